From an optimization exercise on the open Yosys and OpenROAD flow, aimed at small area, a short achievable clock period and few clock cycles per item; shortcuts taken in it are not production practice.
Only simulation tests tie the RTL to the original design; equivalence was not proved.
Order is by start time. A run may have started before the one above it ended, and the first run may already hold edits.
Some runs may be left out. An edit can pass the tests and still lose a function that they never use.

[flow/config.mk]
export PLATFORM = sky130hd
export DESIGN_NAME = decipher
export DESIGN_NICKNAME = decipher
export VERILOG_FILES = /design/flow/design.v
export SDC_FILE = /design/flow/constraint.sdc
export NUM_CORES = 4
export LEC_CHECK = 0
export CAP_MARGIN = 20
export CORE_MARGIN = 2
export CORE_UTILIZATION = 40
export SLEW_MARGIN = 20
[flow/constraint.sdc]
create_clock -name core_clock -period 8.0 [get_ports {clk_in}]
set_input_delay 1.6000 -clock core_clock [delete_from_list [all_inputs] [get_ports {clk_in}]]
set_output_delay 1.6000 -clock core_clock [all_outputs]
set_load 0.01 [all_outputs]
[flow/design.v]
`timescale 1ns / 1ps
`default_nettype none
function automatic [3:0] g4mul(input [3:0] a, input [3:0] b);
    logic [6:0] p;
    begin
        p = ({7{b[0]}} & {3'b0, a}) ^ ({7{b[1]}} & {2'b0, a, 1'b0})
          ^ ({7{b[2]}} & {1'b0, a, 2'b0}) ^ ({7{b[3]}} & {a, 3'b0});
        g4mul = p[3:0] ^ {p[6:4], 1'b0} ^ {1'b0, p[6:4]};
    end
endfunction
function automatic [3:0] g4sq(input [3:0] x);
    g4sq = {x[3], x[1] ^ x[3], x[2], x[0] ^ x[2]};
endfunction
function automatic [3:0] g4sql(input [3:0] x);
    g4sql = {x[0] ^ x[1] ^ x[2], x[1] ^ x[2], x[0] ^ x[1], x[2] ^ x[3]};
endfunction
function automatic [3:0] g4inv(input [3:0] x);
    case (x)
        4'd0: g4inv = 4'd0;
        4'd1: g4inv = 4'd1;
        4'd2: g4inv = 4'd9;
        4'd3: g4inv = 4'd14;
        4'd4: g4inv = 4'd13;
        4'd5: g4inv = 4'd11;
        4'd6: g4inv = 4'd7;
        4'd7: g4inv = 4'd6;
        4'd8: g4inv = 4'd15;
        4'd9: g4inv = 4'd2;
        4'd10: g4inv = 4'd12;
        4'd11: g4inv = 4'd5;
        4'd12: g4inv = 4'd10;
        4'd13: g4inv = 4'd4;
        4'd14: g4inv = 4'd3;
        4'd15: g4inv = 4'd8;
        default: g4inv = 4'd0;
    endcase
endfunction
function automatic [7:0] cinv(input [7:0] a);
    logic [3:0] d, di;
    begin
        d = g4sql(a[7:4]) ^ g4mul(a[7:4], a[3:0]) ^ g4sq(a[3:0]);
        di = g4inv(d);
        cinv = {g4mul(a[7:4], di), g4mul(a[7:4] ^ a[3:0], di)};
    end
endfunction
function automatic [7:0] fwd_in(input [7:0] x);
    fwd_in = {
        x[5] ^ x[7],
        x[1] ^ x[4] ^ x[5] ^ x[6],
        x[2] ^ x[3] ^ x[5] ^ x[7],
        x[2] ^ x[3] ^ x[4] ^ x[6] ^ x[7],
        x[1] ^ x[3] ^ x[6] ^ x[7],
        x[1] ^ x[6] ^ x[7],
        x[2] ^ x[3] ^ x[5],
        x[0] ^ x[5]};
endfunction
function automatic [7:0] fwd_out(input [7:0] a);
    fwd_out = {
        a[1] ^ a[2] ^ a[3] ^ a[4],
        ~(a[4] ^ a[7]),
        ~(a[1] ^ a[2] ^ a[4] ^ a[5] ^ a[7]),
        a[0] ^ a[1] ^ a[2] ^ a[4] ^ a[5] ^ a[7],
        a[0] ^ a[4] ^ a[6],
        a[0] ^ a[1] ^ a[3],
        ~(a[0] ^ a[2]),
        ~(a[0] ^ a[4] ^ a[5] ^ a[7])};
endfunction
function automatic [7:0] inv_in(input [7:0] x);
    inv_in = {
        x[1] ^ x[2] ^ x[6] ^ x[7],
        x[1] ^ x[2] ^ x[3] ^ x[4] ^ x[5] ^ x[7],
        ~(x[0] ^ x[4] ^ x[5] ^ x[6]),
        ~(x[1] ^ x[2] ^ x[7]),
        x[0] ^ x[1] ^ x[2] ^ x[4],
        x[1] ^ x[4] ^ x[5],
        ~(x[0] ^ x[1] ^ x[5]),
        ~(x[4] ^ x[5])};
endfunction
function automatic [7:0] inv_out(input [7:0] a);
    inv_out = {
        a[1] ^ a[5],
        a[1] ^ a[2] ^ a[4] ^ a[6],
        a[1] ^ a[5] ^ a[7],
        a[2] ^ a[6] ^ a[7],
        a[2] ^ a[3],
        a[2] ^ a[3] ^ a[5] ^ a[7],
        a[4] ^ a[5] ^ a[6],
        a[0] ^ a[1] ^ a[5] ^ a[7]};
endfunction
function automatic [7:0] sbox(input [7:0] x);
    sbox = fwd_out(cinv(fwd_in(x)));
endfunction
function automatic [7:0] inv_sbox(input [7:0] x);
    inv_sbox = inv_out(cinv(inv_in(x)));
endfunction
function automatic [7:0] xtime(input [7:0] a);
    xtime = {a[6:0], 1'b0} ^ (8'h1b & {8{a[7]}});
endfunction
function automatic [31:0] inv_mix_col(input [7:0] a0, input [7:0] a1, input [7:0] a2, input [7:0] a3);
    logic [7:0] u, v, b0, b1, b2, b3, t;
    begin
        u = xtime(xtime(a0 ^ a2));
        v = xtime(xtime(a1 ^ a3));
        b0 = a0 ^ u;
        b1 = a1 ^ v;
        b2 = a2 ^ u;
        b3 = a3 ^ v;
        t = b0 ^ b1 ^ b2 ^ b3;
        inv_mix_col = {b0 ^ t ^ xtime(b0 ^ b1),
                       b1 ^ t ^ xtime(b1 ^ b2),
                       b2 ^ t ^ xtime(b2 ^ b3),
                       b3 ^ t ^ xtime(b3 ^ b0)};
    end
endfunction
function automatic [7:0] rcon(input [3:0] i);
    case (i)
        4'd1: rcon = 8'h01;
        4'd2: rcon = 8'h02;
        4'd3: rcon = 8'h04;
        4'd4: rcon = 8'h08;
        4'd5: rcon = 8'h10;
        4'd6: rcon = 8'h20;
        4'd7: rcon = 8'h40;
        4'd8: rcon = 8'h80;
        4'd9: rcon = 8'h1b;
        4'd10: rcon = 8'h36;
        default: rcon = 8'h00;
    endcase
endfunction
module decipher(
    input wire clk_in,
    input wire rst_in,
    input wire start,
    input wire [127:0] block_in,
    input wire [127:0] key_in,
    output logic [127:0] deciphered_block,
    output logic decipher_complete
);
    logic [127:0] state;     
    logic [127:0] key;       
    logic [3:0] idx;         
    logic busy;              
    logic back;              
    wire load = start & ~busy;
    logic [127:0] kb;        
    logic [7:0] rc;
    logic [127:0] knext;     
    always_comb begin
        logic [7:0] x, t;
        kb = load ? key_in : key;
        rc = load ? 8'h01 : rcon(back ? idx : idx + 4'd1);
        for (int r = 0; r < 4; r++) begin
            x = kb[127 - 8 * (4 * ((r + 1) % 4) + 3) -: 8];
            if (back & ~load)
                x = x ^ kb[127 - 8 * (4 * ((r + 1) % 4) + 2) -: 8];
            t = sbox(x) ^ (r == 0 ? rc : 8'h00);
            if (back & ~load) begin
                knext[127 - 8 * (4 * r + 3) -: 8] = kb[127 - 8 * (4 * r + 3) -: 8] ^ kb[127 - 8 * (4 * r + 2) -: 8];
                knext[127 - 8 * (4 * r + 2) -: 8] = kb[127 - 8 * (4 * r + 2) -: 8] ^ kb[127 - 8 * (4 * r + 1) -: 8];
                knext[127 - 8 * (4 * r + 1) -: 8] = kb[127 - 8 * (4 * r + 1) -: 8] ^ kb[127 - 8 * (4 * r + 0) -: 8];
                knext[127 - 8 * (4 * r + 0) -: 8] = kb[127 - 8 * (4 * r + 0) -: 8] ^ t;
            end else begin
                knext[127 - 8 * (4 * r + 0) -: 8] = kb[127 - 8 * (4 * r + 0) -: 8] ^ t;
                knext[127 - 8 * (4 * r + 1) -: 8] = kb[127 - 8 * (4 * r + 1) -: 8] ^ kb[127 - 8 * (4 * r + 0) -: 8] ^ t;
                knext[127 - 8 * (4 * r + 2) -: 8] = kb[127 - 8 * (4 * r + 2) -: 8] ^ kb[127 - 8 * (4 * r + 1) -: 8]
                                                  ^ kb[127 - 8 * (4 * r + 0) -: 8] ^ t;
                knext[127 - 8 * (4 * r + 3) -: 8] = kb[127 - 8 * (4 * r + 3) -: 8] ^ kb[127 - 8 * (4 * r + 2) -: 8]
                                                  ^ kb[127 - 8 * (4 * r + 1) -: 8] ^ kb[127 - 8 * (4 * r + 0) -: 8] ^ t;
            end
        end
    end
    logic [127:0] sub;       
    logic [127:0] mixed;
    always_comb begin
        for (int r = 0; r < 4; r++)
            for (int c = 0; c < 4; c++)
                sub[127 - 8 * (4 * r + c) -: 8] = inv_sbox(state[127 - 8 * (4 * r + (c + 4 - r) % 4) -: 8])
                                                 ^ knext[127 - 8 * (4 * r + c) -: 8];
        for (int c = 0; c < 4; c++)
            {mixed[127 - 8 * (4 * 0 + c) -: 8], mixed[127 - 8 * (4 * 1 + c) -: 8],
             mixed[127 - 8 * (4 * 2 + c) -: 8], mixed[127 - 8 * (4 * 3 + c) -: 8]} =
                inv_mix_col(sub[127 - 8 * (4 * 0 + c) -: 8], sub[127 - 8 * (4 * 1 + c) -: 8],
                            sub[127 - 8 * (4 * 2 + c) -: 8], sub[127 - 8 * (4 * 3 + c) -: 8]);
    end
    assign deciphered_block = sub;
    always_ff @(posedge clk_in) begin
        key <= knext;
        if (load)
            state <= block_in;
        else if (back)
            state <= mixed;
        else if (idx == 4'd9)
            state <= state ^ knext;
        if (rst_in) begin
            busy <= 1'b0;
            decipher_complete <= 1'b0;
        end else begin
            decipher_complete <= 1'b0;
            if (load) begin
                busy <= 1'b1;
                back <= 1'b0;
                idx <= 4'd1;
            end else if (busy) begin
                if (back) begin
                    idx <= idx - 4'd1;
                    if (idx == 4'd2) begin
                        busy <= 1'b0;
                        decipher_complete <= 1'b1;
                    end
                end else begin
                    idx <= idx + 4'd1;
                    if (idx == 4'd9)
                        back <= 1'b1;
                end
            end
        end
    end
endmodule
`default_nettype wire
[flow/run.sh]
#!/bin/bash
# synth_recipe.tcl (not shown) runs the flow's synth.tcl, then flattens the netlist and writes it again
# the make line also repeats each setting of config.mk as NAME=value (left out here)
make -C /OpenROAD-flow-scripts/flow DESIGN_CONFIG=/design/flow/config.mk WORK_HOME=/design/flow/orfs CLKGATE_MAP_FILE= SYNTH_SCRIPT=/design/flow/synth_recipe.tcl finish
==> key figures, run 1 <==
Route
  – DRT antenna net count: 0
  – Drt pass-1 iters: 6
  – Number of vias per cell: 5.40
  – Drt total wl: 269,000 um
  – DRC Markers: 0
  – Via count: 59,100
  – Drt wl/cell: 24.6 um
  – Iteration-0 DRC Markers: 5,784

Yosys
  – Mux contribution to synthesized area: 0.0592
  – FF+latch count, synth: 263
  – Top FF cell, synth: edfxtp_1
  – Synth top area cells: xnor2_1 (25%), xor2_1 (10%), xnor3_1 (7.8%)
  – Count of yosys warnings during synthesis: 1
  – Sequential fraction of the synthesis area: 0.112
  – Mapped cell area: 0.0587 mm2
  – Cells after synthesis: 6,984
  – Post-synth top area cell: xnor2_1
  – Largest family of logic cells by synthesized area: XOR/XNOR gates
  – Post-synth ARST share: 0
  – Synth Area in Compound Gates: 0.122
  – Post-Synth XOR/XNOR Area: 0.481
  – Distinct cell type count after synthesis: 129
  – Area share of the largest cell type after synthesis: 0.246
  – Syn nets: 7,435
  – Synth Area in Adders: 0.0426
  – Simple-Gate Fraction of Synth Area: 0.139
  – Syn_area_per_cell: 8.40 um2
  – Post-synth EDFFs: 133

Place
  – HPWL Detailed: 221,000 um
  – GPL Wtd Cong: 1.02
  – Placed Area: 0.0789 mm2
  – Pre-CTS WS: -2.44 ns
  – IO Port Bufs: 387

STA
  – Final worst-path cycle share: 1.20
  – Setup Viol. Count Final: 256
  – Period minus WS final: 9.63 ns
  – Final hold vios: 0
  – Peak Freq: 104 MHz
  – Worst Tran Pin Value: 1.47 ns
  – RSZ-0062 raised after global routing: true
  – Slew Viols, Final: 0
  – Final setup margin: -1.63 ns
  – Skew final: 0.0380 ns
  – Slew HR: 0.00811
  – Setup TNS: -300.35 ns
  – Worst hold slack: 0.687 ns

Critical path
  – Worst path slowest cell: xor3_2
  – CP Max Fanout: 5
  – Startpoint Class: input pin
  – Kind of critical path: in2out
  – WP data required: 6.40 ns
  – R2r startpoint: busy$_SDFF_PP0_
  – Reg-to-Reg End: state[38]$_DFFE_PP_
  – Setup slack, reg-to-reg: -0.92 ns
  – Critical Path Sink Type: output port
  – Worst EP arrival: 8.03 ns
  – Slowest stage delay, CP: 0.53 ns
  – FF-to-FF path depth: 42

Clock tree
  – Clock transition at path regs: 0.06 ns
  – CTS tree: yes
  – Clk latency of the worst-skew pair: 0.64 ns
  – Cts bufs inserted: 40
  – Max clock buf depth: 3
  – H-Tree Depth: 2
  – Hold_buf cts: 0
  – TritonCTS Sinks: 263
  – CTS root buf: clkbuf_16

Floorplanning
  – Core Rows: 140
  – Core ar.: 0.146 mm2
  – Die W: 387 um
  – Die area: 0.150 mm2
  – Ports: 388
  – Die Y: 387 um
  – Initial core utilization: 0.403

Status
  – Violated checks: max-capacitance violations, negative setup slack
  – Status: finished with violations

Global routing
  – Antenna violations before repair: 11
  – Vias in the first global route: 56,700
  – Overall Global Routing Usage: 0.344
  – Largest net degree at the start of global routing: 65
  – Total gr overflow: 0
  – First-pass GRT wire length: 383,000 um

Layout
  – Register area: 0.00660 mm2
  – Leading cell type in the layout, fill and taps excluded: buf_4
  – Nets: 9,433
  – Commonest non-fill, non-tap cells in the layout: buf_4 (1,682), xnor2_1 (1,420), xor2_1 (606)
  – Synth-to-layout area growth: 47.8%
  – Share of layout cells above drive strength 1: 0.343
  – Multi-input gate area: 0.0553 mm2
  – Fill count: 12,600
  – Fin area: 0.0868 mm2

Min path
  – Worst Min Path Start: key[24]$_DFF_P_
  – Worst hold endpoint: key[16]$_DFF_P_
  – Worst hold path depth: 3
  – Worst Hold Class: reg2reg

Run
  – Max cap viols: 1
worst max-delay path by stage:
stage                     from                     to  slack [ns]  depth (start not counted)
floorplan                start   deciphered_block[68]       -1.03                         30
detailed placement       start   deciphered_block[68]       -2.44                         31
global route             start   deciphered_block[75]       -1.85                         35
global placement         start  deciphered_block[117]       -2.26                         30
finish                   start   deciphered_block[75]       -1.63                         34
CTS                 key_in[35]   deciphered_block[71]       -1.72                         28
cell usage after synthesis (41+ instances only):
| library cell | count |
|---|---|
| a211oi_1 | 44 |
| a21oi_1 | 283 |
| a22oi_1 | 61 |
| and2_1 | 41 |
| and3_1 | 46 |
| clkbuf_1 | 256 |
| dfxtp_1 | 130 |
| edfxtp_1 | 133 |
| ha_1 | 192 |
| inv_1 | 251 |
| mux2_2 | 55 |
| mux2i_1 | 261 |
| nand2_1 | 631 |
| nand2b_1 | 49 |
| nand3_1 | 85 |
| nor2_1 | 534 |
| nor3_1 | 128 |
| o211ai_1 | 49 |
| o21ai_0 | 256 |
| o22ai_1 | 51 |
| xnor2_1 | 1649 |
| xnor2_2 | 73 |
| xnor3_1 | 202 |
| xor2_1 | 684 |
| xor3_1 | 42 |
metrics by stage:
| step | util | std cells |
|---|---|---|
| 3_3_place_gp | 0.541 | 10500 |
| 3_5_place_dp | 0.541 | 10500 |
| 2_1_floorplan | - | 6984 |
| 5_1_grt | 0.595 | 10900 |
| 6_report | 0.595 | 10900 |
| 4_1_cts | 0.576 | 10800 |
worst max-delay path: cells and delay by family:
family / cells / cell delay (ns)
XOR/XNOR: 7 / 2.04
adder cells (fa/ha/maj): 2 / 0.29
AND/OR/NAND/NOR: 6 / 1.44
buffers and inverters: 11 / 1.26
AO/OA/AOI/OAI: 7 / 1.15
multiplexers: 1 / 0.22
logic make-up after synthesis:
kind of cell / after synthesis
adders and majority gates: 202
muxes: 329
DFF: 263
xor gates and xnor gates: 2700
AOI/OAI and AO/OA: 1095
buffers and inverters: 630
and+or+nand+nor: 1765
layer usage:
| layer | wire (um) | share of wire | track usage |
|---|---|---|---|
| met1 | 113000 | 0.42 | 0.465 |
| met2 | 118000 | 0.44 | 0.534 |
| met3 | 22200 | 0.083 | 0.0507 |
| met4 | 16200 | 0.060 | 0.174 |
| met5 | 24 | 0.000089 | 0 |
state kept, by name, indices dropped and copies added, names as in the netlist:
signal,count
idx,4
decipher_complete,1
state,128
back,1
busy,1
key,128
layout make-up:
type                            count  share of cell area
Clock inverter                     26             0.00394
Clock buffer                       48              0.0129
Inverter                          279              0.0129
Antenna cell                        4            0.000115
Sequential cell                   263              0.0760
Timing Repair Buffer             2307               0.229
Multi-Input combinational cell   6091               0.638
Tap cell                         1917              0.0276
timing repair:
| action | 4_1_cts | 5_1_grt |
|---|---|---|
| gates cloned | 4 | 0 |
| pin swaps | 221 | 207 |
| endpoints found under the setup margin | 256 | 256 |
| gates resized for setup | 702 | 475 |
| setup buffers | 208 | 131 |
Testbench counts, summed over its fixed seeds: cycles 5,120, blocks 256.
Power of run 1 is left out: the tool's default activity adds up to more than one toggle a clock period on the data nets, which glitch-free logic cannot reach.
==> run 2, diff against run 1 <==
--- a/flow/design.v
+++ b/flow/design.v
@@ -141,20 +141,20 @@
     logic [3:0] idx;         
     logic busy;              
     logic back;              
-    wire load = start & ~busy;
+    logic last;              
     logic [127:0] kb;        
     logic [7:0] rc;
     logic [127:0] knext;     
     always_comb begin
         logic [7:0] x, t;
-        kb = load ? key_in : key;
-        rc = load ? 8'h01 : rcon(back ? idx : idx + 4'd1);
+        kb = busy ? key : key_in;
+        rc = busy ? rcon(back ? idx : idx + 4'd1) : 8'h01;
         for (int r = 0; r < 4; r++) begin
             x = kb[127 - 8 * (4 * ((r + 1) % 4) + 3) -: 8];
-            if (back & ~load)
+            if (busy & back)
                 x = x ^ kb[127 - 8 * (4 * ((r + 1) % 4) + 2) -: 8];
             t = sbox(x) ^ (r == 0 ? rc : 8'h00);
-            if (back & ~load) begin
+            if (busy & back) begin
                 knext[127 - 8 * (4 * r + 3) -: 8] = kb[127 - 8 * (4 * r + 3) -: 8] ^ kb[127 - 8 * (4 * r + 2) -: 8];
                 knext[127 - 8 * (4 * r + 2) -: 8] = kb[127 - 8 * (4 * r + 2) -: 8] ^ kb[127 - 8 * (4 * r + 1) -: 8];
                 knext[127 - 8 * (4 * r + 1) -: 8] = kb[127 - 8 * (4 * r + 1) -: 8] ^ kb[127 - 8 * (4 * r + 0) -: 8];
@@ -182,13 +182,13 @@
                 inv_mix_col(sub[127 - 8 * (4 * 0 + c) -: 8], sub[127 - 8 * (4 * 1 + c) -: 8],
                             sub[127 - 8 * (4 * 2 + c) -: 8], sub[127 - 8 * (4 * 3 + c) -: 8]);
     end
-    assign deciphered_block = sub;
+    assign deciphered_block = state;
     always_ff @(posedge clk_in) begin
         key <= knext;
-        if (load)
+        if (!busy)
             state <= block_in;
         else if (back)
-            state <= mixed;
+            state <= last ? sub : mixed;
         else if (idx == 4'd9)
             state <= state ^ knext;
         if (rst_in) begin
@@ -196,22 +196,24 @@
             decipher_complete <= 1'b0;
         end else begin
             decipher_complete <= 1'b0;
-            if (load) begin
-                busy <= 1'b1;
-                back <= 1'b0;
-                idx <= 4'd1;
-            end else if (busy) begin
-                if (back) begin
-                    idx <= idx - 4'd1;
-                    if (idx == 4'd2) begin
-                        busy <= 1'b0;
-                        decipher_complete <= 1'b1;
-                    end
-                end else begin
-                    idx <= idx + 4'd1;
-                    if (idx == 4'd9)
-                        back <= 1'b1;
+            if (!busy) begin
+                if (start) begin
+                    busy <= 1'b1;
+                    back <= 1'b0;
+                    last <= 1'b0;
+                    idx <= 4'd1;
                 end
+            end else if (back) begin
+                idx <= idx - 4'd1;
+                last <= idx == 4'd2;
+                if (last) begin
+                    busy <= 1'b0;
+                    decipher_complete <= 1'b1;
+                end
+            end else begin
+                idx <= idx + 4'd1;
+                if (idx == 4'd9)
+                    back <= 1'b1;
             end
         end
     end
==> run 2 against run 1 <==
Effect of this change:
- the layout fails its checks (negative setup slack)
- wire length is 2.0% higher
- fmax is 9.3% higher
- register-to-register slack better by 0.25 ns
- non-clock buffer count fell by 107
- sequential cell count up 1
- core utilization is 0.24 points higher
- synthesized area is 0.49% higher
- critical path depth up 7
- clock skew shrank 0.021 ns
- die area is 0.49% higher
- critical endpoint is now state[4]$_DFFE_PP_
- largest cell class unchanged
==> key figures, run 2 <==
Status
  – Status: finished with violations
  – Violated checks: negative setup slack

Critical path
  – WP data required: 8.43 ns
  – WP buf/inv: 13
  – Startpoint Class: input pin
  – Slowest stage delay, CP: 0.50 ns
  – Cell family with most CP delay: XOR/XNOR gates
  – CP Max Fanout: 4
  – Setup slack, reg-to-reg: -0.67 ns
  – Worst EP arrival: 9.25 ns
  – Critical Path Sink Type: flip-flop
  – Kind of critical path: in2reg
  – Worst path slowest cell: xnor3_2

STA
  – Peak Freq: 113 MHz
  – Final hold vios: 0
  – Period minus WS final: 8.81 ns
  – RSZ-0062 raised after global routing: true
  – Slew HR: 0.197
  – Final worst-path cycle share: 1.10
  – Worst hold slack: 0.667 ns
  – Skew final: 0.0166 ns
  – Setup Viol. Count Final: 128
  – Final setup margin: -0.814 ns
  – Worst Tran Pin Value: 1.20 ns
  – Slew Viols, Final: 0

Yosys
  – Syn nets: 7,343
  – Distinct cell type count after synthesis: 118
  – Mapped cell area: 0.0590 mm2
  – Top FF cell, synth: edfxtp_1
  – Sequential fraction of the synthesis area: 0.112
  – Post-synth top area cell: xnor2_1
  – FF+latch count, synth: 264
  – Area share of the largest cell type after synthesis: 0.239
  – Syn_area_per_cell: 8.58 um2
  – Count of yosys warnings during synthesis: 1
  – Post-synth EDFFs: 134
  – Most common cell in the netlist: xnor2_1
  – Cells after synthesis: 6,876
  – Post-synth ARST share: 0
  – Synth top area cells: xnor2_1 (24%), xor2_1 (10%), xnor3_1 (7.9%)
  – Commonest cells post-synth: xnor2_1 (1,611), xor2_1 (701), nand2_1 (639)

Floorplanning
  – Initial core utilization: 0.404
  – Core Rows: 140
  – Die Y: 388 um
  – Die area: 0.151 mm2
  – Die W: 388 um
  – Ports: 388
  – Core ar.: 0.146 mm2

Route
  – Iteration-0 DRC Markers: 5,483
  – Via count: 58,300
  – DRC Markers: 0
  – Drt total wl: 275,000 um
  – Number of vias per cell: 5.44
  – Drt wl/cell: 25.6 um
  – DRT antenna net count: 0
  – Drt pass-1 iters: 7

Run
  – Max cap viols: 0

Clock tree
  – H-Tree Depth: 2
  – TritonCTS Sinks: 264
  – Cts bufs inserted: 38
  – Max clock buf depth: 3
  – CTS tree: yes
  – Clk latency of the worst-skew pair: 0.60 ns
  – CTS root buf: clkbuf_16
  – Hold_buf cts: 0
  – Clock transition at path regs: 0.06 ns

Layout
  – Synth-to-layout area growth: 48.0%
  – Leading cell type in the layout, fill and taps excluded: buf_4
  – Share of layout cells above drive strength 1: 0.344
  – Commonest non-fill, non-tap cells in the layout: buf_4 (1,597), xnor2_1 (1,288), nand2_1 (623)
  – Largest regs: key: 128 flops, state: 128 flops, idx: 4 flops
  – Nets: 9,240

Place
  – GPL Wtd Cong: 1.07
  – HPWL Detailed: 226,000 um
  – IO Port Bufs: 387

Global routing
  – Total gr overflow: 0
  – Overall Global Routing Usage: 0.352
  – Largest net degree at the start of global routing: 61
  – First-pass GRT wire length: 390,000 um
  – Antenna violations before repair: 13
  – Vias in the first global route: 56,200

Min path
  – Worst Hold Class: reg2reg
run 2: cell count changes in the layout (fill, tap and decap cells not counted), sizes merged, moves of 19 or more:
cell,change
nor3,-37
mux2,+22
xnor2,-32
nor2,-23
o21ai,-50
xor2,+20
clkdlybuf4s50,+100
inv,-38
a22oi,-31
a221oi,+26
buf,-171
a21bo,+19
o221ai,+26
run 2: logic make-up after synthesis:
kind of cell	share of synthesized area
xor+xnor	0.484
fa+ha+maj	0.0462
compound gates	0.126
buf+inv	0.0394
flops	0.112
mux	0.0607
simple gates	0.131
run 2: layer usage:
metal  global-route usage  up-vias  part of all wire
met5                    0        -           0.00017
met4                0.152        8             0.052
met3               0.0738      481             0.092
met2                0.546     2451              0.44
met1                0.470    28400              0.42
li1                     -    27000                 -
run 2: final cells by class:
type | count | area [um2]
clock inverters | 19 | 175
well taps | 1917 | 2400
inverters | 230 | 875
fillers | 12600 | 58800
flip-flops and latches | 264 | 6630
multi-input cells | 6039 | 57300
diodes | 3 | 7.51
clock buffers | 51 | 1080
repair buffers | 2200 | 18900
run 2: worst paths after layout:
check                     start                  to  cells past startpoint
max                  key_in[33]  state[4]$_DFFE_PP_                     41
min              key[7]$_DFF_P_      key[7]$_DFF_P_                      3
max reg2reg  back$_SDFFCE_PN0P_  state[4]$_DFFE_PP_                     41
min reg2reg      key[7]$_DFF_P_      key[7]$_DFF_P_                      3
run 2: worst min-delay path, stage by stage (launching register included):
cell	delay, ns
dfxtp_1	0.35
xor2_1	0.07
nor2_1	0.11
a21oi_2	0.07
run 2: through the flow:
step                       util  area (um2)  setup slack (ns)  TNS, ns  std cells
after floorplan               -       61200            -0.602   -28.87       6876
after global placement    0.533       77900             -1.95  -200.32      10400
after detailed placement  0.534       77900             -2.01  -206.51      10400
after CTS                 0.581       84900            -0.542   -43.40      10600
after global routing      0.598       87300            -0.959   -96.77      10700
final                     0.598       87300            -0.814   -71.37      10700
run 2: repair_timing:
action                     CTS  global route
buffers inserted           229            97
gates resized for setup    719           262
hold endpoints to repair     0             0
setup endpoints to repair  128           128
pin swaps                  463           235
Testbench counts for the RTL of run 2, summed over its fixed seeds: cycles 5,376, blocks 256.
Power of run 2 is left out for the same reason.
==> run 3, diff against run 2 <==
--- a/flow/design.v
+++ b/flow/design.v
@@ -175,7 +175,7 @@
         for (int r = 0; r < 4; r++)
             for (int c = 0; c < 4; c++)
                 sub[127 - 8 * (4 * r + c) -: 8] = inv_sbox(state[127 - 8 * (4 * r + (c + 4 - r) % 4) -: 8])
-                                                 ^ knext[127 - 8 * (4 * r + c) -: 8];
+                                                 ^ key[127 - 8 * (4 * r + c) -: 8];
         for (int c = 0; c < 4; c++)
             {mixed[127 - 8 * (4 * 0 + c) -: 8], mixed[127 - 8 * (4 * 1 + c) -: 8],
              mixed[127 - 8 * (4 * 2 + c) -: 8], mixed[127 - 8 * (4 * 3 + c) -: 8]} =
@@ -184,7 +184,8 @@
     end
     assign deciphered_block = state;
     always_ff @(posedge clk_in) begin
-        key <= knext;
+        if (!(busy & ~back & idx == 4'd9))
+            key <= knext;
         if (!busy)
             state <= block_in;
         else if (back)
@@ -205,15 +206,16 @@
                 end
             end else if (back) begin
                 idx <= idx - 4'd1;
-                last <= idx == 4'd2;
+                last <= idx == 4'd1;
                 if (last) begin
                     busy <= 1'b0;
                     decipher_complete <= 1'b1;
                 end
             end else begin
-                idx <= idx + 4'd1;
                 if (idx == 4'd9)
                     back <= 1'b1;
+                else
+                    idx <= idx + 4'd1;
             end
         end
     end
==> run 3 against run 2 <==
Effect of this change:
- sequential share of layout area up 2.4 points
- core utilization down 10 points
- cell count down 2.5%
- hold slack better by 0.054 ns
- clock skew up 0.013 ns
- cell area down 9.1%
- the run now finishes clean
- sequential cell count unchanged
- non-clock buffer count down 814
- synthesized cell count up 4.8%
- wire length up 2.5%
- synthesized area up 9.4%
- die area up 9.3%
==> key figures, run 3 <==
Route
  – DRT antenna net count: 0
  – DRC Markers: 0
  – Iteration-0 DRC Markers: 7,152
  – Via count: 60,100
  – Drt total wl: 281,000 um
  – Number of vias per cell: 5.75
  – Drt wl/cell: 26.9 um
  – Drt pass-1 iters: 8

Yosys
  – Syn nets: 7,685
  – Sequential fraction of the synthesis area: 0.123
  – Post-synth EDFFs: 262
  – Count of yosys warnings during synthesis: 1
  – Post-synth ARST share: 0
  – Distinct cell type count after synthesis: 125
  – Cells after synthesis: 7,203
  – Mapped cell area: 0.0645 mm2
  – FF+latch count, synth: 264
  – Area share of the largest cell type after synthesis: 0.202
  – Most common cell in the netlist: xnor2_1
  – Synth top area cells: xnor2_1 (20%), edfxtp_1 (12%), xnor3_1 (10%)
  – Commonest cells post-synth: xnor2_1 (1,485), xor2_1 (654), nand2_1 (557)
  – Post-synth top area cell: xnor2_1
  – Syn_area_per_cell: 8.96 um2
  – Top FF cell, synth: edfxtp_1

Floorplanning
  – Initial core utilization: 0.402
  – Die W: 406 um
  – Core Rows: 147
  – Die Y: 406 um
  – Core ar.: 0.160 mm2
  – Die area: 0.165 mm2
  – Ports: 388

STA
  – Slew HR: 0.259
  – Setup TNS: 0 ns
  – Period minus WS final: 7.77 ns
  – Slew Viols, Final: 0
  – Setup Viol. Count Final: 0
  – Worst hold slack: 0.722 ns
  – Final hold vios: 0
  – Worst Tran Pin Value: 1.10 ns
  – Peak Freq: 129 MHz
  – Skew final: 0.0300 ns
  – Final worst-path cycle share: 0.972
  – Final setup margin: 0.226 ns

Place
  – Pre-CTS WS: -0.576 ns
  – GPL Wtd Cong: 1.04
  – HPWL Detailed: 231,000 um
  – IO Port Bufs: 387

Clock tree
  – Hold_buf cts: 0
  – Max clock buf depth: 3
  – TritonCTS Sinks: 264
  – CTS tree: yes
  – Clk latency of the worst-skew pair: 0.64 ns
  – H-Tree Depth: 2
  – Cts bufs inserted: 40
  – Clock transition at path regs: 0.06 ns
  – CTS root buf: clkbuf_16

Layout
  – Synth-to-layout area growth: 23.0%
  – Largest regs: key: 128 flops, state: 128 flops, idx: 4 flops
  – Share of layout cells above drive strength 1: 0.191
  – Leading cell type in the layout, fill and taps excluded: xnor2_1
  – Nets: 8,743
  – Commonest non-fill, non-tap cells in the layout: xnor2_1 (1,431), buf_4 (985), xor2_1 (637)

Critical path
  – Slowest stage delay, CP: 0.51 ns
  – Worst EP arrival: 8.11 ns
  – Critical Path Sink Type: flip-flop
  – Kind of critical path: in2reg
  – Worst path slowest cell: clkdlybuf4s50_1
  – WP data required: 8.34 ns
  – CP Max Fanout: 5
  – Startpoint Class: input pin

Global routing
  – Antenna violations before repair: 11
  – First-pass GRT wire length: 398,000 um
  – Overall Global Routing Usage: 0.331
  – Vias in the first global route: 56,300
  – Largest net degree at the start of global routing: 97
  – Total gr overflow: 0

Run
  – Max cap viols: 0

Min path
  – Worst Hold Class: reg2reg

Status
  – Status: no timing/DRC/antenna violations
==> run 3: cell types whose count changed in the layout (fill, tap and decap cells not counted), moves of 77 or more <==
cell,delta
xnor3_1,+139
xnor2_4,-128
buf_4,-612
xnor2_2,-141
nand3_1,+77
dfxtp_1,-128
buf_6,-156
edfxtp_1,+128
xnor2_1,+143
==> run 3: final timing paths <==
| check | slack (ns) | start | to | cells after the start |
|---|---|---|---|---|
| hold reg to reg | 0.72 | idx[3]$_SDFFCE_PN0P_ | last$_SDFFCE_PN0P_ | 1 |
| hold / removal | 0.72 | idx[3]$_SDFFCE_PN0P_ | last$_SDFFCE_PN0P_ | 1 |
| setup reg to reg | 0.24 | state[18]$_DFFE_PP_ | state[28]$_DFFE_PP_ | 27 |
| setup / recovery | 0.23 | key_in[66] | key[109]$_DFFE_PN_ | 30 |
==> run 3: layout make-up <==
class	instances	area, um2
Clock inverter	24	363
Timing Repair Buffer	1386	11500
Multi-Input combinational cell	6333	55000
Inverter	236	892
Fill cell	15200	81000
Antenna cell	3	7.51
Clock buffer	46	1020
Sequential cell	264	7910
Tap cell	2160	2700
==> run 3: routing by layer <==
metal	vias to the layer above	global-route usage	share of wire
met1	29300	0.453	0.41
met5	-	0	0.00021
met2	3081	0.495	0.42
met4	8	0.152	0.057
li1	27300	-	-
met3	503	0.0703	0.11
==> run 3: what timing repair did <==
item	CTS	global route
setup endpoints to repair	12	119
buffers inserted	0	36
cloned	0	0
gates resized for setup	4	151
pin swaps	0	24
==> run 3: worst max-delay path, delay by kind of cell <==
| kind | cells | cell delay [ns] |
|---|---|---|
| buf+inv | 8 | 1.69 |
| simple gates | 2 | 0.12 |
| xor+xnor | 12 | 2.93 |
| compound gates | 4 | 0.92 |
| fa+ha+maj | 2 | 0.54 |
| mux | 2 | 0.30 |
==> run 3: cells by family after synthesis <==
family	count (synthesis)	synth area share
XOR/XNOR	2663	0.468
AO/OA/AOI/OAI	1306	0.143
adder cells (fa/ha/maj)	237	0.0454
multiplexers	280	0.0466
flip-flops	264	0.123
AND/OR/NAND/NOR	1847	0.136
buffers and inverters	606	0.0399
==> run 3: through the flow <==
step                cells  instance area [um2]  utilization
floorplan            7203                64500            -
global placement    10300                76800        0.479
detailed placement  10300                76800        0.479
CTS                 10400                78200        0.488
global route        10500                79400        0.495
finish              10500                79400        0.495
Testbench counts for the RTL of run 3, summed over its fixed seeds: cycles 5,376, blocks 256.
Power of run 3 is left out for the same reason.
==> run 4, diff against run 3 <==
==> flow/design.v (replaced) <==
`timescale 1ns / 1ps
`default_nettype none
function automatic [3:0] g4inv(input [3:0] x);
    case (x)
        4'd0: g4inv = 4'd0;
        4'd1: g4inv = 4'd1;
        4'd2: g4inv = 4'd9;
        4'd3: g4inv = 4'd14;
        4'd4: g4inv = 4'd13;
        4'd5: g4inv = 4'd11;
        4'd6: g4inv = 4'd7;
        4'd7: g4inv = 4'd6;
        4'd8: g4inv = 4'd15;
        4'd9: g4inv = 4'd2;
        4'd10: g4inv = 4'd12;
        4'd11: g4inv = 4'd5;
        4'd12: g4inv = 4'd10;
        4'd13: g4inv = 4'd4;
        4'd14: g4inv = 4'd3;
        4'd15: g4inv = 4'd8;
        default: g4inv = 4'd0;
    endcase
endfunction
function automatic [7:0] sbox(input [7:0] x);
    logic [125:0] t;
    begin
        t[0] = x[1] ^ x[7];
        t[1] = x[2] ^ x[3];
        t[2] = x[4] ^ x[5];
        t[3] = x[6] ^ t[0];
        t[4] = x[0] ^ t[1];
        t[5] = x[6] ^ t[2];
        t[6] = x[0] ^ x[5];
        t[7] = x[5] ^ t[1];
        t[8] = x[3] ^ t[3];
        t[9] = x[3] ^ x[6];
        t[10] = t[4] ^ t[5];
        t[11] = x[0] ^ x[2];
        t[12] = x[1] ^ x[5];
        t[13] = x[2] ^ x[5];
        t[14] = x[4] ^ x[6];
        t[15] = x[5] ^ x[7];
        t[16] = x[0] ^ t[2];
        t[17] = x[2] ^ t[0];
        t[18] = x[3] ^ t[2];
        t[19] = x[5] ^ t[0];
        t[20] = x[7] ^ t[1];
        t[21] = x[7] ^ t[2];
        t[22] = x[7] ^ t[9];
        t[23] = t[0] ^ t[2];
        t[24] = t[9] ^ t[12];
        t[25] = x[1] ^ t[5];
        t[26] = x[4] ^ t[3];
        t[27] = x[6] ^ t[4];
        t[28] = x[7] ^ t[7];
        t[29] = t[0] ^ t[7];
        t[30] = t[3] ^ t[6];
        t[31] = t[3] ^ t[13];
        t[32] = t[6] ^ t[17];
        t[33] = t[14] ^ t[20];
        t[34] = x[4] ^ t[8];
        t[35] = x[5] ^ t[8];
        t[36] = x[7] ^ t[10];
        t[37] = t[33] & t[6];
        t[38] = t[28] & t[7];
        t[39] = t[5] & t[4];
        t[40] = t[25] & t[3];
        t[41] = t[15] & t[8];
        t[42] = t[26] & x[3];
        t[43] = t[29] & t[30];
        t[44] = t[1] & t[31];
        t[45] = t[19] & t[11];
        t[46] = t[37] ^ t[38];
        t[47] = t[39] ^ t[42];
        t[48] = t[40] ^ t[44];
        t[49] = t[43] ^ t[46];
        t[50] = t[37] ^ t[44];
        t[51] = t[41] ^ t[16];
        t[52] = t[42] ^ t[18];
        t[53] = t[45] ^ t[22];
        t[54] = t[23] ^ t[47];
        t[55] = t[46] ^ t[48];
        t[56] = t[47] ^ t[48];
        t[57] = t[49] ^ t[52];
        t[58] = t[49] ^ t[53];
        t[59] = t[50] ^ t[54];
        t[60] = t[51] ^ t[55];
        t[61] = t[56] ^ t[58];
        {t[65], t[64], t[63], t[62]} = g4inv({t[61], t[57], t[59], t[60]});
        t[66] = t[62] ^ t[63];
        t[67] = t[64] ^ t[65];
        t[68] = t[62] ^ t[64];
        t[69] = t[63] ^ t[65];
        t[70] = t[66] ^ t[67];
        t[71] = t[33] & t[62];
        t[72] = t[28] & t[63];
        t[73] = t[5] & t[66];
        t[74] = t[25] & t[64];
        t[75] = t[15] & t[65];
        t[76] = t[26] & t[67];
        t[77] = t[29] & t[68];
        t[78] = t[1] & t[69];
        t[79] = t[19] & t[70];
        t[80] = t[36] & t[62];
        t[81] = x[7] & t[63];
        t[82] = t[10] & t[66];
        t[83] = t[21] & t[64];
        t[84] = t[24] & t[65];
        t[85] = t[34] & t[67];
        t[86] = t[27] & t[68];
        t[87] = t[35] & t[69];
        t[88] = t[32] & t[70];
        t[89] = t[75] ^ t[77];
        t[90] = t[71] ^ t[78];
        t[91] = t[80] ^ t[83];
        t[92] = t[84] ^ t[87];
        t[93] = t[79] ^ t[89];
        t[94] = t[90] ^ t[91];
        t[95] = t[82] ^ t[86];
        t[96] = t[81] ^ t[92];
        t[97] = t[86] ^ t[92];
        t[98] = t[93] ^ t[94];
        t[99] = t[72] ^ t[74];
        t[100] = t[73] ^ t[76];
        t[101] = t[74] ^ t[76];
        t[102] = t[75] ^ t[85];
        t[103] = t[80] ^ t[88];
        t[104] = t[81] ^ t[87];
        t[105] = t[83] ^ t[85];
        t[106] = t[78] ^ t[89];
        t[107] = t[84] ^ t[95];
        t[108] = t[88] ^ t[99];
        t[109] = t[90] ^ t[95];
        t[110] = t[91] ^ t[101];
        t[111] = t[93] ^ t[100];
        t[112] = t[93] ^ t[104];
        t[113] = t[94] ^ t[102];
        t[114] = t[96] ^ t[106];
        t[115] = t[97] ^ t[103];
        t[116] = t[97] ^ t[105];
        t[117] = t[96] ^ t[98];
        t[118] = t[98] ^ t[107];
        t[119] = t[108] ^ t[113];
        t[120] = t[109] ^ t[112];
        t[121] = t[110] ^ t[114];
        t[122] = ~t[117];
        t[123] = ~t[116];
        t[124] = ~t[120];
        t[125] = ~t[111];
        sbox = {t[119], t[125], t[124], t[118], t[121], t[115], t[123], t[122]};
    end
endfunction
function automatic [7:0] inv_sbox(input [7:0] x);
    logic [134:0] t;
    begin
        t[0] = x[4] ^ x[5];
        t[1] = x[1] ^ x[2];
        t[2] = x[0] ^ x[7];
        t[3] = x[3] ^ t[0];
        t[4] = x[4] ^ x[6];
        t[5] = x[7] ^ t[1];
        t[6] = x[6] ^ t[2];
        t[7] = t[0] ^ t[1];
        t[8] = x[1] ^ t[3];
        t[9] = x[0] ^ x[1];
        t[10] = x[0] ^ x[2];
        t[11] = x[2] ^ x[7];
        t[12] = x[3] ^ t[1];
        t[13] = x[0] ^ x[4];
        t[14] = x[0] ^ x[6];
        t[15] = x[5] ^ x[6];
        t[16] = x[1] ^ t[0];
        t[17] = x[1] ^ t[2];
        t[18] = x[1] ^ t[4];
        t[19] = x[2] ^ t[0];
        t[20] = x[3] ^ t[4];
        t[21] = x[3] ^ t[11];
        t[22] = x[4] ^ t[9];
        t[23] = x[5] ^ t[9];
        t[24] = x[5] ^ t[10];
        t[25] = t[0] ^ t[14];
        t[26] = t[1] ^ t[13];
        t[27] = t[2] ^ t[4];
        t[28] = t[11] ^ t[15];
        t[29] = x[2] ^ t[6];
        t[30] = x[6] ^ t[3];
        t[31] = x[6] ^ t[5];
        t[32] = t[0] ^ t[5];
        t[33] = t[2] ^ t[3];
        t[34] = t[2] ^ t[7];
        t[35] = t[2] ^ t[12];
        t[36] = t[3] ^ t[5];
        t[37] = t[4] ^ t[12];
        t[38] = t[6] ^ t[7];
        t[39] = t[10] ^ t[20];
        t[40] = x[6] ^ t[8];
        t[41] = t[6] ^ t[8];
        t[42] = ~t[5];
        t[43] = ~t[25];
        t[44] = ~t[3];
        t[45] = ~t[34];
        t[46] = ~t[0];
        t[47] = ~t[23];
        t[48] = ~x[1];
        t[49] = ~t[19];
        t[50] = ~t[40];
        t[51] = t[42] & t[46];
        t[52] = t[43] & t[47];
        t[53] = t[38] & t[22];
        t[54] = t[36] & t[16];
        t[55] = t[31] & t[26];
        t[56] = t[30] & t[24];
        t[57] = t[44] & t[48];
        t[58] = t[45] & t[49];
        t[59] = t[35] & t[7];
        t[60] = t[51] ^ t[52];
        t[61] = t[53] ^ t[56];
        t[62] = t[54] ^ t[58];
        t[63] = t[57] ^ t[60];
        t[64] = t[51] ^ t[58];
        t[65] = t[55] ^ t[50];
        t[66] = t[56] ^ t[41];
        t[67] = t[59] ^ t[37];
        t[68] = t[29] ^ t[61];
        t[69] = t[60] ^ t[62];
        t[70] = t[61] ^ t[62];
        t[71] = t[63] ^ t[66];
        t[72] = t[63] ^ t[67];
        t[73] = t[64] ^ t[68];
        t[74] = t[65] ^ t[69];
        t[75] = t[70] ^ t[72];
        {t[79], t[78], t[77], t[76]} = g4inv({t[75], t[71], t[73], t[74]});
        t[80] = t[76] ^ t[77];
        t[81] = t[78] ^ t[79];
        t[82] = t[76] ^ t[78];
        t[83] = t[77] ^ t[79];
        t[84] = t[80] ^ t[81];
        t[85] = t[42] & t[76];
        t[86] = t[43] & t[77];
        t[87] = t[38] & t[80];
        t[88] = t[36] & t[78];
        t[89] = t[31] & t[79];
        t[90] = t[30] & t[81];
        t[91] = t[44] & t[82];
        t[92] = t[45] & t[83];
        t[93] = t[35] & t[84];
        t[94] = t[32] & t[76];
        t[95] = t[18] & t[77];
        t[96] = t[28] & t[80];
        t[97] = t[21] & t[78];
        t[98] = t[27] & t[79];
        t[99] = t[39] & t[81];
        t[100] = t[8] & t[82];
        t[101] = t[17] & t[83];
        t[102] = t[33] & t[84];
        t[103] = t[88] ^ t[91];
        t[104] = t[96] ^ t[101];
        t[105] = t[86] ^ t[93];
        t[106] = t[94] ^ t[99];
        t[107] = t[103] ^ t[104];
        t[108] = t[85] ^ t[87];
        t[109] = t[90] ^ t[92];
        t[110] = t[95] ^ t[100];
        t[111] = t[97] ^ t[102];
        t[112] = t[105] ^ t[107];
        t[113] = t[87] ^ t[88];
        t[114] = t[92] ^ t[93];
        t[115] = t[95] ^ t[96];
        t[116] = t[97] ^ t[98];
        t[117] = t[89] ^ t[103];
        t[118] = t[89] ^ t[109];
        t[119] = t[99] ^ t[103];
        t[120] = t[104] ^ t[106];
        t[121] = t[104] ^ t[111];
        t[122] = t[105] ^ t[115];
        t[123] = t[106] ^ t[110];
        t[124] = t[108] ^ t[109];
        t[125] = t[113] ^ t[114];
        t[126] = t[107] ^ t[110];
        t[127] = t[108] ^ t[117];
        t[128] = t[116] ^ t[119];
        t[129] = t[120] ^ t[124];
        t[130] = t[123] ^ t[125];
        t[131] = t[106] ^ t[112];
        t[132] = t[111] ^ t[112];
        t[133] = t[118] ^ t[126];
        t[134] = t[122] ^ t[128];
        inv_sbox = {t[129], t[133], t[131], t[130], t[121], t[132], t[127], t[134]};
    end
endfunction
function automatic [7:0] xtime(input [7:0] a);
    xtime = {a[6:0], 1'b0} ^ (8'h1b & {8{a[7]}});
endfunction
function automatic [31:0] inv_mix_col(input [7:0] a0, input [7:0] a1, input [7:0] a2, input [7:0] a3);
    logic [7:0] u, v, b0, b1, b2, b3, t;
    begin
        u = xtime(xtime(a0 ^ a2));
        v = xtime(xtime(a1 ^ a3));
        b0 = a0 ^ u;
        b1 = a1 ^ v;
        b2 = a2 ^ u;
        b3 = a3 ^ v;
        t = b0 ^ b1 ^ b2 ^ b3;
        inv_mix_col = {b0 ^ t ^ xtime(b0 ^ b1),
                       b1 ^ t ^ xtime(b1 ^ b2),
                       b2 ^ t ^ xtime(b2 ^ b3),
                       b3 ^ t ^ xtime(b3 ^ b0)};
    end
endfunction
function automatic [7:0] rcon(input [3:0] i);
    case (i)
        4'd1: rcon = 8'h01;
        4'd2: rcon = 8'h02;
        4'd3: rcon = 8'h04;
        4'd4: rcon = 8'h08;
        4'd5: rcon = 8'h10;
        4'd6: rcon = 8'h20;
        4'd7: rcon = 8'h40;
        4'd8: rcon = 8'h80;
        4'd9: rcon = 8'h1b;
        4'd10: rcon = 8'h36;
        default: rcon = 8'h00;
    endcase
endfunction
function automatic [127:0] key_step(input [127:0] k, input [31:0] sw, input [7:0] rc);
    logic [7:0] w;
    begin
        for (int r = 0; r < 4; r++) begin
            w = k[127 - 8 * (4 * r) -: 8] ^ sw[31 - 8 * r -: 8] ^ (r == 0 ? rc : 8'h00);
            key_step[127 - 8 * (4 * r + 0) -: 8] = w;
            for (int c = 1; c < 4; c++) begin
                w = w ^ k[127 - 8 * (4 * r + c) -: 8];
                key_step[127 - 8 * (4 * r + c) -: 8] = w;
            end
        end
    end
endfunction
module decipher(
    input wire clk_in,
    input wire rst_in,
    input wire start,
    input wire [127:0] block_in,
    input wire [127:0] key_in,
    output logic [127:0] deciphered_block,
    output logic decipher_complete
);
    logic [127:0] state;     
    logic [127:0] key;       
    logic [31:0] sw;         
    logic [3:0] idx;         
    logic busy;              
    logic back;              
    logic last;              
    logic [127:0] kfwd;      
    logic [31:0] sx;         
    logic [31:0] so;         
    logic [127:0] krev;      
    always_comb begin
        kfwd = key_step(key, sw, rcon(idx + 4'd1));
        for (int r = 0; r < 4; r++) begin
            if (!busy)
                sx[31 - 8 * r -: 8] = key_in[127 - 8 * (4 * ((r + 1) % 4) + 3) -: 8];
            else if (!back)
                sx[31 - 8 * r -: 8] = kfwd[127 - 8 * (4 * ((r + 1) % 4) + 3) -: 8];
            else
                sx[31 - 8 * r -: 8] = key[127 - 8 * (4 * ((r + 1) % 4) + 3) -: 8]
                                    ^ key[127 - 8 * (4 * ((r + 1) % 4) + 2) -: 8];
            so[31 - 8 * r -: 8] = sbox(sx[31 - 8 * r -: 8]);
        end
        for (int r = 0; r < 4; r++) begin
            for (int c = 1; c < 4; c++)
                krev[127 - 8 * (4 * r + c) -: 8] = key[127 - 8 * (4 * r + c) -: 8] ^ key[127 - 8 * (4 * r + c - 1) -: 8];
            krev[127 - 8 * (4 * r) -: 8] = key[127 - 8 * (4 * r) -: 8] ^ so[31 - 8 * r -: 8]
                                          ^ (r == 0 ? rcon(idx) : 8'h00);
        end
    end
    logic [127:0] sub;       
    logic [127:0] mixed;
    always_comb begin
        for (int r = 0; r < 4; r++)
            for (int c = 0; c < 4; c++)
                sub[127 - 8 * (4 * r + c) -: 8] = inv_sbox(state[127 - 8 * (4 * r + (c + 4 - r) % 4) -: 8])
                                                 ^ key[127 - 8 * (4 * r + c) -: 8];
        for (int c = 0; c < 4; c++)
            {mixed[127 - 8 * (4 * 0 + c) -: 8], mixed[127 - 8 * (4 * 1 + c) -: 8],
             mixed[127 - 8 * (4 * 2 + c) -: 8], mixed[127 - 8 * (4 * 3 + c) -: 8]} =
                inv_mix_col(sub[127 - 8 * (4 * 0 + c) -: 8], sub[127 - 8 * (4 * 1 + c) -: 8],
                            sub[127 - 8 * (4 * 2 + c) -: 8], sub[127 - 8 * (4 * 3 + c) -: 8]);
    end
    assign deciphered_block = state;
    always_ff @(posedge clk_in) begin
        sw <= so;
        if (!busy)
            key <= key_in;
        else if (!back)
            key <= kfwd;
        else
            key <= krev;
        if (!busy)
            state <= block_in;
        else if (back)
            state <= last ? sub : mixed;
        else if (idx == 4'd8)
            state <= state ^ key_step(kfwd, so, rcon(4'd10));
        if (rst_in) begin
            busy <= 1'b0;
            decipher_complete <= 1'b0;
        end else begin
            decipher_complete <= 1'b0;
            if (!busy) begin
                if (start) begin
                    busy <= 1'b1;
                    back <= 1'b0;
                    last <= 1'b0;
                    idx <= 4'd0;
                end
            end else if (back) begin
                idx <= idx - 4'd1;
                last <= idx == 4'd1;
                if (last) begin
                    busy <= 1'b0;
                    decipher_complete <= 1'b1;
                end
            end else begin
                idx <= idx + 4'd1;
                if (idx == 4'd8)
                    back <= 1'b1;
            end
        end
    end
endmodule
`default_nettype wire
==> run 4 against run 3 <==
Effect of this change:
- cell count rose by 1.2%
- critical endpoint is now state[68]$_DFFE_PP_
- via count rose by 0.66%
- cell area fell by 1.3%
- synthesized area rose by 1.9%
- wire length rose by 0.41%
- setup slack got worse by 0.052 ns
- largest cell class unchanged
- core utilization fell by 1.4 points
- hold slack got worse by 0.077 ns
==> key figures, run 4 <==
Layout
  – Leading cell type in the layout, fill and taps excluded: xnor2_1
  – Finished Core Util: 0.481
  – Fin area: 0.0784 mm2
  – Share of layout cells above drive strength 1: 0.168
  – Commonest non-fill, non-tap cells in the layout: xnor2_1 (1,785), buf_4 (751), xor2_1 (679)
  – Largest regs: key: 128 flops, state: 128 flops, sw: 32 flops
  – Nets: 8,788
  – Fill count: 15,800
  – Synth-to-layout area growth: 19.2%

Critical path
  – Startpoint Class: flip-flop
  – WP data required: 8.36 ns
  – Kind of critical path: reg2reg
  – Critical Path Sink Type: flip-flop
  – CP Max Fanout: 10
  – Worst EP arrival: 8.19 ns

Place
  – HPWL Detailed: 233,000 um
  – Pre-CTS WS: -0.567 ns
  – GPL Wtd Cong: 1.04
  – Placed Area: 0.0761 mm2
  – IO Port Bufs: 387

Min path
  – Worst Hold Class: reg2reg

STA
  – Period minus WS final: 7.83 ns
  – Slew HR: 0.179
  – Worst hold slack: 0.645 ns
  – Final worst-path cycle share: 0.978
  – Worst Tran Pin Value: 1.23 ns
  – Setup Viol. Count Final: 0
  – Skew final: 0.0244 ns
  – Peak Freq: 128 MHz
  – Final hold vios: 0
  – Slew Viols, Final: 0
  – Final setup margin: 0.174 ns

Global routing
  – Total gr overflow: 0
  – Antenna violations before repair: 13
  – Vias in the first global route: 57,000
  – First-pass GRT wire length: 401,000 um
  – Overall Global Routing Usage: 0.323
  – Largest net degree at the start of global routing: 73

Floorplanning
  – Core Rows: 148
  – Die area: 0.168 mm2
  – Ports: 388
  – Die W: 409 um
  – Core ar.: 0.163 mm2
  – Initial core utilization: 0.404
  – Die Y: 409 um

Yosys
  – Top FF cell, synth: dfxtp_1
  – Commonest cells post-synth: xnor2_1 (1,826), xor2_1 (693), nor2_1 (479)
  – Post-synth EDFFs: 134
  – Syn_area_per_cell: 8.66 um2
  – Mux contribution to synthesized area: 0.0770
  – Largest family of logic cells by synthesized area: XOR/XNOR gates
  – Distinct cell type count after synthesis: 134
  – Synth Area in Compound Gates: 0.149
  – Area share of the largest cell type after synthesis: 0.243
  – Post-Synth XOR/XNOR Area: 0.461
  – Synth top area cells: xnor2_1 (24%), xor2_1 (9.2%), xnor3_1 (6.4%)
  – Most common cell in the netlist: xnor2_1
  – Mapped cell area: 0.0658 mm2
  – Simple-Gate Fraction of Synth Area: 0.124
  – Sequential fraction of the synthesis area: 0.113
  – Synth Area in Adders: 0.0333
  – Count of yosys warnings during synthesis: 1
  – Cells after synthesis: 7,596
  – Post-synth top area cell: xnor2_1
  – Post-synth ARST share: 0
  – FF+latch count, synth: 304
  – Syn nets: 8,021

Route
  – Via count: 60,500
  – DRT antenna net count: 0
  – DRC Markers: 0
  – Number of vias per cell: 5.72
  – Drt wl/cell: 26.7 um
  – Drt total wl: 283,000 um
  – Drt pass-1 iters: 9
  – Iteration-0 DRC Markers: 7,330

Clock tree
  – Clk latency of the worst-skew pair: 0.64 ns
  – CTS tree: yes
  – H-Tree Depth: 2
  – TritonCTS Sinks: 304
  – Max clock buf depth: 3
  – CTS root buf: clkbuf_16
  – Clock transition at path regs: 0.06 ns
  – Cts bufs inserted: 44

Status
  – Status: no timing/DRC/antenna violations

Run
  – Max cap viols: 0
## run 4: cell count changes after synthesis, moves of 33 or more
cell	previous run	this run
xnor2_1	1485	1826
dfxtp_1	2	170
edfxtp_1	262	134
nand2_1	557	441
xnor3_1	296	187
mux2_2	58	158
mux2i_1	206	281
ha_1	223	166
buf_2	111	161
xor2_1	654	693
nor2_1	514	479
o211ai_1	77	110
## run 4: what timing repair did
action                                  4_1_cts  5_1_grt
resized for setup                             7       97
pin swaps                                     0        9
hold buffers                                  0        0
setup buffers                                 0       15
endpoints found under the setup margin       10      102
## run 4: final timing paths
path | from | endpoint | slack, ns | cells after the start
setup / recovery | state[31]$_DFFE_PP_ | state[68]$_DFFE_PP_ | 0.17 | 26
hold / removal | idx[0]$_DFFE_PP_ | idx[0]$_DFFE_PP_ | 0.64 | 1
setup reg to reg | state[31]$_DFFE_PP_ | state[68]$_DFFE_PP_ | 0.17 | 26
hold reg to reg | idx[0]$_DFFE_PP_ | idx[0]$_DFFE_PP_ | 0.64 | 1
## run 4: area by class of cell
cell class                      count  area (um2)  share of cell area
Multi-Input combinational cell   6619       56100               0.716
Timing Repair Buffer             1146        9670               0.123
Sequential cell                   304        7430              0.0948
Tap cell                         2175        2720              0.0347
Clock buffer                       58        1240              0.0158
Inverter                          248         936              0.0119
Clock inverter                     23         218             0.00278
Antenna cell                        3        7.51           0.0000958
## run 4: critical path: stages (launching register included)
cell,delay (ns)
edfxtp_1,0.55
xor2_2,0.32
xnor3_2,0.57
mux2_2,0.35
xnor2_1,0.29
nor2_1,0.11
or2_2,0.35
ha_1,0.34
mux2_2,0.28
mux2_2,0.38
xnor2_2,0.29
xnor2_1,0.14
or4_1,0.51
o211ai_1,0.14
xnor2_1,0.33
xor2_1,0.20
buf_4,0.15
xor2_1,0.30
buf_4,0.21
xnor2_1,0.09
xnor2_1,0.42
buf_4,0.23
xnor2_1,0.13
xnor2_1,0.16
nor2_1,0.18
a211oi_2,0.43
nor2_1,0.08
## run 4: routing by layer
layer  up-vias  track usage  part of all wire
li1      27700            -                 -
met1     29500        0.443              0.42
met2      2807        0.493              0.43
met3       457       0.0533             0.090
met4         6        0.151             0.056
met5         -            0           0.00013
## run 4: through the flow
step	setup TNS (ns)	instances
finish	0	10600
global route	-0.114	10600
CTS	0	10600
detailed placement	-2.42	10500
global placement	-0.764	10500
floorplan	0	7596
## run 4: logic make-up after synthesis
kind of cell | after synthesis
xor+xnor | 2911
compound gates | 1382
fa+ha+maj | 177
flops | 304
mux | 466
buf+inv | 673
simple gates | 1683
Testbench counts for the RTL of run 4, summed over its fixed seeds: cycles 5,376, blocks 256.
Power of run 4 is left out for the same reason.
==> run 5, diff against run 4 <==
--- a/flow/design.v
+++ b/flow/design.v
@@ -288,39 +288,199 @@
         inv_sbox = {t[129], t[133], t[131], t[130], t[121], t[132], t[127], t[134]};
     end
 endfunction
-function automatic [7:0] xtime(input [7:0] a);
-    xtime = {a[6:0], 1'b0} ^ (8'h1b & {8{a[7]}});
-endfunction
 function automatic [31:0] inv_mix_col(input [7:0] a0, input [7:0] a1, input [7:0] a2, input [7:0] a3);
-    logic [7:0] u, v, b0, b1, b2, b3, t;
+    logic [181:0] t;
     begin
-        u = xtime(xtime(a0 ^ a2));
-        v = xtime(xtime(a1 ^ a3));
-        b0 = a0 ^ u;
-        b1 = a1 ^ v;
-        b2 = a2 ^ u;
-        b3 = a3 ^ v;
-        t = b0 ^ b1 ^ b2 ^ b3;
-        inv_mix_col = {b0 ^ t ^ xtime(b0 ^ b1),
-                       b1 ^ t ^ xtime(b1 ^ b2),
-                       b2 ^ t ^ xtime(b2 ^ b3),
-                       b3 ^ t ^ xtime(b3 ^ b0)};
+        t[0] = a0[5] ^ a2[5];
+        t[1] = a1[5] ^ a3[5];
+        t[2] = a0[6] ^ a2[6];
+        t[3] = a1[6] ^ a3[6];
+        t[4] = a0[3] ^ a1[7];
+        t[5] = a0[7] ^ a2[7];
+        t[6] = a2[3] ^ a3[7];
+        t[7] = a0[0] ^ a2[0];
+        t[8] = a0[1] ^ a2[1];
+        t[9] = a0[2] ^ a2[2];
+        t[10] = a0[4] ^ a2[4];
+        t[11] = a1[0] ^ a3[0];
+        t[12] = a1[1] ^ a3[1];
+        t[13] = a1[2] ^ a3[2];
+        t[14] = a1[3] ^ a3[3];
+        t[15] = a1[4] ^ a3[4];
+        t[16] = a1[7] ^ a3[7];
+        t[17] = a0[7] ^ a3[3];
+        t[18] = a1[3] ^ a2[7];
+        t[19] = a0[0] ^ a1[7];
+        t[20] = a0[7] ^ a2[0];
+        t[21] = a1[0] ^ a2[7];
+        t[22] = a0[0] ^ a2[7];
+        t[23] = a0[1] ^ a1[1];
+        t[24] = a0[1] ^ a1[2];
+        t[25] = a0[1] ^ a3[0];
+        t[26] = a0[2] ^ a1[2];
+        t[27] = a0[2] ^ a2[1];
+        t[28] = a0[2] ^ a2[3];
+        t[29] = a0[3] ^ a1[2];
+        t[30] = a0[4] ^ a1[4];
+        t[31] = a0[4] ^ a1[5];
+        t[32] = a0[5] ^ a1[5];
+        t[33] = a0[5] ^ a1[6];
+        t[34] = a0[5] ^ a2[4];
+        t[35] = a0[6] ^ a1[6];
+        t[36] = a0[6] ^ a1[7];
+        t[37] = a0[6] ^ a2[5];
+        t[38] = a0[7] ^ a1[0];
+        t[39] = a0[7] ^ a1[1];
+        t[40] = a0[7] ^ a2[2];
+        t[41] = a0[7] ^ a2[6];
+        t[42] = a1[1] ^ a2[1];
+        t[43] = a1[4] ^ a2[4];
+        t[44] = a1[5] ^ a2[5];
+        t[45] = a1[6] ^ a2[6];
+        t[46] = a1[7] ^ a2[7];
+        t[47] = a2[0] ^ a3[1];
+        t[48] = t[0] ^ t[1];
+        t[49] = t[2] ^ t[3];
+        t[50] = t[2] ^ t[8];
+        t[51] = t[3] ^ t[12];
+        t[52] = t[4] ^ t[6];
+        t[53] = t[5] ^ t[14];
+        t[54] = t[7] ^ t[11];
+        t[55] = t[9] ^ t[13];
+        t[56] = t[10] ^ t[15];
+        t[57] = a3[2] ^ t[4];
+        t[58] = t[0] ^ t[16];
+        t[59] = t[1] ^ t[5];
+        t[60] = t[2] ^ t[11];
+        t[61] = t[2] ^ t[15];
+        t[62] = t[3] ^ t[7];
+        t[63] = t[3] ^ t[10];
+        t[64] = t[5] ^ t[9];
+        t[65] = t[6] ^ t[17];
+        t[66] = t[7] ^ t[13];
+        t[67] = t[8] ^ t[9];
+        t[68] = t[10] ^ t[12];
+        t[69] = a0[4] ^ t[15];
+        t[70] = a1[4] ^ t[4];
+        t[71] = a1[7] ^ t[20];
+        t[72] = a2[1] ^ t[19];
+        t[73] = a2[2] ^ t[16];
+        t[74] = a2[2] ^ t[29];
+        t[75] = a2[4] ^ t[4];
+        t[76] = a2[5] ^ t[1];
+        t[77] = a2[6] ^ t[32];
+        t[78] = a2[7] ^ t[6];
+        t[79] = a2[7] ^ t[35];
+        t[80] = a3[0] ^ t[19];
+        t[81] = a3[0] ^ t[46];
+        t[82] = a3[1] ^ t[11];
+        t[83] = a3[1] ^ t[16];
+        t[84] = a3[2] ^ t[11];
+        t[85] = a3[4] ^ t[0];
+        t[86] = a3[4] ^ t[1];
+        t[87] = a3[4] ^ t[6];
+        t[88] = a3[5] ^ t[0];
+        t[89] = a3[5] ^ t[33];
+        t[90] = a3[5] ^ t[37];
+        t[91] = a3[6] ^ t[36];
+        t[92] = a3[6] ^ t[41];
+        t[93] = a3[6] ^ t[44];
+        t[94] = a3[7] ^ t[20];
+        t[95] = a3[7] ^ t[21];
+        t[96] = a3[7] ^ t[22];
+        t[97] = a3[7] ^ t[38];
+        t[98] = a3[7] ^ t[45];
+        t[99] = t[13] ^ t[17];
+        t[100] = t[13] ^ t[18];
+        t[101] = t[14] ^ t[26];
+        t[102] = t[14] ^ t[40];
+        t[103] = t[15] ^ t[18];
+        t[104] = t[18] ^ t[28];
+        t[105] = t[48] ^ t[50];
+        t[106] = t[48] ^ t[51];
+        t[107] = t[49] ^ t[55];
+        t[108] = t[52] ^ t[53];
+        t[109] = t[48] ^ t[60];
+        t[110] = t[48] ^ t[62];
+        t[111] = t[49] ^ t[64];
+        t[112] = t[49] ^ t[66];
+        t[113] = t[54] ^ t[57];
+        t[114] = t[56] ^ t[58];
+        t[115] = t[56] ^ t[59];
+        t[116] = t[21] ^ t[72];
+        t[117] = t[23] ^ t[73];
+        t[118] = t[24] ^ t[82];
+        t[119] = t[25] ^ t[94];
+        t[120] = t[27] ^ t[83];
+        t[121] = t[30] ^ t[52];
+        t[122] = t[31] ^ t[53];
+        t[123] = t[34] ^ t[52];
+        t[124] = t[39] ^ t[80];
+        t[125] = t[42] ^ t[84];
+        t[126] = t[43] ^ t[53];
+        t[127] = t[47] ^ t[95];
+        t[128] = t[54] ^ t[65];
+        t[129] = t[54] ^ t[78];
+        t[130] = t[61] ^ t[89];
+        t[131] = t[61] ^ t[93];
+        t[132] = t[63] ^ t[77];
+        t[133] = t[63] ^ t[90];
+        t[134] = t[65] ^ t[67];
+        t[135] = t[67] ^ t[75];
+        t[136] = t[68] ^ t[70];
+        t[137] = t[68] ^ t[87];
+        t[138] = t[69] ^ t[106];
+        t[139] = t[71] ^ t[109];
+        t[140] = t[74] ^ t[106];
+        t[141] = t[76] ^ t[107];
+        t[142] = t[79] ^ t[114];
+        t[143] = t[81] ^ t[110];
+        t[144] = t[85] ^ t[107];
+        t[145] = t[86] ^ t[107];
+        t[146] = t[88] ^ t[107];
+        t[147] = t[91] ^ t[115];
+        t[148] = t[92] ^ t[114];
+        t[149] = t[96] ^ t[109];
+        t[150] = t[97] ^ t[110];
+        t[151] = t[98] ^ t[115];
+        t[152] = t[99] ^ t[105];
+        t[153] = t[100] ^ t[105];
+        t[154] = t[101] ^ t[105];
+        t[155] = t[102] ^ t[105];
+        t[156] = t[103] ^ t[106];
+        t[157] = t[104] ^ t[106];
+        t[158] = t[105] ^ t[124];
+        t[159] = t[105] ^ t[127];
+        t[160] = t[106] ^ t[116];
+        t[161] = t[106] ^ t[119];
+        t[162] = t[108] ^ t[130];
+        t[163] = t[108] ^ t[131];
+        t[164] = t[108] ^ t[132];
+        t[165] = t[108] ^ t[133];
+        t[166] = t[111] ^ t[118];
+        t[167] = t[111] ^ t[125];
+        t[168] = t[112] ^ t[117];
+        t[169] = t[112] ^ t[120];
+        t[170] = t[113] ^ t[155];
+        t[171] = t[113] ^ t[157];
+        t[172] = t[121] ^ t[141];
+        t[173] = t[122] ^ t[144];
+        t[174] = t[123] ^ t[145];
+        t[175] = t[126] ^ t[146];
+        t[176] = t[128] ^ t[140];
+        t[177] = t[129] ^ t[154];
+        t[178] = t[134] ^ t[138];
+        t[179] = t[135] ^ t[156];
+        t[180] = t[136] ^ t[152];
+        t[181] = t[137] ^ t[153];
+        inv_mix_col = {{t[142], t[164], t[172], t[179], t[177], t[168], t[160], t[139]}, {t[151], t[163], t[175], t[181], t[176], t[167], t[159], t[143]}, {t[148], t[165], t[174], t[178], t[170], t[169], t[161], t[149]}, {t[147], t[162], t[173], t[180], t[171], t[166], t[158], t[150]}};
     end
 endfunction
-function automatic [7:0] rcon(input [3:0] i);
-    case (i)
-        4'd1: rcon = 8'h01;
-        4'd2: rcon = 8'h02;
-        4'd3: rcon = 8'h04;
-        4'd4: rcon = 8'h08;
-        4'd5: rcon = 8'h10;
-        4'd6: rcon = 8'h20;
-        4'd7: rcon = 8'h40;
-        4'd8: rcon = 8'h80;
-        4'd9: rcon = 8'h1b;
-        4'd10: rcon = 8'h36;
-        default: rcon = 8'h00;
-    endcase
+function automatic [7:0] xtime(input [7:0] a);
+    xtime = {a[6:0], 1'b0} ^ (8'h1b & {8{a[7]}});
+endfunction
+function automatic [7:0] inv_xtime(input [7:0] a);
+    inv_xtime = {1'b0, a[7:1]} ^ (8'h8d & {8{a[0]}});
 endfunction
 function automatic [127:0] key_step(input [127:0] k, input [31:0] sw, input [7:0] rc);
     logic [7:0] w;
@@ -348,6 +508,7 @@
     logic [127:0] key;       
     logic [31:0] sw;         
     logic [3:0] idx;         
+    logic [7:0] rc;          
     logic busy;              
     logic back;              
     logic last;              
@@ -356,7 +517,7 @@
     logic [31:0] so;         
     logic [127:0] krev;      
     always_comb begin
-        kfwd = key_step(key, sw, rcon(idx + 4'd1));
+        kfwd = key_step(key, sw, rc);
         for (int r = 0; r < 4; r++) begin
             if (!busy)
                 sx[31 - 8 * r -: 8] = key_in[127 - 8 * (4 * ((r + 1) % 4) + 3) -: 8];
@@ -371,7 +532,18 @@
             for (int c = 1; c < 4; c++)
                 krev[127 - 8 * (4 * r + c) -: 8] = key[127 - 8 * (4 * r + c) -: 8] ^ key[127 - 8 * (4 * r + c - 1) -: 8];
             krev[127 - 8 * (4 * r) -: 8] = key[127 - 8 * (4 * r) -: 8] ^ so[31 - 8 * r -: 8]
-                                          ^ (r == 0 ? rcon(idx) : 8'h00);
+                                          ^ (r == 0 ? rc : 8'h00);
+        end
+    end
+    logic [127:0] k10_pre;
+    always_comb begin
+        logic [7:0] w;
+        for (int r = 0; r < 4; r++) begin
+            w = (r == 0) ? 8'h36 : 8'h00;
+            for (int c = 0; c < 4; c++) begin
+                w = w ^ kfwd[127 - 8 * (4 * r + c) -: 8];
+                k10_pre[127 - 8 * (4 * r + c) -: 8] = state[127 - 8 * (4 * r + c) -: 8] ^ w;
+            end
         end
     end
     logic [127:0] sub;       
@@ -391,6 +563,12 @@
     always_ff @(posedge clk_in) begin
         sw <= so;
         if (!busy)
+            rc <= 8'h01;
+        else if (back)
+            rc <= inv_xtime(rc);
+        else if (idx != 4'd8)
+            rc <= xtime(rc);
+        if (!busy)
             key <= key_in;
         else if (!back)
             key <= kfwd;
@@ -401,7 +579,7 @@
         else if (back)
             state <= last ? sub : mixed;
         else if (idx == 4'd8)
-            state <= state ^ key_step(kfwd, so, rcon(4'd10));
+            state <= k10_pre ^ {{4{so[31:24]}}, {4{so[23:16]}}, {4{so[15:8]}}, {4{so[7:0]}}};
         if (rst_in) begin
             busy <= 1'b0;
             decipher_complete <= 1'b0;
==> flow/flow/run.sh (new file) <==
#!/bin/bash
# Own flow: the standard layout, except that synthesis maps the logic with an
# area-recovering ABC script (flow/abc_speed.script) in place of ORFS's abc_speed.script.
# Registers are mapped before ABC runs, so they are the standard synthesis's.
set -euo pipefail
here=$(pwd)
rm -rf "$here/scripts_synth"
cp -r "$FLOW_HOME/scripts" "$here/scripts_synth"
cp "$here/flow/abc_speed.script" "$here/scripts_synth/abc_speed.script"
SCRIPTS_DIR="$here/scripts_synth" bash standard.sh synth > "$here/synth.log" 2>&1
bash standard.sh > "$here/layout.log" 2>&1
test -f out/final.def
==> flow/flow/abc_speed.script (new file) <==
strash
&get -n
&fraig -x
&put
scorr
dc2
strash
&get -n
&dch -f
&nf -R 1000
&put
buffer -c
topo
stime -c
dnsize -c
==> flow/standard.sh (new file) <==
#!/bin/bash
# synth_recipe.tcl (not shown) runs the flow's synth.tcl, then flattens the netlist and writes it again
# the make line also repeats each setting of config.mk as NAME=value (left out here)
make -C /OpenROAD-flow-scripts/flow DESIGN_CONFIG=/design/flow/config.mk WORK_HOME=/design/flow/orfs CLKGATE_MAP_FILE= SYNTH_SCRIPT=/design/flow/synth_recipe.tcl "${@:-finish}"
removed: flow/run.sh
==> run 5 against run 4 <==
Effect of this change:
- sequential share of layout area rose by 3.3 points
- still clean on timing, DRC and antenna
- critical path depth is the same
- core utilization grew 0.25 points
- critical path type unchanged
- largest cell class unchanged
- first-iteration DRC count fell by 51%
==> key figures, run 5 <==
Status
  – Status: no timing/DRC/antenna violations

Route
  – Drt pass-1 iters: 6
  – Drt wl/cell: 23.1 um
  – DRT antenna net count: 0
  – Iteration-0 DRC Markers: 3,601
  – Drt total wl: 190,000 um
  – Via count: 43,000
  – Number of vias per cell: 5.22
  – DRC Markers: 0

Yosys
  – Post-Synth XOR/XNOR Area: 0.560
  – Commonest cells post-synth: xnor2_1 (2,219), xor2_1 (861), nand2_1 (439)
  – Synth Area in Adders: 0.0298
  – Sequential fraction of the synthesis area: 0.154
  – Post-synth ARST share: 0
  – Synth Area in Compound Gates: 0.118
  – Syn nets: 6,386
  – Syn_area_per_cell: 8.01 um2
  – Simple-Gate Fraction of Synth Area: 0.0976
  – Synth top area cells: xnor2_1 (40%), xor2_1 (16%), edfxtp_1 (8.3%)
  – Top FF cell, synth: dfxtp_1
  – Mux contribution to synthesized area: 0.00561
  – Post-synth EDFFs: 134
  – Area share of the largest cell type after synthesis: 0.403
  – Mapped cell area: 0.0482 mm2
  – Largest family of logic cells by synthesized area: XOR/XNOR gates
  – Cells after synthesis: 6,017
  – FF+latch count, synth: 304
  – Most common cell in the netlist: xnor2_1
  – Distinct cell type count after synthesis: 53
  – Post-synth top area cell: xnor2_1
  – Count of yosys warnings during synthesis: 1

Critical path
  – Critical Path Sink Type: flip-flop
  – Slowest stage delay, CP: 0.57 ns
  – WP buf/inv: 3
  – Kind of critical path: reg2reg
  – Startpoint Class: flip-flop
  – Cell family with most CP delay: XOR/XNOR gates
  – Worst EP arrival: 8.21 ns
  – WP data required: 8.48 ns
  – CP startpoint: state[84]$_DFFE_PP_
  – R2r startpoint: state[84]$_DFFE_PP_
  – Cell with the most instances on the worst path: xnor2_1
  – Worst path slowest cell: edfxtp_1
  – CP Max Fanout: 6

Floorplanning
  – Initial core utilization: 0.402
  – Core ar.: 0.120 mm2
  – Die W: 351 um
  – Die Y: 351 um
  – Ports: 388
  – Core Rows: 127
  – Die area: 0.123 mm2

Place
  – GPL Wtd Cong: 0.993
  – Placed Area: 0.0563 mm2
  – IO Port Bufs: 387
  – HPWL Detailed: 157,000 um

Clock tree
  – Cts bufs inserted: 41
  – H-Tree Depth: 2
  – Hold_buf cts: 0
  – CTS root buf: clkbuf_16
  – CTS tree: yes
  – Max clock buf depth: 3
  – TritonCTS Sinks: 304
  – Clk latency of the worst-skew pair: 0.62 ns
  – Clock transition at path regs: 0.06 ns
  – Post-CTS setup buffer count: 0

Layout
  – Leading cell type in the layout, fill and taps excluded: xnor2_1
  – Register area: 0.00743 mm2
  – Commonest non-fill, non-tap cells in the layout: xnor2_1 (2,197), xor2_1 (854), nand2_1 (437)
  – Synth-to-layout area growth: 20.1%
  – Multi-input gate area: 0.0393 mm2
  – Fin area: 0.0579 mm2
  – Fill count: 11,900
  – Nets: 6,959
  – Share of layout cells above drive strength 1: 0.0840
  – Largest regs: key: 128 flops, state: 128 flops, sw: 32 flops
  – Finished Core Util: 0.483

STA
  – Setup TNS: 0 ns
  – Peak Freq: 129 MHz
  – Setup Viol. Count Final: 0
  – Skew final: 0.0330 ns
  – Worst hold slack: 0.541 ns
  – Final worst-path cycle share: 0.967
  – Slew Viols, Final: 0
  – Slew HR: 0.266
  – Period minus WS final: 7.74 ns
  – RSZ-0062 raised after global routing: true
  – Final hold vios: 0
  – Worst Tran Pin Value: 1.10 ns

Global routing
  – Largest net degree at the start of global routing: 184
  – GR peak layer: met2
  – Overall Global Routing Usage: 0.298
  – First-pass GRT wire length: 275,000 um
  – GRT met1 Usage: 0.393
  – Met2 usage in global routing: 0.486
  – Total gr overflow: 0
  – Antenna violations before repair: 0
  – Vias in the first global route: 41,400
  – Met3 usage: 0.0398

Min path
  – Worst Hold Class: reg2reg
  – Worst Min Path Start: rc[1]$_SDFFE_PN0P_

Run
  – Max cap viols: 0
==> run 5: metrics by stage <==
stage | std cells | setup WS [ns]
6_report | 8235 | 0.264
4_1_cts | 8234 | 0.0388
2_1_floorplan | 6017 | 0.806
3_3_place_gp | 8159 | 0.104
5_1_grt | 8234 | -0.0498
3_5_place_dp | 8159 | 0.103
==> run 5: worst register-to-register path, stage by stage, from the launching register on <==
cell and delay [ns]:
edfxtp_1 0.57, xor2_1 0.44, xnor2_1 0.27, ha_1 0.34, xnor2_1 0.27, xnor2_1 0.12, xnor2_1 0.16, and2_1 0.19
or3_1 0.45, o21ai_0 0.25, xor2_1 0.42, xnor2_1 0.24, nor2_1 0.12, xnor2_1 0.40, xor2_1 0.29, xor2_1 0.39
xnor2_1 0.26, xor2_1 0.24, xnor2_1 0.46, buf_4 0.22, xnor2_1 0.07, buf_4 0.17, xnor2_1 0.28, o21ai_0 0.12
buf_4 0.18, a21oi_1 0.46, o22a_1 0.24
==> run 5: what timing repair did <==
item                                    CTS  global route
endpoints found under the setup margin    0            87
resized for setup                         0            30
hold endpoints to repair                  0             0
==> run 5: cell type report <==
| cell class | count | area share |
|---|---|---|
| clock buffers | 54 | 0.0211 |
| repair buffers | 815 | 0.123 |
| multi-input cells | 5267 | 0.679 |
| flip-flops and latches | 304 | 0.128 |
| diodes | 1 | 0.0000432 |
| well taps | 1612 | 0.0348 |
| clock inverters | 21 | 0.00274 |
| inverters | 161 | 0.0105 |
==> run 5: routing by layer <==
metal / up-vias / share of wire
met3: 276 / 0.070
met5: - / 0
met1: 20600 / 0.42
met4: 0 / 0.047
met2: 1535 / 0.46
li1: 20600 / -
==> run 5: cells by family (layout without fill, tap and decap cells) <==
| family | Yosys count | after routing |
|---|---|---|
| buffers and inverters | 446 | 1051 |
| flip-flops | 304 | 304 |
| other | 0 | 1 |
| multiplexers | 25 | 25 |
| AND/OR/NAND/NOR | 1087 | 1087 |
| AO/OA/AOI/OAI | 959 | 959 |
| adder cells (fa/ha/maj) | 116 | 116 |
| XOR/XNOR | 3080 | 3080 |
==> run 5: final timing paths <==
check	to	slack (ns)	depth (start not counted)
worst max-delay path	state[9]$_DFFE_PP_	0.26	26
worst min-delay path	rc[2]$_SDFFE_PN0P_	0.54	2
worst min register to register	rc[2]$_SDFFE_PN0P_	0.54	2
worst max register to register	state[9]$_DFFE_PP_	0.26	26
Testbench counts for the RTL of run 5, summed over its fixed seeds: cycles 5,376, blocks 256.
Power of run 5 is left out for the same reason.
==> run 6, diff against run 5 <==
--- a/flow/config.mk
+++ b/flow/config.mk
@@ -8,4 +8,5 @@
 export CAP_MARGIN = 20
 export CORE_MARGIN = 2
 export CORE_UTILIZATION = 40
+export SETUP_SLACK_MARGIN = 1.3
 export SLEW_MARGIN = 20
==> run 6 against run 5 <==
Effect of this change:
- still clean on timing, DRC and antenna
- cell area grew 13%
- fmax grew 18%
- core utilization grew 6.1 points
- synthesized area is the same
- global-route usage grew 1.1 points
- hold slack lost 0.0094 ns
- setup slack gained 1.2 ns
- count of clock-buffer cells in the layout grew 7
- non-clock buffer count grew 275
- cell count grew 3.3%
- critical path type unchanged
- highest routed layer is now met5
==> key figures, run 6 <==
Status
  – Status: no timing/DRC/antenna violations

Place
  – GPL Wtd Cong: 1.01
  – HPWL Detailed: 160,000 um
  – IO Port Bufs: 387
  – Inst Count DP: 8,146

Run
  – Max cap viols: 0

Route
  – Via count: 45,100
  – DRT antenna net count: 0
  – Drt pass-1 iters: 7
  – Drt total wl: 203,000 um
  – Number of vias per cell: 5.31
  – Iteration-0 DRC Markers: 4,013
  – DRC Markers: 0
  – Drt wl/cell: 23.8 um

Clock tree
  – Cts bufs inserted: 39
  – Hold_buf cts: 0
  – CTS tree: yes
  – Clk latency of the worst-skew pair: 0.62 ns
  – CTS root buf: clkbuf_16
  – Clock transition at path regs: 0.07 ns
  – TritonCTS Sinks: 304
  – Max clock buf depth: 3
  – H-Tree Depth: 2

Global routing
  – Antenna violations before repair: 8
  – Vias in the first global route: 43,000
  – First-pass GRT wire length: 283,000 um
  – Overall Global Routing Usage: 0.309
  – Total gr overflow: 0
  – Largest net degree at the start of global routing: 101

Layout
  – Largest regs: key: 128 flops, state: 128 flops, sw: 32 flops
  – Commonest non-fill, non-tap cells in the layout: xnor2_1 (1,868), xor2_1 (704), buf_4 (677)
  – Finished Core Util: 0.544
  – Leading cell type in the layout, fill and taps excluded: xnor2_1
  – Final Non-Filler Cells: 8,508
  – Nets: 7,232
  – Synth-to-layout area growth: 35.2%
  – Share of layout cells above drive strength 1: 0.210
  – Fill count: 11,000

STA
  – Final hold vios: 0
  – Final worst-path cycle share: 0.817
  – Setup Viol. Count Final: 0
  – Skew final: 0.0365 ns
  – Slew HR: 0.221
  – Worst Tran Pin Value: 1.17 ns
  – Period minus WS final: 6.53 ns
  – Slew Viols, Final: 0
  – Worst hold slack: 0.531 ns
  – Setup TNS: 0 ns
  – Peak Freq: 153 MHz
  – RSZ-0062 raised after global routing: true

Critical path
  – Setup slack, reg-to-reg: 1.47 ns
  – Slowest stage delay, CP: 0.72 ns
  – WP data required: 8.48 ns
  – FF-to-FF path depth: 23
  – Cell family with most CP delay: XOR/XNOR gates
  – Cell with the most instances on the worst path: xor2_1
  – Worst EP arrival: 7.02 ns
  – Startpoint Class: flip-flop
  – Kind of critical path: reg2reg
  – CP Max Fanout: 6
  – WP buf/inv: 3
  – Crit path cell chain: buf_4 > xnor2_1 > xor2_1 > nand2_1 > xor2_2 > xor2_1 > xnor2_2 > inv_1 > ha_1 > mux4_2 > xnor2_2 > nor2_1 > xor2_1 > xor2_1 > xnor2_1 > xnor2_1 > xor2_1 > xnor2_2 > buf_4 > xnor2_1 > o21ai_0 > a21oi_1 > o22a_1
  – Worst path slowest cell: xnor2_1
  – Reg-to-Reg End: state[108]$_DFFE_PP_
  – Critical Path Sink Type: flip-flop
  – R2r startpoint: state[0]$_DFFE_PP_

Floorplanning
  – Die Y: 351 um
  – Initial core utilization: 0.402
  – Core Rows: 127
  – Ports: 388
  – Core ar.: 0.120 mm2
  – Die W: 351 um
  – Die area: 0.123 mm2

Yosys
  – Cells after synthesis: 6,017
  – Post-synth top area cell: xnor2_1
  – Area share of the largest cell type after synthesis: 0.403
  – FF+latch count, synth: 304
  – Post-synth ARST share: 0
  – Syn_area_per_cell: 8.01 um2
  – Syn nets: 6,386
  – Top FF cell, synth: dfxtp_1
  – Commonest cells post-synth: xnor2_1 (2,219), xor2_1 (861), nand2_1 (439)
  – Mapped cell area: 0.0482 mm2
  – Sequential fraction of the synthesis area: 0.154
  – Post-synth EDFFs: 134
  – Count of yosys warnings during synthesis: 1
  – Most common cell in the netlist: xnor2_1
  – Synth top area cells: xnor2_1 (40%), xor2_1 (16%), edfxtp_1 (8.3%)
  – Distinct cell type count after synthesis: 53

Min path
  – Worst Min Path Start: rc[1]$_SDFFE_PN0P_
  – Worst Hold Class: reg2reg
  – Worst hold path depth: 2
  – Worst hold endpoint: rc[2]$_SDFFE_PN0P_
==> run 6: cell counts after synthesis <==
No cell type changed its count.
==> run 6: metal layers <==
metal / wire [um] / vias to the layer above / track usage
li1: - / 21000 / -
met1: 81700 / 21800 / 0.398
met2: 92300 / 1865 / 0.499
met3: 16300 / 428 / 0.0532
met4: 12200 / 4 / 0.149
met5: 29 / - / 0
==> run 6: worst max path at each step <==
stage | from | to | slack [ns] | depth (start not counted)
2_1_floorplan | state[37]$_DFFE_PP_ | state[19]$_DFFE_PP_ | 1.23 | 25
3_3_place_gp | key_in[34] | state[93]$_DFFE_PP_ | -0.1 | 22
3_5_place_dp | key_in[34] | state[84]$_DFFE_PP_ | -0.07 | 22
4_1_cts | state[61]$_DFFE_PP_ | state[44]$_DFFE_PP_ | 1.19 | 24
5_1_grt | state[125]$_DFFE_PP_ | state[92]$_DFFE_PP_ | 1.16 | 28
6_report | state[0]$_DFFE_PP_ | state[108]$_DFFE_PP_ | 1.47 | 23
==> run 6: what timing repair did <==
item,in CTS,in global routing
pin swaps,29,108
cloned,1,3
buffers inserted,72,211
gates resized for setup,316,422
endpoints found under the hold margin,0,0
setup endpoints to repair,150,154
==> run 6: cell type report <==
cell class / instances / area (um2) / share of cell area
Clock inverter: 11 / 126 / 0.00194
Inverter: 161 / 608 / 0.00933
Antenna cell: 2 / 5.00 / 0.0000768
Timing Repair Buffer: 1090 / 9460 / 0.145
Clock buffer: 61 / 1210 / 0.0186
Multi-Input combinational cell: 5267 / 44300 / 0.680
Sequential cell: 304 / 7450 / 0.114
Tap cell: 1612 / 2020 / 0.0310
==> run 6: metrics by stage <==
| stage | cell area (um2) | setup WS [ns] |
|---|---|---|
| 6_report | 65200 | 1.47 |
| 5_1_grt | 65200 | 1.16 |
| 4_1_cts | 60500 | 1.19 |
| 3_5_place_dp | 56400 | -0.0715 |
| 3_3_place_gp | 56300 | -0.0974 |
| 2_1_floorplan | 48400 | 1.23 |
==> run 6: cell families after synthesis <==
logic type | share of synthesized area
muxes | 0.00561
xor gates and xnor gates | 0.560
DFF | 0.154
AOI/OAI and AO/OA | 0.118
and+or+nand+nor | 0.0976
buffers and inverters | 0.0350
adders and majority gates | 0.0298
==> run 6: worst reg2reg max path, stage by stage (launching register included) <==
cell and delay, ns:
edfxtp_1 0.49, buf_4 0.23, xnor2_1 0.30, xor2_1 0.25, nand2_1 0.13, xor2_2 0.22
xor2_1 0.29, xnor2_2 0.20, inv_1 0.17, ha_1 0.22, mux4_2 0.53, xnor2_2 0.20
nor2_1 0.21, xor2_1 0.28, xor2_1 0.13, xnor2_1 0.72, xnor2_1 0.29, xor2_1 0.23
xnor2_2 0.32, buf_4 0.23, xnor2_1 0.12, o21ai_0 0.08, a21oi_1 0.35, o22a_1 0.21
Power of run 6 is left out for the same reason.
==> run 7, diff against run 6 <==
--- a/flow/design.v
+++ b/flow/design.v
@@ -150,8 +150,8 @@
         sbox = {t[119], t[125], t[124], t[118], t[121], t[115], t[123], t[122]};
     end
 endfunction
-function automatic [7:0] inv_sbox(input [7:0] x);
-    logic [134:0] t;
+function automatic [7:0] inv_sbox_add(input [7:0] x, input [7:0] k);
+    logic [142:0] t;
     begin
         t[0] = x[4] ^ x[5];
         t[1] = x[1] ^ x[2];
@@ -264,28 +264,36 @@
         t[111] = t[97] ^ t[102];
         t[112] = t[105] ^ t[107];
         t[113] = t[87] ^ t[88];
-        t[114] = t[92] ^ t[93];
-        t[115] = t[95] ^ t[96];
-        t[116] = t[97] ^ t[98];
-        t[117] = t[89] ^ t[103];
-        t[118] = t[89] ^ t[109];
-        t[119] = t[99] ^ t[103];
-        t[120] = t[104] ^ t[106];
-        t[121] = t[104] ^ t[111];
-        t[122] = t[105] ^ t[115];
-        t[123] = t[106] ^ t[110];
-        t[124] = t[108] ^ t[109];
-        t[125] = t[113] ^ t[114];
-        t[126] = t[107] ^ t[110];
-        t[127] = t[108] ^ t[117];
-        t[128] = t[116] ^ t[119];
-        t[129] = t[120] ^ t[124];
-        t[130] = t[123] ^ t[125];
-        t[131] = t[106] ^ t[112];
-        t[132] = t[111] ^ t[112];
-        t[133] = t[118] ^ t[126];
-        t[134] = t[122] ^ t[128];
-        inv_sbox = {t[129], t[133], t[131], t[130], t[121], t[132], t[127], t[134]};
+        t[114] = t[89] ^ k[1];
+        t[115] = t[89] ^ k[6];
+        t[116] = t[92] ^ t[93];
+        t[117] = t[95] ^ t[96];
+        t[118] = t[97] ^ t[98];
+        t[119] = t[99] ^ k[0];
+        t[120] = k[2] ^ t[111];
+        t[121] = k[3] ^ t[104];
+        t[122] = k[4] ^ t[106];
+        t[123] = k[5] ^ t[106];
+        t[124] = k[7] ^ t[104];
+        t[125] = t[103] ^ t[105];
+        t[126] = t[103] ^ t[108];
+        t[127] = t[106] ^ t[108];
+        t[128] = t[109] ^ t[110];
+        t[129] = t[110] ^ t[113];
+        t[130] = t[117] ^ t[118];
+        t[131] = t[107] ^ t[115];
+        t[132] = t[109] ^ t[124];
+        t[133] = t[111] ^ t[121];
+        t[134] = t[114] ^ t[126];
+        t[135] = t[116] ^ t[122];
+        t[136] = t[119] ^ t[125];
+        t[137] = t[112] ^ t[120];
+        t[138] = t[112] ^ t[123];
+        t[139] = t[127] ^ t[132];
+        t[140] = t[128] ^ t[131];
+        t[141] = t[129] ^ t[135];
+        t[142] = t[130] ^ t[136];
+        inv_sbox_add = {t[139], t[140], t[138], t[141], t[133], t[137], t[134], t[142]};
     end
 endfunction
 function automatic [31:0] inv_mix_col(input [7:0] a0, input [7:0] a1, input [7:0] a2, input [7:0] a3);
@@ -551,14 +559,31 @@
     always_comb begin
         for (int r = 0; r < 4; r++)
             for (int c = 0; c < 4; c++)
-                sub[127 - 8 * (4 * r + c) -: 8] = inv_sbox(state[127 - 8 * (4 * r + (c + 4 - r) % 4) -: 8])
-                                                 ^ key[127 - 8 * (4 * r + c) -: 8];
+                sub[127 - 8 * (4 * r + c) -: 8] = inv_sbox_add(state[127 - 8 * (4 * r + (c + 4 - r) % 4) -: 8],
+                                                               key[127 - 8 * (4 * r + c) -: 8]);
         for (int c = 0; c < 4; c++)
             {mixed[127 - 8 * (4 * 0 + c) -: 8], mixed[127 - 8 * (4 * 1 + c) -: 8],
              mixed[127 - 8 * (4 * 2 + c) -: 8], mixed[127 - 8 * (4 * 3 + c) -: 8]} =
                 inv_mix_col(sub[127 - 8 * (4 * 0 + c) -: 8], sub[127 - 8 * (4 * 1 + c) -: 8],
                             sub[127 - 8 * (4 * 2 + c) -: 8], sub[127 - 8 * (4 * 3 + c) -: 8]);
     end
+    logic [127:0] rotated;
+    logic [127:0] state_rest;
+    logic [127:0] state_next;
+    always_comb begin
+        for (int r = 0; r < 4; r++)
+            for (int c = 0; c < 4; c++)
+                rotated[127 - 8 * (4 * r + c) -: 8] = state[127 - 8 * (4 * r + (c + 1) % 4) -: 8];
+        if (!busy)
+            state_rest = block_in;
+        else if (back)
+            state_rest = sub;
+        else if (idx == 4'd8)
+            state_rest = k10_pre ^ {{4{so[31:24]}}, {4{so[23:16]}}, {4{so[15:8]}}, {4{so[7:0]}}};
+        else
+            state_rest = rotated;
+        state_next = (busy & back & ~last) ? mixed : state_rest;
+    end
     assign deciphered_block = state;
     always_ff @(posedge clk_in) begin
         sw <= so;
@@ -574,12 +599,7 @@
             key <= kfwd;
         else
             key <= krev;
-        if (!busy)
-            state <= block_in;
-        else if (back)
-            state <= last ? sub : mixed;
-        else if (idx == 4'd8)
-            state <= k10_pre ^ {{4{so[31:24]}}, {4{so[23:16]}}, {4{so[15:8]}}, {4{so[7:0]}}};
+        state <= state_next;
         if (rst_in) begin
             busy <= 1'b0;
             decipher_complete <= 1'b0;
--- a/flow/config.mk
+++ b/flow/config.mk
@@ -8,5 +8,5 @@
 export CAP_MARGIN = 20
 export CORE_MARGIN = 2
 export CORE_UTILIZATION = 40
-export SETUP_SLACK_MARGIN = 1.3
+export SETUP_SLACK_MARGIN = 1.5
 export SLEW_MARGIN = 20
==> run 7 against run 6 <==
Effect of this change:
- sequential cell count stayed put
- critical path type unchanged
- wire length is 11% higher
- sequential share of layout area is 1.7 points lower
- clock skew is 0.016 ns lower
- global-route usage is 3.9 points higher
- via count is 4.8% higher
- synthesized area is 0.84% lower
- synthesized cell count is 2.1% higher
==> key figures, run 7 <==
Status
  – Status: no timing/DRC/antenna violations

Yosys
  – Mapped cell area: 0.0478 mm2
  – Most common cell in the netlist: xnor2_1
  – Cells after synthesis: 6,146
  – Area share of the largest cell type after synthesis: 0.392
  – FF+latch count, synth: 304
  – Synth top area cells: xnor2_1 (39%), xor2_1 (16%), dfxtp_1 (12%)
  – Syn nets: 6,555
  – Syn_area_per_cell: 7.78 um2
  – Sequential fraction of the synthesis area: 0.129
  – Commonest cells post-synth: xnor2_1 (2,140), xor2_1 (860), o21ai_0 (442)
  – Post-synth ARST share: 0
  – Top FF cell, synth: dfxtp_1
  – Count of yosys warnings during synthesis: 1
  – Post-synth EDFFs: 6
  – Distinct cell type count after synthesis: 59
  – Post-synth top area cell: xnor2_1

Global routing
  – Vias in the first global route: 44,200
  – Largest net degree at the start of global routing: 141
  – Overall Global Routing Usage: 0.348
  – Total gr overflow: 0
  – Antenna violations before repair: 5
  – First-pass GRT wire length: 311,000 um

Place
  – GPL Wtd Cong: 1.04
  – IO Port Bufs: 387
  – HPWL Detailed: 178,000 um

Critical path
  – Startpoint Class: flip-flop
  – WP data required: 8.46 ns
  – Kind of critical path: reg2reg
  – Worst EP arrival: 6.91 ns
  – Worst path slowest cell: dfxtp_2
  – Slowest stage delay, CP: 0.40 ns
  – Cell with the most instances on the worst path: xnor2_2
  – Critical Path Sink Type: flip-flop
  – CP Max Fanout: 9

Run
  – Max cap viols: 0

Layout
  – Commonest non-fill, non-tap cells in the layout: xnor2_1 (1,820), xor2_1 (710), buf_4 (634)
  – Leading cell type in the layout, fill and taps excluded: xnor2_1
  – Nets: 7,312
  – Share of layout cells above drive strength 1: 0.202
  – Largest regs: key: 128 flops, state: 128 flops, sw: 32 flops
  – Synth-to-layout area growth: 33.7%

Clock tree
  – Hold_buf cts: 0
  – Cts bufs inserted: 41
  – Max clock buf depth: 3
  – Clock transition at path regs: 0.07 ns
  – CTS tree: yes
  – H-Tree Depth: 2
  – TritonCTS Sinks: 304
  – CTS root buf: clkbuf_16
  – Clk latency of the worst-skew pair: 0.61 ns

Route
  – Drt wl/cell: 26.5 um
  – Via count: 47,300
  – Iteration-0 DRC Markers: 5,419
  – Met2 wire len: 92,500 um
  – DRT antenna net count: 0
  – Drt pass-1 iters: 7
  – Number of vias per cell: 5.58
  – Top Layer Used: met5
  – DRC Markers: 0
  – Drt total wl: 224,000 um
  – DRT met1 WL: 90,700 um
  – Met3 wire len: 25,400 um

Floorplanning
  – Core ar.: 0.118 mm2
  – Initial core utilization: 0.404
  – Ports: 388
  – Die W: 350 um
  – Core Rows: 126
  – Die Y: 350 um
  – Die area: 0.122 mm2

STA
  – Peak Freq: 155 MHz
  – Setup TNS: 0 ns
  – Period minus WS final: 6.45 ns
  – Slew Viols, Final: 0
  – Final hold vios: 0
  – Final worst-path cycle share: 0.806
  – Worst Tran Pin Value: 1.12 ns
  – Worst hold slack: 0.548 ns
  – Slew HR: 0.246
  – Setup Viol. Count Final: 0
  – RSZ-0062 raised after global routing: true
  – Skew final: 0.0204 ns

Min path
  – Worst Hold Class: reg2reg
run 7: routing by layer:
metal	GRT usage	up-vias
met5	0	-
met4	0.194	2
met3	0.0840	606
met2	0.506	2724
met1	0.467	22500
li1	-	21400
run 7: metrics by stage:
step	area [um2]	std cells	setup WS, ns	util
after global placement	56300	8245	0.323	0.476
after detailed placement	56300	8245	0.166	0.476
after CTS	60000	8345	1.47	0.507
after floorplan	47900	6146	1.42	-
after global routing	63900	8469	1.16	0.540
final	63900	8473	1.55	0.540
run 7: critical path: cells and delay by family, from the launching register on:
kind                     cells  cell delay (ns)
AO/OA/AOI/OAI                5             1.09
XOR/XNOR                    14             2.97
adder cells (fa/ha/maj)      1             0.19
buffers and inverters        5             0.88
flip-flops                   1             0.40
AND/OR/NAND/NOR              7             0.76
run 7: cells by family after synthesis:
| group | share of synthesized area |
|---|---|
| and+or+nand+nor | 0.0861 |
| xor gates and xnor gates | 0.550 |
| DFF | 0.129 |
| AOI/OAI and AO/OA | 0.148 |
| adders and majority gates | 0.0403 |
| muxes | 0.00945 |
| buffers and inverters | 0.0372 |
run 7: path summary, 6_finish.rpt:
| kind | from | to | slack [ns] | cells after the start |
|---|---|---|---|---|
| min reg2reg | key[53]$_DFF_P_ | key[53]$_DFF_P_ | 0.55 | 1 |
| max reg2reg | rc[4]$_SDFFE_PN0P_ | state[16]$_DFF_P_ | 1.55 | 32 |
| max | rc[4]$_SDFFE_PN0P_ | state[16]$_DFF_P_ | 1.55 | 32 |
| min | key[53]$_DFF_P_ | key[53]$_DFF_P_ | 0.55 | 1 |
run 7: repair_timing:
item                       4_1_cts  5_1_grt
resized for setup              302      462
setup buffers                   26      124
cloned                           1        0
setup endpoints to repair      177      159
pin swaps                       27      106
run 7: final cells by class:
type                       count  area (um2)
multi-input combinational   5374       44800
sequential                   304        6220
fill                       10900       54300
antenna                        4        10.0
timing repair buffer        1037        8920
tap                         1536        1920
clock buffer                  59        1250
inverter                     145         551
clock inverter                14         184
Testbench counts for the RTL of run 7, summed over its fixed seeds: cycles 5,376, blocks 256.
Power of run 7 is left out for the same reason.
==> run 8, diff against run 7 <==
--- a/flow/config.mk
+++ b/flow/config.mk
@@ -7,6 +7,6 @@
 export LEC_CHECK = 0
 export CAP_MARGIN = 20
 export CORE_MARGIN = 2
-export CORE_UTILIZATION = 40
+export CORE_UTILIZATION = 60
 export SETUP_SLACK_MARGIN = 1.5
 export SLEW_MARGIN = 20
==> run 8 against run 7 <==
Effect of this change:
- core utilization up 27 points
- cell count down 5.8%
- sequential cell count unchanged
- largest cell class unchanged
==> key figures, run 8 <==
Floorplanning
  – Ports: 388
  – Die W: 286 um
  – Initial core utilization: 0.606
  – Core ar.: 0.0789 mm2
  – Die Y: 286 um
  – Die area: 0.0819 mm2
  – Core Rows: 103

Route
  – DRC Markers: 0
  – Drt wl/cell: 28.3 um
  – Drt pass-1 iters: 9
  – Number of vias per cell: 6.32
  – Met2 wire len: 89,400 um
  – DRT antenna net count: 0
  – Met3 wire len: 35,000 um
  – Iteration-0 DRC Markers: 7,508
  – DRT met1 WL: 79,700 um
  – Drt total wl: 225,000 um
  – Top Layer Used: met5
  – Via count: 50,400

Critical path
  – R2r startpoint: state[79]$_DFF_P_
  – Reg-to-Reg End: state[100]$_DFF_P_
  – Startpoint Class: flip-flop
  – Worst EP arrival: 7.51 ns
  – FF-to-FF path depth: 24
  – Critical Path Sink Type: flip-flop
  – Setup slack, reg-to-reg: 0.93 ns
  – CP Max Fanout: 7
  – WP data required: 8.44 ns
  – Kind of critical path: reg2reg

Status
  – Status: no timing/DRC/antenna violations

Global routing
  – Overall Global Routing Usage: 0.490
  – Vias in the first global route: 45,400
  – Total gr overflow: 0
  – Antenna violations before repair: 7
  – First-pass GRT wire length: 299,000 um
  – Largest net degree at the start of global routing: 135

STA
  – Final hold vios: 0
  – Final worst-path cycle share: 0.884
  – Slew Viols, Final: 0
  – Setup Viol. Count Final: 0
  – Period minus WS final: 7.07 ns
  – RSZ-0062 raised after global routing: true
  – Slew HR: 0.245
  – Worst Tran Pin Value: 1.12 ns
  – Setup TNS: 0 ns
  – Skew final: 0.0267 ns
  – Peak Freq: 141 MHz

Yosys
  – Post-synth ARST share: 0
  – Distinct cell type count after synthesis: 59
  – Syn nets: 6,555
  – Area share of the largest cell type after synthesis: 0.392
  – Most common cell in the netlist: xnor2_1
  – Mapped cell area: 0.0478 mm2
  – Count of yosys warnings during synthesis: 1
  – Syn_area_per_cell: 7.78 um2
  – Synth top area cells: xnor2_1 (39%), xor2_1 (16%), dfxtp_1 (12%)
  – Commonest cells post-synth: xnor2_1 (2,140), xor2_1 (860), o21ai_0 (442)
  – FF+latch count, synth: 304
  – Top FF cell, synth: dfxtp_1
  – Post-synth top area cell: xnor2_1
  – Cells after synthesis: 6,146
  – Post-synth EDFFs: 6
  – Sequential fraction of the synthesis area: 0.129

Layout
  – Commonest non-fill, non-tap cells in the layout: xnor2_1 (1,796), xor2_1 (694), buf_4 (614)
  – Share of layout cells above drive strength 1: 0.210
  – Largest regs: key: 128 flops, state: 128 flops, sw: 32 flops
  – Leading cell type in the layout, fill and taps excluded: xnor2_1
  – Nets: 7,299
  – Synth-to-layout area growth: 33.3%

Clock tree
  – TritonCTS Sinks: 304
  – Clock transition at path regs: 0.07 ns
  – H-Tree Depth: 2
  – Max clock buf depth: 3
  – CTS root buf: clkbuf_16
  – Cts bufs inserted: 40
  – CTS tree: yes
  – Clk latency of the worst-skew pair: 0.61 ns

Place
  – HPWL Detailed: 165,000 um
  – GPL Wtd Cong: 1.16
  – IO Port Bufs: 387

Run
  – Max cap viols: 0

Min path
  – Worst Min Path Start: key[53]$_DFF_P_
  – Worst hold path depth: 1
  – Worst Hold Class: reg2reg
  – Worst hold endpoint: key[53]$_DFF_P_
[run 8: cell counts after synthesis]
No cell type changed its count.
[run 8: worst max-delay path by stage]
| stage | from | to | slack [ns] | cells after the start |
|---|---|---|---|---|
| global route | key[60]$_DFF_P_ | state[83]$_DFF_P_ | 0.94 | 29 |
| floorplan | key_in[1] | state[61]$_DFF_P_ | 1.42 | 25 |
| detailed placement | key_in[3] | state[61]$_DFF_P_ | 0.08 | 26 |
| global placement | key_in[68] | state[101]$_DFF_P_ | 0.32 | 25 |
| CTS | key[27]$_DFF_P_ | state[61]$_DFF_P_ | 1.46 | 31 |
| finish | state[79]$_DFF_P_ | state[100]$_DFF_P_ | 0.93 | 24 |
[run 8: layout make-up]
type | count | area [um2]
diodes | 7 | 17.5
clock inverters | 24 | 265
clock buffers | 49 | 1080
multi-input cells | 5374 | 45400
flip-flops and latches | 304 | 6250
well taps | 1050 | 1310
repair buffers | 1025 | 8870
fillers | 5186 | 15100
inverters | 145 | 551
[run 8: timing repair]
item / 4_1_cts / 5_1_grt
cloned: 1 / 0
buffers inserted: 28 / 156
pin swaps: 31 / 145
hold buffers: 0 / 0
endpoints found under the setup margin: 182 / 170
resized for setup: 339 / 522
[run 8: metal layers]
layer / global-route usage / up-vias
li1: - / 21400
met1: 0.634 / 23700
met2: 0.694 / 4207
met3: 0.158 / 1132
met4: 0.322 / 4
met5: 0 / -
[run 8: through the flow]
stage          cell area, um2  std cells  worst slack [ns]  hold slack [ns]   util
3_5_place_dp            55400       7713            0.0789            0.579  0.702
3_3_place_gp            55400       7713             0.316            0.571  0.702
4_1_cts                 59200       7815              1.46            0.591  0.750
6_report                63700       7978             0.929            0.580  0.808
2_1_floorplan           47900       6146              1.42            0.522      -
5_1_grt                 63700       7974             0.938            0.597  0.808
[run 8: cells by family after synthesis]
group | after synthesis | synth area share
xor gates and xnor gates | 3001 | 0.550
AOI/OAI and AO/OA | 1198 | 0.148
and+or+nand+nor | 980 | 0.0861
buffers and inverters | 468 | 0.0372
DFF | 304 | 0.129
adders and majority gates | 155 | 0.0403
muxes | 40 | 0.00945
[run 8: worst max-delay path: stages (launching register included)]
cell and delay, ns:
dfxtp_1 0.46, buf_4 0.25, xor2_1 0.27, buf_4 0.25, xnor2_1 0.16, nand2_1 0.18
xnor2_1 0.41, xor2_1 0.20, xnor2_2 0.37, ha_1 0.35, o21ai_0 0.31, o22ai_2 0.22
xor2_1 0.41, xor2_1 0.24, nand2_1 0.09, xor2_1 0.19, xnor2_1 0.90, xnor2_2 0.25
xnor2_1 0.20, xnor2_1 0.15, xnor2_1 0.36, o21ai_0 0.21, a21oi_1 0.24, buf_4 0.17
a31oi_1 0.04
Power of run 8 is left out for the same reason.
==> run 9, diff against run 8 <==
==> flow/flow/run.sh (replaced) <==
#!/bin/bash
# Own flow: the standard layout, except that
#  - synthesis maps the logic with an area-recovering ABC script (flow/abc_speed.script)
#    in place of ORFS's abc_speed.script; registers are mapped before ABC runs, so they
#    are the standard synthesis's;
#  - every input and output port still gets its own buffer, but a buf_1 (the smallest
#    buffer) in place of the clkdlybuf4s50_1 that buffer_ports picks by default.
set -euo pipefail
here=$(pwd)
rm -rf "$here/scripts_synth"
cp -r "$FLOW_HOME/scripts" "$here/scripts_synth"
cp "$here/flow/abc_speed.script" "$here/scripts_synth/abc_speed.script"
export BUFFER_PORTS_ARGS="-buffer_cell sky130_fd_sc_hd__buf_1"
SCRIPTS_DIR="$here/scripts_synth" bash standard.sh synth > "$here/synth.log" 2>&1
bash standard.sh > "$here/layout.log" 2>&1
test -f out/final.def
--- a/flow/config.mk
+++ b/flow/config.mk
@@ -7,6 +7,6 @@
 export LEC_CHECK = 0
 export CAP_MARGIN = 20
 export CORE_MARGIN = 2
-export CORE_UTILIZATION = 60
+export CORE_UTILIZATION = 40
 export SETUP_SLACK_MARGIN = 1.5
 export SLEW_MARGIN = 20
==> run 9 against run 8 <==
Effect of this change:
- global-route usage down 13 points
- setup slack better by 0.50 ns
- cell count up 6.3%
- register-to-register slack better by 0.50 ns
- via count down 4.9%
- die area up 49%
- critical path depth up 7
- synthesized area unchanged
==> key figures, run 9 <==
Floorplanning
  – Die W: 350 um
  – Die area: 0.122 mm2
  – Core Rows: 126
  – Core ar.: 0.118 mm2
  – Die Y: 350 um
  – Ports: 388
  – Initial core utilization: 0.404

Layout
  – Nets: 7,320
  – Commonest non-fill, non-tap cells in the layout: xnor2_1 (1,764), xor2_1 (706), buf_4 (635)
  – Share of layout cells above drive strength 1: 0.220
  – Largest regs: key: 128 flops, state: 128 flops, sw: 32 flops
  – Fill count: 11,100
  – Leading cell type in the layout, fill and taps excluded: xnor2_1
  – Finished Core Util: 0.531
  – Final Non-Filler Cells: 8,481
  – Synth-to-layout area growth: 31.3%
  – Fin area: 0.0628 mm2

Clock tree
  – Cts bufs inserted: 41
  – H-Tree Depth: 2
  – TritonCTS Sinks: 304
  – Clock transition at path regs: 0.07 ns
  – Clk latency of the worst-skew pair: 0.63 ns
  – CTS tree: yes
  – CTS root buf: clkbuf_16
  – Max clock buf depth: 3

Global routing
  – Total gr overflow: 0
  – Vias in the first global route: 44,500
  – Overall Global Routing Usage: 0.355
  – Antenna violations before repair: 8
  – First-pass GRT wire length: 317,000 um
  – Largest net degree at the start of global routing: 122

STA
  – Slew Viols, Final: 0
  – Final worst-path cycle share: 0.821
  – RSZ-0062 raised after global routing: true
  – Worst Tran Pin Value: 1.05 ns
  – Peak Freq: 152 MHz
  – Period minus WS final: 6.57 ns
  – Slew HR: 0.293
  – Skew final: 0.0443 ns
  – Final hold vios: 0
  – Setup Viol. Count Final: 0

Route
  – DRT antenna net count: 0
  – Drt total wl: 231,000 um
  – Number of vias per cell: 5.65
  – Drt wl/cell: 27.2 um
  – Iteration-0 DRC Markers: 5,351
  – Via count: 48,000
  – Drt pass-1 iters: 8
  – DRC Markers: 0

Run
  – Max cap viols: 0

Critical path
  – FF-to-FF path depth: 31
  – R2r startpoint: rc[4]$_SDFFE_PN0P_
  – Startpoint Class: flip-flop
  – Critical Path Sink Type: flip-flop
  – WP data required: 8.47 ns
  – Setup slack, reg-to-reg: 1.43 ns
  – Kind of critical path: reg2reg
  – Slowest stage delay, CP: 0.38 ns
  – CP Max Fanout: 8
  – Reg-to-Reg End: state[3]$_DFF_P_
  – Worst path slowest cell: xnor2_2
  – Worst EP arrival: 7.04 ns

Yosys
  – Syn_area_per_cell: 7.78 um2
  – Top FF cell, synth: dfxtp_1
  – Post-synth top area cell: xnor2_1
  – Cells after synthesis: 6,146
  – Mapped cell area: 0.0478 mm2
  – Commonest cells post-synth: xnor2_1 (2,140), xor2_1 (860), o21ai_0 (442)
  – Post-synth ARST share: 0
  – Post-synth EDFFs: 6
  – Area share of the largest cell type after synthesis: 0.392
  – Count of yosys warnings during synthesis: 1
  – Most common cell in the netlist: xnor2_1
  – Synth top area cells: xnor2_1 (39%), xor2_1 (16%), dfxtp_1 (12%)
  – FF+latch count, synth: 304
  – Distinct cell type count after synthesis: 59
  – Syn nets: 6,555
  – Sequential fraction of the synthesis area: 0.129

Min path
  – Worst hold path depth: 1
  – Worst hold endpoint: key[16]$_DFF_P_
  – Worst Hold Class: reg2reg
  – Worst Min Path Start: key[16]$_DFF_P_

Place
  – Inst Count DP: 8,210
  – Placed Area: 0.0536 mm2
  – IO Port Bufs: 387
  – HPWL Detailed: 181,000 um
  – GPL Wtd Cong: 1.06

Status
  – Status: no timing/DRC/antenna violations
==> run 9: area by class of cell <==
class	count	area, um2	share of cell area
tap	1536	1920	0.0306
inverter	145	552	0.00879
multi-input combinational	5375	45900	0.731
timing repair buffer	1044	6640	0.106
antenna	4	10.0	0.000159
clock buffer	47	1100	0.0175
clock inverter	26	379	0.00604
sequential	304	6300	0.100
==> run 9: timing repair <==
item / CTS / global route
hold buffers: 0 / 0
cloned: 2 / 3
pin swaps: 51 / 122
setup buffers: 49 / 140
endpoints found under the setup margin: 175 / 162
resized for setup: 400 / 552
==> run 9: cells by family after synthesis <==
| kind of cell | count (synthesis) | synth area share |
|---|---|---|
| xor+xnor | 3001 | 0.550 |
| fa+ha+maj | 155 | 0.0403 |
| simple gates | 980 | 0.0861 |
| buf+inv | 468 | 0.0372 |
| compound gates | 1198 | 0.148 |
| flops | 304 | 0.129 |
| mux | 40 | 0.00945 |
==> run 9: metrics by stage <==
step                setup slack (ns)  hold WS [ns]  TNS (ns)
floorplan                       1.42         0.522         0
global placement              -0.347         0.577    -0.901
detailed placement            -0.257         0.584    -0.726
CTS                             1.44         0.578         0
global route                    1.15         0.608         0
finish                          1.43         0.584         0
==> run 9: metal layers <==
metal,global-route usage,part of all wire
met3,0.0855,0.11
met2,0.521,0.42
met5,0,0.00015
met4,0.212,0.073
met1,0.470,0.40
==> run 9: how the worst max path moves through the flow <==
stage	from	to	slack, ns	depth (start not counted)
after floorplan	key_in[1]	state[61]$_DFF_P_	1.42	25
after global placement	state[117]$_DFF_P_	state[49]$_DFF_P_	-0.35	24
after detailed placement	state[117]$_DFF_P_	state[52]$_DFF_P_	-0.26	24
after CTS	back$_SDFFCE_PN0P_	state[108]$_DFF_P_	1.44	31
after global routing	key[126]$_DFF_P_	state[3]$_DFF_P_	1.15	32
final	rc[4]$_SDFFE_PN0P_	state[3]$_DFF_P_	1.43	31
==> run 9: critical path: cells and delay by family (launching register included) <==
kind,cells,cell delay [ns]
buf+inv,5,1.01
flops,1,0.37
xor+xnor,14,3.35
compound gates,6,0.95
simple gates,6,0.72
Power of run 9 is left out for the same reason.
==> run 10, diff against run 9 <==
--- a/flow/design.v
+++ b/flow/design.v
@@ -520,6 +520,7 @@
     logic busy;              
     logic back;              
     logic last;              
+    logic mixsel;            
     logic [127:0] kfwd;      
     logic [31:0] sx;         
     logic [31:0] so;         
@@ -582,7 +583,7 @@
             state_rest = k10_pre ^ {{4{so[31:24]}}, {4{so[23:16]}}, {4{so[15:8]}}, {4{so[7:0]}}};
         else
             state_rest = rotated;
-        state_next = (busy & back & ~last) ? mixed : state_rest;
+        state_next = mixsel ? mixed : state_rest;
     end
     assign deciphered_block = state;
     always_ff @(posedge clk_in) begin
@@ -602,8 +603,10 @@
         state <= state_next;
         if (rst_in) begin
             busy <= 1'b0;
+            mixsel <= 1'b0;
             decipher_complete <= 1'b0;
         end else begin
+            mixsel <= busy & (back ? (idx != 4'd1 && !last) : idx == 4'd8);
             decipher_complete <= 1'b0;
             if (!busy) begin
                 if (start) begin
--- a/flow/config.mk
+++ b/flow/config.mk
@@ -7,6 +7,7 @@
 export LEC_CHECK = 0
 export CAP_MARGIN = 20
 export CORE_MARGIN = 2
-export CORE_UTILIZATION = 40
-export SETUP_SLACK_MARGIN = 1.5
+export CORE_UTILIZATION = 45
+export CTS_BUF_LIST = sky130_fd_sc_hd__clkbuf_8
+export SETUP_SLACK_MARGIN = 1.3
 export SLEW_MARGIN = 20
==> run 10 against run 9 <==
Effect of this change:
- synthesized cell count up 1.3%
- highest routed layer unchanged
- still clean on timing, DRC and antenna
- hold slack worse by 0.090 ns
- clock skew up 0.032 ns
- sequential cell count up 1
- global-route usage up 2.8 points
- wire length down 4.4%
- sequential share of layout area up 0.33 points
- fmax up 1.2%
- critical path depth down 5
- synthesized area up 0.55%
- non-clock buffer count down 72
- count of clock-buffer cells in the layout up 26
==> key figures, run 10 <==
STA
  – Slew Viols, Final: 0
  – Final hold vios: 0
  – Peak Freq: 154 MHz
  – RSZ-0062 raised after global routing: true
  – Final worst-path cycle share: 0.811
  – Setup TNS: 0 ns
  – Slew HR: 0.240
  – Period minus WS final: 6.49 ns
  – Skew final: 0.0763 ns
  – Worst Tran Pin Value: 1.14 ns
  – Setup Viol. Count Final: 0

Yosys
  – Syn_area_per_cell: 7.72 um2
  – FF+latch count, synth: 305
  – Sequential fraction of the synthesis area: 0.128
  – Post-synth top area cell: xnor2_1
  – Post-synth EDFFs: 6
  – Synth top area cells: xnor2_1 (39%), xor2_1 (16%), dfxtp_1 (12%)
  – Post-synth ARST share: 0
  – Mapped cell area: 0.0481 mm2
  – Cells after synthesis: 6,225
  – Count of yosys warnings during synthesis: 1
  – Commonest cells post-synth: xnor2_1 (2,139), xor2_1 (877), nand2_1 (505)
  – Distinct cell type count after synthesis: 62
  – Syn nets: 6,634
  – Top FF cell, synth: dfxtp_1
  – Area share of the largest cell type after synthesis: 0.390
  – Most common cell in the netlist: xnor2_1

Layout
  – Commonest non-fill, non-tap cells in the layout: xnor2_1 (1,865), xor2_1 (747), buf_4 (564)
  – Largest regs: key: 128 flops, state: 128 flops, sw: 32 flops
  – Share of layout cells above drive strength 1: 0.182
  – Fill count: 9,791
  – Leading cell type in the layout, fill and taps excluded: xnor2_1
  – Synth-to-layout area growth: 25.2%
  – Nets: 7,341

Clock tree
  – Clk latency of the worst-skew pair: 0.81 ns
  – Clock transition at path regs: 0.06 ns
  – TritonCTS Sinks: 305
  – H-Tree Depth: 2
  – Hold_buf cts: 0
  – CTS tree: yes
  – Cts bufs inserted: 61
  – CTS root buf: clkbuf_8
  – Max clock buf depth: 3

Critical path
  – Kind of critical path: reg2reg
  – Startpoint Class: flip-flop
  – WP data required: 8.70 ns
  – CP startpoint: state[91]$_DFF_P_
  – Worst EP arrival: 7.19 ns
  – Critical Path Sink Type: flip-flop
  – CP Max Fanout: 7
  – R2r startpoint: state[91]$_DFF_P_

Status
  – Status: no timing/DRC/antenna violations

Floorplanning
  – Die W: 331 um
  – Ports: 388
  – Core Rows: 119
  – Core ar.: 0.106 mm2
  – Die Y: 331 um
  – Initial core utilization: 0.455
  – Die area: 0.109 mm2

Global routing
  – Total gr overflow: 0
  – Overall Global Routing Usage: 0.383
  – Largest net degree at the start of global routing: 90
  – Vias in the first global route: 44,500
  – Antenna violations before repair: 1
  – First-pass GRT wire length: 306,000 um

Route
  – Drt pass-1 iters: 9
  – Drt wl/cell: 26.3 um
  – Drt total wl: 221,000 um
  – Iteration-0 DRC Markers: 5,927
  – Number of vias per cell: 5.70
  – Via count: 47,700
  – DRC Markers: 0
  – DRT antenna net count: 0

Place
  – IO Port Bufs: 387
  – GPL Wtd Cong: 1.07
  – HPWL Detailed: 176,000 um

Run
  – Max cap viols: 0

Min path
  – Worst Hold Class: reg2reg
  – Worst Min Path Start: last$_SDFFCE_PN0P_
[run 10: changes by cell type after synthesis, moves of 12 or more]
cell	delta
o32ai_1	+39
o22ai_1	-17
o31ai_1	+14
buf_2	-12
o21ai_0	-151
xor2_1	+17
o21bai_1	-12
a221oi_1	-24
clkbuf_1	+12
nor2_1	+135
nand2_1	+66
[run 10: timing repair]
action | CTS | global route
cloned | 0 | 2
resized for setup | 238 | 393
pin swaps | 24 | 91
setup buffers | 34 | 78
endpoints found under the setup margin | 159 | 160
[run 10: cell families after synthesis]
kind of cell	count (synthesis)	share of synthesized area
xor gates and xnor gates	3016	0.550
and+or+nand+nor	1194	0.103
AOI/OAI and AO/OA	1058	0.135
buffers and inverters	465	0.0366
DFF	305	0.128
adders and majority gates	154	0.0399
muxes	33	0.00752
[run 10: path summary, 6_finish.rpt]
kind              slack (ns)            endpoint  cells past startpoint
hold / removal          0.49     busy$_SDFF_PP0_                      1
hold reg to reg         0.49     busy$_SDFF_PP0_                      1
setup / recovery        1.51  state[115]$_DFF_P_                     26
setup reg to reg        1.51  state[115]$_DFF_P_                     26
[run 10: worst max-delay path, stage by stage (launching register included)]
cell and delay (ns):
dfxtp_1 0.85, xnor2_1 0.15, buf_4 0.19, ha_1 0.34
xnor2_1 0.26, xnor2_2 0.18, inv_1 0.15, ha_1 0.31
nor2_1 0.06, a21oi_1 0.12, nor2_1 0.06, a21oi_2 0.25
xnor2_1 0.22, and2_1 0.25, xnor2_1 0.15, buf_4 0.17
xor2_1 0.31, xor2_1 0.21, xnor2_1 0.61, buf_4 0.29
xor2_1 0.19, xnor2_1 0.15, xnor2_1 0.15, xnor2_1 0.11
xnor2_1 0.46, nand2_1 0.12, o31ai_1 0.08
[run 10: area by class of cell]
cell class	count	area (um2)	area share
Clock buffer	73	1000	0.0167
Inverter	137	519	0.00863
Antenna cell	3	7.51	0.000125
Timing Repair Buffer	972	6060	0.101
Multi-Input combinational cell	5455	44300	0.736
Sequential cell	305	6240	0.104
Clock inverter	37	332	0.00551
Tap cell	1391	1740	0.0289
[run 10: stage by stage]
step                setup slack [ns]   util  hold WS, ns  std cells  instance area (um2)
global placement             0.00531  0.509        0.473       8146                53700
finish                          1.51  0.570        0.494       8373                60200
detailed placement           0.00570  0.509        0.469       8146                53800
global route                    1.16  0.570        0.532       8371                60200
floorplan                       1.29      -        0.448       6225                48200
CTS                             1.28  0.540        0.495       8290                57000
[run 10: routing by layer]
layer | vias to the layer above | routed length (um) | track usage | share of wire
li1 | 21500 | - | - | -
met1 | 22600 | 85900 | 0.499 | 0.39
met2 | 2960 | 90600 | 0.555 | 0.41
met3 | 696 | 28400 | 0.124 | 0.13
met4 | 2 | 15500 | 0.216 | 0.070
met5 | - | 153 | 0 | 0.00069
Testbench counts for the RTL of run 10, summed over its fixed seeds: cycles 5,376, blocks 256.
Power of run 10 is left out for the same reason.
==> run 11, diff against run 10 <==
--- a/flow/config.mk
+++ b/flow/config.mk
@@ -7,7 +7,6 @@
 export LEC_CHECK = 0
 export CAP_MARGIN = 20
 export CORE_MARGIN = 2
-export CORE_UTILIZATION = 45
-export CTS_BUF_LIST = sky130_fd_sc_hd__clkbuf_8
+export CORE_UTILIZATION = 40
 export SETUP_SLACK_MARGIN = 1.3
 export SLEW_MARGIN = 20
==> run 11 against run 10 <==
Effect of this change:
- still clean
- non-clock buffer count rose by 24
- synthesized area did not move
- register-to-register slack got worse by 0.13 ns
- sequential cell count did not move
- critical path depth rose by 1
- via count barely moved
- synthesized cell count did not move
- die area rose by 12%
- cell count rose by 2.5%
- wire length rose by 2.8%
- sequential share of layout area barely moved
- critical path type unchanged
- largest cell class unchanged
==> key figures, run 11 <==
Clock tree
  – Clock transition at path regs: 0.06 ns
  – H-Tree Depth: 2
  – Hold_buf cts: 0
  – Clk latency of the worst-skew pair: 0.61 ns
  – Max clock buf depth: 3
  – CTS tree: yes
  – CTS root buf: clkbuf_16
  – Cts bufs inserted: 40
  – TritonCTS Sinks: 305

Floorplanning
  – Ports: 388
  – Die W: 351 um
  – Initial core utilization: 0.402
  – Core ar.: 0.119 mm2
  – Die area: 0.123 mm2
  – Die Y: 351 um
  – Core Rows: 127

Layout
  – Fin area: 0.0600 mm2
  – Commonest non-fill, non-tap cells in the layout: xnor2_1 (1,897), xor2_1 (773), buf_4 (594)
  – Multi-input gate area: 0.0435 mm2
  – Largest regs: key: 128 flops, state: 128 flops, sw: 32 flops
  – Nets: 7,345
  – Leading cell type in the layout, fill and taps excluded: xnor2_1
  – Share of layout cells above drive strength 1: 0.171
  – Finished Core Util: 0.502
  – Synth-to-layout area growth: 24.8%
  – Register area: 0.00624 mm2
  – Fill count: 11,600

Place
  – IO Port Bufs: 387
  – Placed Area: 0.0544 mm2
  – HPWL Detailed: 182,000 um
  – GPL Wtd Cong: 1.04

STA
  – Final hold vios: 0
  – Peak Freq: 151 MHz
  – Final worst-path cycle share: 0.827
  – Setup Viol. Count Final: 0
  – Setup TNS: 0 ns
  – Slew HR: 0.237
  – Worst Tran Pin Value: 1.14 ns
  – RSZ-0062 raised after global routing: true
  – Skew final: 0.0235 ns
  – Period minus WS final: 6.62 ns
  – Slew Viols, Final: 0

Route
  – Drt total wl: 227,000 um
  – Number of vias per cell: 5.56
  – Drt wl/cell: 26.4 um
  – Via count: 47,800
  – Iteration-0 DRC Markers: 6,007
  – DRC Markers: 0
  – Drt pass-1 iters: 8
  – DRT antenna net count: 0

Yosys
  – Cells after synthesis: 6,225
  – Post-synth top area cell: xnor2_1
  – Sequential fraction of the synthesis area: 0.128
  – Syn nets: 6,634
  – Syn_area_per_cell: 7.72 um2
  – Post-synth EDFFs: 6
  – Area share of the largest cell type after synthesis: 0.390
  – Distinct cell type count after synthesis: 62
  – Count of yosys warnings during synthesis: 1
  – Commonest cells post-synth: xnor2_1 (2,139), xor2_1 (877), nand2_1 (505)
  – Synth top area cells: xnor2_1 (39%), xor2_1 (16%), dfxtp_1 (12%)
  – Top FF cell, synth: dfxtp_1
  – Mapped cell area: 0.0481 mm2
  – Most common cell in the netlist: xnor2_1
  – FF+latch count, synth: 305
  – Post-synth ARST share: 0

Critical path
  – CP Max Fanout: 5
  – Critical Path Sink Type: flip-flop
  – Worst EP arrival: 7.12 ns
  – Startpoint Class: flip-flop
  – Kind of critical path: reg2reg
  – WP data required: 8.50 ns

Global routing
  – Antenna violations before repair: 8
  – Largest net degree at the start of global routing: 77
  – Vias in the first global route: 44,700
  – Total gr overflow: 0
  – Overall Global Routing Usage: 0.350
  – First-pass GRT wire length: 314,000 um

Min path
  – Worst Hold Class: reg2reg

Run
  – Max cap viols: 0

Status
  – Status: no timing/DRC/antenna violations
-- run 11: cell counts after synthesis --
No cell type changed its count.
-- run 11: metrics by stage --
| step | setup slack (ns) | instances | hold slack (ns) |
|---|---|---|---|
| after detailed placement | 0.169 | 8410 | 0.492 |
| final | 1.38 | 8582 | 0.506 |
| after global routing | 1.11 | 8581 | 0.518 |
| after CTS | 1.30 | 8498 | 0.504 |
| after floorplan | 1.29 | 6225 | 0.448 |
| after global placement | 0.285 | 8410 | 0.474 |
-- run 11: kinds of logic (layout without fill, tap and decap cells) --
group | Yosys count | count (layout) | synth area share
muxes | 33 | 33 | 0.00752
adders and majority gates | 154 | 154 | 0.0399
and+or+nand+nor | 1194 | 1194 | 0.103
DFF | 305 | 305 | 0.128
xor gates and xnor gates | 3016 | 3017 | 0.550
buffers and inverters | 465 | 1205 | 0.0366
other | 0 | 4 | 0
AOI/OAI and AO/OA | 1058 | 1058 | 0.135
-- run 11: what timing repair did --
action / CTS / global route
endpoints found under the setup margin: 152 / 153
buffers inserted: 16 / 79
pin swaps: 19 / 61
gates cloned: 0 / 1
gates resized for setup: 191 / 341
-- run 11: final cells by class --
class                   count  share of cell area
repair buffers            996               0.103
multi-input cells        5456               0.726
diodes                      4            0.000167
well taps                1612              0.0336
clock inverters            14             0.00436
clock buffers              58              0.0200
flip-flops and latches    305               0.104
inverters                 137             0.00887
-- run 11: critical path, stage by stage (launching register included) --
cell and delay [ns]:
dfxtp_1 0.54, xnor2_1 0.21, xnor2_1 0.16, nor2_1 0.08, a21oi_1 0.53, xor2_1 0.22
nand2_1 0.09, o21ai_0 0.21, inv_1 0.19, xnor2_1 0.17, ha_1 0.23, xnor2_2 0.17
xnor2_1 0.31, xor2_2 0.29, buf_4 0.17, ha_1 0.26, mux2i_1 0.22, nand2_1 0.11
o21ai_2 0.17, xnor2_1 0.18, nand2_1 0.15, xor2_1 0.23, xnor2_2 0.57, xor2_4 0.37
buf_4 0.18, xnor2_1 0.11, a21oi_1 0.10, o32ai_1 0.29
-- run 11: per-layer routing --
metal  share of wire  vias up  global-route usage
met5         0.00013        -                   0
met4           0.068        4               0.196
met3            0.12      627              0.0883
met2            0.42     2877               0.521
met1            0.40    22800               0.459
li1                -    21500                   -
-- run 11: worst paths after layout --
path	slack (ns)	to	from	depth (start not counted)
setup / recovery	1.38	state[76]$_DFF_P_	key[40]$_DFF_P_	27
hold / removal	0.51	busy$_SDFF_PP0_	last$_SDFFCE_PN0P_	1
setup reg to reg	1.38	state[76]$_DFF_P_	key[40]$_DFF_P_	27
hold reg to reg	0.51	busy$_SDFF_PP0_	last$_SDFFCE_PN0P_	1
Power of run 11 is left out for the same reason.
==> run 12, diff against run 11 <==
--- a/flow/design.v
+++ b/flow/design.v
@@ -297,191 +297,185 @@
     end
 endfunction
 function automatic [31:0] inv_mix_col(input [7:0] a0, input [7:0] a1, input [7:0] a2, input [7:0] a3);
-    logic [181:0] t;
+    logic [175:0] t;
     begin
         t[0] = a0[5] ^ a2[5];
         t[1] = a1[5] ^ a3[5];
-        t[2] = a0[6] ^ a2[6];
-        t[3] = a1[6] ^ a3[6];
-        t[4] = a0[3] ^ a1[7];
-        t[5] = a0[7] ^ a2[7];
+        t[2] = a1[6] ^ a3[6];
+        t[3] = a0[6] ^ a2[6];
+        t[4] = a0[7] ^ a3[3];
+        t[5] = a0[3] ^ a1[7];
         t[6] = a2[3] ^ a3[7];
-        t[7] = a0[0] ^ a2[0];
-        t[8] = a0[1] ^ a2[1];
-        t[9] = a0[2] ^ a2[2];
-        t[10] = a0[4] ^ a2[4];
-        t[11] = a1[0] ^ a3[0];
-        t[12] = a1[1] ^ a3[1];
-        t[13] = a1[2] ^ a3[2];
-        t[14] = a1[3] ^ a3[3];
-        t[15] = a1[4] ^ a3[4];
+        t[7] = a1[3] ^ a2[7];
+        t[8] = a1[1] ^ a3[1];
+        t[9] = a1[2] ^ a3[2];
+        t[10] = a0[2] ^ a2[2];
+        t[11] = a1[4] ^ a3[4];
+        t[12] = a0[1] ^ a2[1];
+        t[13] = a0[0] ^ a2[0];
+        t[14] = a0[4] ^ a2[4];
+        t[15] = a1[0] ^ a3[0];
         t[16] = a1[7] ^ a3[7];
-        t[17] = a0[7] ^ a3[3];
-        t[18] = a1[3] ^ a2[7];
-        t[19] = a0[0] ^ a1[7];
+        t[17] = a0[7] ^ a2[7];
+        t[18] = a1[0] ^ a2[7];
+        t[19] = a1[7] ^ a3[0];
         t[20] = a0[7] ^ a2[0];
-        t[21] = a1[0] ^ a2[7];
-        t[22] = a0[0] ^ a2[7];
-        t[23] = a0[1] ^ a1[1];
-        t[24] = a0[1] ^ a1[2];
-        t[25] = a0[1] ^ a3[0];
-        t[26] = a0[2] ^ a1[2];
+        t[21] = a0[3] ^ a2[2];
+        t[22] = a1[4] ^ a3[5];
+        t[23] = a0[6] ^ a2[7];
+        t[24] = a0[5] ^ a1[6];
+        t[25] = a0[2] ^ a1[2];
+        t[26] = a1[3] ^ a3[2];
         t[27] = a0[2] ^ a2[1];
-        t[28] = a0[2] ^ a2[3];
-        t[29] = a0[3] ^ a1[2];
-        t[30] = a0[4] ^ a1[4];
-        t[31] = a0[4] ^ a1[5];
-        t[32] = a0[5] ^ a1[5];
-        t[33] = a0[5] ^ a1[6];
-        t[34] = a0[5] ^ a2[4];
-        t[35] = a0[6] ^ a1[6];
-        t[36] = a0[6] ^ a1[7];
-        t[37] = a0[6] ^ a2[5];
-        t[38] = a0[7] ^ a1[0];
-        t[39] = a0[7] ^ a1[1];
-        t[40] = a0[7] ^ a2[2];
-        t[41] = a0[7] ^ a2[6];
-        t[42] = a1[1] ^ a2[1];
-        t[43] = a1[4] ^ a2[4];
-        t[44] = a1[5] ^ a2[5];
-        t[45] = a1[6] ^ a2[6];
-        t[46] = a1[7] ^ a2[7];
-        t[47] = a2[0] ^ a3[1];
-        t[48] = t[0] ^ t[1];
-        t[49] = t[2] ^ t[3];
-        t[50] = t[2] ^ t[8];
-        t[51] = t[3] ^ t[12];
-        t[52] = t[4] ^ t[6];
-        t[53] = t[5] ^ t[14];
-        t[54] = t[7] ^ t[11];
-        t[55] = t[9] ^ t[13];
-        t[56] = t[10] ^ t[15];
-        t[57] = a3[2] ^ t[4];
-        t[58] = t[0] ^ t[16];
-        t[59] = t[1] ^ t[5];
-        t[60] = t[2] ^ t[11];
-        t[61] = t[2] ^ t[15];
-        t[62] = t[3] ^ t[7];
-        t[63] = t[3] ^ t[10];
-        t[64] = t[5] ^ t[9];
-        t[65] = t[6] ^ t[17];
-        t[66] = t[7] ^ t[13];
-        t[67] = t[8] ^ t[9];
-        t[68] = t[10] ^ t[12];
-        t[69] = a0[4] ^ t[15];
-        t[70] = a1[4] ^ t[4];
-        t[71] = a1[7] ^ t[20];
-        t[72] = a2[1] ^ t[19];
-        t[73] = a2[2] ^ t[16];
-        t[74] = a2[2] ^ t[29];
-        t[75] = a2[4] ^ t[4];
-        t[76] = a2[5] ^ t[1];
-        t[77] = a2[6] ^ t[32];
-        t[78] = a2[7] ^ t[6];
-        t[79] = a2[7] ^ t[35];
-        t[80] = a3[0] ^ t[19];
-        t[81] = a3[0] ^ t[46];
-        t[82] = a3[1] ^ t[11];
-        t[83] = a3[1] ^ t[16];
-        t[84] = a3[2] ^ t[11];
-        t[85] = a3[4] ^ t[0];
-        t[86] = a3[4] ^ t[1];
-        t[87] = a3[4] ^ t[6];
-        t[88] = a3[5] ^ t[0];
-        t[89] = a3[5] ^ t[33];
-        t[90] = a3[5] ^ t[37];
-        t[91] = a3[6] ^ t[36];
-        t[92] = a3[6] ^ t[41];
-        t[93] = a3[6] ^ t[44];
-        t[94] = a3[7] ^ t[20];
-        t[95] = a3[7] ^ t[21];
-        t[96] = a3[7] ^ t[22];
-        t[97] = a3[7] ^ t[38];
-        t[98] = a3[7] ^ t[45];
-        t[99] = t[13] ^ t[17];
-        t[100] = t[13] ^ t[18];
-        t[101] = t[14] ^ t[26];
-        t[102] = t[14] ^ t[40];
-        t[103] = t[15] ^ t[18];
-        t[104] = t[18] ^ t[28];
-        t[105] = t[48] ^ t[50];
-        t[106] = t[48] ^ t[51];
-        t[107] = t[49] ^ t[55];
-        t[108] = t[52] ^ t[53];
-        t[109] = t[48] ^ t[60];
-        t[110] = t[48] ^ t[62];
-        t[111] = t[49] ^ t[64];
-        t[112] = t[49] ^ t[66];
-        t[113] = t[54] ^ t[57];
-        t[114] = t[56] ^ t[58];
-        t[115] = t[56] ^ t[59];
-        t[116] = t[21] ^ t[72];
-        t[117] = t[23] ^ t[73];
-        t[118] = t[24] ^ t[82];
-        t[119] = t[25] ^ t[94];
-        t[120] = t[27] ^ t[83];
-        t[121] = t[30] ^ t[52];
-        t[122] = t[31] ^ t[53];
-        t[123] = t[34] ^ t[52];
-        t[124] = t[39] ^ t[80];
-        t[125] = t[42] ^ t[84];
-        t[126] = t[43] ^ t[53];
-        t[127] = t[47] ^ t[95];
-        t[128] = t[54] ^ t[65];
-        t[129] = t[54] ^ t[78];
-        t[130] = t[61] ^ t[89];
-        t[131] = t[61] ^ t[93];
-        t[132] = t[63] ^ t[77];
-        t[133] = t[63] ^ t[90];
-        t[134] = t[65] ^ t[67];
-        t[135] = t[67] ^ t[75];
-        t[136] = t[68] ^ t[70];
-        t[137] = t[68] ^ t[87];
-        t[138] = t[69] ^ t[106];
-        t[139] = t[71] ^ t[109];
-        t[140] = t[74] ^ t[106];
-        t[141] = t[76] ^ t[107];
-        t[142] = t[79] ^ t[114];
-        t[143] = t[81] ^ t[110];
-        t[144] = t[85] ^ t[107];
-        t[145] = t[86] ^ t[107];
-        t[146] = t[88] ^ t[107];
-        t[147] = t[91] ^ t[115];
-        t[148] = t[92] ^ t[114];
-        t[149] = t[96] ^ t[109];
-        t[150] = t[97] ^ t[110];
-        t[151] = t[98] ^ t[115];
-        t[152] = t[99] ^ t[105];
-        t[153] = t[100] ^ t[105];
-        t[154] = t[101] ^ t[105];
-        t[155] = t[102] ^ t[105];
-        t[156] = t[103] ^ t[106];
-        t[157] = t[104] ^ t[106];
-        t[158] = t[105] ^ t[124];
-        t[159] = t[105] ^ t[127];
-        t[160] = t[106] ^ t[116];
-        t[161] = t[106] ^ t[119];
-        t[162] = t[108] ^ t[130];
-        t[163] = t[108] ^ t[131];
-        t[164] = t[108] ^ t[132];
-        t[165] = t[108] ^ t[133];
-        t[166] = t[111] ^ t[118];
-        t[167] = t[111] ^ t[125];
-        t[168] = t[112] ^ t[117];
-        t[169] = t[112] ^ t[120];
-        t[170] = t[113] ^ t[155];
-        t[171] = t[113] ^ t[157];
-        t[172] = t[121] ^ t[141];
-        t[173] = t[122] ^ t[144];
-        t[174] = t[123] ^ t[145];
-        t[175] = t[126] ^ t[146];
-        t[176] = t[128] ^ t[140];
-        t[177] = t[129] ^ t[154];
-        t[178] = t[134] ^ t[138];
-        t[179] = t[135] ^ t[156];
-        t[180] = t[136] ^ t[152];
-        t[181] = t[137] ^ t[153];
-        inv_mix_col = {{t[142], t[164], t[172], t[179], t[177], t[168], t[160], t[139]}, {t[151], t[163], t[175], t[181], t[176], t[167], t[159], t[143]}, {t[148], t[165], t[174], t[178], t[170], t[169], t[161], t[149]}, {t[147], t[162], t[173], t[180], t[171], t[166], t[158], t[150]}};
+        t[28] = a1[2] ^ a3[1];
+        t[29] = a0[4] ^ a1[5];
+        t[30] = a1[1] ^ a2[1];
+        t[31] = a0[2] ^ a3[2];
+        t[32] = a0[7] ^ a3[7];
+        t[33] = a0[1] ^ a3[0];
+        t[34] = a0[0] ^ a2[7];
+        t[35] = a0[6] ^ a2[5];
+        t[36] = a0[5] ^ a3[4];
+        t[37] = a0[4] ^ a1[4];
+        t[38] = a0[1] ^ a2[2];
+        t[39] = a0[5] ^ a1[5];
+        t[40] = a2[5] ^ a3[6];
+        t[41] = a2[6] ^ a3[6];
+        t[42] = a2[0] ^ a3[1];
+        t[43] = a1[7] ^ a3[6];
+        t[44] = a1[6] ^ a2[6];
+        t[45] = a0[0] ^ a0[7];
+        t[46] = a1[7] ^ a2[1];
+        t[47] = t[0] ^ t[1];
+        t[48] = t[3] ^ t[9];
+        t[49] = t[2] ^ t[10];
+        t[50] = t[2] ^ t[13];
+        t[51] = t[6] ^ t[7];
+        t[52] = t[3] ^ t[15];
+        t[53] = t[4] ^ t[5];
+        t[54] = t[11] ^ t[14];
+        t[55] = t[8] ^ t[12];
+        t[56] = t[3] ^ t[12];
+        t[57] = t[8] ^ t[15];
+        t[58] = t[4] ^ t[6];
+        t[59] = t[0] ^ t[7];
+        t[60] = t[5] ^ t[6];
+        t[61] = t[2] ^ t[14];
+        t[62] = t[5] ^ t[7];
+        t[63] = t[3] ^ t[11];
+        t[64] = t[0] ^ t[16];
+        t[65] = t[12] ^ t[13];
+        t[66] = t[1] ^ t[17];
+        t[67] = t[2] ^ t[8];
+        t[68] = a2[4] ^ t[11];
+        t[69] = t[17] ^ t[30];
+        t[70] = t[4] ^ t[29];
+        t[71] = a3[3] ^ t[25];
+        t[72] = a1[1] ^ t[19];
+        t[73] = a0[0] ^ t[18];
+        t[74] = a1[7] ^ t[20];
+        t[75] = a2[5] ^ t[37];
+        t[76] = a1[4] ^ t[14];
+        t[77] = a2[4] ^ t[36];
+        t[78] = t[16] ^ t[27];
+        t[79] = a0[1] ^ t[17];
+        t[80] = a1[1] ^ t[16];
+        t[81] = a0[4] ^ t[11];
+        t[82] = a3[7] ^ t[42];
+        t[83] = a2[4] ^ t[22];
+        t[84] = a3[7] ^ t[44];
+        t[85] = a1[6] ^ t[23];
+        t[86] = a1[0] ^ t[32];
+        t[87] = a0[6] ^ t[43];
+        t[88] = a3[5] ^ t[35];
+        t[89] = a3[7] ^ t[34];
+        t[90] = a2[3] ^ t[31];
+        t[91] = a3[7] ^ t[33];
+        t[92] = a3[4] ^ t[14];
+        t[93] = a1[2] ^ t[21];
+        t[94] = a3[5] ^ t[24];
+        t[95] = a0[7] ^ t[41];
+        t[96] = a2[7] ^ t[19];
+        t[97] = a2[6] ^ t[39];
+        t[98] = a2[2] ^ t[26];
+        t[99] = a1[5] ^ t[40];
+        t[100] = t[47] ^ t[50];
+        t[101] = t[51] ^ t[53];
+        t[102] = t[47] ^ t[52];
+        t[103] = t[47] ^ t[55];
+        t[104] = t[48] ^ t[49];
+        t[105] = t[49] ^ t[52];
+        t[106] = t[54] ^ t[66];
+        t[107] = t[1] ^ t[60];
+        t[108] = t[47] ^ t[56];
+        t[109] = t[47] ^ t[67];
+        t[110] = t[54] ^ t[64];
+        t[111] = t[48] ^ t[50];
+        t[112] = t[18] ^ t[82];
+        t[113] = t[59] ^ t[83];
+        t[114] = t[46] ^ t[73];
+        t[115] = a3[4] ^ t[59];
+        t[116] = t[51] ^ t[92];
+        t[117] = t[62] ^ t[68];
+        t[118] = t[61] ^ t[97];
+        t[119] = t[38] ^ t[80];
+        t[120] = t[65] ^ t[71];
+        t[121] = t[61] ^ t[88];
+        t[122] = t[62] ^ t[90];
+        t[123] = t[28] ^ t[79];
+        t[124] = t[57] ^ t[93];
+        t[125] = t[58] ^ t[81];
+        t[126] = t[45] ^ t[72];
+        t[127] = t[48] ^ t[53];
+        t[128] = a3[2] ^ t[69];
+        t[129] = t[65] ^ t[98];
+        t[130] = t[63] ^ t[94];
+        t[131] = a3[1] ^ t[78];
+        t[132] = t[20] ^ t[91];
+        t[133] = t[63] ^ t[99];
+        t[134] = t[49] ^ t[103];
+        t[135] = t[104] ^ t[107];
+        t[136] = t[100] ^ t[124];
+        t[137] = t[53] ^ t[102];
+        t[138] = t[76] ^ t[127];
+        t[139] = t[89] ^ t[102];
+        t[140] = t[101] ^ t[118];
+        t[141] = t[57] ^ t[100];
+        t[142] = t[109] ^ t[132];
+        t[143] = t[103] ^ t[116];
+        t[144] = t[105] ^ t[128];
+        t[145] = t[51] ^ t[102];
+        t[146] = t[85] ^ t[110];
+        t[147] = t[70] ^ t[115];
+        t[148] = t[4] ^ t[113];
+        t[149] = t[108] ^ t[112];
+        t[150] = t[101] ^ t[121];
+        t[151] = t[105] ^ t[123];
+        t[152] = t[95] ^ t[110];
+        t[153] = t[111] ^ t[119];
+        t[154] = t[86] ^ t[100];
+        t[155] = t[111] ^ t[131];
+        t[156] = t[108] ^ t[126];
+        t[157] = t[96] ^ t[100];
+        t[158] = t[84] ^ t[106];
+        t[159] = t[74] ^ t[102];
+        t[160] = t[109] ^ t[114];
+        t[161] = t[101] ^ t[130];
+        t[162] = t[101] ^ t[133];
+        t[163] = t[87] ^ t[106];
+        t[164] = t[104] ^ t[147];
+        t[165] = t[117] ^ t[134];
+        t[166] = t[129] ^ t[137];
+        t[167] = t[103] ^ t[138];
+        t[168] = t[58] ^ t[136];
+        t[169] = t[104] ^ t[148];
+        t[170] = t[75] ^ t[135];
+        t[171] = t[122] ^ t[141];
+        t[172] = t[120] ^ t[145];
+        t[173] = t[77] ^ t[135];
+        t[174] = t[125] ^ t[134];
+        t[175] = t[48] ^ t[143];
+        inv_mix_col = {{t[146], t[140], t[170], t[165], t[172], t[153], t[160], t[159]}, {t[158], t[162], t[169], t[175], t[168], t[144], t[149], t[157]}, {t[152], t[150], t[173], t[174], t[166], t[155], t[142], t[139]}, {t[163], t[161], t[164], t[167], t[171], t[151], t[156], t[154]}};
     end
 endfunction
 function automatic [7:0] xtime(input [7:0] a);
@@ -546,12 +540,17 @@
     end
     logic [127:0] k10_pre;
     always_comb begin
-        logic [7:0] w;
+        logic [7:0] p;
         for (int r = 0; r < 4; r++) begin
-            w = (r == 0) ? 8'h36 : 8'h00;
             for (int c = 0; c < 4; c++) begin
-                w = w ^ kfwd[127 - 8 * (4 * r + c) -: 8];
-                k10_pre[127 - 8 * (4 * r + c) -: 8] = state[127 - 8 * (4 * r + c) -: 8] ^ w;
+                case (c)
+                    0: p = kfwd[127 - 8 * (4 * r) -: 8];
+                    1: p = key[127 - 8 * (4 * r + 1) -: 8];
+                    2: p = kfwd[127 - 8 * (4 * r) -: 8] ^ key[127 - 8 * (4 * r + 2) -: 8];
+                    default: p = key[127 - 8 * (4 * r + 1) -: 8] ^ key[127 - 8 * (4 * r + 3) -: 8];
+                endcase
+                k10_pre[127 - 8 * (4 * r + c) -: 8] = state[127 - 8 * (4 * r + c) -: 8] ^ p
+                                                     ^ ((r == 0) ? 8'h36 : 8'h00);
             end
         end
     end
--- a/flow/config.mk
+++ b/flow/config.mk
@@ -7,6 +7,7 @@
 export LEC_CHECK = 0
 export CAP_MARGIN = 20
 export CORE_MARGIN = 2
-export CORE_UTILIZATION = 40
+export CORE_UTILIZATION = 45
+export CTS_BUF_LIST = sky130_fd_sc_hd__clkbuf_8
 export SETUP_SLACK_MARGIN = 1.3
 export SLEW_MARGIN = 20
==> run 12 against run 11 <==
Effect of this change:
- still clean on timing, DRC and antenna
- fmax grew 0.63%
- sequential share of layout area down 0.074 points
- wire length rose by 0.46%
- core utilization grew 7.1 points
- via count is 0.84% higher
- sequential cell count is the same
- non-clock buffer count is 14 lower
- count of clock-buffer cells in the layout up 25
- setup slack improved by 0.041 ns
- global-route usage up 4.5 points
- synthesized area shrank 0.11%
==> key figures, run 12 <==
Status
  – Status: no timing/DRC/antenna violations

Clock tree
  – Max clock buf depth: 3
  – Clock transition at path regs: 0.06 ns
  – TritonCTS Sinks: 305
  – H-Tree Depth: 2
  – Cts bufs inserted: 61
  – CTS tree: yes
  – CTS root buf: clkbuf_8
  – Clk latency of the worst-skew pair: 0.76 ns

Yosys
  – Cells after synthesis: 6,265
  – Syn_area_per_cell: 7.66 um2
  – Count of yosys warnings during synthesis: 1
  – Synth Area in Compound Gates: 0.131
  – Post-synth top area cell: xnor2_1
  – Syn nets: 6,675
  – Post-Synth XOR/XNOR Area: 0.539
  – Commonest cells post-synth: xnor2_1 (2,110), xor2_1 (844), nand2_1 (560)
  – Largest family of logic cells by synthesized area: XOR/XNOR gates
  – Most common cell in the netlist: xnor2_1
  – Top FF cell, synth: dfxtp_1
  – Simple-Gate Fraction of Synth Area: 0.112
  – Synth top area cells: xnor2_1 (38%), xor2_1 (15%), dfxtp_1 (12%)
  – Area share of the largest cell type after synthesis: 0.385
  – Post-synth EDFFs: 6
  – FF+latch count, synth: 305
  – Mapped cell area: 0.0480 mm2
  – Distinct cell type count after synthesis: 59
  – Post-synth ARST share: 0
  – Sequential fraction of the synthesis area: 0.128
  – Mux contribution to synthesized area: 0.0141
  – Synth Area in Adders: 0.0396

STA
  – RSZ-0062 raised after global routing: true
  – Final worst-path cycle share: 0.822
  – Final hold vios: 0
  – Setup Viol. Count Final: 0
  – Slew Viols, Final: 0
  – Period minus WS final: 6.58 ns
  – Skew final: 0.0347 ns
  – Peak Freq: 152 MHz
  – Worst Tran Pin Value: 0.920 ns
  – Slew HR: 0.387

Floorplanning
  – Ports: 388
  – Core Rows: 119
  – Initial core utilization: 0.455
  – Die W: 331 um
  – Die area: 0.109 mm2
  – Core ar.: 0.106 mm2
  – Die Y: 331 um

Route
  – DRC Markers: 0
  – DRT antenna net count: 0
  – Drt pass-1 iters: 8
  – Drt total wl: 228,000 um
  – Number of vias per cell: 5.71
  – Iteration-0 DRC Markers: 5,766
  – Via count: 48,200
  – Drt wl/cell: 27.0 um

Layout
  – Finished Core Util: 0.572
  – Commonest non-fill, non-tap cells in the layout: xnor2_1 (1,825), xor2_1 (730), buf_4 (576)
  – Synth-to-layout area growth: 25.9%
  – Final Non-Filler Cells: 8,433
  – Leading cell type in the layout, fill and taps excluded: xnor2_1
  – Fin area: 0.0604 mm2
  – Nets: 7,397
  – Share of layout cells above drive strength 1: 0.188
  – Largest regs: key: 128 flops, state: 128 flops, sw: 32 flops
  – Fill count: 9,876

Global routing
  – Antenna violations before repair: 12
  – Total gr overflow: 0
  – Vias in the first global route: 45,000
  – Largest net degree at the start of global routing: 103
  – Overall Global Routing Usage: 0.395
  – First-pass GRT wire length: 315,000 um

Run
  – Max cap viols: 0

Critical path
  – Kind of critical path: reg2reg
  – WP buf/inv: 4
  – Startpoint Class: flip-flop
  – Worst EP arrival: 7.15 ns
  – Worst path slowest cell: mux4_2
  – Cell with the most instances on the worst path: xnor2_2
  – CP Max Fanout: 5
  – Slowest stage delay, CP: 0.57 ns
  – WP data required: 8.57 ns
  – Critical Path Sink Type: flip-flop
  – Cell family with most CP delay: XOR/XNOR gates

Place
  – HPWL Detailed: 181,000 um
  – Inst Count DP: 8,180
  – GPL Wtd Cong: 1.06
  – Placed Area: 0.0536 mm2
  – IO Port Bufs: 387

Min path
  – Worst Hold Class: reg2reg
run 12: cell types whose count changed in the layout (fill, tap and decap cells not counted), sizes merged, moves of 17 or more:
cell / before / now
clkbuf: 58 / 85
mux2i: 26 / 43
nand2: 505 / 560
nor2: 488 / 553
o22ai: 45 / 18
o32ai: 41 / 60
xnor2: 2139 / 2110
xor2: 878 / 844
run 12: final cells by class:
| type | count | area (um2) | area share |
|---|---|---|---|
| flip-flops and latches | 305 | 6240 | 0.103 |
| repair buffers | 982 | 6110 | 0.101 |
| diodes | 3 | 7.51 | 0.000124 |
| inverters | 141 | 534 | 0.00884 |
| clock buffers | 83 | 1140 | 0.0189 |
| clock inverters | 32 | 333 | 0.00551 |
| well taps | 1391 | 1740 | 0.0288 |
| multi-input cells | 5496 | 44300 | 0.733 |
run 12: metal layers:
layer  part of all wire  wire [um]  up-vias  global-route usage
met5            0.00044        100        -                   0
met4              0.072      16400       14               0.231
met3               0.12      26500      711               0.102
met2               0.42      96000     2920               0.586
met1               0.39      88900    22900               0.515
li1                   -          -    21600                   -
run 12: what timing repair did:
action	4_1_cts	5_1_grt
gates resized for setup	261	416
hold buffers	0	0
hold endpoints to repair	0	0
endpoints found under the setup margin	165	159
buffers inserted	15	117
cloned	0	3
pin swaps	15	95
run 12: cell families after synthesis:
| kind of cell | after synthesis |
|---|---|
| AOI/OAI and AO/OA | 1024 |
| muxes | 59 |
| DFF | 305 |
| and+or+nand+nor | 1307 |
| xor gates and xnor gates | 2954 |
| adders and majority gates | 152 |
| buffers and inverters | 464 |
run 12: path summary, 6_finish.rpt:
kind / depth (start not counted) / start / slack (ns) / end
hold reg to reg: 1 / last$_SDFFCE_PN0P_ / 0.49 / busy$_SDFF_PP0_
setup / recovery: 26 / state[82]$_DFF_P_ / 1.42 / state[108]$_DFF_P_
hold / removal: 1 / last$_SDFFCE_PN0P_ / 0.49 / busy$_SDFF_PP0_
setup reg to reg: 26 / state[82]$_DFF_P_ / 1.42 / state[108]$_DFF_P_
run 12: worst reg2reg max path, stage by stage, from the launching register on:
cell     delay, ns
dfxtp_1       0.34
xor2_1        0.16
buf_4         0.20
xor2_1        0.28
inv_1         0.20
ha_1          0.28
xor2_1        0.18
xnor2_1       0.16
xnor2_1       0.17
xnor2_2       0.32
inv_1         0.15
ha_1          0.23
mux4_2        0.57
xnor2_2       0.28
nor2_1        0.15
xnor2_2       0.34
xor2_2        0.26
xor2_2        0.34
xnor2_1       0.23
xnor2_2       0.36
xnor2_2       0.20
buf_4         0.25
xnor2_2       0.12
xnor2_2       0.27
nand2_1       0.09
nand2_1       0.14
o32ai_1       0.12
run 12: through the flow:
stage	worst slack, ns	hold slack [ns]	TNS (ns)
floorplan	1.33	0.448	0
global placement	0.0544	0.471	0
detailed placement	-0.110	0.475	-0.110
CTS	1.24	0.484	0
global route	1.17	0.533	0
finish	1.42	0.488	0
Testbench counts for the RTL of run 12, summed over its fixed seeds: cycles 5,376, blocks 256.
Power of run 12 is left out for the same reason.
==> run 13, diff against run 12 <==
--- a/flow/config.mk
+++ b/flow/config.mk
@@ -7,7 +7,7 @@
 export LEC_CHECK = 0
 export CAP_MARGIN = 20
 export CORE_MARGIN = 2
-export CORE_UTILIZATION = 45
+export CORE_UTILIZATION = 50
 export CTS_BUF_LIST = sky130_fd_sc_hd__clkbuf_8
 export SETUP_SLACK_MARGIN = 1.3
 export SLEW_MARGIN = 20
==> run 13 against run 12 <==
Effect of this change:
- still clean
- critical path depth rose by 9
- register-to-register slack got worse by 0.12 ns
- sequential share of layout area barely moved
- die area fell by 9.9%
- setup slack got worse by 0.12 ns
- global-route usage rose by 3.8 points
- cell area rose by 0.39%
- via count rose by 0.66%
- synthesized area did not move
- highest routed layer unchanged
- cell count fell by 0.85%
- hold slack got worse by 0.0032 ns
==> key figures, run 13 <==
Layout
  – Largest regs: key: 128 flops, state: 128 flops, sw: 32 flops
  – Nets: 7,457
  – Synth-to-layout area growth: 26.3%
  – Leading cell type in the layout, fill and taps excluded: xnor2_1
  – Share of layout cells above drive strength 1: 0.191
  – Commonest non-fill, non-tap cells in the layout: xnor2_1 (1,826), xor2_1 (731), buf_4 (628)
  – Fill count: 8,619

Global routing
  – Met2 usage in global routing: 0.635
  – Largest net degree at the start of global routing: 154
  – GR peak layer: met2
  – Antenna violations before repair: 7
  – Total gr overflow: 0
  – Vias in the first global route: 45,400
  – Overall Global Routing Usage: 0.433
  – First-pass GRT wire length: 313,000 um
  – Met3 usage: 0.115
  – GRT met1 Usage: 0.577

Clock tree
  – Cts bufs inserted: 66
  – TritonCTS Sinks: 305
  – Clock transition at path regs: 0.06 ns
  – Hold_buf cts: 0
  – CTS tree: yes
  – H-Tree Depth: 3
  – Max clock buf depth: 3
  – Clk latency of the worst-skew pair: 0.74 ns
  – CTS root buf: clkbuf_8

Run
  – Max cap viols: 0

Route
  – Drt wl/cell: 27.1 um
  – Number of vias per cell: 5.80
  – DRC Markers: 0
  – Drt total wl: 226,000 um
  – Via count: 48,500
  – Drt pass-1 iters: 8
  – DRT antenna net count: 0
  – Iteration-0 DRC Markers: 6,070

STA
  – Final hold vios: 0
  – Slew HR: 0.320
  – Worst Tran Pin Value: 1.02 ns
  – Period minus WS final: 6.70 ns
  – Peak Freq: 149 MHz
  – Final worst-path cycle share: 0.837
  – RSZ-0062 raised after global routing: false
  – Slew Viols, Final: 0
  – Setup Viol. Count Final: 0
  – Skew final: 0.0640 ns
  – Setup TNS: 0 ns

Yosys
  – Area share of the largest cell type after synthesis: 0.385
  – Sequential fraction of the synthesis area: 0.128
  – Simple-Gate Fraction of Synth Area: 0.112
  – Mux contribution to synthesized area: 0.0141
  – Commonest cells post-synth: xnor2_1 (2,110), xor2_1 (844), nand2_1 (560)
  – Post-synth top area cell: xnor2_1
  – Post-synth EDFFs: 6
  – Cells after synthesis: 6,265
  – FF+latch count, synth: 305
  – Most common cell in the netlist: xnor2_1
  – Count of yosys warnings during synthesis: 1
  – Synth Area in Compound Gates: 0.131
  – Distinct cell type count after synthesis: 59
  – Mapped cell area: 0.0480 mm2
  – Synth Area in Adders: 0.0396
  – Post-synth ARST share: 0
  – Synth top area cells: xnor2_1 (38%), xor2_1 (15%), dfxtp_1 (12%)
  – Largest family of logic cells by synthesized area: XOR/XNOR gates
  – Post-Synth XOR/XNOR Area: 0.539
  – Syn_area_per_cell: 7.66 um2
  – Top FF cell, synth: dfxtp_1
  – Syn nets: 6,675

Critical path
  – Critical Path Sink Type: flip-flop
  – Startpoint Class: flip-flop
  – CP Max Fanout: 5
  – Worst path slowest cell: dfxtp_4
  – Kind of critical path: reg2reg
  – Setup slack, reg-to-reg: 1.30 ns
  – WP buf/inv: 5
  – Cell family with most CP delay: XOR/XNOR gates
  – Worst EP arrival: 7.23 ns
  – Cell with the most instances on the worst path: xnor2_2
  – Slowest stage delay, CP: 0.36 ns
  – WP data required: 8.53 ns

Place
  – IO Port Bufs: 387
  – HPWL Detailed: 178,000 um
  – GPL Wtd Cong: 1.08

Floorplanning
  – Die Y: 314 um
  – Die area: 0.0985 mm2
  – Core ar.: 0.0950 mm2
  – Initial core utilization: 0.505
  – Die W: 314 um
  – Core Rows: 113
  – Ports: 388

Status
  – Status: no timing/DRC/antenna violations

Min path
  – Worst Hold Class: reg2reg
-- run 13: final cells by class --
| cell class | count | area (um2) | share of cell area |
|---|---|---|---|
| sequential | 305 | 6240 | 0.103 |
| tap | 1265 | 1580 | 0.0261 |
| multi-input combinational | 5497 | 44400 | 0.732 |
| clock inverter | 34 | 245 | 0.00404 |
| clock buffer | 81 | 1110 | 0.0184 |
| timing repair buffer | 1036 | 6540 | 0.108 |
| antenna | 2 | 5.00 | 0.0000825 |
| inverter | 141 | 534 | 0.00881 |
-- run 13: what timing repair did --
action	CTS	global route
setup endpoints to repair	155	154
cloned	2	3
setup buffers	25	121
resized for setup	267	399
pin swaps	19	103
-- run 13: cell families after synthesis --
kind of cell,after synthesis
AOI/OAI and AO/OA,1024
xor gates and xnor gates,2954
adders and majority gates,152
buffers and inverters,464
DFF,305
muxes,59
and+or+nand+nor,1307
-- run 13: metrics by stage --
step / util / setup slack, ns / instances / hold WS (ns) / instance area, um2
2_1_floorplan: - / 1.33 / 6265 / 0.448 / 48100
3_3_place_gp: 0.565 / -0.00410 / 8093 / 0.469 / 53700
3_5_place_dp: 0.566 / -0.0627 / 8093 / 0.476 / 53700
4_1_cts: 0.602 / 1.30 / 8235 / 0.484 / 57200
5_1_grt: 0.638 / 1.06 / 8360 / 0.507 / 60700
6_report: 0.638 / 1.30 / 8361 / 0.485 / 60700
-- run 13: worst register-to-register path: cells and delay by family, from the launching register on --
kind                       cells  cell delay [ns]
xor gates and xnor gates      15             3.20
AOI/OAI and AO/OA              7             1.07
and+or+nand+nor                7             0.90
buffers and inverters          5             0.81
DFF                            1             0.36
adders and majority gates      1             0.19
-- run 13: path summary, 6_finish.rpt --
kind	start	to	cells past startpoint
setup reg to reg	key[121]$_DFF_P_	state[0]$_DFF_P_	35
setup / recovery	key[121]$_DFF_P_	state[0]$_DFF_P_	35
hold reg to reg	last$_SDFFCE_PN0P_	busy$_SDFF_PP0_	1
hold / removal	last$_SDFFCE_PN0P_	busy$_SDFF_PP0_	1
-- run 13: layer usage --
metal / share of wire / routed length (um) / up-vias
li1: - / - / 21700
met1: 0.39 / 88400 / 23000
met4: 0.070 / 15700 / 4
met2: 0.41 / 93300 / 2981
met3: 0.13 / 28800 / 704
met5: 0.00011 / 25 / -
Power of run 13 is left out for the same reason.
==> run 14, diff against run 13 <==
--- a/flow/flow/run.sh
+++ b/flow/flow/run.sh
@@ -1,6 +1,6 @@
 #!/bin/bash
 # Own flow: the standard layout, except that
-#  - synthesis maps the logic with an area-recovering ABC script (flow/abc_speed.script)
+#  - synthesis maps the logic with an area-recovering ABC script (flow/abc_speed.script, with ABC gate sizing)
 #    in place of ORFS's abc_speed.script; registers are mapped before ABC runs, so they
 #    are the standard synthesis's;
 #  - every input and output port still gets its own buffer, but a buf_1 (the smallest
==> flow/flow/abc_speed.script (replaced) <==
strash
&get -n
&fraig -x
&put
scorr
dc2
strash
&get -n
&dch -f
&nf -R 1000
&put
buffer -c
topo
stime -c
upsize -c
dnsize -c
--- a/flow/config.mk
+++ b/flow/config.mk
@@ -7,7 +7,7 @@
 export LEC_CHECK = 0
 export CAP_MARGIN = 20
 export CORE_MARGIN = 2
-export CORE_UTILIZATION = 50
+export CORE_UTILIZATION = 45
 export CTS_BUF_LIST = sky130_fd_sc_hd__clkbuf_8
 export SETUP_SLACK_MARGIN = 1.3
 export SLEW_MARGIN = 20
==> run 14 against run 13 <==
Effect of this change:
- sequential cell count unchanged
- hold slack worse by 0.0032 ns
- still clean on timing, DRC and antenna
- count of clock-buffer cells in the layout up 1
- die area up 17%
- highest routed layer unchanged
- sequential share of layout area down 0.16 points
==> key figures, run 14 <==
STA
  – RSZ-0062 raised after global routing: true
  – Skew final: 0.0526 ns
  – Peak Freq: 151 MHz
  – Worst Tran Pin Value: 1.10 ns
  – Final worst-path cycle share: 0.829
  – Slew Viols, Final: 0
  – Setup TNS: 0 ns
  – Period minus WS final: 6.63 ns
  – Final hold vios: 0
  – Slew HR: 0.264
  – Setup Viol. Count Final: 0

Yosys
  – Top FF cell, synth: dfxtp_1
  – FF+latch count, synth: 305
  – Commonest cells post-synth: xnor2_1 (1,963), xor2_1 (788), nand2_1 (558)
  – Syn nets: 6,675
  – Distinct cell type count after synthesis: 90
  – Cells after synthesis: 6,265
  – Post-synth top area cell: xnor2_1
  – Post-synth ARST share: 0
  – Most common cell in the netlist: xnor2_1
  – Synth top area cells: xnor2_1 (34%), xor2_1 (14%), dfxtp_1 (12%)
  – Count of yosys warnings during synthesis: 1
  – Post-synth EDFFs: 6
  – Mapped cell area: 0.0508 mm2
  – Area share of the largest cell type after synthesis: 0.338
  – Syn_area_per_cell: 8.11 um2
  – Sequential fraction of the synthesis area: 0.121

Clock tree
  – CTS root buf: clkbuf_8
  – Hold_buf cts: 0
  – Max clock buf depth: 3
  – CTS tree: yes
  – H-Tree Depth: 3
  – TritonCTS Sinks: 305
  – Clock transition at path regs: 0.06 ns
  – Cts bufs inserted: 66
  – Clk latency of the worst-skew pair: 0.70 ns

Layout
  – Share of layout cells above drive strength 1: 0.199
  – Finished Core Util: 0.551
  – Commonest non-fill, non-tap cells in the layout: xnor2_1 (1,751), xor2_1 (702), nand2_1 (554)
  – Fin area: 0.0618 mm2
  – Nets: 7,358
  – Synth-to-layout area growth: 21.6%
  – Largest regs: key: 128 flops, state: 128 flops, sw: 32 flops
  – Leading cell type in the layout, fill and taps excluded: xnor2_1

Place
  – HPWL Detailed: 183,000 um
  – GPL Wtd Cong: 1.06
  – IO Port Bufs: 387
  – Placed Area: 0.0553 mm2

Status
  – Status: no timing/DRC/antenna violations

Min path
  – Worst Hold Class: reg2reg
  – Worst hold endpoint: busy$_SDFF_PP0_
  – Worst Min Path Start: last$_SDFFCE_PN0P_
  – Worst hold path depth: 1

Route
  – Drt total wl: 229,000 um
  – Number of vias per cell: 5.62
  – Iteration-0 DRC Markers: 5,456
  – Drt wl/cell: 26.9 um
  – Drt pass-1 iters: 6
  – DRT antenna net count: 0
  – Via count: 47,700
  – DRC Markers: 0

Critical path
  – Startpoint Class: flip-flop
  – CP Max Fanout: 6
  – Reg-to-Reg End: state[18]$_DFF_P_
  – R2r startpoint: key[126]$_DFF_P_
  – Worst EP arrival: 7.15 ns
  – Slowest stage delay, CP: 0.65 ns
  – WP buf/inv: 2
  – Critical Path Sink Type: flip-flop
  – Kind of critical path: reg2reg
  – Worst path slowest cell: xnor2_1
  – Setup slack, reg-to-reg: 1.37 ns
  – FF-to-FF path depth: 29
  – WP data required: 8.52 ns
  – Cell family with most CP delay: XOR/XNOR gates

Run
  – Max cap viols: 0

Global routing
  – Overall Global Routing Usage: 0.375
  – GRT met1 Usage: 0.493
  – Largest net degree at the start of global routing: 192
  – First-pass GRT wire length: 318,000 um
  – Vias in the first global route: 45,200
  – Total gr overflow: 0
  – Antenna violations before repair: 5
  – GR peak layer: met2
  – Met3 usage: 0.0923
  – Met2 usage in global routing: 0.554

Floorplanning
  – Die Y: 340 um
  – Initial core utilization: 0.453
  – Die area: 0.116 mm2
  – Core ar.: 0.112 mm2
  – Core Rows: 123
  – Die W: 340 um
  – Ports: 388
-- run 14: what timing repair did --
| action | 4_1_cts | 5_1_grt |
|---|---|---|
| resized for setup | 207 | 332 |
| buffers inserted | 28 | 143 |
| gates cloned | 0 | 1 |
| pin swaps | 20 | 102 |
| setup endpoints to repair | 154 | 151 |
-- run 14: final cells by class --
class | instances | area, um2
Antenna cell | 2 | 5.00
Clock buffer | 82 | 1130
Clock inverter | 32 | 251
Fill cell | 10500 | 50400
Inverter | 141 | 532
Multi-Input combinational cell | 5496 | 45900
Sequential cell | 305 | 6250
Tap cell | 1500 | 1880
Timing Repair Buffer | 938 | 5880
-- run 14: worst max path at each step --
stage	to	start	slack, ns	depth (start not counted)
6_report	state[18]$_DFF_P_	key[126]$_DFF_P_	1.37	29
5_1_grt	state[24]$_DFF_P_	key[122]$_DFF_P_	1.19	32
4_1_cts	state[45]$_DFF_P_	state[81]$_DFF_P_	1.28	27
3_5_place_dp	state[45]$_DFF_P_	state[7]$_DFF_P_	0.07	25
3_3_place_gp	state[45]$_DFF_P_	state[7]$_DFF_P_	-0.005	25
2_1_floorplan	state[107]$_DFF_P_	key_in[71]	1.58	22
-- run 14: through the flow --
stage	hold slack, ns	setup slack [ns]	instances
2_1_floorplan	0.448	1.58	6265
3_3_place_gp	0.470	-0.00492	8208
3_5_place_dp	0.475	0.0680	8208
4_1_cts	0.482	1.28	8350
5_1_grt	0.510	1.19	8495
6_report	0.482	1.37	8496
-- run 14: layer usage --
layer  vias up  share of wire
met2      2688           0.42
met5         -       0.000057
met4         2          0.072
met1     22800           0.40
met3       670           0.11
li1      21500              -
-- run 14: logic make-up after synthesis --
logic type | count (synthesis) | synth area share
xor+xnor | 2954 | 0.546
simple gates | 1307 | 0.107
flops | 305 | 0.121
fa+ha+maj | 152 | 0.0374
mux | 59 | 0.0133
compound gates | 1024 | 0.128
buf+inv | 464 | 0.0471
Power of run 14 is left out for the same reason.
==> run 15, diff against run 14 <==
--- a/flow/flow/run.sh
+++ b/flow/flow/run.sh
@@ -1,6 +1,6 @@
 #!/bin/bash
 # Own flow: the standard layout, except that
-#  - synthesis maps the logic with an area-recovering ABC script (flow/abc_speed.script, with ABC gate sizing)
+#  - synthesis maps the logic with an area-recovering ABC script (flow/abc_speed.script)
 #    in place of ORFS's abc_speed.script; registers are mapped before ABC runs, so they
 #    are the standard synthesis's;
 #  - every input and output port still gets its own buffer, but a buf_1 (the smallest
==> flow/flow/abc_speed.script (replaced) <==
strash
&get -n
&fraig -x
&put
scorr
dc2
strash
&get -n
&dch -f
&nf -R 1000
&put
buffer -c
topo
stime -c
dnsize -c
--- a/flow/config.mk
+++ b/flow/config.mk
@@ -9,5 +9,5 @@
 export CORE_MARGIN = 2
 export CORE_UTILIZATION = 45
 export CTS_BUF_LIST = sky130_fd_sc_hd__clkbuf_8
-export SETUP_SLACK_MARGIN = 1.3
+export SETUP_SLACK_MARGIN = 1.6
 export SLEW_MARGIN = 20
==> run 15 against run 14 <==
Effect of this change:
- setup slack better by 0.28 ns
- wire length decreased by 0.60%
- die area fell by 5.5%
- sequential cell count unchanged
- non-clock buffer count rose by 180
- critical path depth increased by 1
- critical endpoint is now state[68]$_DFF_P_
- highest routed layer unchanged
- cell count grew 0.89%
- register-to-register slack gained 0.28 ns
- core utilization rose by 5.5 points
- synthesized cell count stayed put
- sequential share of layout area is 0.28 points lower
==> key figures, run 15 <==
Critical path
  – R2r startpoint: key[61]$_DFF_P_
  – Worst EP arrival: 6.96 ns
  – Critical Path Sink Type: flip-flop
  – CP Max Fanout: 7
  – Worst path slowest cell: dfxtp_1
  – Slowest stage delay, CP: 0.50 ns
  – Setup slack, reg-to-reg: 1.65 ns
  – Reg-to-Reg End: state[68]$_DFF_P_
  – CP startpoint: key[61]$_DFF_P_
  – Kind of critical path: reg2reg
  – Startpoint Class: flip-flop
  – Cell with the most instances on the worst path: xnor2_2
  – Worst Setup EP: state[68]$_DFF_P_
  – FF-to-FF path depth: 30
  – WP data required: 8.62 ns

Place
  – Inst Count DP: 8,180
  – GPL Wtd Cong: 1.08
  – Placed Area: 0.0538 mm2
  – IO Port Bufs: 387
  – HPWL Detailed: 178,000 um

STA
  – Skew final: 0.0622 ns
  – Slew HR: 0.219
  – Setup Viol. Count Final: 0
  – Slew Viols, Final: 0
  – Period minus WS final: 6.35 ns
  – Worst Tran Pin Value: 1.17 ns
  – RSZ-0062 raised after global routing: true
  – Peak Freq: 158 MHz
  – Final hold vios: 0
  – Final worst-path cycle share: 0.794
  – Setup TNS: 0 ns

Clock tree
  – Max clock buf depth: 3
  – H-Tree Depth: 3
  – Cts bufs inserted: 66
  – Clk latency of the worst-skew pair: 0.74 ns
  – Hold_buf cts: 0
  – Clock transition at path regs: 0.05 ns
  – CTS tree: yes
  – TritonCTS Sinks: 305
  – CTS root buf: clkbuf_8

Global routing
  – Total gr overflow: 0
  – Vias in the first global route: 45,200
  – Overall Global Routing Usage: 0.390
  – Largest net degree at the start of global routing: 183
  – First-pass GRT wire length: 311,000 um
  – Antenna violations before repair: 5

Layout
  – Leading cell type in the layout, fill and taps excluded: xnor2_1
  – Synth-to-layout area growth: 33.3%
  – Share of layout cells above drive strength 1: 0.241
  – Final Non-Filler Cells: 8,572
  – Fin area: 0.0640 mm2
  – Nets: 7,540
  – Commonest non-fill, non-tap cells in the layout: xnor2_1 (1,693), buf_4 (689), xor2_1 (677)
  – Largest regs: key: 128 flops, state: 128 flops, sw: 32 flops

Yosys
  – Mapped cell area: 0.0480 mm2
  – Post-synth ARST share: 0
  – Largest family of logic cells by synthesized area: XOR/XNOR gates
  – Syn nets: 6,675
  – FF+latch count, synth: 305
  – Synth Area in Compound Gates: 0.131
  – Mux contribution to synthesized area: 0.0141
  – Count of yosys warnings during synthesis: 1
  – Post-Synth XOR/XNOR Area: 0.539
  – Simple-Gate Fraction of Synth Area: 0.112
  – Area share of the largest cell type after synthesis: 0.385
  – Post-synth EDFFs: 6
  – Synth top area cells: xnor2_1 (38%), xor2_1 (15%), dfxtp_1 (12%)
  – Syn_area_per_cell: 7.66 um2
  – Cells after synthesis: 6,265
  – Most common cell in the netlist: xnor2_1
  – Commonest cells post-synth: xnor2_1 (2,110), xor2_1 (844), nand2_1 (560)
  – Top FF cell, synth: dfxtp_1
  – Synth Area in Adders: 0.0396
  – Sequential fraction of the synthesis area: 0.128
  – Distinct cell type count after synthesis: 59
  – Post-synth top area cell: xnor2_1

Route
  – Via count: 48,800
  – Drt total wl: 227,000 um
  – Drt wl/cell: 26.5 um
  – DRT antenna net count: 0
  – DRC Markers: 0
  – Number of vias per cell: 5.70
  – Iteration-0 DRC Markers: 5,689
  – Drt pass-1 iters: 8

Status
  – Status: no timing/DRC/antenna violations

Min path
  – Worst Hold Class: reg2reg
  – Worst Min Path Start: last$_SDFFCE_PN0P_

Floorplanning
  – Die W: 331 um
  – Ports: 388
  – Die Y: 331 um
  – Initial core utilization: 0.455
  – Die area: 0.109 mm2
  – Core ar.: 0.106 mm2
  – Core Rows: 119

Run
  – Max cap viols: 0
run 15: changes by cell type in the layout (fill, tap and decap cells not counted), sizes merged, moves of 3 or more:
cell,change
and2b,-8
buf,+179
bufinv,+3
clkbuf,-4
clkinv,+6
clkinvlp,+8
inv,-8
nor2b,+8
run 15: cell type report:
| cell class | instances | area, um2 |
|---|---|---|
| sequential | 305 | 6300 |
| tap | 1391 | 1740 |
| clock buffer | 77 | 1060 |
| clock inverter | 41 | 393 |
| inverter | 141 | 536 |
| timing repair buffer | 1118 | 7310 |
| antenna | 1 | 2.50 |
| multi-input combinational | 5498 | 46600 |
| fill | 9438 | 41600 |
run 15: metrics by stage:
stage	util	hold slack, ns	worst slack (ns)
4_1_cts	0.554	0.480	1.50
2_1_floorplan	-	0.448	1.56
3_5_place_dp	0.510	0.466	0.212
5_1_grt	0.606	0.519	1.37
3_3_place_gp	0.510	0.471	0.268
6_report	0.606	0.481	1.65
run 15: how the worst min path moves through the flow:
stage | endpoint | cells past startpoint
floorplan | busy$_SDFF_PP0_ | 1
global placement | busy$_SDFF_PP0_ | 1
detailed placement | busy$_SDFF_PP0_ | 1
CTS | busy$_SDFF_PP0_ | 1
global route | busy$_SDFF_PP0_ | 1
finish | busy$_SDFF_PP0_ | 1
run 15: critical path, delay by kind of cell, from the launching register on:
kind / cells / cell delay (ns)
AO/OA/AOI/OAI: 8 / 1.56
flip-flops: 1 / 0.50
XOR/XNOR: 12 / 2.63
adder cells (fa/ha/maj): 1 / 0.21
buffers and inverters: 5 / 0.75
AND/OR/NAND/NOR: 4 / 0.60
run 15: routing by layer:
metal	part of all wire	track usage
met4	0.069	0.214
met5	0.00012	0
met1	0.39	0.511
met2	0.42	0.577
met3	0.12	0.106
run 15: cells by family after synthesis:
logic type | after synthesis
DFF | 305
adders and majority gates | 152
buffers and inverters | 464
muxes | 59
and+or+nand+nor | 1307
xor gates and xnor gates | 2954
AOI/OAI and AO/OA | 1024
run 15: timing repair:
action,CTS,global route
setup endpoints to repair,176,155
buffers inserted,56,214
pin swaps,45,190
gates cloned,0,3
endpoints found under the hold margin,0,0
gates resized for setup,415,592
Power of run 15 is left out for the same reason.
==> run 16, diff against run 15 <==
--- a/flow/config.mk
+++ b/flow/config.mk
@@ -9,5 +9,5 @@
 export CORE_MARGIN = 2
 export CORE_UTILIZATION = 45
 export CTS_BUF_LIST = sky130_fd_sc_hd__clkbuf_8
-export SETUP_SLACK_MARGIN = 1.6
+export SETUP_SLACK_MARGIN = 1.0
 export SLEW_MARGIN = 20
==> run 16 against run 15 <==
Effect of this change:
- still clean on timing, DRC and antenna
- setup slack got worse by 0.62 ns
- core utilization down 5.8 points
- non-clock buffer count down 197
- cell count down 2.4%
- synthesized area did not move
- wire length is 1.5% lower
- register-to-register slack got worse by 0.62 ns
- via count down 2.7%
- first-iteration DRC count decreased by 4.1%
- critical path type unchanged
==> key figures, run 16 <==
STA
  – Period minus WS final: 6.97 ns
  – Slew Viols, Final: 0
  – Worst hold slack: 0.505 ns
  – Skew final: 0.0368 ns
  – Final worst-path cycle share: 0.871
  – Setup TNS: 0 ns
  – Peak Freq: 144 MHz
  – Final setup margin: 1.03 ns
  – Final hold vios: 0
  – RSZ-0062 raised after global routing: true
  – Setup Viol. Count Final: 0
  – Slew HR: 0.204
  – Worst Tran Pin Value: 1.19 ns

Route
  – Iteration-0 DRC Markers: 5,456
  – DRT antenna net count: 0
  – Drt pass-1 iters: 8
  – Drt total wl: 224,000 um
  – Drt wl/cell: 26.7 um
  – DRC Markers: 0
  – Number of vias per cell: 5.68
  – Via count: 47,500

Floorplanning
  – Die W: 331 um
  – Ports: 388
  – Die Y: 331 um
  – Initial core utilization: 0.455
  – Core Rows: 119
  – Die area: 0.109 mm2
  – Core ar.: 0.106 mm2

Clock tree
  – H-Tree Depth: 3
  – Clk latency of the worst-skew pair: 0.70 ns
  – Max clock buf depth: 3
  – CTS tree: yes
  – TritonCTS Sinks: 305
  – Cts bufs inserted: 66
  – CTS root buf: clkbuf_8
  – Clock transition at path regs: 0.07 ns

Critical path
  – Worst EP arrival: 7.52 ns
  – Critical Path Sink Type: flip-flop
  – WP data required: 8.56 ns
  – Setup slack, reg-to-reg: 1.03 ns
  – CP Max Fanout: 7
  – Reg-to-Reg End: state[118]$_DFF_P_
  – FF-to-FF path depth: 23
  – Startpoint Class: flip-flop
  – R2r startpoint: state[90]$_DFF_P_
  – Kind of critical path: reg2reg

Yosys
  – Syn nets: 6,675
  – Count of yosys warnings during synthesis: 1
  – Post-synth ARST share: 0
  – Commonest cells post-synth: xnor2_1 (2,110), xor2_1 (844), nand2_1 (560)
  – Cells after synthesis: 6,265
  – Synth top area cells: xnor2_1 (38%), xor2_1 (15%), dfxtp_1 (12%)
  – Area share of the largest cell type after synthesis: 0.385
  – Mapped cell area: 0.0480 mm2
  – Top FF cell, synth: dfxtp_1
  – Most common cell in the netlist: xnor2_1
  – Post-synth top area cell: xnor2_1
  – Syn_area_per_cell: 7.66 um2
  – FF+latch count, synth: 305
  – Post-synth EDFFs: 6
  – Sequential fraction of the synthesis area: 0.128
  – Distinct cell type count after synthesis: 59

Min path
  – Worst hold endpoint: busy$_SDFF_PP0_
  – Worst hold path depth: 1
  – Worst Min Path Start: last$_SDFFCE_PN0P_
  – Worst Hold Class: reg2reg

Layout
  – Nets: 7,341
  – Share of layout cells above drive strength 1: 0.144
  – Largest regs: key: 128 flops, state: 128 flops, sw: 32 flops
  – Leading cell type in the layout, fill and taps excluded: xnor2_1
  – Synth-to-layout area growth: 20.6%
  – Commonest non-fill, non-tap cells in the layout: xnor2_1 (1,923), xor2_1 (783), nand2_1 (559)
  – Fill count: 10,200

Status
  – Status: no timing/DRC/antenna violations

Global routing
  – Overall Global Routing Usage: 0.393
  – Total gr overflow: 0
  – Vias in the first global route: 44,900
  – Antenna violations before repair: 8
  – Largest net degree at the start of global routing: 147
  – First-pass GRT wire length: 312,000 um

Place
  – IO Port Bufs: 387
  – GPL Wtd Cong: 1.07
  – HPWL Detailed: 181,000 um
  – Pre-CTS WS: 0.0485 ns

Run
  – Max cap viols: 0
[run 16: cell count changes in the layout (fill, tap and decap cells not counted), sizes merged]
cell and delta:
inv +1, diode +1, clkinv +1, xnor2 -2, buf -195, bufinv -5, clkbuf +3, clkinvlp -6
[run 16: worst max-delay path by stage]
stage                      startpoint                 end  slack (ns)  cells past startpoint
floorplan                  key_in[71]   state[96]$_DFF_P_        1.11                     23
global placement    state[92]$_DFF_P_   state[52]$_DFF_P_        0.01                     24
detailed placement  state[42]$_DFF_P_   state[91]$_DFF_P_        0.05                     22
CTS                 state[69]$_DFF_P_   state[91]$_DFF_P_        0.86                     23
global route          key[62]$_DFF_P_   state[80]$_DFF_P_        0.88                     30
finish              state[90]$_DFF_P_  state[118]$_DFF_P_        1.03                     23
[run 16: final cells by class]
cell class                      instances  area [um2]  share of cell area
Antenna cell                            2        5.00           0.0000865
Timing Repair Buffer                  921        5540              0.0958
Clock buffer                           82        1130              0.0195
Inverter                              141         532             0.00919
Clock inverter                         32         198             0.00342
Sequential cell                       305        6200               0.107
Tap cell                             1391        1740              0.0301
Multi-Input combinational cell       5496       42500               0.735
[run 16: logic make-up after synthesis]
kind of cell | Yosys count | synth area share
compound gates | 1024 | 0.131
xor+xnor | 2954 | 0.539
fa+ha+maj | 152 | 0.0396
buf+inv | 464 | 0.0364
flops | 305 | 0.128
mux | 59 | 0.0141
simple gates | 1307 | 0.112
[run 16: stage by stage]
stage,cells,instance area (um2),util
floorplan,6265,48000,-
global placement,8207,53700,0.509
detailed placement,8207,53800,0.509
CTS,8325,55900,0.530
global route,8369,57900,0.548
finish,8370,57900,0.548
[run 16: worst max-delay path, stage by stage, from the launching register on]
cell	delay [ns]
dfxtp_1	0.61
buf_4	0.36
xnor2_1	0.22
xnor2_1	0.17
nor2_1	0.08
xnor2_1	0.29
xor2_1	0.13
xnor2_1	0.45
ha_1	0.36
nand2b_1	0.15
o211ai_1	0.08
o21ai_0	0.29
xnor2_1	0.41
nand2_1	0.16
xor2_1	0.45
xnor2_1	0.15
xnor2_1	0.17
xnor2_1	0.60
xnor2_2	0.35
xor2_1	0.29
xnor2_1	0.41
o21ai_0	0.14
a21oi_1	0.41
a21oi_1	0.09
[run 16: layer usage]
layer	part of all wire	vias to the layer above	global-route usage	wire length [um]
met4	0.065	8	0.217	14600
met5	0.0010	-	0	230
met2	0.42	2688	0.589	94600
met1	0.40	22600	0.517	89700
met3	0.11	663	0.0914	24600
li1	-	21500	-	-
[run 16: repair_timing]
| item | in CTS | in global routing |
|---|---|---|
| gates resized for setup | 112 | 262 |
| pin swaps | 4 | 33 |
| setup endpoints to repair | 132 | 150 |
| hold buffers | 0 | 0 |
| buffers inserted | 4 | 43 |
Power of run 16 is left out for the same reason.
==> run 17, diff against run 16 <==
==> flow/design.v: back to that of run 10 <==
--- a/flow/config.mk
+++ b/flow/config.mk
@@ -9,5 +9,5 @@
 export CORE_MARGIN = 2
 export CORE_UTILIZATION = 45
 export CTS_BUF_LIST = sky130_fd_sc_hd__clkbuf_8
-export SETUP_SLACK_MARGIN = 1.0
+export SETUP_SLACK_MARGIN = 1.15
 export SLEW_MARGIN = 20
==> run 17 against run 16 <==
Effect of this change:
- still clean
- setup slack better by 0.34 ns
- fmax is 5.2% higher
- synthesized cell count is 0.64% lower
- hold slack worse by 0.015 ns
==> key figures, run 17 <==
Critical path
  – FF-to-FF path depth: 27
  – Kind of critical path: reg2reg
  – R2r startpoint: state[60]$_DFF_P_
  – Startpoint Class: flip-flop
  – Worst Setup EP: state[110]$_DFF_P_
  – Worst EP arrival: 7.23 ns
  – Reg-to-Reg End: state[110]$_DFF_P_
  – CP startpoint: state[60]$_DFF_P_
  – Setup slack, reg-to-reg: 1.37 ns
  – WP data required: 8.60 ns
  – Critical Path Sink Type: flip-flop
  – CP Max Fanout: 8

Yosys
  – Largest family of logic cells by synthesized area: XOR/XNOR gates
  – Mux contribution to synthesized area: 0.00752
  – Syn nets: 6,634
  – Syn_area_per_cell: 7.72 um2
  – Synth Area in Compound Gates: 0.135
  – Post-Synth XOR/XNOR Area: 0.550
  – Synth top area cells: xnor2_1 (39%), xor2_1 (16%), dfxtp_1 (12%)
  – Cells after synthesis: 6,225
  – FF+latch count, synth: 305
  – Post-synth EDFFs: 6
  – Mapped cell area: 0.0481 mm2
  – Most common cell in the netlist: xnor2_1
  – Simple-Gate Fraction of Synth Area: 0.103
  – Post-synth top area cell: xnor2_1
  – Commonest cells post-synth: xnor2_1 (2,139), xor2_1 (877), nand2_1 (505)
  – Distinct cell type count after synthesis: 62
  – Synth Area in Adders: 0.0399
  – Sequential fraction of the synthesis area: 0.128
  – Post-synth ARST share: 0
  – Count of yosys warnings during synthesis: 1
  – Top FF cell, synth: dfxtp_1
  – Area share of the largest cell type after synthesis: 0.390

Floorplanning
  – Initial core utilization: 0.455
  – Core Rows: 119
  – Die W: 331 um
  – Core ar.: 0.106 mm2
  – Die area: 0.109 mm2
  – Ports: 388
  – Die Y: 331 um

Clock tree
  – CTS tree: yes
  – Cts bufs inserted: 61
  – Max clock buf depth: 3
  – TritonCTS Sinks: 305
  – CTS root buf: clkbuf_8
  – Clock transition at path regs: 0.06 ns
  – Clk latency of the worst-skew pair: 0.75 ns
  – Hold_buf cts: 0
  – H-Tree Depth: 2

Layout
  – Largest regs: key: 128 flops, state: 128 flops, sw: 32 flops
  – Share of layout cells above drive strength 1: 0.157
  – Commonest non-fill, non-tap cells in the layout: xnor2_1 (1,928), xor2_1 (788), buf_4 (545)
  – Fill count: 10,100
  – Synth-to-layout area growth: 21.9%
  – Fin area: 0.0586 mm2
  – Nets: 7,313
  – Leading cell type in the layout, fill and taps excluded: xnor2_1

Route
  – DRT antenna net count: 0
  – Number of vias per cell: 5.70
  – Iteration-0 DRC Markers: 6,697
  – Drt pass-1 iters: 8
  – Via count: 47,600
  – Drt wl/cell: 26.5 um
  – DRC Markers: 0
  – Drt total wl: 221,000 um

Global routing
  – Largest net degree at the start of global routing: 127
  – Total gr overflow: 0
  – Overall Global Routing Usage: 0.385
  – Antenna violations before repair: 7
  – First-pass GRT wire length: 307,000 um
  – Vias in the first global route: 44,000

Place
  – GPL Wtd Cong: 1.08
  – IO Port Bufs: 387
  – Pre-CTS WS: -0.102 ns
  – Placed Area: 0.0538 mm2
  – HPWL Detailed: 178,000 um

STA
  – Final worst-path cycle share: 0.828
  – Skew final: 0.0392 ns
  – Slew HR: 0.318
  – Final hold vios: 0
  – Period minus WS final: 6.63 ns
  – RSZ-0062 raised after global routing: true
  – Setup Viol. Count Final: 0
  – Worst hold slack: 0.489 ns
  – Peak Freq: 151 MHz
  – Final setup margin: 1.37 ns
  – Worst Tran Pin Value: 1.01 ns
  – Slew Viols, Final: 0

Min path
  – Worst Hold Class: reg2reg

Status
  – Status: no timing/DRC/antenna violations

Run
  – Max cap viols: 0
## run 17: cell count changes after synthesis, sizes merged, moves of 6 or more
cell / change
o32ai: -19
xnor2: +29
buf: +7
o22ai: +27
nand2: -55
nand3: +6
a211oi: +15
a221oi: -10
nor2: -65
xor2: +33
and2: +11
mux2i: -17
## run 17: layer usage
layer  global-route usage  part of all wire  vias up
met5                    0           0.00011        -
met1                0.521              0.40    22600
met4                0.191             0.061        4
li1                     -                 -    21400
met2                0.556              0.41     2976
met3                0.108              0.13      528
## run 17: layout make-up
type                            instances  area [um2]  share of cell area
Multi-Input combinational cell       5456       43100               0.735
Sequential cell                       305        6220               0.106
Timing Repair Buffer                  943        5740              0.0979
Tap cell                             1391        1740              0.0297
Clock buffer                           78        1070              0.0183
Inverter                              137         519             0.00886
Clock inverter                         33         213             0.00363
Antenna cell                            1        2.50           0.0000427
## run 17: cell families after synthesis
| family | after synthesis |
|---|---|
| xor gates and xnor gates | 3016 |
| and+or+nand+nor | 1194 |
| AOI/OAI and AO/OA | 1058 |
| buffers and inverters | 465 |
| DFF | 305 |
| adders and majority gates | 154 |
| muxes | 33 |
## run 17: how the worst min path moves through the flow
stage	startpoint	end	cells past startpoint	slack (ns)
floorplan	last$_SDFFCE_PN0P_	busy$_SDFF_PP0_	1	0.45
detailed placement	last$_SDFFCE_PN0P_	busy$_SDFF_PP0_	1	0.47
finish	last$_SDFFCE_PN0P_	busy$_SDFF_PP0_	1	0.49
global route	last$_SDFFCE_PN0P_	busy$_SDFF_PP0_	1	0.53
CTS	last$_SDFFCE_PN0P_	busy$_SDFF_PP0_	1	0.50
global placement	last$_SDFFCE_PN0P_	busy$_SDFF_PP0_	1	0.48
## run 17: per-stage QoR
stage | setup TNS [ns] | utilization | cells
6_report | 0 | 0.555 | 8344
5_1_grt | 0 | 0.555 | 8344
4_1_cts | 0 | 0.533 | 8283
3_5_place_dp | -0.191 | 0.510 | 8161
3_3_place_gp | -0.0858 | 0.509 | 8161
2_1_floorplan | 0 | - | 6225
## run 17: worst max-delay path, cell delays in order, from the launching register on
cell      delay, ns
dfxtp_1        0.30
buf_4          0.19
xor2_1         0.17
buf_4          0.18
xnor2_1        0.12
buf_4          0.19
xor2_1         0.16
nand2b_1       0.25
xnor2_1        0.37
xnor2_2        0.25
ha_1           0.31
nor2b_1        0.14
a21o_1         0.16
a21oi_2        0.32
xor2_1         0.31
nand2b_1       0.16
xor2_1         0.60
xnor2_1        0.21
xnor2_1        0.19
xnor2_1        0.34
buf_4          0.30
xnor2_1        0.17
xnor2_1        0.42
xor2_1         0.18
buf_4          0.20
nand2_1        0.13
nand2_1        0.10
o32ai_1        0.08
## run 17: repair_timing
item	CTS	global route
cloned	0	1
endpoints found under the setup margin	149	156
setup buffers	11	59
pin swaps	10	60
resized for setup	145	305
Testbench counts for the RTL of run 17, summed over its fixed seeds: cycles 5,376, blocks 256.
Power of run 17 is left out for the same reason.
==> run 18, diff against run 17 <==
--- a/flow/config.mk
+++ b/flow/config.mk
@@ -9,5 +9,6 @@
 export CORE_MARGIN = 2
 export CORE_UTILIZATION = 45
 export CTS_BUF_LIST = sky130_fd_sc_hd__clkbuf_8
+export GPL_ROUTABILITY_DRIVEN = 0
 export SETUP_SLACK_MARGIN = 1.15
 export SLEW_MARGIN = 20
==> run 18 against run 17 <==
Effect of this change:
- still clean
- clock skew shrank 0.0020 ns
- sequential cell count is the same
- non-clock buffer count shrank 43
- die area did not move
- critical path depth is 4 lower
- via count about the same
- count of clock-buffer cells in the layout is 2 higher
- wire length decreased by 3.2%
- fmax fell by 1.5%
- setup slack got worse by 0.10 ns
==> key figures, run 18 <==
STA
  – Final worst-path cycle share: 0.841
  – RSZ-0062 raised after global routing: true
  – Setup TNS: 0 ns
  – Skew final: 0.0372 ns
  – Slew HR: 0.282
  – Setup Viol. Count Final: 0
  – Final hold vios: 0
  – Slew Viols, Final: 0
  – Peak Freq: 149 MHz
  – Period minus WS final: 6.73 ns
  – Worst Tran Pin Value: 1.08 ns

Yosys
  – Post-synth top area cell: xnor2_1
  – Sequential fraction of the synthesis area: 0.128
  – Mapped cell area: 0.0481 mm2
  – Area share of the largest cell type after synthesis: 0.390
  – Top FF cell, synth: dfxtp_1
  – Largest family of logic cells by synthesized area: XOR/XNOR gates
  – Post-Synth XOR/XNOR Area: 0.550
  – Most common cell in the netlist: xnor2_1
  – Synth top area cells: xnor2_1 (39%), xor2_1 (16%), dfxtp_1 (12%)
  – Simple-Gate Fraction of Synth Area: 0.103
  – Synth Area in Compound Gates: 0.135
  – Mux contribution to synthesized area: 0.00752
  – Count of yosys warnings during synthesis: 1
  – Synth Area in Adders: 0.0399
  – Distinct cell type count after synthesis: 62
  – Post-synth ARST share: 0
  – Commonest cells post-synth: xnor2_1 (2,139), xor2_1 (877), nand2_1 (505)
  – Post-synth EDFFs: 6
  – Syn nets: 6,634
  – Syn_area_per_cell: 7.72 um2
  – FF+latch count, synth: 305
  – Cells after synthesis: 6,225

Layout
  – Synth-to-layout area growth: 21.2%
  – Leading cell type in the layout, fill and taps excluded: xnor2_1
  – Fill count: 9,965
  – Finished Core Util: 0.552
  – Largest regs: key: 128 flops, state: 128 flops, sw: 32 flops
  – Share of layout cells above drive strength 1: 0.151
  – Final Non-Filler Cells: 8,299
  – Commonest non-fill, non-tap cells in the layout: xnor2_1 (1,925), xor2_1 (791), buf_4 (506)
  – Nets: 7,269

Global routing
  – Overall Global Routing Usage: 0.372
  – Antenna violations before repair: 4
  – Vias in the first global route: 44,100
  – First-pass GRT wire length: 300,000 um
  – Total gr overflow: 0
  – Largest net degree at the start of global routing: 74

Clock tree
  – Cts bufs inserted: 61
  – TritonCTS Sinks: 305
  – Max clock buf depth: 3
  – CTS tree: yes
  – H-Tree Depth: 2
  – Clock transition at path regs: 0.07 ns
  – CTS root buf: clkbuf_8
  – Clk latency of the worst-skew pair: 0.75 ns

Critical path
  – Critical Path Sink Type: flip-flop
  – WP data required: 8.60 ns
  – Kind of critical path: reg2reg
  – Worst EP arrival: 7.32 ns
  – Startpoint Class: flip-flop
  – CP Max Fanout: 9

Route
  – Number of vias per cell: 5.73
  – Iteration-0 DRC Markers: 6,271
  – DRC Markers: 0
  – DRT antenna net count: 0
  – Drt pass-1 iters: 8
  – Drt total wl: 214,000 um
  – Drt wl/cell: 25.8 um
  – Via count: 47,600

Min path
  – Worst Hold Class: reg2reg

Floorplanning
  – Core Rows: 119
  – Die Y: 331 um
  – Die area: 0.109 mm2
  – Ports: 388
  – Core ar.: 0.106 mm2
  – Initial core utilization: 0.455
  – Die W: 331 um

Run
  – Max cap viols: 0

Place
  – IO Port Bufs: 387
  – Inst Count DP: 8,113
  – HPWL Detailed: 172,000 um

Status
  – Status: no timing/DRC/antenna violations
## run 18: timing repair
item,in CTS,in global routing
cloned,0,0
hold buffers,0,0
endpoints found under the setup margin,148,153
setup buffers,11,64
pin swaps,11,46
resized for setup,154,295
## run 18: per-stage QoR
step	worst slack, ns	area (um2)	hold WS (ns)
final	1.27	58200	0.511
after global routing	1.01	58200	0.540
after floorplan	1.16	48100	0.448
after CTS	1.13	55800	0.504
after global placement	0.209	53400	0.499
after detailed placement	0.0630	53400	0.495
## run 18: path summary, 6_finish.rpt
check,start,end,slack (ns),cells after the start
worst max register to register,state[65]$_DFF_P_,state[93]$_DFF_P_,1.27,23
worst max-delay path,state[65]$_DFF_P_,state[93]$_DFF_P_,1.27,23
worst min-delay path,last$_SDFFCE_PN0P_,busy$_SDFF_PP0_,0.51,1
worst min register to register,last$_SDFFCE_PN0P_,busy$_SDFF_PP0_,0.51,1
## run 18: kinds of logic (layout without fill, tap and decap cells)
kind of cell / Yosys count / after routing
fa+ha+maj: 154 / 154
buf+inv: 465 / 1146
other cells: 0 / 2
compound gates: 1058 / 1058
mux: 33 / 33
xor+xnor: 3016 / 3016
flops: 305 / 305
simple gates: 1194 / 1194
## run 18: layout make-up
class                      instances  area [um2]  share of cell area
antenna                            2        5.00           0.0000859
clock buffer                      80        1100              0.0189
clock inverter                    29         250             0.00430
inverter                         137         519             0.00892
multi-input combinational       5455       43000               0.739
sequential                       305        6220               0.107
tap                             1391        1740              0.0299
timing repair buffer             900        5370              0.0921
## run 18: routing by layer
| metal | part of all wire | wire (um) | global-route usage |
|---|---|---|---|
| met2 | 0.40 | 86600 | 0.538 |
| met4 | 0.071 | 15200 | 0.210 |
| met3 | 0.13 | 28500 | 0.0959 |
| met5 | 0.00014 | 29 | 0 |
| met1 | 0.39 | 84000 | 0.499 |
## run 18: critical path: stages, from the launching register on
cell	delay, ns
dfxtp_2	0.50
xnor2_1	0.16
buf_4	0.17
xor2_1	0.14
buf_4	0.18
ha_1	0.21
xor2_1	0.25
xor2_1	0.16
xnor2_1	0.47
buf_4	0.24
o21ai_0	0.08
o21ai_1	0.46
xnor2_1	0.21
a21oi_1	0.10
a21oi_1	0.44
xor2_1	0.30
xor2_1	0.21
xnor2_1	0.64
xor2_1	0.28
xnor2_1	0.43
xnor2_1	0.12
buf_4	0.17
xnor2_1	0.49
a21oi_1	0.14
Power of run 18 is left out for the same reason.
==> run 19, diff against run 18 <==
--- a/flow/config.mk
+++ b/flow/config.mk
@@ -7,8 +7,7 @@
 export LEC_CHECK = 0
 export CAP_MARGIN = 20
 export CORE_MARGIN = 2
-export CORE_UTILIZATION = 45
+export CORE_UTILIZATION = 48
 export CTS_BUF_LIST = sky130_fd_sc_hd__clkbuf_8
-export GPL_ROUTABILITY_DRIVEN = 0
-export SETUP_SLACK_MARGIN = 1.15
+export SETUP_SLACK_MARGIN = 1.2
 export SLEW_MARGIN = 20
==> run 19 against run 18 <==
Effect of this change:
- hold slack got worse by 0.038 ns
- cell area rose by 1.4%
- count of clock-buffer cells in the layout down 3
- synthesized area is the same
- core utilization grew 4.0 points
- setup slack better by 0.076 ns
==> key figures, run 19 <==
Yosys
  – Sequential fraction of the synthesis area: 0.128
  – Distinct cell type count after synthesis: 62
  – Simple-Gate Fraction of Synth Area: 0.103
  – Count of yosys warnings during synthesis: 1
  – Most common cell in the netlist: xnor2_1
  – Post-synth top area cell: xnor2_1
  – Mux contribution to synthesized area: 0.00752
  – Mapped cell area: 0.0481 mm2
  – Top FF cell, synth: dfxtp_1
  – Synth top area cells: xnor2_1 (39%), xor2_1 (16%), dfxtp_1 (12%)
  – Synth Area in Adders: 0.0399
  – Syn_area_per_cell: 7.72 um2
  – Largest family of logic cells by synthesized area: XOR/XNOR gates
  – Syn nets: 6,634
  – Commonest cells post-synth: xnor2_1 (2,139), xor2_1 (877), nand2_1 (505)
  – Post-synth EDFFs: 6
  – Area share of the largest cell type after synthesis: 0.390
  – Synth Area in Compound Gates: 0.135
  – Post-Synth XOR/XNOR Area: 0.550
  – FF+latch count, synth: 305
  – Cells after synthesis: 6,225
  – Post-synth ARST share: 0

STA
  – Period minus WS final: 6.65 ns
  – Worst Tran Pin Value: 1.06 ns
  – Final worst-path cycle share: 0.831
  – Final hold vios: 0
  – Setup TNS: 0 ns
  – RSZ-0062 raised after global routing: true
  – Slew Viols, Final: 0
  – Skew final: 0.0549 ns
  – Peak Freq: 150 MHz
  – Setup Viol. Count Final: 0
  – Slew HR: 0.295

Floorplanning
  – Die Y: 320 um
  – Ports: 388
  – Die area: 0.103 mm2
  – Initial core utilization: 0.482
  – Core Rows: 116
  – Core ar.: 0.0997 mm2
  – Die W: 320 um

Critical path
  – Kind of critical path: reg2reg
  – FF-to-FF path depth: 26
  – Critical Path Sink Type: flip-flop
  – WP data required: 8.62 ns
  – CP Max Fanout: 6
  – Startpoint Class: flip-flop
  – Worst EP arrival: 7.27 ns

Global routing
  – Overall Global Routing Usage: 0.406
  – First-pass GRT wire length: 306,000 um
  – Antenna violations before repair: 7
  – Total gr overflow: 0
  – Vias in the first global route: 44,600
  – Largest net degree at the start of global routing: 72

Layout
  – Largest regs: key: 128 flops, state: 128 flops, sw: 32 flops
  – Finished Core Util: 0.592
  – Nets: 7,331
  – Commonest non-fill, non-tap cells in the layout: xnor2_1 (1,904), xor2_1 (767), buf_4 (563)
  – Share of layout cells above drive strength 1: 0.167
  – Synth-to-layout area growth: 22.8%
  – Leading cell type in the layout, fill and taps excluded: xnor2_1

Place
  – GPL Wtd Cong: 1.09
  – HPWL Detailed: 175,000 um
  – IO Port Bufs: 387

Clock tree
  – H-Tree Depth: 2
  – CTS root buf: clkbuf_8
  – TritonCTS Sinks: 305
  – Max clock buf depth: 3
  – CTS tree: yes
  – Cts bufs inserted: 60
  – Clk latency of the worst-skew pair: 0.77 ns
  – Clock transition at path regs: 0.06 ns
  – Hold_buf cts: 0

Run
  – Max cap viols: 0

Route
  – Drt pass-1 iters: 10
  – DRT met1 WL: 86,800 um
  – Met2 wire len: 88,600 um
  – Via count: 47,600
  – Drt wl/cell: 26.5 um
  – DRC Markers: 0
  – Drt total wl: 219,000 um
  – DRT antenna net count: 0
  – Iteration-0 DRC Markers: 6,269
  – Top Layer Used: met5
  – Number of vias per cell: 5.75
  – Met3 wire len: 28,200 um

Status
  – Status: no timing/DRC/antenna violations

Min path
  – Worst Hold Class: reg2reg
  – Worst hold path depth: 1
-- run 19: cells by family (layout without fill, tap and decap cells) --
| logic type | after synthesis | count (layout) |
|---|---|---|
| flip-flops | 305 | 305 |
| AND/OR/NAND/NOR | 1194 | 1194 |
| XOR/XNOR | 3016 | 3016 |
| AO/OA/AOI/OAI | 1058 | 1058 |
| multiplexers | 33 | 33 |
| adder cells (fa/ha/maj) | 154 | 154 |
| other | 0 | 4 |
| buffers and inverters | 465 | 1214 |
-- run 19: metrics by stage --
step / instances / instance area, um2 / worst slack [ns] / hold slack, ns
global route: 8274 / 59000 / 1.01 / 0.497
floorplan: 6225 / 48100 / 1.23 / 0.448
global placement: 8078 / 53700 / 0.311 / 0.483
detailed placement: 8078 / 53700 / 0.344 / 0.471
finish: 8276 / 59000 / 1.35 / 0.473
CTS: 8199 / 56200 / 1.21 / 0.473
-- run 19: worst max-delay path, stage by stage, from the launching register on --
cell	delay, ns
dfxtp_1	0.36
xor2_1	0.40
buf_4	0.26
xnor2_1	0.15
buf_4	0.20
xor2_1	0.11
nand2b_1	0.23
xnor2_1	0.37
xnor2_2	0.17
ha_1	0.31
nand2b_1	0.10
o31ai_1	0.06
o21ai_0	0.58
xnor2_2	0.20
xor2_1	0.20
nor2_1	0.23
xnor2_1	0.13
xnor2_1	0.38
xor2_2	0.29
xnor2_2	0.19
xor2_1	0.33
xor2_2	0.32
buf_4	0.22
xnor2_4	0.12
buf_4	0.19
xnor2_1	0.30
a21oi_1	0.12
-- run 19: final cells by class --
class / instances / area (um2)
well taps: 1298 / 1620
clock inverters: 37 / 170
inverters: 137 / 519
repair buffers: 963 / 5910
multi-input cells: 5455 / 43500
fillers: 9233 / 40700
diodes: 4 / 10.0
flip-flops and latches: 305 / 6220
clock buffers: 77 / 1060
-- run 19: metal layers --
| layer | track usage | vias to the layer above |
|---|---|---|
| li1 | - | 21500 |
| met1 | 0.528 | 22500 |
| met2 | 0.579 | 2880 |
| met3 | 0.130 | 723 |
| met4 | 0.246 | 4 |
| met5 | 0.00804 | - |
-- run 19: worst paths after layout --
kind         slack [ns]          endpoint               start
min reg2reg        0.47   busy$_SDFF_PP0_  last$_SDFFCE_PN0P_
max                1.35  state[9]$_DFF_P_   state[61]$_DFF_P_
max reg2reg        1.35  state[9]$_DFF_P_   state[61]$_DFF_P_
min                0.47   busy$_SDFF_PP0_  last$_SDFFCE_PN0P_
-- run 19: repair_timing --
item	CTS	global route
cloned	0	2
buffers inserted	7	71
resized for setup	177	340
pin swaps	10	69
setup endpoints to repair	148	156
Power of run 19 is left out for the same reason.

[what the ideal ports hide]
The flow's constraints put no driver on any port. The routed layouts listed below were extracted and timed again, unchanged, in two steps. Step 1 (the two cells are an assumption about what drives the block):
set clk [get_ports {clk_in}]
set_driving_cell -lib_cell sky130_fd_sc_hd__clkbuf_16 $clk
set_driving_cell -lib_cell sky130_fd_sc_hd__buf_2 [delete_from_list [all_inputs] $clk]
Step 2, shift: input delay + t, output delay - t, t = (earliest + latest rising clock arrival at the registers) / 2. This alone moves slack from input paths to output paths. Three values: ideal, step 1, step 2; two values: the first two.
| run | shift t [ns] | setup slack, ns | worst hold slack (ns) | slew at the worst register clock pin (ns) |
|---|---|---|---|---|
| run 1 | 0.697 | -1.632 / -1.767 / -2.143 | 0.687 / 0.687 / 0.687 | 0.07 / 0.07 |
| run 2 | 0.679 | -0.814 / -0.786 / -1.465 | 0.667 / 0.667 / 0.667 | 0.07 / 0.07 |
| run 3 | 0.696 | 0.226 / 0.243 / -0.430 | 0.722 / 0.722 / 0.722 | 0.08 / 0.08 |
| run 4 | 0.711 | 0.174 / 0.174 / -0.353 | 0.645 / 0.645 / 0.645 | 0.08 / 0.08 |
| run 5 | 0.680 | 0.264 / 0.264 / 0.227 | 0.541 / 0.541 / 0.541 | 0.08 / 0.08 |
| run 6 | 0.673 | 1.466 / 1.466 / 0.896 | 0.531 / 0.531 / 0.531 | 0.07 / 0.07 |
| run 7 | 0.676 | 1.552 / 1.552 / 0.954 | 0.548 / 0.548 / 0.548 | 0.07 / 0.07 |
| run 8 | 0.667 | 0.929 / 0.929 / 0.599 | 0.580 / 0.580 / 0.580 | 0.07 / 0.07 |
| run 9 | 0.686 | 1.431 / 1.431 / 1.268 | 0.584 / 0.584 / 0.584 | 0.07 / 0.07 |
| run 10 | 0.841 | 1.511 / 1.511 / 1.220 | 0.494 / 0.494 / 0.494 | 0.07 / 0.07 |
| run 11 | 0.674 | 1.383 / 1.383 / 1.154 | 0.506 / 0.506 / 0.506 | 0.07 / 0.07 |
| run 12 | 0.811 | 1.424 / 1.424 / 1.135 | 0.488 / 0.488 / 0.488 | 0.08 / 0.08 |
| run 13 | 0.773 | 1.303 / 1.303 / 1.097 | 0.485 / 0.485 / 0.485 | 0.07 / 0.07 |
| run 14 | 0.744 | 1.367 / 1.367 / 0.980 | 0.482 / 0.482 / 0.482 | 0.07 / 0.07 |
| run 15 | 0.779 | 1.651 / 1.651 / 1.263 | 0.481 / 0.481 / 0.481 | 0.07 / 0.07 |
| run 16 | 0.746 | 1.034 / 1.034 / 0.948 | 0.505 / 0.505 / 0.505 | 0.07 / 0.07 |
| run 17 | 0.799 | 1.375 / 1.375 / 0.885 | 0.489 / 0.489 / 0.489 | 0.07 / 0.07 |
| run 18 | 0.804 | 1.273 / 1.273 / 0.722 | 0.511 / 0.511 / 0.511 | 0.08 / 0.08 |
| run 19 | 0.809 | 1.350 / 1.350 / 1.067 | 0.473 / 0.473 / 0.473 | 0.08 / 0.08 |
Met with ideal ports but missed after step 2: setup timing in run 3 and run 4. For run 3, which loses most, drivers alone change the setup slack by +0.017 ns; drivers and shift together by -0.656 ns.
